What follows belongs to an exercise in optimizing a design on an open flow for small area; a production flow would make more cautious choices.
Only simulation tests tie the RTL to the original design; equivalence was not proved.
The runs stand in the order in which they began. Some may have run side by side, so a run need not build on the results above it, and the first need not be the original design.
Some runs may be left out. An edit can pass the tests and still lose a function that they never use.
Power is estimated from default activity; no workload was simulated.

**flow/config.mk**
```make
export PLATFORM = sky130hd
export DESIGN_NAME = snn_top
export DESIGN_NICKNAME = snn_top
export VERILOG_FILES = /design/flow/design.v
export SDC_FILE = /design/flow/constraint.sdc
export NUM_CORES = 4
export LEC_CHECK = 0
export CAP_MARGIN = 20
export CORE_MARGIN = 2
export CORE_UTILIZATION = 40
export SLEW_MARGIN = 20
```
**flow/design.v**
```verilog
module snn_top #(
parameter ACT_PER_ADDR = 1,
parameter BW_PER_ACT = 1
)
(
    input                  clk,           
    input                  srstn,         
    input                  encode_input,  
    input                  en_compute_FC1,  
    input                  en_compute_FC2,  
    output sram_wen_a,
    output sram_wen_b,
    output [20:0] sram_addr_a,
    output [9:0] sram_addr_b,
    input [ACT_PER_ADDR*BW_PER_ACT-1:0] sram_rdata_a,
    input [ACT_PER_ADDR*BW_PER_ACT-1:0] sram_rdata_b,
    output [ACT_PER_ADDR*BW_PER_ACT-1:0] sram_wdata_a,
    output [ACT_PER_ADDR*BW_PER_ACT-1:0] sram_wdata_b,
    input [17:0]                              sram_raddr_weight,  
    input [7:0]                               sram_rdata_weight,  
    output                                    en_compute_FC1_finish,
    output                                    en_compute_FC2_finish
);
localparam NW = 99;             
reg  [6*NW-1:0] ring;           
wire [5:0] r_out1 = ring[6*98 +: 6];    
wire [5:0] r_out2 = ring[6*8 +: 6];     
wire       b6_out2 = ring[6*17];        
reg        done1;               
reg        done2;
reg        fc2_go;              
reg [9:0]  i;                   
reg [11:0] z;                   
reg [8:0]  b;                   
reg [3:0]  m;                   
reg        wen_b_r;
reg        d;                   
reg signed [17:0] acc;
wire l2     = done1;
wire active = l2 ? (fc2_go & ~done2) : en_compute_FC1;
wire last   = active & (l2 ? (i == 10'd99) : (i == 10'd783));
wire gate = l2 ? sram_rdata_a[0] : encode_input;
wire signed [17:0] wg = gate ? {{10{sram_rdata_weight[7]}}, sram_rdata_weight} : 18'sd0;
wire signed [17:0] s = acc + wg;
wire spike = l2 ? (s >= 18'sd182) : (s >= 18'sd136);
wire low   = (s <= 18'sd1);
wire [6:0] nv = spike ? (l2 ? 7'd91 : 7'd68) : (low ? 7'd0 : s[7:1]);
wire t0n = ~srstn | (l2 ? (b <= 9'd9) : (z <= 12'd99));
wire [5:0] fb  = l2 ? r_out2 : r_out1;
wire       fb6 = l2 ? b6_out2 : sram_rdata_a[0];
wire [6:0] init = t0n ? 7'd0 : {fb6, fb};
wire load = ~srstn | ~active | last;
always @(posedge clk)
    acc <= load ? {11'd0, init} : s;
wire [5:0] r0_in  = last ? nv[5:0] : fb;
wire       r9_in  = l2 ? (last ? nv[6] : b6_out2) : ring[6*8];
always @(posedge clk)
begin
    ring <= {ring[6*NW-7:6*8+1], r9_in, ring[6*8-1:0], r0_in};
    if (last)
        d <= l2 ? spike : nv[6];
end
always @(posedge clk)
begin
    if (!srstn)
    begin
        done1 <= 0;
        done2 <= 0;
        fc2_go <= 0;
        i <= 0;
        z <= 0;
        b <= 1;
        m <= 0;
        wen_b_r <= 1;
    end
    else
    begin
        fc2_go <= en_compute_FC2;
        i <= (active & ~last) ? i + 10'd1 : 10'd0;
        wen_b_r <= ~(last & l2);
        if (!l2)
        begin
            if (active && i == 10'd1)
            begin
                z <= z + 12'd1;
                if (z == 12'd3500)
                    done1 <= 1;
            end
        end
        else
        begin
            if (!en_compute_FC2)
                z <= 12'd1;
            else if (!done2)
                z <= z + ((i == 10'd98 && !(m[3] && m[0])) ? 12'hF9D : 12'd1);   
            if (last)
                m <= (m[3] && m[0]) ? 4'd0 : m + 4'd1;
            if (!wen_b_r)
            begin
                b <= b + 9'd1;
                if (b == 9'd350)
                    done2 <= 1;
            end
        end
    end
end
wire wr_spk = (i == 10'd0) & (z != 12'd0);
wire wr_b6  = (i == 10'd1) & (z != 12'd0) & (z <= 12'd3400);
assign sram_wen_a   = ~(~done1 & (wr_spk | wr_b6));
assign sram_addr_a  = {9'd0, z + (((i == 10'd1) & ~done1) ? 12'd99 : 12'd0)};
assign sram_wdata_a = d & (i[0] | (ring[5:0] == 6'd4));    
assign sram_wen_b   = wen_b_r;
assign sram_addr_b  = {1'b0, b};
assign sram_wdata_b = d;
assign en_compute_FC1_finish = done1;
assign en_compute_FC2_finish = done2;
endmodule
```
**flow/run.sh**
```bash
#!/bin/bash
# synth_recipe.tcl (not shown) runs the flow's synth.tcl, then flattens the netlist and writes it again
# the make line also repeats each setting of config.mk as NAME=value (left out here)
make -C /OpenROAD-flow-scripts/flow DESIGN_CONFIG=/design/flow/config.mk WORK_HOME=/design/flow/orfs CLKGATE_MAP_FILE= SYNTH_SCRIPT=/design/flow/synth_recipe.tcl finish
```
**flow/constraint.sdc**
```tcl
create_clock -name core_clock -period 14.0 [get_ports {clk}]
set_input_delay 2.8000 -clock core_clock [delete_from_list [all_inputs] [get_ports {clk}]]
set_output_delay 2.8000 -clock core_clock [all_outputs]
set_load 0.01 [all_outputs]
```
==> results of run 1 <==
==> per-stage QoR <==
stage               setup WS [ps]  utilization  area, µm²  hold WS [ps]  power, mW
finish                       6930        0.478      19600           307       3.54
global route                 6580        0.478      19600           308       3.67
CTS                          6870        0.478      19600           304       3.59
detailed placement           6890        0.428      17600           312       1.96
global placement             6890        0.428      17600           310       1.96
floorplan                    7760            -      16700           310       1.95
==> cell type report <==
class                      instances  area (µm²)
tap                              532         666
sequential                       652       13100
multi-input combinational        477        3310
clock inverter                    27         402
inverter                          28         105
fill                            3544       21400
timing repair buffer              44         430
clock buffer                      80        1630
==> power by group <==
part / internal, mW / total [mW] / switching, mW / leakage, nW
Clock: 0.968 / 1.62 / 0.656 / 0.992
Sequential: 1.86 / 1.86 / 0.00386 / 5.26
Combinational: 0.0241 / 0.0571 / 0.0329 / 1.57
Total: 2.85 / 3.54 / 0.693 / 7.82
==> cell families after synthesis <==
family / Yosys count / synth area share
multiplexers: 12 / 0.00751
adder cells (fa/ha/maj): 31 / 0.0242
AND/OR/NAND/NOR: 216 / 0.0695
other: 1 / 0.000225
AO/OA/AOI/OAI: 161 / 0.0697
flip-flops: 652 / 0.784
buffers and inverters: 71 / 0.0199
XOR/XNOR: 47 / 0.0252
==> state kept, by name, summed over array words and instances (netlist names) <==
signal / cells
m: 4
i: 10
done1: 1
done2: 1
d: 1
wen_b_r: 1
ring: 594
fc2_go: 1
z: 12
acc: 18
b: 9
==> worst min path at each step <==
stage / startpoint / endpoint / slack [ps] / depth (start not counted)
after global routing: ring[37] / ring[43] / 310 / 0
final: ring[37] / ring[43] / 310 / 0
after detailed placement: ring[203] / ring[209] / 310 / 0
after floorplan: ring[94] / ring[100] / 310 / 0
after CTS: ring[37] / ring[43] / 300 / 0
after global placement: ring[7] / ring[13] / 310 / 0
==> metal layers <==
layer / global-route usage / wire [µm] / up-vias
met5: 0 / 0 / -
met4: 0.0511 / 763 / 0
met3: 0.0229 / 906 / 56
met2: 0.152 / 9280 / 138
met1: 0.165 / 12600 / 3765
li1: - / - / 4139
==> placed cells by master (no fill, tap or decap), types with 18 or more instances in the layout <==
cell             instances
a21oi_1                 31
nor2_1                  40
and2_1                  19
xor2_1                  19
ha_1                    29
nor3_1                  18
xnor2_1                 27
dfxtp_1                651
clkbuf_16               57
nand3_1                 19
inv_1                   27
o21ai_0                 23
clkdlybuf4s50_1         40
nand2_1                 43
==> key figures, run 1 <==
Critical path
  • Crit-path most repeated cell: inv_1
  • Reg2Reg Setup Slack: 9250 ps
  • Worst Path Max Fanout: 6
  • CP Capture Type: primary output
  • Critical Path Max Stage Delay: 560 ps
  • FF-to-FF End: ring[0]
  • CP startpoint kind: register
  • Crit path max-delay cell type: or4_1
  • Critical path's top delay family: simple AND/OR/NAND/NOR gates
  • Crit path kind: register to primary output
  • Critical Path End: sram_addr_a[10]
  • Worst path required time: 11200 ps
  • Critical Path Source: i[2]
  • Reg2reg start: done1
  • Stages on the worst setup path: 14
  • Arr. time, crit path: 4270 ps
  • Reg2Reg Depth: 14
  • Worst-path cell chain: or4_1, nor3_1, nand3_1, inv_1, ha_1, inv_1, fa_1, inv_1, a31oi_1, nor2b_1, o21ai_0, nor2_1, xor2_1, clkdlybuf4s50_1
  • WP buf/inv: 4

Placement
  • Post-DP HPWL: 13400 µm
  • Port-buffer cells: 40
  • Placed Instances: 1733
  • Placer Congestion: 0.813

Timing
  • Slew headroom: 0.405
  • Max Fclk: 0.142 GHz
  • Min cycle time layout: 7070 ps
  • Tcrit/Tclk final: 0.505
  • Final setup TNS: 0 ps
  • Hold Violations, Final: 0
  • Final Setup Violations: 0
  • Pins Over Slew Limit: 0
  • RSZ-0062 raised after global routing: no
  • Worst slew pin tran: 891 ps
  • Worst Clk Skew: 18.7 ps

Die
  • Horiz. Die Dim: 208 µm
  • Core box area: 41000 µm²
  • Die area: 43300 µm²
  • IO Count: 70
  • Die Y: 208 µm
  • Starting Density: 0.406
  • Rows: 74

Clock network
  • CTS tree: done
  • Skew-Pair Late Insertion Delay: 580 ps
  • PostCTS Resize Cnt: 0
  • CTS Hold Buffers Added: 0
  • Clock transition at path regs: 70 ps
  • Longest Clk Path Bufs: 3
  • CTS Root Buffer Type: clkbuf_16
  • Number of buffers inserted during clock tree synthesis: 57
  • Postcts setup bufs: 0
  • Htree depth: 2
  • CTS sink count: 652

Global route
  • Largest net degree at the start of global routing: 40
  • Initial antenna violation count: 0
  • Tot GR Track Use: 0.110
  • Vias in the first global route: 7847
  • First-pass GRT wire length: 39800 µm
  • Remaining Overflow, GRT: 0

Detailed routing
  • Post-route ant nets: 0
  • Post-Route WL: 23600 µm
  • Drt initial violations: 376
  • Routed vias: 8098
  • WL/cell: 12.8 µm
  • Via density: 4.40
  • Residual DRC: 0
  • Drt first pass iters: 4

Logic synthesis
  • Cell taking the most area after synthesis: dfxtp_1
  • Yosys top cell area share: 0.782
  • Most numerous cell in the Yosys netlist: dfxtp_1
  • Share of the yosys chip area belonging to registers: 0.784
  • Number of flops mapped to enable cells by yosys: 1
  • Post-Synthesis Cells: 1191
  • Cell Area, Synth: 16700 µm²
  • Synth top cells by count: 651 x dfxtp_1, 43 x nand2_1, 40 x nor2_1
  • Synth unique cells: 75
  • Top cells by area, synth: dfxtp_1 78%, ha_1 2.2%, xnor2_1 1.4%, xor2_1 1.0%, nand2_1 0.97%
  • Yosys warnings: 1
  • Main synth FF type: dfxtp_1
  • Syn Area/Cell: 14.0 µm²
  • Seq cells post-synth: 652
  • Ys async rst share: 0

Final layout
  • Finished Layout Cells: 1840
  • # diodes: 0
  • Area Growth Syn to Fin: 17.6%
  • Layout cells sized above 1: 0.0986
  • # nets final: 1324

Worst hold path
  • Hold Crit Class: register to register

Outcome
  • Run status: timing/DRC/antenna clean

Power and ir drop
  • VDD IR-drop max: 0.000124 V
  • Pwr/cell area: 181 nW/µm²
  • Leak: 7.82 nW

Job
  • Max_cap viols: 0
==> run 2: changes to the inputs <==
--- a/flow/design.v
+++ b/flow/design.v
@@ -22,10 +22,9 @@
     output                                    en_compute_FC2_finish
 );
 localparam NW = 99;             
-reg  [6*NW-1:0] ring;           
-wire [5:0] r_out1 = ring[6*98 +: 6];    
-wire [5:0] r_out2 = ring[6*8 +: 6];     
-wire       b6_out2 = ring[6*17];        
+reg  [7*NW-1:0] ring;           
+wire [6:0] r_out1 = ring[7*98 +: 7];    
+wire [6:0] r_out2 = ring[7*8 +: 7];     
 reg        done1;               
 reg        done2;
 reg        fc2_go;              
@@ -46,19 +45,17 @@
 wire low   = (s <= 18'sd1);
 wire [6:0] nv = spike ? (l2 ? 7'd91 : 7'd68) : (low ? 7'd0 : s[7:1]);
 wire t0n = ~srstn | (l2 ? (b <= 9'd9) : (z <= 12'd99));
-wire [5:0] fb  = l2 ? r_out2 : r_out1;
-wire       fb6 = l2 ? b6_out2 : sram_rdata_a[0];
-wire [6:0] init = t0n ? 7'd0 : {fb6, fb};
+wire [6:0] fb  = l2 ? r_out2 : r_out1;
+wire [6:0] init = t0n ? 7'd0 : fb;
 wire load = ~srstn | ~active | last;
 always @(posedge clk)
     acc <= load ? {11'd0, init} : s;
-wire [5:0] r0_in  = last ? nv[5:0] : fb;
-wire       r9_in  = l2 ? (last ? nv[6] : b6_out2) : ring[6*8];
+wire [6:0] r0_in  = last ? nv : fb;
 always @(posedge clk)
 begin
-    ring <= {ring[6*NW-7:6*8+1], r9_in, ring[6*8-1:0], r0_in};
+    ring <= {ring[7*NW-8:0], r0_in};
     if (last)
-        d <= l2 ? spike : nv[6];
+        d <= spike;
 end
 always @(posedge clk)
 begin
@@ -104,11 +101,9 @@
         end
     end
 end
-wire wr_spk = (i == 10'd0) & (z != 12'd0);
-wire wr_b6  = (i == 10'd1) & (z != 12'd0) & (z <= 12'd3400);
-assign sram_wen_a   = ~(~done1 & (wr_spk | wr_b6));
-assign sram_addr_a  = {9'd0, z + (((i == 10'd1) & ~done1) ? 12'd99 : 12'd0)};
-assign sram_wdata_a = d & (i[0] | (ring[5:0] == 6'd4));    
+assign sram_wen_a   = ~(~done1 & (i == 10'd0) & (z != 12'd0));
+assign sram_addr_a  = {9'd0, z};
+assign sram_wdata_a = d;
 assign sram_wen_b   = wen_b_r;
 assign sram_addr_b  = {1'b0, b};
 assign sram_wdata_b = d;
==> run 2 against run 1 <==
Die area is 8.0% higher. Highest routed layer unchanged. Final cell count is 6.6% higher. Register-to-register slack better by 340 ps. Combinational power is 13% lower. First-iteration DRC count is 15% higher. Power is 16% higher. Design area is 9.5% higher. Critical path depth is 1 lower. Clock-buffer cell count is 22 higher. Clock power is 19% higher.
==> key figures, run 2 <==
Global route
  • GR Util met1: 0.154
  • First-pass GRT wire length: 40400 µm
  • Largest net degree at the start of global routing: 36
  • Met2 usage: 0.140
  • Initial antenna violation count: 0
  • Busiest grt layer: met1
  • Vias in the first global route: 8134
  • Routing usage on met3: 0.0292
  • Remaining Overflow, GRT: 0
  • Tot GR Track Use: 0.104

Critical path
  • Stages on the worst setup path: 13
  • Worst-path cell chain: clkdlybuf4s50_1, mux2_4, and2_1, ha_1, a21oi_1, o211ai_2, a31oi_1, o22ai_1, xor2_1, or3_1, nor4_4, a21o_1, a32oi_1
  • Critical path's top delay family: compound AO/OA/AOI/OAI gates
  • Reg2Reg Setup Slack: 9590 ps
  • CP Capture Type: register
  • Crit path kind: input pin to register
  • Arr. time, crit path: 6650 ps
  • Reg2Reg Depth: 13
  • Worst Path Max Fanout: 18
  • Worst path required time: 14440 ps
  • Critical Path Max Stage Delay: 490 ps
  • WP buf/inv: 1
  • Crit path max-delay cell type: nor4_4
  • CP startpoint kind: input pin

Logic synthesis
  • Synth Area in Compound Gates: 0.0414
  • Syn Area/Cell: 14.7 µm²
  • Share of the yosys chip area belonging to registers: 0.835
  • Cell Area, Synth: 18000 µm²
  • Main synth FF type: dfxtp_1
  • Top cells by area, synth: dfxtp_1 83%, ha_1 1.7%, nor2_1 1.2%, xnor2_1 1.0%, xor2_1 0.97%
  • Cell taking the most area after synthesis: dfxtp_1
  • Number of flops mapped to enable cells by yosys: 1
  • Post-Synthesis Cells: 1224
  • Synth top cells by count: 750 x dfxtp_1, 57 x nor2_1, 34 x nand2_1
  • Most numerous cell in the Yosys netlist: dfxtp_1
  • Ys async rst share: 0
  • Synth Area in XOR/XNOR: 0.0208
  • Synth Area in Simple Gates: 0.0612
  • Seq cells post-synth: 751
  • Synth unique cells: 56
  • Post-Synth Adder-Cell Area: 0.0178
  • Mux cell area share after synthesis: 0.00861
  • Yosys top cell area share: 0.833
  • Yosys warnings: 1
  • Main combinational cell family by area after synthesis: simple AND/OR/NAND/NOR gates

Clock network
  • Htree depth: 3
  • Skew-Pair Late Insertion Delay: 570 ps
  • CTS Root Buffer Type: clkbuf_16
  • CTS tree: done
  • Longest Clk Path Bufs: 3
  • CTS sink count: 751
  • CTS Hold Buffers Added: 0
  • Clock transition at path regs: 60 ps
  • Number of buffers inserted during clock tree synthesis: 70
  • PostCTS Resize Cnt: 0
  • Postcts setup bufs: 0

Detailed routing
  • Via density: 4.25
  • Drt first pass iters: 5
  • WL/cell: 12.1 µm
  • Post-route ant nets: 0
  • Routed vias: 8331
  • Residual DRC: 0
  • Drt initial violations: 434
  • Post-Route WL: 23800 µm

Placement
  • Placed instance area: 19000 µm²
  • Placer Congestion: 0.812
  • Port-buffer cells: 40
  • Post-DP HPWL: 13100 µm

Worst hold path
  • Hold depth: 0
  • Hold Crit Class: register to register

Final layout
  • Layout cells sized above 1: 0.0877
  • Max FFs per register: 693
  • Final Cell Area: 21500 µm²
  • Regs by FF count: ring: 693 flops, acc: 18 flops, z: 12 flops
  • # diodes: 0
  • # nets final: 1372
  • Most flops, register: ring
  • Commonest cells after routing, fill and taps aside: 750 x dfxtp_1, 71 x clkbuf_16, 57 x nor2_1
  • Commonest non-fill, non-tap cell in the layout: dfxtp_1
  • Area Growth Syn to Fin: 19.1%
  • Fill cells: 3876

Timing
  • Hold Violations, Final: 0
  • Tcrit/Tclk final: 0.444
  • Pins Over Slew Limit: 0
  • Slew headroom: 0.354
  • Final hold slack: 314 ps
  • Min cycle time layout: 6220 ps
  • Worst Clk Skew: 14.3 ps
  • RSZ-0062 raised after global routing: no
  • Max Fclk: 0.161 GHz
  • Final setup TNS: 0 ps
  • Worst slew pin tran: 966 ps
  • Final Setup Violations: 0

Outcome
  • Run status: timing/DRC/antenna clean

Power and ir drop
  • VDD IR-drop max: 0.000105 V
  • Pwr/cell area: 192 nW/µm²
  • Leak: 8.49 nW

Die
  • Rows: 77
  • Starting Density: 0.407
  • Horiz. Die Dim: 216 µm
  • Die area: 46800 µm²
  • Die Y: 216 µm
  • IO Count: 70
  • Core box area: 44300 µm²

Job
  • Max_cap viols: 0
run 2: cell count changes after synthesis, moves of 5 or more:
cell	change
ha_1	-5
xnor2_1	-6
nand2_1	-9
o22ai_2	-5
nand3_1	+14
dfxtp_1	+99
or2_2	-5
clkbuf_1	-6
a32oi_1	+6
nor2_1	+17
nor2b_1	-14
a21boi_0	-5
run 2: per-stage QoR:
step | total power, mW | utilization | cells | worst slack, ps
6_report | 4.12 | 0.484 | 1961 | 7780
2_1_floorplan | 2.23 | - | 1233 | 8010
5_1_grt | 4.28 | 0.484 | 1961 | 7550
4_1_cts | 4.18 | 0.484 | 1961 | 7770
3_3_place_gp | 2.24 | 0.430 | 1834 | 7190
3_5_place_dp | 2.24 | 0.430 | 1834 | 7190
run 2: cell families after synthesis:
kind of cell / Yosys count
fa+ha+maj: 25
flops: 751
buf+inv: 59
simple gates: 214
other cells: 1
xor+xnor: 42
mux: 15
compound gates: 117
run 2: path summary, 6_finish.rpt:
kind / from / end
worst max register to register: done1 / ring[0]
worst min register to register: ring[143] / ring[150]
worst max-delay path: encode_input / ring[0]
worst min-delay path: ring[143] / ring[150]
run 2: report_power, final:
part | switching, mW | internal (mW) | total (mW) | leakage [nW]
sequential | 0.00358 | 2.14 | 2.14 | 6.06
combinational | 0.0299 | 0.0196 | 0.0495 | 1.25
clock | 0.766 | 1.17 | 1.93 | 1.18
run 2: layout make-up:
class | instances | area [µm²] | share of cell area
inverter | 25 | 93.8 | 0.00437
timing repair buffer | 43 | 423 | 0.0197
clock inverter | 25 | 398 | 0.0185
clock buffer | 102 | 2020 | 0.0943
multi-input combinational | 423 | 2740 | 0.128
sequential | 751 | 15000 | 0.701
tap | 592 | 741 | 0.0345
run 2: layer usage:
layer | vias to the layer above | wire (µm)
met5 | - | 0
met4 | 0 | 680
met3 | 62 | 1190
met2 | 167 | 9360
met1 | 3886 | 12600
li1 | 4216 | -
==> run 3: changes to the inputs <==
--- a/flow/design.v
+++ b/flow/design.v
@@ -22,9 +22,10 @@
     output                                    en_compute_FC2_finish
 );
 localparam NW = 99;             
-reg  [7*NW-1:0] ring;           
-wire [6:0] r_out1 = ring[7*98 +: 7];    
-wire [6:0] r_out2 = ring[7*8 +: 7];     
+reg  [6*NW-1:0] ring;           
+wire [5:0] r_out1 = ring[6*98 +: 6];    
+wire [5:0] r_out2 = ring[6*8 +: 6];     
+wire       b6_out2 = ring[6*17];        
 reg        done1;               
 reg        done2;
 reg        fc2_go;              
@@ -45,17 +46,19 @@
 wire low   = (s <= 18'sd1);
 wire [6:0] nv = spike ? (l2 ? 7'd91 : 7'd68) : (low ? 7'd0 : s[7:1]);
 wire t0n = ~srstn | (l2 ? (b <= 9'd9) : (z <= 12'd99));
-wire [6:0] fb  = l2 ? r_out2 : r_out1;
-wire [6:0] init = t0n ? 7'd0 : fb;
+wire [5:0] fb  = l2 ? r_out2 : r_out1;
+wire       fb6 = l2 ? b6_out2 : sram_rdata_a[0];
+wire [6:0] init = t0n ? 7'd0 : {fb6, fb};
 wire load = ~srstn | ~active | last;
 always @(posedge clk)
     acc <= load ? {11'd0, init} : s;
-wire [6:0] r0_in  = last ? nv : fb;
+wire [5:0] r0_in  = last ? nv[5:0] : fb;
+wire       r9_in  = l2 ? (last ? nv[6] : b6_out2) : ring[6*8];
 always @(posedge clk)
 begin
-    ring <= {ring[7*NW-8:0], r0_in};
+    ring <= {ring[6*NW-7:6*8+1], r9_in, ring[6*8-1:0], r0_in};
     if (last)
-        d <= spike;
+        d <= l2 ? spike : nv[6];
 end
 always @(posedge clk)
 begin
@@ -101,9 +104,11 @@
         end
     end
 end
-assign sram_wen_a   = ~(~done1 & (i == 10'd0) & (z != 12'd0));
-assign sram_addr_a  = {9'd0, z};
-assign sram_wdata_a = d;
+wire wr_spk = (i == 10'd0) & (z != 12'd0);
+wire wr_b6  = (i == 10'd1) & (z != 12'd0) & (z <= 12'd3400);
+assign sram_wen_a   = ~(~done1 & (wr_spk | wr_b6));
+assign sram_addr_a  = {9'd0, z + (((i == 10'd1) & ~done1) ? 12'd99 : 12'd0)};
+assign sram_wdata_a = d & (i[0] | (ring[5:0] == 6'd4));    
 assign sram_wen_b   = wen_b_r;
 assign sram_addr_b  = {1'b0, b};
 assign sram_wdata_b = d;
--- a/flow/config.mk
+++ b/flow/config.mk
@@ -8,4 +8,5 @@
 export CAP_MARGIN = 20
 export CORE_MARGIN = 2
 export CORE_UTILIZATION = 40
+export CTS_BUF_LIST = sky130_fd_sc_hd__clkbuf_1 sky130_fd_sc_hd__clkbuf_2 sky130_fd_sc_hd__clkbuf_4
 export SLEW_MARGIN = 20
==> run 3 against run 2 <==
Still clean on timing, DRC and antenna. Global-route usage grew 1.3 points. Sequential share of layout area fell by 2.1 points. Clock-buffer cell count up 119. Design area fell by 11%. Via count up 4.6%. Synthesized cell count is 2.7% lower. Critical endpoint is now sram_addr_a[10]. Highest routed layer unchanged.
==> key figures, run 3 <==
Outcome
  • Run status: timing/DRC/antenna clean

Die
  • Rows: 74
  • Horiz. Die Dim: 208 µm
  • Die area: 43300 µm²
  • Core box area: 41000 µm²
  • Starting Density: 0.406
  • Die Y: 208 µm
  • IO Count: 70

Critical path
  • Worst Path Max Fanout: 6
  • Critical Path Max Stage Delay: 560 ps
  • Crit path max-delay cell type: or4_1
  • WP buf/inv: 4
  • CP Capture Type: primary output
  • CP startpoint kind: register
  • Crit-path most repeated cell: inv_1
  • Worst-path cell chain: or4_1, nor3_1, nand3_1, inv_1, ha_1, inv_1, fa_1, inv_1, a31oi_1, nor2b_1, o21ai_0, nor2_1, xor2_1, clkdlybuf4s50_1
  • Worst path required time: 11200 ps
  • Critical path's top delay family: simple AND/OR/NAND/NOR gates
  • Crit path kind: register to primary output
  • Arr. time, crit path: 4430 ps

Final layout
  • Fill cells: 3669
  • Commonest cells after routing, fill and taps aside: 651 x dfxtp_1, 152 x clkbuf_4, 69 x clkbuf_1
  • Most flops, register: ring
  • Area Growth Syn to Fin: 15.2%
  • # nets final: 1418
  • Max FFs per register: 594
  • Regs by FF count: ring: 594 flops, acc: 18 flops, z: 12 flops
  • Commonest non-fill, non-tap cell in the layout: dfxtp_1
  • Layout cells sized above 1: 0.139

Timing
  • Worst Clk Skew: 42.6 ps
  • Min cycle time layout: 7230 ps
  • Pins Over Slew Limit: 0
  • Hold Violations, Final: 0
  • Final Setup Violations: 0
  • Final setup TNS: 0 ps
  • Slew headroom: 0.406
  • RSZ-0062 raised after global routing: no
  • Worst slew pin tran: 889 ps
  • Tcrit/Tclk final: 0.517
  • Max Fclk: 0.138 GHz
  • Final hold slack: 295 ps

Placement
  • Post-DP HPWL: 13400 µm
  • Placer Congestion: 0.813
  • Port-buffer cells: 40

Detailed routing
  • Drt first pass iters: 4
  • Via density: 4.38
  • Post-Route WL: 24400 µm
  • Routed vias: 8718
  • WL/cell: 12.3 µm
  • Residual DRC: 0
  • Drt initial violations: 387
  • Post-route ant nets: 0

Logic synthesis
  • Synth top cells by count: 651 x dfxtp_1, 43 x nand2_1, 40 x nor2_1
  • Top cells by area, synth: dfxtp_1 78%, ha_1 2.2%, xnor2_1 1.4%, xor2_1 1.0%, nand2_1 0.97%
  • Most numerous cell in the Yosys netlist: dfxtp_1
  • Yosys warnings: 1
  • Cell taking the most area after synthesis: dfxtp_1
  • Syn Area/Cell: 14.0 µm²
  • Cell Area, Synth: 16700 µm²
  • Ys async rst share: 0
  • Share of the yosys chip area belonging to registers: 0.784
  • Post-Synthesis Cells: 1191
  • Synth unique cells: 75
  • Number of flops mapped to enable cells by yosys: 1
  • Yosys top cell area share: 0.782
  • Main synth FF type: dfxtp_1
  • Seq cells post-synth: 652

Job
  • Max_cap viols: 0

Clock network
  • Htree depth: 4
  • CTS Hold Buffers Added: 0
  • Number of buffers inserted during clock tree synthesis: 151
  • Longest Clk Path Bufs: 3
  • CTS sink count: 652
  • CTS Root Buffer Type: clkbuf_4
  • CTS tree: done
  • Postcts setup bufs: 0
  • Skew-Pair Late Insertion Delay: 770 ps
  • Clock transition at path regs: 70 ps
  • PostCTS Resize Cnt: 0

Global route
  • Initial antenna violation count: 1
  • Remaining Overflow, GRT: 0
  • Tot GR Track Use: 0.118
  • Largest net degree at the start of global routing: 40
  • Vias in the first global route: 8829
  • First-pass GRT wire length: 42100 µm

Power and ir drop
  • Register share of total power: 0.578
  • VDD IR-drop max: 0.0000825 V
  • Int Pwr: 2.51 mW
  • Pwr/cell area: 168 nW/µm²
  • NetSw: 0.712 mW
  • Clock power share: 0.405
  • Leak: 7.72 nW
  • Sw Ratio: 0.221
  • Combinational Power Share: 0.018

Worst hold path
  • Hold Crit Class: register to register
## run 3: cell count changes after synthesis, sizes merged, moves of 6 or more
cell	previous run	this run
clkbuf	17	24
nand2	34	44
nand3	33	19
dfxtp	750	651
a32oi	6	0
nor2b	3	17
nor2	58	40
xnor2	21	27
## run 3: final timing paths
check / start / to / slack (ps) / cells after the start
setup / recovery: i[2] / sram_addr_a[10] / 6770 / 14
hold / removal: ring[17] / ring[23] / 300 / 0
setup reg to reg: done1 / ring[1] / 9250 / 14
hold reg to reg: ring[17] / ring[23] / 300 / 0
## run 3: kinds of logic after synthesis
logic type,Yosys count,synth area share
XOR/XNOR,47,0.0252
buffers and inverters,71,0.0199
other,1,0.000225
adder cells (fa/ha/maj),31,0.0242
AO/OA/AOI/OAI,161,0.0697
AND/OR/NAND/NOR,216,0.0695
flip-flops,652,0.784
multiplexers,12,0.00751
## run 3: power groups by stage
stage | combinational [mW] | clock [mW] | sequential, mW
2_1_floorplan | 0.0446 | 0 | 1.90
4_1_cts | 0.0572 | 1.37 | 1.86
5_1_grt | 0.0633 | 1.47 | 1.86
3_3_place_gp | 0.0565 | 0 | 1.90
6_report | 0.0568 | 1.31 | 1.86
3_5_place_dp | 0.0568 | 0 | 1.90
## run 3: per-stage QoR
stage	instance area [µm²]	cells	util	power, mW	worst slack [ps]
after floorplan	16700	1200	-	1.95	7760
after global routing	19200	1990	0.468	3.40	6340
after global placement	17600	1733	0.428	1.96	6890
after detailed placement	17600	1733	0.428	1.96	6890
after CTS	19200	1989	0.468	3.29	6640
final	19200	1990	0.468	3.23	6770
## run 3: per-layer routing
| metal | global-route usage | part of all wire | wire length (µm) | up-vias |
|---|---|---|---|---|
| li1 | - | - | - | 4415 |
| met4 | 0.0707 | 0.027 | 650 | 0 |
| met3 | 0.0385 | 0.048 | 1170 | 50 |
| met1 | 0.161 | 0.51 | 12500 | 4059 |
| met5 | 0 | 0 | 0 | - |
| met2 | 0.162 | 0.41 | 10100 | 194 |
## run 3: worst reg2reg max path, delay by kind of cell, from the launching register on
kind,cells,cell delay (ps)
AOI/OAI and AO/OA,7,1770
adders and majority gates,2,630
buffers and inverters,1,470
DFF,1,350
muxes,1,450
and+or+nand+nor,3,980
## run 3: layout make-up
cell class	instances	area [µm²]	area share
clock inverters	35	234	0.0122
inverters	28	105	0.00547
flip-flops and latches	652	13100	0.680
well taps	532	666	0.0347
multi-input cells	477	3310	0.172
clock buffers	221	1400	0.0729
repair buffers	44	430	0.0224
diodes	1	2.50	0.000130
==> run 4: changes to the inputs <==
==> flow/flow/run.sh (new file) <==
#!/bin/bash
# Standard layout (standard.sh: standard synthesis and ORFS steps) with two
# CTS / placement options changed:
#  - CTS: small clock buffers only and no dummy loads on the leaf nets;
#  - port buffers: sky130_fd_sc_hd__buf_1 instead of the flow's default pick.
# All of make's output goes to flow_make.log in the work folder.
set -euo pipefail
export CTS_ARGS="-sink_clustering_enable -repair_clock_nets -dont_use_dummy_load -buf_list {sky130_fd_sc_hd__clkbuf_1 sky130_fd_sc_hd__clkbuf_2 sky130_fd_sc_hd__clkbuf_4}"
export BUFFER_PORTS_ARGS="-buffer_cell sky130_fd_sc_hd__buf_1"
bash standard.sh > flow_make.log 2>&1
==> flow/standard.sh (new file) <==
#!/bin/bash
# synth_recipe.tcl (not shown) runs the flow's synth.tcl, then flattens the netlist and writes it again
# the make line also repeats each setting of config.mk as NAME=value (left out here)
make -C /OpenROAD-flow-scripts/flow DESIGN_CONFIG=/design/flow/config.mk WORK_HOME=/design/flow/orfs CLKGATE_MAP_FILE= SYNTH_SCRIPT=/design/flow/synth_recipe.tcl "${@:-finish}"
--- a/flow/config.mk
+++ b/flow/config.mk
@@ -8,5 +8,4 @@
 export CAP_MARGIN = 20
 export CORE_MARGIN = 2
 export CORE_UTILIZATION = 40
-export CTS_BUF_LIST = sky130_fd_sc_hd__clkbuf_1 sky130_fd_sc_hd__clkbuf_2 sky130_fd_sc_hd__clkbuf_4
 export SLEW_MARGIN = 20
removed: flow/run.sh
==> run 4 against run 3 <==
Design area fell by 3.9%. Synthesized area unchanged. Critical endpoint unchanged. Non-clock buffer count fell by 1. Synthesized cell count unchanged. Sequential share of layout area is 2.7 points higher. Critical path depth unchanged.
==> key figures, run 4 <==
Logic synthesis
  • Synth unique cells: 75
  • Post-Synthesis Cells: 1191
  • Syn Area/Cell: 14.0 µm²
  • Share of the yosys chip area belonging to registers: 0.784
  • Yosys warnings: 1
  • Top cells by area, synth: dfxtp_1 78%, ha_1 2.2%, xnor2_1 1.4%, xor2_1 1.0%, nand2_1 0.97%
  • Synth Area in XOR/XNOR: 0.0252
  • Synth top cells by count: 651 x dfxtp_1, 43 x nand2_1, 40 x nor2_1
  • Post-Synth Adder-Cell Area: 0.0242
  • Mux cell area share after synthesis: 0.00751
  • Main combinational cell family by area after synthesis: compound AO/OA/AOI/OAI gates
  • Number of flops mapped to enable cells by yosys: 1
  • Synth Area in Compound Gates: 0.0697
  • Seq cells post-synth: 652
  • Yosys top cell area share: 0.782
  • Cell taking the most area after synthesis: dfxtp_1
  • Cell Area, Synth: 16700 µm²
  • Most numerous cell in the Yosys netlist: dfxtp_1
  • Synth Area in Simple Gates: 0.0695
  • Ys async rst share: 0
  • Main synth FF type: dfxtp_1

Die
  • Rows: 74
  • IO Count: 70
  • Horiz. Die Dim: 208 µm
  • Die Y: 208 µm
  • Die area: 43300 µm²
  • Core box area: 41000 µm²
  • Starting Density: 0.406

Final layout
  • Area Growth Syn to Fin: 10.8%
  • Max FFs per register: 594
  • Most flops, register: ring
  • Layout cells sized above 1: 0.137
  • Commonest cells after routing, fill and taps aside: 651 x dfxtp_1, 152 x clkbuf_4, 43 x nand2_1
  • Commonest non-fill, non-tap cell in the layout: dfxtp_1
  • Finished Layout Cells: 1885
  • # nets final: 1418
  • Regs by FF count: ring: 594 flops, acc: 18 flops, z: 12 flops

Global route
  • Largest net degree at the start of global routing: 40
  • Tot GR Track Use: 0.113
  • Remaining Overflow, GRT: 0
  • Initial antenna violation count: 1
  • Vias in the first global route: 8561
  • First-pass GRT wire length: 40300 µm

Detailed routing
  • Via density: 4.44
  • Drt first pass iters: 4
  • Post-Route WL: 23800 µm
  • Routed vias: 8374
  • Post-route ant nets: 0
  • WL/cell: 12.6 µm
  • Residual DRC: 0
  • Drt initial violations: 364

Clock network
  • PostCTS Resize Cnt: 0
  • Clock transition at path regs: 60 ps
  • CTS Hold Buffers Added: 0
  • Number of buffers inserted during clock tree synthesis: 152
  • Skew-Pair Late Insertion Delay: 760 ps
  • CTS Root Buffer Type: clkbuf_4
  • Longest Clk Path Bufs: 3
  • CTS tree: done
  • Postcts setup bufs: 0
  • Htree depth: 4
  • CTS sink count: 652

Placement
  • Placed Instances: 1732
  • Port-buffer cells: 40
  • Post-DP HPWL: 13500 µm
  • Placer Congestion: 0.818

Timing
  • Worst Clk Skew: 91.6 ps
  • Hold Violations, Final: 0
  • Final hold slack: 259 ps
  • Slew headroom: 0.399
  • Final setup TNS: 0 ps
  • Final Setup Violations: 0
  • Pins Over Slew Limit: 0
  • Worst slew pin tran: 899 ps
  • Min cycle time layout: 6850 ps
  • Tcrit/Tclk final: 0.489
  • RSZ-0062 raised after global routing: no
  • Max Fclk: 0.146 GHz

Critical path
  • Worst path required time: 11200 ps
  • CP startpoint kind: register
  • Worst Path Max Fanout: 6
  • CP Capture Type: primary output
  • Reg2reg start: done1
  • Critical Path Source: i[2]
  • Crit path kind: register to primary output
  • Arr. time, crit path: 4050 ps

Power and ir drop
  • Leak: 7.43 nW
  • Total power: 2.99 mW
  • Pwr/cell area: 162 nW/µm²
  • VDD IR-drop max: 0.0000744 V

Outcome
  • Run status: timing/DRC/antenna clean

Job
  • Max_cap viols: 0

Worst hold path
  • Hold path start: ring[430]
  • Hold Crit Class: register to register
## run 4: changes by cell type in the layout (fill, tap and decap cells not counted), moves of 4 or more
| cell | delta |
|---|---|
| inv_6 | -4 |
| clkbuf_1 | -69 |
| clkinv_2 | -4 |
| clkinvlp_4 | -4 |
| clkdlybuf4s50_1 | -40 |
| clkinv_1 | -17 |
| buf_1 | +40 |
## run 4: metrics by stage
| stage | instance area (µm²) | setup slack [ps] | utilization |
|---|---|---|---|
| 2_1_floorplan | 16700 | 7760 | - |
| 3_3_place_gp | 17300 | 7250 | 0.422 |
| 3_5_place_dp | 17300 | 7190 | 0.422 |
| 4_1_cts | 18500 | 7060 | 0.450 |
| 5_1_grt | 18500 | 6810 | 0.450 |
| 6_report | 18500 | 7150 | 0.450 |
## run 4: report_power, final
part | internal (mW) | leakage [nW] | switching (mW)
Clock | 0.493 | 0.699 | 0.574
Combinational | 0.0202 | 1.47 | 0.0326
Sequential | 1.86 | 5.26 | 0.00374
Total | 2.37 | 7.43 | 0.611
## run 4: cells by family after synthesis
group / count (synthesis)
buffers and inverters: 71
and+or+nand+nor: 216
DFF: 652
other: 1
adders and majority gates: 31
AOI/OAI and AO/OA: 161
xor gates and xnor gates: 47
muxes: 12
## run 4: layer usage
metal / share of wire / up-vias / wire, µm / track usage
li1: - / 4291 / - / -
met1: 0.53 / 3910 / 12500 / 0.154
met2: 0.42 / 139 / 9910 / 0.157
met3: 0.042 / 34 / 994 / 0.0417
met4: 0.016 / 0 / 380 / 0.0581
met5: 0 / - / 0 / 0
## run 4: cell type report
type / count / area [µm²]
fill: 3746 / 22600
sequential: 652 / 13100
multi-input combinational: 477 / 3310
clock buffer: 152 / 1140
tap: 532 / 666
timing repair buffer: 43 / 173
inverter: 28 / 105
antenna: 1 / 2.50
## run 4: worst paths after layout
kind	endpoint	slack [ps]	cells after the start
setup / recovery	sram_addr_a[10]	7150	14
hold / removal	ring[436]	260	0
setup reg to reg	ring[0]	9250	14
hold reg to reg	ring[436]	260	0
## run 4: critical path: stages, from the launching register on
cell	delay (ps)
dfxtp_1	350
or4_1	560
nor3_1	400
nand3_1	230
inv_1	190
ha_1	200
inv_1	60
fa_1	430
inv_1	80
a31oi_1	100
nor2b_1	110
o21ai_0	120
nor2_1	170
xor2_1	160
buf_1	160
==> run 5: changes to the inputs <==
--- a/flow/design.v
+++ b/flow/design.v
@@ -22,10 +22,11 @@
     output                                    en_compute_FC2_finish
 );
 localparam NW = 99;             
-reg  [6*NW-1:0] ring;           
-wire [5:0] r_out1 = ring[6*98 +: 6];    
-wire [5:0] r_out2 = ring[6*8 +: 6];     
-wire       b6_out2 = ring[6*17];        
+reg  [5*NW-1:0] ring;           
+wire [4:0] r_out1 = ring[5*98 +: 5];    
+wire [4:0] r_out2 = ring[5*8 +: 5];     
+wire       b5_out2 = ring[5*17];        
+wire       b6_out2 = ring[5*17+1];      
 reg        done1;               
 reg        done2;
 reg        fc2_go;              
@@ -34,7 +35,9 @@
 reg [8:0]  b;                   
 reg [3:0]  m;                   
 reg        wen_b_r;
-reg        d;                   
+reg        d5;                  
+reg        d6;                  
+reg        h;                   
 reg signed [17:0] acc;
 wire l2     = done1;
 wire active = l2 ? (fc2_go & ~done2) : en_compute_FC1;
@@ -46,19 +49,27 @@
 wire low   = (s <= 18'sd1);
 wire [6:0] nv = spike ? (l2 ? 7'd91 : 7'd68) : (low ? 7'd0 : s[7:1]);
 wire t0n = ~srstn | (l2 ? (b <= 9'd9) : (z <= 12'd99));
-wire [5:0] fb  = l2 ? r_out2 : r_out1;
+wire [4:0] fb  = l2 ? r_out2 : r_out1;
+wire       fb5 = l2 ? b5_out2 : h;
 wire       fb6 = l2 ? b6_out2 : sram_rdata_a[0];
-wire [6:0] init = t0n ? 7'd0 : {fb6, fb};
+wire [6:0] init = t0n ? 7'd0 : {fb6, fb5, fb};
 wire load = ~srstn | ~active | last;
 always @(posedge clk)
     acc <= load ? {11'd0, init} : s;
-wire [5:0] r0_in  = last ? nv[5:0] : fb;
-wire       r9_in  = l2 ? (last ? nv[6] : b6_out2) : ring[6*8];
+wire [4:0] r0_in  = last ? nv[4:0] : fb;
+wire       r9a_in = l2 ? (last ? nv[5] : b5_out2) : ring[5*8];
+wire       r9b_in = l2 ? (last ? nv[6] : b6_out2) : ring[5*8+1];
+wire       t34    = (z >= 12'd3401);        
 always @(posedge clk)
 begin
-    ring <= {ring[6*NW-7:6*8+1], r9_in, ring[6*8-1:0], r0_in};
+    ring <= {ring[5*NW-6:5*8+2], r9b_in, r9a_in, ring[5*8-1:0], r0_in};
     if (last)
-        d <= l2 ? spike : nv[6];
+    begin
+        d5 <= (l2 | t34) ? spike : nv[5];
+        d6 <= nv[6];
+    end
+    if (i == 10'd782)
+        h <= sram_rdata_a[0];
 end
 always @(posedge clk)
 begin
@@ -80,7 +91,7 @@
         wen_b_r <= ~(last & l2);
         if (!l2)
         begin
-            if (active && i == 10'd1)
+            if (active && i == 10'd2)
             begin
                 z <= z + 12'd1;
                 if (z == 12'd3500)
@@ -104,14 +115,21 @@
         end
     end
 end
-wire wr_spk = (i == 10'd0) & (z != 12'd0);
-wire wr_b6  = (i == 10'd1) & (z != 12'd0) & (z <= 12'd3400);
-assign sram_wen_a   = ~(~done1 & (wr_spk | wr_b6));
-assign sram_addr_a  = {9'd0, z + (((i == 10'd1) & ~done1) ? 12'd99 : 12'd0)};
-assign sram_wdata_a = d & (i[0] | (ring[5:0] == 6'd4));    
+wire c0 = (i == 10'd0), c1 = (i == 10'd1), c2 = (i == 10'd2);
+wire c781 = (i == 10'd781), c782 = (i == 10'd782);
+wire wr_s  = c0 & (z >= 12'd100) & (z <= 12'd3499);
+wire wr_b5 = c1 & (z != 12'd0);
+wire wr_b6 = c2 & (z != 12'd0) & (z <= 12'd3400);
+wire [11:0] aoff = done1       ? 12'd0 :
+                   (c0 | c781) ? 12'hF9D :       
+                   c2          ? 12'd100 :
+                   c782        ? 12'd1 : 12'd0;
+assign sram_wen_a   = ~(~done1 & (wr_s | wr_b5 | wr_b6));
+assign sram_addr_a  = {9'd0, z + aoff};
+assign sram_wdata_a = c0 ? (acc[6:0] == 7'd68) : (c1 ? d5 : d6);
 assign sram_wen_b   = wen_b_r;
 assign sram_addr_b  = {1'b0, b};
-assign sram_wdata_b = d;
+assign sram_wdata_b = d5;
 assign en_compute_FC1_finish = done1;
 assign en_compute_FC2_finish = done2;
 endmodule
==> flow/flow/run.sh (replaced) <==
#!/bin/bash
# Standard layout (standard.sh: standard synthesis and ORFS steps) with CTS and
# port-buffer options changed:
#  - CTS: clock buffers up to clkbuf_8, sink clusters of up to 16 flip-flops within 80 um,
#    and no dummy loads on the leaf nets;
#  - port buffers: sky130_fd_sc_hd__buf_1 instead of the flow's default pick.
# All of make's output goes to flow_make.log in the work folder (ORFS's per-step logs are
# under orfs/logs/).
set -euo pipefail
export CTS_ARGS="-sink_clustering_enable -repair_clock_nets -dont_use_dummy_load -sink_clustering_size 16 -sink_clustering_max_diameter 80 -buf_list {sky130_fd_sc_hd__clkbuf_1 sky130_fd_sc_hd__clkbuf_2 sky130_fd_sc_hd__clkbuf_4 sky130_fd_sc_hd__clkbuf_8}"
export BUFFER_PORTS_ARGS="-buffer_cell sky130_fd_sc_hd__buf_1"
bash standard.sh > flow_make.log 2>&1
==> run 5 against run 4 <==
Combinational power is 16% higher. Maximum frequency is 3.9% lower. Sequential share of layout area is 1.1 points lower. Clock skew is 34 ps lower. Via count is 8.9% lower. First-iteration DRC count is 12% higher. Design area is 13% lower. Highest routed layer unchanged.
==> key figures, run 5 <==
Outcome
  • Run status: timing/DRC/antenna clean

Critical path
  • Critical path's top delay family: simple AND/OR/NAND/NOR gates
  • Crit path max-delay cell type: nor2_1
  • Reg2reg start: done1
  • FF-to-FF End: ring[2]
  • CP Capture Type: primary output
  • Stages on the worst setup path: 15
  • Crit-path most repeated cell: a21oi_1
  • Reg2Reg Setup Slack: 9110 ps
  • Worst path required time: 11200 ps
  • Worst Path Max Fanout: 7
  • Critical Path Max Stage Delay: 540 ps
  • Crit path kind: register to primary output
  • Reg2Reg Depth: 15
  • Arr. time, crit path: 4330 ps
  • CP startpoint kind: register
  • WP buf/inv: 1
  • Worst-path cell chain: nor4_1, and3_1, a32oi_1, nor2_1, ha_1, a21oi_1, o21bai_1, a21oi_1, nor2b_1, o21a_1, o21ai_0, nand2b_1, a21oi_1, xnor2_1, buf_1

Timing
  • Worst slew pin tran: 895 ps
  • Worst Clk Skew: 57.6 ps
  • Tcrit/Tclk final: 0.509
  • Final setup TNS: 0 ps
  • Slew headroom: 0.399
  • Min cycle time layout: 7130 ps
  • Max Fclk: 0.140 GHz
  • Pins Over Slew Limit: 0
  • Final Setup Violations: 0
  • Hold Violations, Final: 0
  • RSZ-0062 raised after global routing: no

Logic synthesis
  • Cell taking the most area after synthesis: dfxtp_1
  • Top cells by area, synth: dfxtp_1 75%, ha_1 3.2%, nor2_1 1.9%, a21oi_1 1.6%, xnor2_1 1.6%
  • Number of flops mapped to enable cells by yosys: 3
  • Share of the yosys chip area belonging to registers: 0.752
  • Syn Area/Cell: 13.1 µm²
  • Main synth FF type: dfxtp_1
  • Seq cells post-synth: 555
  • Ys async rst share: 0
  • Cell Area, Synth: 14800 µm²
  • Synth unique cells: 75
  • Synth top cells by count: 552 x dfxtp_1, 75 x nor2_1, 48 x a21oi_1
  • Most numerous cell in the Yosys netlist: dfxtp_1
  • Post-Synthesis Cells: 1131
  • Yosys top cell area share: 0.746
  • Yosys warnings: 1

Final layout
  • # diodes: 0
  • Regs by FF count: ring: 495 flops, acc: 18 flops, z: 12 flops
  • Most flops, register: ring
  • Layout cells sized above 1: 0.0540
  • Max FFs per register: 495
  • # nets final: 1260
  • Area Growth Syn to Fin: 7.88%
  • Final Cell Area: 16000 µm²
  • Commonest non-fill, non-tap cell in the layout: dfxtp_1
  • Commonest cells after routing, fill and taps aside: 551 x dfxtp_1, 75 x nor2_1, 48 x a21oi_1

Clock network
  • CTS sink count: 555
  • CTS tree: done
  • Htree depth: 2
  • Skew-Pair Late Insertion Delay: 560 ps
  • CTS Root Buffer Type: clkbuf_8
  • CTS Hold Buffers Added: 0
  • PostCTS Resize Cnt: 0
  • Longest Clk Path Bufs: 3
  • Postcts setup bufs: 0
  • Number of buffers inserted during clock tree synthesis: 41
  • Clock transition at path regs: 110 ps

Die
  • Rows: 70
  • Horiz. Die Dim: 196 µm
  • Die Y: 196 µm
  • Die area: 38600 µm²
  • Starting Density: 0.406
  • IO Count: 70
  • Core box area: 36500 µm²

Power and ir drop
  • Total power: 2.35 mW
  • Leak: 6.22 nW
  • VDD IR-drop max: 0.0000802 V
  • Pwr/cell area: 147 nW/µm²

Global route
  • Largest net degree at the start of global routing: 27
  • First-pass GRT wire length: 36800 µm
  • Initial antenna violation count: 0
  • Vias in the first global route: 7257
  • Tot GR Track Use: 0.116
  • Remaining Overflow, GRT: 0

Placement
  • Placed instance area: 15400 µm²
  • Placer Congestion: 0.893
  • Post-DP HPWL: 14000 µm
  • Port-buffer cells: 40

Detailed routing
  • WL/cell: 13.5 µm
  • Residual DRC: 0
  • Post-route ant nets: 0
  • Via density: 4.61
  • Routed vias: 7631
  • Drt first pass iters: 5
  • Drt initial violations: 406
  • Post-Route WL: 22300 µm

Worst hold path
  • Hold depth: 0
  • Hold path start: ring[12]
  • Endpoint, Worst Hold: ring[17]
  • Hold Crit Class: register to register

Job
  • Max_cap viols: 0
run 5: changes by cell type in the layout (fill, tap and decap cells not counted), moves of 11 or more:
cell      before  now
dfxtp_1      651  551
a21oi_1       31   48
nor2_1        40   75
clkbuf_4     152    0
nor2b_1       17    4
clkbuf_8       0   41
nor3_1        18    7
run 5: layer usage:
metal  track usage  part of all wire  vias up
met5             0                 0        -
met4        0.0354             0.020        0
met3        0.0258             0.053       35
met2         0.167              0.40      156
met1         0.174              0.52     3575
li1              -                 -     3865
run 5: cells by family after synthesis:
kind of cell	Yosys count	share of synthesized area
other	1	0.000253
adder cells (fa/ha/maj)	39	0.0334
AND/OR/NAND/NOR	237	0.0809
multiplexers	13	0.0100
XOR/XNOR	50	0.0295
AO/OA/AOI/OAI	166	0.0723
flip-flops	555	0.752
buffers and inverters	70	0.0219
run 5: report_power, final:
group	leakage, nW	switching [mW]	internal, mW
registers	4.48	0.00387	1.58
clock network	0.295	0.435	0.264
logic	1.44	0.0387	0.0227
run 5: final cells by class:
| cell class | instances | area [µm²] |
|---|---|---|
| clock buffers | 41 | 564 |
| fillers | 3339 | 20500 |
| repair buffers | 44 | 188 |
| inverters | 31 | 119 |
| well taps | 468 | 586 |
| multi-input cells | 515 | 3390 |
| flip-flops and latches | 555 | 11100 |
run 5: worst register-to-register path, delay by kind of cell, from the launching register on:
kind,cells,cell delay [ps]
and+or+nand+nor,3,750
DFF,1,570
AOI/OAI and AO/OA,7,2090
muxes,1,400
adders and majority gates,2,380
buffers and inverters,2,500
run 5: worst max path at each step:
stage	slack [ps]	startpoint	endpoint
2_1_floorplan	8020	encode_input	d5
3_3_place_gp	7330	sram_rdata_a[0]	ring[2]
3_5_place_dp	7340	sram_rdata_a[0]	ring[2]
4_1_cts	6810	i[8]	sram_addr_a[10]
5_1_grt	6390	i[4]	sram_addr_a[10]
6_report	6870	i[8]	sram_addr_a[10]
run 5: stage by stage:
stage	setup slack, ps	util	hold WS, ps	instances
floorplan	8020	-	310	1140
global placement	7330	0.422	311	1612
detailed placement	7340	0.422	312	1613
CTS	6810	0.438	267	1654
global route	6390	0.438	259	1654
finish	6870	0.438	270	1654
==> run 6: changes to the inputs <==
--- a/flow/config.mk
+++ b/flow/config.mk
@@ -7,5 +7,6 @@
 export LEC_CHECK = 0
 export CAP_MARGIN = 20
 export CORE_MARGIN = 2
-export CORE_UTILIZATION = 40
+export CORE_UTILIZATION = 65
+export PLACE_DENSITY = 0.8
 export SLEW_MARGIN = 20
==> run 6 against run 5 <==
Design area fell by 1.6%. Combinational power barely moved. Register-to-register slack improved by 80 ps. First-iteration DRC count rose by 39%.
==> key figures, run 6 <==
Outcome
  • Run status: timing/DRC/antenna clean

Timing
  • Worst slew pin tran: 757 ps
  • Tcrit/Tclk final: 0.501
  • Final Setup Violations: 0
  • Max Fclk: 0.143 GHz
  • Final setup TNS: 0 ps
  • Worst Clk Skew: 55.6 ps
  • RSZ-0062 raised after global routing: no
  • Pins Over Slew Limit: 0
  • Setup WS post-layout: 6990 ps
  • Slew headroom: 0.492
  • Min cycle time layout: 7010 ps
  • Hold Violations, Final: 0

Critical path
  • Reg2Reg Depth: 15
  • Critical Path End: sram_addr_a[10]
  • Critical Path Max Stage Delay: 460 ps
  • Stages on the worst setup path: 15
  • Worst-path cell chain: nor4_1, and3_1, a32oi_1, nor2_1, ha_1, a21oi_1, o21bai_1, a21oi_1, nor2b_1, o21a_1, o21ai_0, nand2b_1, a21oi_1, xnor2_1, buf_1
  • Reg2Reg Setup Slack: 9190 ps
  • Worst Path Max Fanout: 7
  • FF-to-FF End: ring[2]
  • Crit path max-delay cell type: nor2_1
  • Critical path's top delay family: simple AND/OR/NAND/NOR gates
  • Worst path required time: 11200 ps
  • Arr. time, crit path: 4210 ps
  • WP buf/inv: 1
  • CP Capture Type: primary output
  • CP startpoint kind: register
  • Reg2reg start: done1
  • Crit path kind: register to primary output
  • Crit-path most repeated cell: a21oi_1
  • Critical Path Source: i[8]

Logic synthesis
  • Share of the yosys chip area belonging to registers: 0.752
  • Post-Synth Adder-Cell Area: 0.0334
  • Synth unique cells: 75
  • Yosys warnings: 1
  • Synth Area in XOR/XNOR: 0.0295
  • Top cells by area, synth: dfxtp_1 75%, ha_1 3.2%, nor2_1 1.9%, a21oi_1 1.6%, xnor2_1 1.6%
  • Post-Synthesis Cells: 1131
  • Main combinational cell family by area after synthesis: simple AND/OR/NAND/NOR gates
  • Synth Area in Compound Gates: 0.0723
  • Main synth FF type: dfxtp_1
  • Seq cells post-synth: 555
  • Ys async rst share: 0
  • Cell taking the most area after synthesis: dfxtp_1
  • Syn Area/Cell: 13.1 µm²
  • Most numerous cell in the Yosys netlist: dfxtp_1
  • Synth Area in Simple Gates: 0.0809
  • Cell Area, Synth: 14800 µm²
  • Number of flops mapped to enable cells by yosys: 3
  • Synth top cells by count: 552 x dfxtp_1, 75 x nor2_1, 48 x a21oi_1
  • Mux cell area share after synthesis: 0.0100
  • Yosys top cell area share: 0.746

Detailed routing
  • Residual DRC: 0
  • Via density: 5.28
  • WL/cell: 15.4 µm
  • Drt initial violations: 564
  • Post-Route WL: 22700 µm
  • Post-route ant nets: 0
  • Routed vias: 7759
  • Drt first pass iters: 5

Final layout
  • Area Growth Syn to Fin: 6.15%
  • Regs by FF count: ring: 495 flops, acc: 18 flops, z: 12 flops
  • # nets final: 1258
  • Layout cells sized above 1: 0.0524
  • Most flops, register: ring
  • Layout Utilization: 0.699
  • Commonest non-fill, non-tap cell in the layout: dfxtp_1
  • Max FFs per register: 495
  • FF/Latch Area: 11100 µm²
  • Area of the multi-input gates: 3390 µm²
  • Commonest cells after routing, fill and taps aside: 551 x dfxtp_1, 75 x nor2_1, 48 x a21oi_1
  • Fill cells: 1535
  • Finished Layout Cells: 1470

Worst hold path
  • Hold path start: ring[5]
  • Hold Crit Class: register to register

Clock network
  • PostCTS Resize Cnt: 0
  • Clock transition at path regs: 100 ps
  • Htree depth: 2
  • CTS sink count: 555
  • CTS Root Buffer Type: clkbuf_8
  • Number of buffers inserted during clock tree synthesis: 40
  • CTS tree: done
  • CTS Hold Buffers Added: 0
  • Skew-Pair Late Insertion Delay: 560 ps
  • Longest Clk Path Bufs: 3
  • Postcts setup bufs: 0

Power and ir drop
  • Total power: 2.33 mW
  • Pwr/cell area: 148 nW/µm²
  • VDD IR-drop max: 0.000117 V
  • Leak: 6.20 nW

Global route
  • Initial antenna violation count: 1
  • First-pass GRT wire length: 37400 µm
  • Remaining Overflow, GRT: 0
  • Tot GR Track Use: 0.193
  • Vias in the first global route: 7583
  • Largest net degree at the start of global routing: 40

Die
  • Die Y: 155 µm
  • Core box area: 22500 µm²
  • IO Count: 70
  • Die area: 24000 µm²
  • Rows: 55
  • Horiz. Die Dim: 155 µm
  • Starting Density: 0.659

Placement
  • Placer Congestion: 0.875
  • Placed Instances: 1429
  • Dpl ws: 7200 ps
  • Port-buffer cells: 40
  • Post-DP HPWL: 14800 µm

Job
  • Max_cap viols: 0
-- run 6: layout make-up --
class / instances / area share
Clock buffer: 40 / 0.0350
Sequential cell: 555 / 0.708
Timing Repair Buffer: 43 / 0.0110
Inverter: 31 / 0.00755
Tap cell: 285 / 0.0227
Antenna cell: 1 / 0.000159
Multi-Input combinational cell: 515 / 0.216
-- run 6: cell families after synthesis --
group,after synthesis
flops,555
compound gates,166
simple gates,237
other cells,1
xor+xnor,50
buf+inv,70
mux,13
fa+ha+maj,39
-- run 6: where the power goes --
part | leakage, nW | switching [mW] | internal, mW
logic | 1.43 | 0.0392 | 0.0225
registers | 4.48 | 0.00378 | 1.58
clock network | 0.288 | 0.423 | 0.257
total | 6.20 | 0.466 | 1.86
-- run 6: worst min-delay path by stage --
stage / end / slack [ps] / depth (start not counted)
finish: ring[10] / 290 / 0
global route: ring[10] / 280 / 0
CTS: ring[483] / 280 / 0
detailed placement: ring[108] / 310 / 0
global placement: ring[86] / 310 / 0
floorplan: ring[100] / 310 / 0
-- run 6: metrics by stage --
| stage | hold WS, ps | instance area [µm²] |
|---|---|---|
| global route | 284 | 15700 |
| finish | 291 | 15700 |
| detailed placement | 312 | 15200 |
| global placement | 310 | 15200 |
| floorplan | 310 | 14900 |
| CTS | 278 | 15700 |
-- run 6: worst register-to-register path: cells and delay by family, from the launching register on --
family	cells	cell delay (ps)
muxes	2	620
buffers and inverters	2	510
DFF	1	390
xor gates and xnor gates	1	160
AOI/OAI and AO/OA	5	1550
adders and majority gates	2	570
and+or+nand+nor	3	800
-- run 6: per-layer routing --
metal	GRT usage	share of wire	vias up
met2	0.299	0.44	189
met4	0.0688	0.028	0
met3	0.0415	0.059	54
met1	0.272	0.47	3638
met5	0	0	-
li1	-	-	3878
==> run 7: changes to the inputs <==
--- a/flow/config.mk
+++ b/flow/config.mk
@@ -5,6 +5,7 @@
 export SDC_FILE = /design/flow/constraint.sdc
 export NUM_CORES = 4
 export LEC_CHECK = 0
+export ABC_AREA = 1
 export CAP_MARGIN = 20
 export CORE_MARGIN = 2
 export CORE_UTILIZATION = 65
==> run 7 against run 6 <==
Synthesized area up 2.5%. Register-to-register slack better by 680 ps. Design area up 2.9%. Via count up 8.3%. Flip-flop and latch count unchanged. Critical path depth up 6. Setup slack better by 44 ps. Power up 1.2%. Combinational power up about 30%. Die area up 2.5%. Critical path type unchanged.
==> key figures, run 7 <==
Detailed routing
  • WL/cell: 14.2 µm
  • Post-route ant nets: 0
  • M1 WL: 11300 µm
  • Met2 routed WL: 10800 µm
  • Drt initial violations: 578
  • Residual DRC: 0
  • Drt first pass iters: 5
  • Via density: 4.97
  • Wire length on met3: 1290 µm
  • Post-Route WL: 24000 µm
  • Routed vias: 8402
  • Uppermost layer routed: met4

Final layout
  • Regs by FF count: ring: 495 flops, acc: 18 flops, z: 12 flops
  • Layout cells sized above 1: 0.0581
  • # diodes: 0
  • Area Growth Syn to Fin: 6.52%
  • Commonest cells after routing, fill and taps aside: 552 x dfxtp_1, 182 x nand2_1, 127 x inv_1
  • Finished Layout Cells: 1689
  • Most flops, register: ring
  • Fill cells: 1624
  • Commonest non-fill, non-tap cell in the layout: dfxtp_1
  • Area of the multi-input gates: 3430 µm²
  • Layout Utilization: 0.711
  • Max FFs per register: 495
  • FF/Latch Area: 11100 µm²
  • # nets final: 1450

Logic synthesis
  • Yosys warnings: 1
  • Cell taking the most area after synthesis: dfxtp_1
  • Synth Area in XOR/XNOR: 0.0144
  • Ys async rst share: 0
  • Yosys top cell area share: 0.727
  • Mux cell area share after synthesis: 0.00329
  • Post-Synth Adder-Cell Area: 0.0326
  • Seq cells post-synth: 555
  • Synth Area in Simple Gates: 0.120
  • Synth Area in Compound Gates: 0.0534
  • Most numerous cell in the Yosys netlist: dfxtp_1
  • Main synth FF type: dfxtp_1
  • Cell Area, Synth: 15200 µm²
  • Share of the yosys chip area belonging to registers: 0.733
  • Syn Area/Cell: 11.6 µm²
  • Synth unique cells: 55
  • Top cells by area, synth: dfxtp_1 73%, nand2_1 4.5%, inv_1 3.1%, ha_1 3.1%, nor2_1 2.1%
  • Main combinational cell family by area after synthesis: simple AND/OR/NAND/NOR gates
  • Synth top cells by count: 552 x dfxtp_1, 182 x nand2_1, 127 x inv_1
  • Post-Synthesis Cells: 1308
  • Number of flops mapped to enable cells by yosys: 3

Critical path
  • Crit path max-delay cell type: dfxtp_1
  • Crit-path most repeated cell: nand2_1
  • CP startpoint kind: register
  • Arr. time, crit path: 4170 ps
  • Crit path kind: register to primary output
  • Worst path required time: 11200 ps
  • Critical Path Max Stage Delay: 360 ps
  • Worst-path cell chain: nor2_1, nand2_1, nor2_1, nand3_1, o21ai_0, nand2_1, inv_1, ha_1, a21oi_1, o21bai_1, nand2_1, nand2_1, a21oi_1, nor2_1, o21ai_0, nand2_1, nand2_1, nand2_1, a21oi_1, xor2_1, buf_1
  • Worst Path Max Fanout: 6
  • CP Capture Type: primary output

Global route
  • Tot GR Track Use: 0.202
  • Largest net degree at the start of global routing: 28
  • Remaining Overflow, GRT: 0
  • Vias in the first global route: 8116
  • First-pass GRT wire length: 39600 µm
  • Initial antenna violation count: 0

Timing
  • RSZ-0062 raised after global routing: no
  • Pins Over Slew Limit: 0
  • Worst slew pin tran: 882 ps
  • Hold Violations, Final: 0
  • Worst Clk Skew: 31.3 ps
  • Final setup TNS: 0 ps
  • Slew headroom: 0.412
  • Final Setup Violations: 0
  • Final hold slack: 313 ps
  • Max Fclk: 0.144 GHz
  • Min cycle time layout: 6970 ps
  • Tcrit/Tclk final: 0.498

Die
  • IO Count: 70
  • Starting Density: 0.667
  • Die Y: 157 µm
  • Horiz. Die Dim: 157 µm
  • Core box area: 22800 µm²
  • Die area: 24600 µm²
  • Rows: 55

Clock network
  • Postcts setup bufs: 0
  • CTS tree: done
  • PostCTS Resize Cnt: 0
  • Skew-Pair Late Insertion Delay: 550 ps
  • CTS sink count: 555
  • Number of buffers inserted during clock tree synthesis: 40
  • Htree depth: 2
  • Longest Clk Path Bufs: 3
  • Clock transition at path regs: 110 ps
  • CTS Hold Buffers Added: 0
  • CTS Root Buffer Type: clkbuf_8

Power and ir drop
  • Clock power share: 0.293
  • NetSw: 0.490 mW
  • Int Pwr: 1.87 mW
  • Register share of total power: 0.673
  • Sw Ratio: 0.208
  • Pwr/cell area: 146 nW/µm²
  • Leak: 6.89 nW
  • VDD IR-drop max: 0.000120 V
  • Combinational Power Share: 0.034
  • Total power: 2.36 mW

Placement
  • Placed Instances: 1649
  • Placer Congestion: 0.859
  • Port-buffer cells: 40
  • Post-DP HPWL: 15500 µm

Worst hold path
  • Hold Crit Class: register to register

Job
  • Max_cap viols: 0

Outcome
  • Run status: timing/DRC/antenna clean
-- run 7: cell count changes after synthesis, moves of 12 or more --
cell and delta:
nand2_1 +135, inv_1 +98, nand3_1 +26, xnor2_1 -21
and2_1 -16, clkbuf_1 -15, nor2_1 +12
-- run 7: final cells by class --
type                    instances  area share
flip-flops and latches        555       0.688
repair buffers                 42      0.0102
well taps                     313      0.0242
multi-input cells             605       0.212
inverters                     134      0.0312
clock buffers                  40      0.0340
-- run 7: metal layers --
layer,vias up,track usage
li1,4283,-
met1,3851,0.280
met2,211,0.324
met3,57,0.0366
met4,0,0.0664
met5,-,0
-- run 7: cells by family after synthesis --
logic type      after synthesis
buf+inv                     157
xor+xnor                     25
other cells                   1
flops                       555
mux                           5
fa+ha+maj                    39
compound gates              134
simple gates                392
-- run 7: per-stage QoR --
stage | instance area, µm² | setup slack [ps]
after floorplan | 15200 | 8270
after global placement | 15600 | 7680
after detailed placement | 15600 | 7640
after CTS | 16200 | 7020
after global routing | 16200 | 6440
final | 16200 | 7030
-- run 7: final timing paths --
path                                start              end  slack [ps]  cells past startpoint
worst min-delay path            ring[200]        ring[205]         310                      0
worst min register to register  ring[200]        ring[205]         310                      0
worst max register to register      done1          ring[0]        9870                     23
worst max-delay path                 i[7]  sram_addr_a[11]        7030                     21
-- run 7: power by group through the flow --
stage	combinational (mW)	clock, mW	sequential, mW
after floorplan	0.0635	0	1.62
after global placement	0.0770	0	1.62
after detailed placement	0.0786	0	1.62
after CTS	0.0792	0.715	1.59
after global routing	0.0905	0.771	1.59
final	0.0800	0.690	1.59
-- run 7: critical path, delay by kind of cell (launching register included) --
| kind | cells | cell delay [ps] |
|---|---|---|
| and+or+nand+nor | 11 | 1430 |
| AOI/OAI and AO/OA | 6 | 960 |
| buffers and inverters | 2 | 400 |
| DFF | 1 | 360 |
| adders and majority gates | 1 | 320 |
| xor gates and xnor gates | 1 | 160 |
==> run 8: changes to the inputs <==
==> flow/flow/run.sh (replaced) <==
#!/bin/bash
# Standard layout (standard.sh: standard synthesis and ORFS steps) with these
# options changed:
#  - CTS: clock buffers up to clkbuf_8, sink clusters of up to 16 flip-flops within 80 um,
#    and no dummy loads on the leaf nets;
#  - port buffers: sky130_fd_sc_hd__buf_1 instead of the flow's default pick;
#  - the buffers ABC inserts are removed at floorplan (REMOVE_ABC_BUFFERS);
#  - after global routing, cells on paths with slack are downsized (RECOVER_POWER).
# All of make's output goes to flow_make.log in the work folder (ORFS's per-step logs are
# under orfs/logs/).
set -euo pipefail
export CTS_ARGS="-sink_clustering_enable -repair_clock_nets -dont_use_dummy_load -sink_clustering_size 16 -sink_clustering_max_diameter 80 -buf_list {sky130_fd_sc_hd__clkbuf_1 sky130_fd_sc_hd__clkbuf_2 sky130_fd_sc_hd__clkbuf_4 sky130_fd_sc_hd__clkbuf_8}"
export BUFFER_PORTS_ARGS="-buffer_cell sky130_fd_sc_hd__buf_1"
export REMOVE_ABC_BUFFERS=1
export RECOVER_POWER=100
bash standard.sh > flow_make.log 2>&1
--- a/flow/config.mk
+++ b/flow/config.mk
@@ -5,7 +5,6 @@
 export SDC_FILE = /design/flow/constraint.sdc
 export NUM_CORES = 4
 export LEC_CHECK = 0
-export ABC_AREA = 1
 export CAP_MARGIN = 20
 export CORE_MARGIN = 2
 export CORE_UTILIZATION = 65
==> run 8 against run 7 <==
Clock-buffer cell count unchanged. Global-route usage fell by 0.88 points. Synthesized area shrank 2.5%. Register-to-register slack worse by 1700 ps. Clock skew rose by 22 ps. Power is 1.2% lower. Clock power shrank 0.9%. Sequential power is essentially flat. Highest routed layer unchanged.
==> key figures, run 8 <==
Final layout
  • Commonest cells after routing, fill and taps aside: 552 x dfxtp_1, 75 x nor2_1, 48 x a21oi_1
  • Most flops, register: ring
  • # nets final: 1258
  • Fill cells: 1529
  • Regs by FF count: ring: 495 flops, acc: 18 flops, z: 12 flops
  • Layout Utilization: 0.698
  • Max FFs per register: 495
  • Final Cell Area: 15700 µm²
  • Commonest non-fill, non-tap cell in the layout: dfxtp_1
  • Layout cells sized above 1: 0.0481
  • Area Growth Syn to Fin: 5.93%
  • # diodes: 0

Placement
  • Dpl ws: 7280 ps
  • Post-DP HPWL: 14100 µm
  • Port-buffer cells: 40
  • Placed instance area: 15200 µm²
  • Placer Congestion: 0.870

Logic synthesis
  • Share of the yosys chip area belonging to registers: 0.752
  • Syn Area/Cell: 13.1 µm²
  • Yosys warnings: 1
  • Synth top cells by count: 552 x dfxtp_1, 75 x nor2_1, 48 x a21oi_1
  • Seq cells post-synth: 555
  • Top cells by area, synth: dfxtp_1 75%, ha_1 3.2%, nor2_1 1.9%, a21oi_1 1.6%, xnor2_1 1.6%
  • Ys async rst share: 0
  • Cell taking the most area after synthesis: dfxtp_1
  • Number of flops mapped to enable cells by yosys: 3
  • Yosys top cell area share: 0.746
  • Synth unique cells: 75
  • Post-Synthesis Cells: 1131
  • Main synth FF type: dfxtp_1
  • Most numerous cell in the Yosys netlist: dfxtp_1
  • Cell Area, Synth: 14800 µm²

Clock network
  • Longest Clk Path Bufs: 3
  • CTS sink count: 555
  • Skew-Pair Late Insertion Delay: 550 ps
  • Number of buffers inserted during clock tree synthesis: 40
  • CTS Root Buffer Type: clkbuf_8
  • Postcts setup bufs: 0
  • PostCTS Resize Cnt: 0
  • Clock transition at path regs: 90 ps
  • CTS tree: done
  • CTS Hold Buffers Added: 0
  • Htree depth: 2

Die
  • Die Y: 155 µm
  • Core box area: 22500 µm²
  • Rows: 55
  • Die area: 24000 µm²
  • Horiz. Die Dim: 155 µm
  • Starting Density: 0.659
  • IO Count: 70

Detailed routing
  • Post-Route WL: 22400 µm
  • Via density: 5.23
  • Routed vias: 7688
  • WL/cell: 15.2 µm
  • Drt first pass iters: 5
  • Residual DRC: 0
  • Post-route ant nets: 0
  • Drt initial violations: 476

Timing
  • Setup WS post-layout: 6850 ps
  • Tcrit/Tclk final: 0.511
  • Worst slew pin tran: 1210 ps
  • Pins Over Slew Limit: 0
  • RSZ-0062 raised after global routing: no
  • Final Setup Violations: 0
  • Min cycle time layout: 7150 ps
  • Worst Clk Skew: 53.1 ps
  • Final setup TNS: 0 ps
  • Slew headroom: 0.197
  • Max Fclk: 0.140 GHz
  • Hold Violations, Final: 0

Critical path
  • Worst Path Max Fanout: 7
  • Arr. time, crit path: 4350 ps
  • Worst path required time: 11200 ps
  • CP startpoint kind: register
  • CP Capture Type: primary output
  • Crit path kind: register to primary output

Power and ir drop
  • Int Pwr: 1.86 mW
  • NetSw: 0.468 mW
  • VDD IR-drop max: 0.000101 V
  • Total power: 2.33 mW
  • Pwr/cell area: 148 nW/µm²
  • Register share of total power: 0.681
  • Leak: 6.19 nW
  • Combinational Power Share: 0.025
  • Sw Ratio: 0.201
  • Clock power share: 0.294

Global route
  • Remaining Overflow, GRT: 0
  • First-pass GRT wire length: 37600 µm
  • Initial antenna violation count: 0
  • Vias in the first global route: 7566
  • Busiest grt layer: met2
  • Routing usage on met3: 0.0354
  • Largest net degree at the start of global routing: 28
  • Tot GR Track Use: 0.193
  • Met2 usage: 0.305
  • GR Util met1: 0.274

Outcome
  • Run status: timing/DRC/antenna clean

Job
  • Max_cap viols: 0

Worst hold path
  • Hold Crit Class: register to register
[run 8: per-layer routing]
layer  routed length [µm]  vias to the layer above  part of all wire
li1                     -                     3870                 -
met1                10900                     3588              0.49
met2                 9860                      189              0.44
met3                 1190                       41             0.053
met4                  402                        0             0.018
met5                    0                        -                 0
[run 8: cells by family after synthesis]
family                     after synthesis  synth area share
DFF                                    555             0.752
buffers and inverters                   70            0.0219
other                                    1          0.000253
and+or+nand+nor                        237            0.0809
adders and majority gates               39            0.0334
xor gates and xnor gates                50            0.0295
muxes                                   13            0.0100
AOI/OAI and AO/OA                      166            0.0723
[run 8: power by group through the flow]
stage	logic, mW	registers [mW]	clock network (mW)
3_5_place_dp	0.0601	1.62	0
6_report	0.0585	1.59	0.684
2_1_floorplan	0.0448	1.62	0
3_3_place_gp	0.0593	1.62	0
4_1_cts	0.0605	1.59	0.712
5_1_grt	0.0653	1.59	0.770
[run 8: stage by stage]
stage | instances | hold WS (ps)
after floorplan | 1101 | 310
after global placement | 1429 | 310
after detailed placement | 1429 | 312
after CTS | 1469 | 276
after global routing | 1469 | 281
final | 1469 | 291
[run 8: critical path, cell delays in order, from the launching register on]
cell	delay (ps)
dfxtp_1	360
nor4_1	330
and3_1	350
a32oi_1	150
nor2_1	580
ha_1	390
inv_1	70
o21bai_1	80
a21oi_1	290
o21bai_1	100
a21oi_1	230
o21ai_0	180
a21o_1	210
a21oi_1	180
xnor2_1	170
buf_1	170
[run 8: worst paths after layout]
path	from	cells after the start	slack, ps	endpoint
max	i[8]	15	6850	sram_addr_a[11]
min	ring[9]	0	290	ring[14]
max reg2reg	done1	16	8200	d5
min reg2reg	ring[9]	0	290	ring[14]
[run 8: cell type report]
type | count | area [µm²] | area share
Tap cell | 285 | 357 | 0.0227
Inverter | 31 | 119 | 0.00757
Timing Repair Buffer | 43 | 169 | 0.0108
Clock buffer | 40 | 551 | 0.0351
Sequential cell | 555 | 11100 | 0.710
Multi-Input combinational cell | 515 | 3360 | 0.214
==> run 9: changes to the inputs <==
==> flow/design.v (replaced) <==
module snn_top #(
parameter ACT_PER_ADDR = 1,
parameter BW_PER_ACT = 1
)
(
    input                  clk,           
    input                  srstn,         
    input                  encode_input,  
    input                  en_compute_FC1,  
    input                  en_compute_FC2,  
    output sram_wen_a,
    output sram_wen_b,
    output [20:0] sram_addr_a,
    output [9:0] sram_addr_b,
    input [ACT_PER_ADDR*BW_PER_ACT-1:0] sram_rdata_a,
    input [ACT_PER_ADDR*BW_PER_ACT-1:0] sram_rdata_b,
    output [ACT_PER_ADDR*BW_PER_ACT-1:0] sram_wdata_a,
    output [ACT_PER_ADDR*BW_PER_ACT-1:0] sram_wdata_b,
    input [17:0]                              sram_raddr_weight,  
    input [7:0]                               sram_rdata_weight,  
    output                                    en_compute_FC1_finish,
    output                                    en_compute_FC2_finish
);
localparam NW = 99;             
reg  [5*NW-1:0] ring;           
wire [4:0] r_out1 = ring[5*98 +: 5];    
wire [4:0] r_out2 = ring[5*8 +: 5];     
wire       b5_out2 = ring[5*17];        
wire       b6_out2 = ring[5*17+1];      
wire       sp_out2 = ring[5*98+3];      
reg        done1;               
reg        done2;
reg        fc2_go;              
reg [9:0]  i;                   
reg [11:0] z;                   
reg [8:0]  b;                   
reg [3:0]  m;                   
reg        wen_b_r;
reg        d5;                  
reg        d6;                  
reg        h;                   
reg signed [17:0] acc;
localparam [9:0] P0 = 10'd0, P1 = 10'd1, P99 = 10'd761,
                 P781 = 10'd424, P782 = 10'd849, P783 = 10'd675;
wire [9:0] i_nx = {i[8:0], ~(i[9] ^ i[6])};
wire c0 = (i == P0), c1 = (i == P1), c782 = (i == P782);
wire l2     = done1;
wire active = l2 ? (fc2_go & ~done2) : en_compute_FC1;
wire last   = active & (l2 ? (i == P99) : (i == P783));
wire m0     = (m == 4'd0);
wire m9     = m[3] & m[0];
wire gate = l2 ? (m0 ? sram_rdata_a[0] : sp_out2) : encode_input;
wire signed [17:0] wg = gate ? {{10{sram_rdata_weight[7]}}, sram_rdata_weight} : 18'sd0;
wire signed [17:0] s = acc + wg;
wire spike = l2 ? (s >= 18'sd182) : (s >= 18'sd136);
wire low   = (s <= 18'sd1);
wire [6:0] nv = spike ? (l2 ? 7'd91 : 7'd68) : (low ? 7'd0 : s[7:1]);
wire t0n = ~srstn | ~active | (l2 ? (b <= 9'd9) : (z <= 12'd98));
wire [4:0] fb  = l2 ? r_out2 : r_out1;
wire       fb5 = l2 ? b5_out2 : h;
wire       fb6 = l2 ? b6_out2 : sram_rdata_a[0];
wire [6:0] pv  = {fb6, fb5, fb};
wire [6:0] init = t0n ? 7'd0 : pv;
wire load = ~srstn | ~active | last;
always @(posedge clk)
    acc <= load ? {11'd0, init} : s;
wire [4:0] r0_in  = last ? nv[4:0] : fb;
wire       r9a_in = l2 ? (last ? nv[5] : b5_out2) : ring[5*8];
wire       r9b_in = l2 ? (last ? nv[6] : b6_out2) : ring[5*8+1];
wire       r9c_in = l2 ? gate : ring[5*8+2];
wire       r89_in = l2 ? ring[5*98+2] : ring[5*88+3];
wire       t34    = (z >= 12'd3400);        
always @(posedge clk)
begin
    ring <= {ring[5*NW-6:5*89-1], r89_in, ring[5*89-3:5*8+3], r9c_in, r9b_in, r9a_in, ring[5*8-1:0], r0_in};
    if (last)
    begin
        d5 <= (l2 | t34) ? spike : nv[5];
        d6 <= nv[6];
    end
    if (c782)
        h <= sram_rdata_a[0];
end
wire [11:0] aoff = (l2 | c0) ? 12'd1 :
                   c1        ? 12'd100 :
                   c782      ? 12'd2 : 12'hF9E;      
wire [11:0] addr = z + aoff;
wire adv2 = en_compute_FC2 & ~done2 & (~fc2_go | (m0 & (i != P99)) | (m9 & (i == P99)));
always @(posedge clk)
begin
    if (!srstn)
    begin
        done1 <= 0;
        done2 <= 0;
        fc2_go <= 0;
        i <= P0;
        z <= 12'hFFF;
        b <= 1;
        m <= 0;
        wen_b_r <= 1;
    end
    else
    begin
        fc2_go <= en_compute_FC2;
        i <= (active & ~last) ? i_nx : P0;
        wen_b_r <= ~(last & l2);
        if (!l2)
        begin
            if (active && c0)
            begin
                z <= addr;
                if (z == 12'd3499)
                    done1 <= 1;
            end
        end
        else
        begin
            if (!en_compute_FC2)
                z <= 12'd0;
            else if (adv2)
                z <= addr;
            if (last)
                m <= m9 ? 4'd0 : m + 4'd1;
            if (!wen_b_r)
            begin
                b <= b + 9'd1;
                if (b == 9'd350)
                    done2 <= 1;
            end
        end
    end
end
wire wr_b5 = c0 & (z != 12'hFFF);
wire wr_b6 = c1 & (z <= 12'd3400);
wire wr_s  = last & (z >= 12'd99) & (z <= 12'd3498);
assign sram_wen_a   = ~(~done1 & (wr_b5 | wr_b6 | wr_s));
assign sram_addr_a  = {9'd0, addr};
assign sram_wdata_a = c0 ? d5 : (c1 ? d6 : (pv == 7'd68));    
assign sram_wen_b   = wen_b_r;
assign sram_addr_b  = {1'b0, b};
assign sram_wdata_b = d5;
assign en_compute_FC1_finish = done1;
assign en_compute_FC2_finish = done2;
endmodule
==> run 9 against run 8 <==
Now fails the layout checks on max-capacitance violations, max-slew violations. Power up 3.4%. Synthesized cell count is 9.7% lower. Via count shrank 9.7%. Setup slack worse by 380 ps. Critical path depth rose by 2. Hold slack improved by 15 ps. Design area down 3.9%. Global-route usage is 2.1 points lower. Flip-flop and latch count unchanged. Clock power about the same. Core utilization about the same. Highest routed layer unchanged.
==> key figures, run 9 <==
Timing
  • Final Setup Violations: 0
  • RSZ-0062 raised after global routing: no
  • Hold Violations, Final: 0
  • Max Fclk: 0.133 GHz
  • Tcrit/Tclk final: 0.538
  • Worst slew pin tran: 1720 ps
  • Pins Over Slew Limit: 30
  • Worst Clk Skew: 33.2 ps
  • Final setup TNS: 0 ps
  • Min cycle time layout: 7530 ps
  • Slew headroom: -0.144

Detailed routing
  • Post-route ant nets: 0
  • Drt initial violations: 318
  • Residual DRC: 0
  • Routed vias: 6944
  • Drt first pass iters: 5
  • WL/cell: 14.6 µm
  • Post-Route WL: 19900 µm
  • Via density: 5.09

Clock network
  • Number of buffers inserted during clock tree synthesis: 40
  • Clock transition at path regs: 100 ps
  • CTS tree: done
  • Skew-Pair Late Insertion Delay: 540 ps
  • Postcts setup bufs: 0
  • CTS sink count: 555
  • PostCTS Resize Cnt: 0
  • Htree depth: 2
  • Longest Clk Path Bufs: 3
  • CTS Root Buffer Type: clkbuf_8
  • CTS Hold Buffers Added: 0

Critical path
  • Worst Path Max Fanout: 11
  • Crit path kind: input pin to register
  • Arr. time, crit path: 7800 ps
  • CP startpoint kind: input pin
  • Worst path required time: 14270 ps
  • CP Capture Type: register

Placement
  • Post-DP HPWL: 12300 µm
  • Port-buffer cells: 40
  • Placed instance area: 14600 µm²
  • Placed Instances: 1325
  • Placer Congestion: 0.895

Logic synthesis
  • Cell taking the most area after synthesis: dfxtp_1
  • Synth top cells by count: 552 x dfxtp_1, 54 x nor2_1, 43 x nand2_1
  • Yosys warnings: 1
  • Post-Synthesis Cells: 1021
  • Cell Area, Synth: 14200 µm²
  • Number of flops mapped to enable cells by yosys: 3
  • Most numerous cell in the Yosys netlist: dfxtp_1
  • Top cells by area, synth: dfxtp_1 78%, ha_1 2.1%, nor2_1 1.4%, nand2_1 1.1%, xnor2_1 1.1%
  • Syn Area/Cell: 13.9 µm²
  • Synth unique cells: 70
  • Seq cells post-synth: 555
  • Yosys top cell area share: 0.777
  • Ys async rst share: 0
  • Main synth FF type: dfxtp_1
  • Share of the yosys chip area belonging to registers: 0.784

Final layout
  • FF/Latch Area: 11100 µm²
  • Area Growth Syn to Fin: 6.17%
  • Final Cell Area: 15100 µm²
  • Commonest cells after routing, fill and taps aside: 552 x dfxtp_1, 54 x nor2_1, 43 x nand2_1
  • Area of the multi-input gates: 2810 µm²
  • Fill cells: 1473
  • # diodes: 0
  • Regs by FF count: ring: 495 flops, acc: 18 flops, z: 12 flops
  • Finished Layout Cells: 1365
  • # nets final: 1146
  • Max FFs per register: 495
  • Layout cells sized above 1: 0.0507
  • Commonest non-fill, non-tap cell in the layout: dfxtp_1
  • Most flops, register: ring

Die
  • Horiz. Die Dim: 152 µm
  • Die area: 23100 µm²
  • IO Count: 70
  • Starting Density: 0.658
  • Rows: 54
  • Die Y: 152 µm
  • Core box area: 21600 µm²

Global route
  • Largest net degree at the start of global routing: 30
  • First-pass GRT wire length: 32800 µm
  • Tot GR Track Use: 0.172
  • Initial antenna violation count: 0
  • Vias in the first global route: 6701
  • Remaining Overflow, GRT: 0

Job
  • Max_cap viols: 1

Power and ir drop
  • VDD IR-drop max: 0.000111 V
  • Pwr/cell area: 159 nW/µm²
  • Leak: 6.00 nW

Outcome
  • Run status: complete, but fails checks
  • Failing Checks: max-capacitance violations, max-slew violations

Worst hold path
  • Hold Crit Class: register to register
run 9: changes by cell type after synthesis, sizes merged, moves of 6 or more:
cell    change
a21oi      -25
nor2       -20
ha         -14
clkbuf     -12
o211ai     +12
nand3       -9
xor2        -9
xnor2       -8
inv         -7
nor3        +7
o21ai       -7
nand3b      +6
run 9: power by group:
group	switching [mW]	total, mW	internal [mW]
Combinational	0.0772	0.127	0.0502
Sequential	0.00939	1.60	1.59
Clock	0.426	0.684	0.258
run 9: final cells by class:
| class | instances | share of cell area |
|---|---|---|
| sequential | 555 | 0.738 |
| multi-input combinational | 425 | 0.186 |
| clock buffer | 40 | 0.0365 |
| tap | 280 | 0.0232 |
| timing repair buffer | 42 | 0.0104 |
| inverter | 23 | 0.00572 |
run 9: kinds of logic after synthesis:
logic type | count (synthesis) | share of synthesized area
XOR/XNOR | 33 | 0.0209
multiplexers | 20 | 0.0145
adder cells (fa/ha/maj) | 26 | 0.0239
buffers and inverters | 50 | 0.0170
flip-flops | 555 | 0.784
AND/OR/NAND/NOR | 211 | 0.0767
AO/OA/AOI/OAI | 125 | 0.0631
other | 1 | 0.000264
run 9: final timing paths:
kind	start	endpoint	slack, ps	depth (start not counted)
setup / recovery	sram_rdata_a[0]	d5	6470	17
hold / removal	ring[315]	ring[320]	310	0
setup reg to reg	done1	d5	7310	16
hold reg to reg	ring[315]	ring[320]	310	0
run 9: per-stage QoR:
| stage | util | total power [mW] | worst slack (ps) | hold slack [ps] |
|---|---|---|---|---|
| 2_1_floorplan | - | 1.73 | 7570 | 310 |
| 3_3_place_gp | 0.676 | 1.76 | 6760 | 310 |
| 3_5_place_dp | 0.676 | 1.76 | 6690 | 312 |
| 4_1_cts | 0.701 | 2.43 | 6610 | 301 |
| 5_1_grt | 0.698 | 2.50 | 5990 | 299 |
| 6_report | 0.698 | 2.41 | 6470 | 306 |
run 9: critical path, stage by stage:
cell,delay [ps]
buf_1,170
nor2b_1,80
mux2_1,480
nor2_1,380
and2_0,200
ha_1,190
inv_1,70
fa_1,390
and2b_1,250
o31ai_1,100
a21oi_1,540
mux2i_1,220
o32ai_1,400
o211ai_1,200
o41ai_1,970
mux2i_1,270
a21oi_1,80
run 9: per-layer routing:
metal / vias to the layer above / track usage / share of wire
met5: - / 0 / 0
li1: 3520 / - / -
met4: 0 / 0.0712 / 0.031
met2: 193 / 0.245 / 0.41
met1: 3185 / 0.260 / 0.51
met3: 46 / 0.0348 / 0.050
==> run 10: changes to the inputs <==
--- a/flow/config.mk
+++ b/flow/config.mk
@@ -7,6 +7,6 @@
 export LEC_CHECK = 0
 export CAP_MARGIN = 20
 export CORE_MARGIN = 2
-export CORE_UTILIZATION = 65
-export PLACE_DENSITY = 0.8
+export CORE_UTILIZATION = 80
+export PLACE_DENSITY = 0.9
 export SLEW_MARGIN = 20
==> run 10 against run 9 <==
Still fails the layout checks on max-capacitance violations, max-slew violations. Combinational power is 6% higher. Clock power is 3% higher. Sequential share of layout area is 0.30 points higher. Clock skew is 10 ps lower. Critical path depth is 1 lower. Die area is 18% lower. Clock-buffer cell count stayed put. Core utilization is 17 points higher. Global-route usage is 12 points higher. Power is 1.1% higher.
==> key figures, run 10 <==
Detailed routing
  • Routed vias: 7542
  • WL/cell: 20.3 µm
  • Post-Route WL: 26600 µm
  • Drt first pass iters: 5
  • Post-route ant nets: 0
  • Residual DRC: 0
  • Via density: 5.76
  • Drt initial violations: 565

Global route
  • Largest net degree at the start of global routing: 30
  • Remaining Overflow, GRT: 0
  • Tot GR Track Use: 0.292
  • Initial antenna violation count: 0
  • First-pass GRT wire length: 41400 µm
  • Vias in the first global route: 7664

Timing
  • Pins Over Slew Limit: 30
  • Tcrit/Tclk final: 0.599
  • RSZ-0062 raised after global routing: no
  • Worst Clk Skew: 23.0 ps
  • Worst slew pin tran: 1820 ps
  • Hold Violations, Final: 0
  • Slew headroom: -0.211
  • Max Fclk: 0.119 GHz
  • Setup WS post-layout: 5620 ps
  • Final Setup Violations: 0
  • Final setup TNS: 0 ps
  • Min cycle time layout: 8380 ps

Logic synthesis
  • Top cells by area, synth: dfxtp_1 78%, ha_1 2.1%, nor2_1 1.4%, nand2_1 1.1%, xnor2_1 1.1%
  • Yosys top cell area share: 0.777
  • Ys async rst share: 0
  • Most numerous cell in the Yosys netlist: dfxtp_1
  • Syn Area/Cell: 13.9 µm²
  • Yosys warnings: 1
  • Synth unique cells: 70
  • Number of flops mapped to enable cells by yosys: 3
  • Synth top cells by count: 552 x dfxtp_1, 54 x nor2_1, 43 x nand2_1
  • Share of the yosys chip area belonging to registers: 0.784
  • Post-Synthesis Cells: 1021
  • Cell Area, Synth: 14200 µm²
  • Main synth FF type: dfxtp_1
  • Cell taking the most area after synthesis: dfxtp_1
  • Seq cells post-synth: 555

Die
  • IO Count: 70
  • Rows: 48
  • Horiz. Die Dim: 137 µm
  • Starting Density: 0.819
  • Core box area: 17400 µm²
  • Die Y: 137 µm
  • Die area: 18900 µm²

Critical path
  • Crit path kind: input pin to register
  • Crit-path most repeated cell: mux2i_1
  • Crit path max-delay cell type: o41ai_1
  • Arr. time, crit path: 8650 ps
  • Reg2Reg Depth: 16
  • CP Capture Type: register
  • Critical Path Max Stage Delay: 1230 ps
  • Worst Path Max Fanout: 11
  • Worst path required time: 14270 ps
  • Reg2Reg Setup Slack: 6440 ps
  • CP startpoint kind: input pin
  • Worst-path cell chain: buf_1, nor2b_1, mux2_1, nor2_1, nand2_1, inv_1, ha_1, a211oi_1, o21ai_0, a31oi_1, mux2i_1, xnor2_1, nand4_1, o41ai_1, mux2i_1, a21oi_1
  • Reg2reg start: done1
  • FF-to-FF End: d5

Final layout
  • Max FFs per register: 495
  • Regs by FF count: ring: 495 flops, acc: 18 flops, z: 12 flops
  • Layout cells sized above 1: 0.0516
  • Commonest non-fill, non-tap cell in the layout: dfxtp_1
  • # diodes: 0
  • Layout Utilization: 0.866
  • # nets final: 1146
  • FF/Latch Area: 11100 µm²
  • Area Growth Syn to Fin: 5.74%
  • Most flops, register: ring
  • Fill cells: 720
  • Commonest cells after routing, fill and taps aside: 552 x dfxtp_1, 54 x nor2_1, 43 x nand2_1
  • Area of the multi-input gates: 2820 µm²

Clock network
  • Htree depth: 2
  • PostCTS Resize Cnt: 0
  • Longest Clk Path Bufs: 3
  • Clock transition at path regs: 100 ps
  • Number of buffers inserted during clock tree synthesis: 40
  • CTS tree: done
  • CTS sink count: 555
  • Postcts setup bufs: 0
  • CTS Hold Buffers Added: 0
  • CTS Root Buffer Type: clkbuf_8
  • Skew-Pair Late Insertion Delay: 550 ps

Placement
  • Post-DP HPWL: 16100 µm
  • Placer Congestion: 0.915
  • Port-buffer cells: 40
  • Dpl ws: 6450 ps

Power and ir drop
  • Pwr/cell area: 162 nW/µm²
  • VDD IR-drop max: 0.000133 V
  • Leak: 6.01 nW

Outcome
  • Run status: complete, but fails checks
  • Failing Checks: max-capacitance violations, max-slew violations

Job
  • Max_cap viols: 1

Worst hold path
  • Endpoint, Worst Hold: ring[405]
  • Hold Crit Class: register to register
  • Hold depth: 0
  • Hold path start: ring[400]
-- run 10: worst max path at each step --
stage | startpoint | to | slack, ps
5_1_grt | sram_rdata_a[0] | d5 | 5400
4_1_cts | i[4] | sram_addr_a[10] | 6640
3_3_place_gp | sram_rdata_a[0] | d5 | 6860
2_1_floorplan | sram_rdata_a[0] | d5 | 7570
3_5_place_dp | sram_rdata_a[0] | d5 | 6450
6_report | sram_rdata_a[0] | d5 | 5620
-- run 10: layer usage --
layer	global-route usage	up-vias	routed length, µm
li1	-	3505	-
met1	0.352	3573	10800
met2	0.507	357	13000
met3	0.0596	107	1630
met4	0.133	0	1090
met5	0	-	0
-- run 10: cell type report --
type | instances | area share
timing repair buffer | 42 | 0.0105
tap | 225 | 0.0187
clock buffer | 40 | 0.0366
inverter | 23 | 0.00574
multi-input combinational | 425 | 0.187
sequential | 555 | 0.741
-- run 10: kinds of logic after synthesis --
kind of cell,count (synthesis),share of synthesized area
AO/OA/AOI/OAI,125,0.0631
XOR/XNOR,33,0.0209
adder cells (fa/ha/maj),26,0.0239
buffers and inverters,50,0.0170
flip-flops,555,0.784
multiplexers,20,0.0145
other,1,0.000264
AND/OR/NAND/NOR,211,0.0767
-- run 10: metrics by stage --
step	instance area [µm²]	hold WS, ps	power, mW	cells
floorplan	14100	310	1.73	1003
global placement	14500	310	1.76	1270
detailed placement	14500	312	1.76	1270
CTS	15100	318	2.43	1310
global route	15000	324	2.50	1310
finish	15000	322	2.43	1310
-- run 10: critical path, delay by kind of cell --
family,cells,cell delay [ps]
AOI/OAI and AO/OA,5,2850
xor gates and xnor gates,1,200
adders and majority gates,1,270
buffers and inverters,2,300
muxes,3,1190
and+or+nand+nor,4,1010
-- run 10: where the power goes --
group / leakage [nW] / switching (mW) / internal [mW]
logic: 1.23 / 0.0829 / 0.0508
registers: 4.49 / 0.00991 / 1.59
clock network: 0.288 / 0.444 / 0.258
total: 6.01 / 0.537 / 1.90
==> run 11: changes to the inputs <==
--- a/flow/design.v
+++ b/flow/design.v
@@ -74,10 +74,11 @@
 begin
     ring <= {ring[5*NW-6:5*89-1], r89_in, ring[5*89-3:5*8+3], r9c_in, r9b_in, r9a_in, ring[5*8-1:0], r0_in};
     if (last)
-    begin
         d5 <= (l2 | t34) ? spike : nv[5];
+    if (!srstn)
+        d6 <= 0;                
+    else if (last)
         d6 <= nv[6];
-    end
     if (c782)
         h <= sram_rdata_a[0];
 end
==> flow/flow/run.sh (replaced) <==
#!/bin/bash
# Standard layout (standard.sh: standard synthesis and ORFS steps) with these
# options changed:
#  - CTS: clock buffers up to clkbuf_8, sink clusters of up to 16 flip-flops within 80 um,
#    and no dummy loads on the leaf nets;
#  - port buffers: sky130_fd_sc_hd__buf_1 instead of the flow's default pick;
#  - the buffers ABC inserts are removed at floorplan (REMOVE_ABC_BUFFERS); placement's
#    repair_design then buffers whatever still needs it.
# All of make's output goes to flow_make.log in the work folder (ORFS's per-step logs are
# under orfs/logs/).
set -euo pipefail
export CTS_ARGS="-sink_clustering_enable -repair_clock_nets -dont_use_dummy_load -sink_clustering_size 16 -sink_clustering_max_diameter 80 -buf_list {sky130_fd_sc_hd__clkbuf_1 sky130_fd_sc_hd__clkbuf_2 sky130_fd_sc_hd__clkbuf_4 sky130_fd_sc_hd__clkbuf_8}"
export BUFFER_PORTS_ARGS="-buffer_cell sky130_fd_sc_hd__buf_1"
export REMOVE_ABC_BUFFERS=1
bash standard.sh > flow_make.log 2>&1
--- a/flow/config.mk
+++ b/flow/config.mk
@@ -7,6 +7,6 @@
 export LEC_CHECK = 0
 export CAP_MARGIN = 20
 export CORE_MARGIN = 2
-export CORE_UTILIZATION = 80
-export PLACE_DENSITY = 0.9
+export CORE_UTILIZATION = 65
+export PLACE_DENSITY = 0.8
 export SLEW_MARGIN = 20
==> run 11 against run 10 <==
The run now finishes clean. Non-clock buffer count increased by 1. Largest cell class unchanged. Clock skew increased by 4.5 ps. Die area rose by 23%. Power decreased by 1.3%. Clock-buffer cell count stayed put. Global-route usage shrank 11 points. Flip-flop and latch count is the same. Combinational power shrank 7%. Synthesized area increased by 0.80%. Critical endpoint is now sram_addr_a[11]. Sequential power is essentially flat.
==> key figures, run 11 <==
Global route
  • Remaining Overflow, GRT: 0
  • Vias in the first global route: 7028
  • Largest net degree at the start of global routing: 33
  • First-pass GRT wire length: 34100 µm
  • Tot GR Track Use: 0.177
  • Initial antenna violation count: 0

Timing
  • Pins Over Slew Limit: 0
  • Final Setup Violations: 0
  • Worst slew pin tran: 1030 ps
  • Tcrit/Tclk final: 0.531
  • Min cycle time layout: 7430 ps
  • Final setup TNS: 0 ps
  • Max Fclk: 0.135 GHz
  • Hold Violations, Final: 0
  • Worst Clk Skew: 27.5 ps
  • RSZ-0062 raised after global routing: no
  • Final hold slack: 308 ps
  • Slew headroom: 0.306

Die
  • Starting Density: 0.659
  • IO Count: 70
  • Die Y: 152 µm
  • Die area: 23300 µm²
  • Rows: 54
  • Horiz. Die Dim: 152 µm
  • Core box area: 21800 µm²

Detailed routing
  • Via density: 5.18
  • Drt initial violations: 443
  • WL/cell: 14.8 µm
  • Post-Route WL: 20600 µm
  • Drt first pass iters: 5
  • Routed vias: 7188
  • Residual DRC: 0
  • Post-route ant nets: 0

Power and ir drop
  • Pwr/cell area: 157 nW/µm²
  • Register share of total power: 0.664
  • NetSw: 0.509 mW
  • Int Pwr: 1.89 mW
  • Sw Ratio: 0.212
  • VDD IR-drop max: 0.000113 V
  • Leak: 6.08 nW
  • Total power: 2.40 mW
  • Combinational Power Share: 0.052
  • Clock power share: 0.284

Clock network
  • CTS Hold Buffers Added: 0
  • Number of buffers inserted during clock tree synthesis: 40
  • Skew-Pair Late Insertion Delay: 530 ps
  • Htree depth: 2
  • Longest Clk Path Bufs: 3
  • CTS sink count: 555
  • CTS Root Buffer Type: clkbuf_8
  • PostCTS Resize Cnt: 0
  • Postcts setup bufs: 0
  • CTS tree: done
  • Clock transition at path regs: 100 ps

Logic synthesis
  • Post-Synthesis Cells: 1045
  • Share of the yosys chip area belonging to registers: 0.777
  • Number of flops mapped to enable cells by yosys: 2
  • Syn Area/Cell: 13.7 µm²
  • Ys async rst share: 0
  • Main combinational cell family by area after synthesis: simple AND/OR/NAND/NOR gates
  • Cell taking the most area after synthesis: dfxtp_1
  • Synth top cells by count: 553 x dfxtp_1, 50 x nand2_1, 45 x nor2_1
  • Seq cells post-synth: 555
  • Post-Synth Adder-Cell Area: 0.0237
  • Yosys warnings: 1
  • Mux cell area share after synthesis: 0.0107
  • Main synth FF type: dfxtp_1
  • Synth Area in Simple Gates: 0.0855
  • Yosys top cell area share: 0.773
  • Synth Area in Compound Gates: 0.0651
  • Top cells by area, synth: dfxtp_1 77%, ha_1 2.1%, xnor2_1 1.6%, and2_1 1.3%, nand2_1 1.3%
  • Synth unique cells: 70
  • Most numerous cell in the Yosys netlist: dfxtp_1
  • Cell Area, Synth: 14300 µm²
  • Synth Area in XOR/XNOR: 0.0196

Final layout
  • Layout Utilization: 0.702
  • # nets final: 1168
  • Commonest cells after routing, fill and taps aside: 553 x dfxtp_1, 50 x nand2_1, 45 x nor2_1
  • Layout cells sized above 1: 0.0524
  • # diodes: 0
  • Max FFs per register: 495
  • Finished Layout Cells: 1387
  • Most flops, register: ring
  • Regs by FF count: ring: 495 flops, acc: 18 flops, z: 12 flops
  • Commonest non-fill, non-tap cell in the layout: dfxtp_1
  • Area Growth Syn to Fin: 6.61%

Critical path
  • Reg2Reg Setup Slack: 8800 ps
  • Worst Path Max Fanout: 6
  • Critical Path Max Stage Delay: 700 ps
  • Worst path required time: 11200 ps
  • Arr. time, crit path: 4630 ps
  • Critical path's top delay family: compound AO/OA/AOI/OAI gates
  • CP Capture Type: primary output
  • WP buf/inv: 1
  • Worst-path cell chain: or3_1, nor4_1, nor2_1, ha_1, a21o_1, a21oi_1, o21bai_1, a211oi_1, o31ai_1, o41ai_1, xor2_1, xnor2_1, buf_1
  • Crit path max-delay cell type: nor4_1
  • CP startpoint kind: register
  • Crit path kind: register to primary output

Placement
  • Placer Congestion: 0.902
  • Port-buffer cells: 40
  • Placed Instances: 1347
  • Post-DP HPWL: 13100 µm

Outcome
  • Run status: timing/DRC/antenna clean

Worst hold path
  • Hold Crit Class: register to register

Job
  • Max_cap viols: 0
## run 11: changes by cell type in the layout (fill, tap and decap cells not counted), moves of 5 or more
| cell | previous run | this run |
|---|---|---|
| xnor2_1 | 18 | 26 |
| nand2_1 | 43 | 50 |
| nand4_1 | 10 | 16 |
| and2_1 | 9 | 30 |
| a21oi_1 | 25 | 20 |
| xor2_1 | 14 | 6 |
| and2_0 | 10 | 0 |
| nor2_1 | 54 | 45 |
| o21ai_0 | 22 | 27 |
| or4_1 | 0 | 7 |
| a221o_1 | 5 | 0 |
| and3_1 | 8 | 3 |
| o21a_1 | 2 | 7 |
## run 11: worst reg2reg max path: stages (launching register included)
cell	delay, ps
dfxtp_1	610
clkinv_1	440
a211oi_2	580
nor2_1	240
nand2_1	170
inv_1	50
ha_1	280
a211oi_1	460
o21a_1	250
or2_1	390
o311a_1	250
nor2_1	60
a2111o_1	440
nor3_4	410
a21oi_1	120
o21a_1	200
## run 11: logic make-up (layout without fill, tap and decap cells)
family | count (synthesis) | count (layout)
xor+xnor | 32 | 32
flops | 555 | 555
simple gates | 228 | 228
buf+inv | 56 | 109
compound gates | 132 | 132
fa+ha+maj | 26 | 26
other cells | 1 | 10
mux | 15 | 15
## run 11: power groups by stage
stage | clock network, mW | registers, mW | logic, mW
final | 0.682 | 1.60 | 0.124
after global routing | 0.759 | 1.60 | 0.137
after CTS | 0.707 | 1.59 | 0.123
after detailed placement | 0 | 1.63 | 0.122
after global placement | 0 | 1.63 | 0.119
after floorplan | 0 | 1.63 | 0.0923
## run 11: final timing paths
path	from	end	cells past startpoint
setup reg to reg	done1	d5	15
hold / removal	ring[302]	ring[307]	0
setup / recovery	i[1]	sram_addr_a[11]	13
hold reg to reg	ring[302]	ring[307]	0
## run 11: cell type report
cell class	count	area, µm²
clock buffers	40	551
repair buffers	43	173
well taps	280	350
inverters	26	103
flip-flops and latches	555	11100
multi-input cells	443	2970
fillers	1474	6480
## run 11: per-layer routing
layer | vias up | part of all wire | track usage
met3 | 46 | 0.050 | 0.0338
met2 | 178 | 0.43 | 0.264
met5 | - | 0 | 0
met4 | 0 | 0.024 | 0.0631
met1 | 3368 | 0.50 | 0.263
li1 | 3596 | - | -
## run 11: through the flow
stage               setup WS (ps)  cell area [µm²]
floorplan                    7520            14200
global placement             6800            14700
detailed placement           6780            14700
CTS                          6520            15300
global route                 6260            15300
finish                       6570            15300
==> run 12: changes to the inputs <==
--- a/flow/config.mk
+++ b/flow/config.mk
@@ -7,6 +7,6 @@
 export LEC_CHECK = 0
 export CAP_MARGIN = 20
 export CORE_MARGIN = 2
-export CORE_UTILIZATION = 65
-export PLACE_DENSITY = 0.8
+export CORE_UTILIZATION = 80
+export PLACE_DENSITY = 0.9
 export SLEW_MARGIN = 20
==> run 12 against run 11 <==
Largest cell class unchanged. Final cell count is 3.9% lower. Synthesized cell count unchanged. Setup slack lost 420 ps. Hold slack gained 14 ps. Synthesized area is the same. Critical path type unchanged. Highest routed layer unchanged.
==> key figures, run 12 <==
Clock network
  • CTS Hold Buffers Added: 0
  • CTS Root Buffer Type: clkbuf_8
  • Number of buffers inserted during clock tree synthesis: 40
  • CTS sink count: 555
  • PostCTS Resize Cnt: 0
  • Skew-Pair Late Insertion Delay: 540 ps
  • Longest Clk Path Bufs: 3
  • Clock transition at path regs: 100 ps
  • Htree depth: 2
  • Postcts setup bufs: 0
  • CTS tree: done

Timing
  • Tcrit/Tclk final: 0.561
  • Min cycle time layout: 7850 ps
  • Final hold slack: 322 ps
  • Worst Clk Skew: 26.4 ps
  • Slew headroom: 0.196
  • Max Fclk: 0.127 GHz
  • Worst slew pin tran: 1200 ps
  • Pins Over Slew Limit: 0
  • Final Setup Violations: 0
  • RSZ-0062 raised after global routing: no
  • Hold Violations, Final: 0
  • Final setup TNS: 0 ps

Power and ir drop
  • Total power: 2.43 mW
  • Pwr/cell area: 160 nW/µm²
  • Leak: 6.08 nW
  • VDD IR-drop max: 0.000164 V

Logic synthesis
  • Top cells by area, synth: dfxtp_1 77%, ha_1 2.1%, xnor2_1 1.6%, and2_1 1.3%, nand2_1 1.3%
  • Post-Synthesis Cells: 1045
  • Ys async rst share: 0
  • Most numerous cell in the Yosys netlist: dfxtp_1
  • Seq cells post-synth: 555
  • Share of the yosys chip area belonging to registers: 0.777
  • Main synth FF type: dfxtp_1
  • Synth top cells by count: 553 x dfxtp_1, 50 x nand2_1, 45 x nor2_1
  • Number of flops mapped to enable cells by yosys: 2
  • Syn Area/Cell: 13.7 µm²
  • Cell taking the most area after synthesis: dfxtp_1
  • Synth unique cells: 70
  • Yosys top cell area share: 0.773
  • Yosys warnings: 1
  • Cell Area, Synth: 14300 µm²

Die
  • Starting Density: 0.823
  • IO Count: 70
  • Rows: 48
  • Horiz. Die Dim: 138 µm
  • Die Y: 138 µm
  • Core box area: 17400 µm²
  • Die area: 19000 µm²

Final layout
  • Fill cells: 668
  • Area Growth Syn to Fin: 6.18%
  • Commonest non-fill, non-tap cell in the layout: dfxtp_1
  • Regs by FF count: ring: 495 flops, acc: 18 flops, z: 12 flops
  • Max FFs per register: 495
  • Layout cells sized above 1: 0.0533
  • # nets final: 1168
  • Commonest cells after routing, fill and taps aside: 553 x dfxtp_1, 50 x nand2_1, 45 x nor2_1
  • Most flops, register: ring

Global route
  • Largest net degree at the start of global routing: 33
  • Tot GR Track Use: 0.297
  • Vias in the first global route: 7979
  • Initial antenna violation count: 1
  • Remaining Overflow, GRT: 0
  • First-pass GRT wire length: 42200 µm

Critical path
  • CP Capture Type: primary output
  • Arr. time, crit path: 5050 ps
  • Crit path kind: register to primary output
  • Worst Path Max Fanout: 6
  • Reg2Reg Depth: 16
  • FF-to-FF End: d5
  • CP startpoint kind: register
  • Reg2reg start: done1
  • Worst path required time: 11200 ps
  • Reg2Reg Setup Slack: 8280 ps

Detailed routing
  • Routed vias: 7868
  • WL/cell: 20.6 µm
  • Post-route ant nets: 0
  • Residual DRC: 0
  • Post-Route WL: 27400 µm
  • Via density: 5.90
  • Drt first pass iters: 6
  • Drt initial violations: 723

Placement
  • Placer Congestion: 0.904
  • Port-buffer cells: 40
  • Post-DP HPWL: 17300 µm

Outcome
  • Run status: timing/DRC/antenna clean

Worst hold path
  • Hold Crit Class: register to register
  • Endpoint, Worst Hold: ring[257]
  • Hold depth: 0
  • Hold path start: ring[252]

Job
  • Max_cap viols: 0
-- run 12: kinds of logic after synthesis --
| group | count (synthesis) | synth area share |
|---|---|---|
| flip-flops | 555 | 0.777 |
| AND/OR/NAND/NOR | 228 | 0.0855 |
| AO/OA/AOI/OAI | 132 | 0.0651 |
| buffers and inverters | 56 | 0.0183 |
| XOR/XNOR | 32 | 0.0196 |
| adder cells (fa/ha/maj) | 26 | 0.0237 |
| multiplexers | 15 | 0.0107 |
| other | 1 | 0.000262 |
-- run 12: critical path: stages, from the launching register on --
cell and delay [ps]:
dfxtp_1 370, or3_1 440, nor4_1 920, nor2_1 200
ha_1 350, a21o_1 160, a21oi_1 260, o21bai_1 150
a211oi_1 410, o31ai_1 170, o41ai_1 460, xor2_1 280
xnor2_1 150, buf_1 190
-- run 12: layout make-up --
type	count	area (µm²)	area share
inverters	26	103	0.00674
well taps	225	282	0.0185
repair buffers	43	173	0.0113
diodes	1	2.50	0.000164
clock buffers	40	551	0.0362
multi-input cells	443	2980	0.196
flip-flops and latches	555	11100	0.732
-- run 12: how the worst max path moves through the flow --
stage | startpoint | end
3_3_place_gp | sram_rdata_a[0] | ring[4]
6_report | i[1] | sram_addr_a[11]
2_1_floorplan | en_compute_FC1 | sram_wen_a
5_1_grt | i[1] | sram_addr_a[11]
4_1_cts | i[1] | sram_addr_a[11]
3_5_place_dp | sram_rdata_a[0] | d5
-- run 12: where the power goes --
group / total (mW) / leakage, nW / switching [mW] / internal, mW
Combinational: 0.140 / 1.31 / 0.0894 / 0.0503
Clock: 0.694 / 0.288 / 0.436 / 0.258
Sequential: 1.60 / 4.48 / 0.0115 / 1.59
Total: 2.43 / 6.08 / 0.537 / 1.89
-- run 12: layer usage --
layer,vias up,routed length (µm),track usage
met5,-,0,0
met4,0,1380,0.138
met3,131,1740,0.0552
met2,455,13500,0.522
met1,3688,10900,0.354
li1,3594,-,-
-- run 12: metrics by stage --
stage	cells	utilization	instance area, µm²	worst slack [ps]
global placement	1292	0.842	14700	6820
CTS	1332	0.873	15200	6360
finish	1333	0.874	15200	6150
detailed placement	1292	0.842	14700	6600
global route	1332	0.873	15200	5860
floorplan	1024	-	14200	7520
==> run 13: changes to the inputs <==
==> flow/flow/run.sh (replaced) <==
#!/bin/bash
# The standard layout (standard.sh: ORFS synthesis and steps) with these changes:
#  - synthesis: synth_recipe.tcl as given, plus flow/abc_override.tcl, which maps the
#    combinational logic with ABC's default (area) script instead of ORFS's speed script;
#    yosys synth still runs with -nofsm -noshare, and flattening and renaming are the standard flow's;
#  - CTS: clock buffers up to clkbuf_8, sink clusters of up to 16 flip-flops within 80 um,
#    and no dummy loads on the leaf nets;
#  - port buffers: sky130_fd_sc_hd__buf_1 instead of the flow's default pick;
#  - the buffers synthesis inserts are removed at floorplan (REMOVE_ABC_BUFFERS); placement's
#    repair_design then buffers whatever still needs it.
# All of make's output goes to flow_make.log in the work folder (ORFS's per-step logs are
# under orfs/logs/).
set -euo pipefail
{ head -n 1 synth_recipe.tcl; cat flow/abc_override.tcl; tail -n +2 synth_recipe.tcl; } > my_synth.tcl
sed "s#SYNTH_SCRIPT=[^ ]*synth_recipe.tcl'\?#SYNTH_SCRIPT=$PWD/my_synth.tcl#" standard.sh > my_standard.sh
grep -q "SYNTH_SCRIPT=$PWD/my_synth.tcl" my_standard.sh
export CTS_ARGS="-sink_clustering_enable -repair_clock_nets -dont_use_dummy_load -sink_clustering_size 16 -sink_clustering_max_diameter 80 -buf_list {sky130_fd_sc_hd__clkbuf_1 sky130_fd_sc_hd__clkbuf_2 sky130_fd_sc_hd__clkbuf_4 sky130_fd_sc_hd__clkbuf_8}"
export BUFFER_PORTS_ARGS="-buffer_cell sky130_fd_sc_hd__buf_1"
export REMOVE_ABC_BUFFERS=1
bash my_standard.sh > flow_make.log 2>&1
==> flow/flow/abc_override.tcl (new file) <==
# Map the combinational logic with ABC's default script for a liberty library (area
# oriented, no delay target) in place of ORFS's speed script. Only the abc call changes:
# flip-flop mapping, register names, flattening and renaming stay as in the standard flow's synthesis.
proc abc {args} {
  set out {}
  set skip 0
  foreach a $args {
    if {$skip} { set skip 0; continue }
    if {$a eq "-script" || $a eq "-D" || $a eq "-constr"} { set skip 1; continue }
    lappend out $a
  }
  yosys abc {*}$out
}
==> run 13 against run 12 <==
The flow now stops in detailed placement (3_5_place_dp). Synthesized cell count decreased by 4.1%. Synthesized area decreased by 3.4%.
==> key figures, run 13 <==
Die
  • IO Count: 70
  • Horiz. Die Dim: 136 µm
  • Starting Density: 0.808
  • Die Y: 136 µm
  • Rows: 48

Logic synthesis
  • Main combinational cell family by area after synthesis: simple AND/OR/NAND/NOR gates
  • Post-Synthesis Cells: 1002
  • Share of the yosys chip area belonging to registers: 0.804
  • Top cells by area, synth: dfxtp_1 80%, ha_1 2.2%, nand2_1 1.8%, a21oi_1 1.6%, nor2_1 1.5%
  • Cell Area, Synth: 13800 µm²
  • Cell taking the most area after synthesis: dfxtp_1
  • Syn Area/Cell: 13.8 µm²
  • Synth Area in Compound Gates: 0.0507
  • Most numerous cell in the Yosys netlist: dfxtp_1
  • Seq cells post-synth: 555
  • Yosys top cell area share: 0.800
  • Synth unique cells: 51
  • Synth Area in XOR/XNOR: 0.0209
  • Number of flops mapped to enable cells by yosys: 2
  • Main synth FF type: dfxtp_1
  • Synth top cells by count: 553 x dfxtp_1, 66 x nand2_1, 54 x nor2_1
  • Yosys warnings: 1
  • Mux cell area share after synthesis: 0.00696
  • Post-Synth Adder-Cell Area: 0.0246
  • Ys async rst share: 0
  • Synth Area in Simple Gates: 0.0793

Placement
  • Placer Congestion: 0.880
  • Post-DP HPWL: 15800 µm
  • Port-buffer cells: 40

Outcome
  • Halt Stage: detailed placement (3_5_place_dp)
  • Stop err: [ERROR DPL-0033] detailed placement checks failed during check placement.
  • Run status: did not finish
[run 13: cell types whose count changed after synthesis, sizes merged, moves of 9 or more]
cell,before,now
and2,30,15
nor2,45,54
nand3,19,29
and3,3,14
a21oi,20,45
inv,25,0
clkbuf,15,0
clkinv,1,27
o211ai,15,4
nand2,51,66
nand4,16,7
[run 13: stage by stage]
step / worst slack, ps / power [mW] / std cells
after floorplan: 6980 / 1.72 / 1001
after global placement: 5970 / 1.75 / 1271
[run 13: worst max-delay path by stage]
stage                     from         end  slack [ps]  cells past startpoint
3_3_place_gp   sram_rdata_a[0]          d5        5970                     23
2_1_floorplan   en_compute_FC1  sram_wen_a        6980                      7
[run 13: cells by family after synthesis]
logic type | after synthesis
DFF | 555
adders and majority gates | 26
xor gates and xnor gates | 33
muxes | 9
other | 1
and+or+nand+nor | 226
AOI/OAI and AO/OA | 115
buffers and inverters | 37
[run 13: power by group through the flow]
stage / logic, mW / registers (mW) / clock network (mW)
2_1_floorplan: 0.0902 / 1.63 / 0
3_3_place_gp: 0.117 / 1.63 / 0
==> run 14: changes to the inputs <==
--- a/flow/config.mk
+++ b/flow/config.mk
@@ -7,6 +7,6 @@
 export LEC_CHECK = 0
 export CAP_MARGIN = 20
 export CORE_MARGIN = 2
-export CORE_UTILIZATION = 80
-export PLACE_DENSITY = 0.9
+export CORE_UTILIZATION = 65
+export PLACE_DENSITY = 0.8
 export SLEW_MARGIN = 20
==> run 14 against run 13 <==
Now clean on timing, DRC and antenna. Synthesized area unchanged. Synthesized cell count unchanged.
==> key figures, run 14 <==
Outcome
  • Run status: timing/DRC/antenna clean

Detailed routing
  • Routed vias: 6686
  • Drt first pass iters: 5
  • Post-route ant nets: 0
  • Post-Route WL: 18600 µm
  • Drt initial violations: 288
  • Via density: 4.91
  • WL/cell: 13.7 µm
  • Residual DRC: 0

Global route
  • Remaining Overflow, GRT: 0
  • Largest net degree at the start of global routing: 35
  • Vias in the first global route: 6442
  • Initial antenna violation count: 0
  • First-pass GRT wire length: 30500 µm
  • Tot GR Track Use: 0.170

Logic synthesis
  • Yosys warnings: 1
  • Yosys top cell area share: 0.800
  • Cell Area, Synth: 13800 µm²
  • Seq cells post-synth: 555
  • Post-Synthesis Cells: 1002
  • Cell taking the most area after synthesis: dfxtp_1
  • Ys async rst share: 0
  • Number of flops mapped to enable cells by yosys: 2
  • Main synth FF type: dfxtp_1
  • Syn Area/Cell: 13.8 µm²
  • Most numerous cell in the Yosys netlist: dfxtp_1
  • Synth top cells by count: 553 x dfxtp_1, 66 x nand2_1, 54 x nor2_1
  • Synth unique cells: 51
  • Share of the yosys chip area belonging to registers: 0.804
  • Top cells by area, synth: dfxtp_1 80%, ha_1 2.2%, nand2_1 1.8%, a21oi_1 1.6%, nor2_1 1.5%

Placement
  • Port-buffer cells: 40
  • Post-DP HPWL: 11500 µm
  • Placer Congestion: 0.903

Final layout
  • Area Growth Syn to Fin: 7.51%
  • Commonest cells after routing, fill and taps aside: 553 x dfxtp_1, 66 x nand2_1, 54 x nor2_1
  • Layout cells sized above 1: 0.0414
  • Layout Utilization: 0.710
  • Regs by FF count: ring: 495 flops, acc: 18 flops, z: 12 flops
  • # nets final: 1147
  • # diodes: 0
  • Commonest non-fill, non-tap cell in the layout: dfxtp_1
  • Max FFs per register: 495
  • Fill cells: 1458
  • Most flops, register: ring

Clock network
  • Skew-Pair Late Insertion Delay: 570 ps
  • CTS sink count: 555
  • Postcts setup bufs: 0
  • Number of buffers inserted during clock tree synthesis: 40
  • Htree depth: 2
  • Clock transition at path regs: 100 ps
  • CTS Hold Buffers Added: 0
  • Longest Clk Path Bufs: 3
  • PostCTS Resize Cnt: 0
  • CTS Root Buffer Type: clkbuf_8
  • CTS tree: done

Critical path
  • Worst-path cell chain: buf_1, mux2i_1, a21oi_1, and2_0, ha_1, clkinv_1, fa_1, nor2b_1, o21ai_0, a21boi_0, o21a_1, o21ai_0, a2111oi_0, o211ai_1, a31oi_1, a21oi_1, xor2_1, a211oi_1, nand4b_1, o21ai_0, a21oi_1, or3_1, a21oi_1
  • Reg2reg start: m[0]
  • Worst path required time: 14400 ps
  • Critical Path Source: sram_rdata_a[0]
  • Critical Path Max Stage Delay: 650 ps
  • Arr. time, crit path: 8090 ps
  • Crit-path most repeated cell: a21oi_1
  • Worst Path Max Fanout: 8
  • CP startpoint kind: input pin
  • CP Capture Type: register
  • Reg2Reg Depth: 25
  • Crit path max-delay cell type: a2111oi_0
  • Crit path kind: input pin to register

Timing
  • Final Setup Violations: 0
  • Worst slew pin tran: 1050 ps
  • Worst Clk Skew: 47.9 ps
  • Max Fclk: 0.130 GHz
  • RSZ-0062 raised after global routing: no
  • Tcrit/Tclk final: 0.549
  • Hold Violations, Final: 0
  • Final setup TNS: 0 ps
  • Slew headroom: 0.302
  • Pins Over Slew Limit: 0
  • Min cycle time layout: 7690 ps

Die
  • Starting Density: 0.660
  • Core box area: 21000 µm²
  • Horiz. Die Dim: 150 µm
  • Die Y: 150 µm
  • IO Count: 70
  • Rows: 53
  • Die area: 22500 µm²

Power and ir drop
  • NetSw: 0.511 mW
  • Pwr/cell area: 161 nW/µm²
  • Total power: 2.40 mW
  • Sw Ratio: 0.213
  • Leak: 5.94 nW
  • VDD IR-drop max: 0.0000785 V
  • Combinational Power Share: 0.050
  • Register share of total power: 0.664
  • Int Pwr: 1.89 mW
  • Clock power share: 0.286

Job
  • Max_cap viols: 0

Worst hold path
  • Hold depth: 0
  • Hold path start: ring[482]
  • Hold Crit Class: register to register
[run 14: cell counts after synthesis]
Identical to the previous run, type by type.
[run 14: final cells by class]
type                    instances  area [µm²]  share of cell area
flip-flops and latches        555       11100               0.748
multi-input cells             419        2560               0.172
clock buffers                  40         551              0.0370
well taps                     275         344              0.0231
repair buffers                 45         185              0.0124
inverters                      27         101             0.00681
[run 14: logic make-up after synthesis]
group / count (synthesis) / share of synthesized area
muxes: 9 / 0.00696
and+or+nand+nor: 226 / 0.0793
buffers and inverters: 37 / 0.0128
DFF: 555 / 0.804
xor gates and xnor gates: 33 / 0.0209
AOI/OAI and AO/OA: 115 / 0.0507
other: 1 / 0.000271
adders and majority gates: 26 / 0.0246
[run 14: power groups by stage]
| stage | sequential, mW | combinational, mW | clock, mW |
|---|---|---|---|
| floorplan | 1.63 | 0.0902 | 0 |
| global placement | 1.63 | 0.117 | 0 |
| detailed placement | 1.63 | 0.119 | 0 |
| CTS | 1.60 | 0.120 | 0.710 |
| global route | 1.60 | 0.136 | 0.768 |
| finish | 1.60 | 0.120 | 0.687 |
[run 14: critical path: cells and delay by family]
family                   cells  cell delay, ps
AO/OA/AOI/OAI               13            3200
AND/OR/NAND/NOR              4             900
adder cells (fa/ha/maj)      2             580
buffers and inverters        2             260
XOR/XNOR                     1             190
multiplexers                 1             160
[run 14: metrics by stage]
| stage | worst slack, ps | hold slack, ps | instances | area (µm²) |
|---|---|---|---|---|
| after floorplan | 6980 | 310 | 1001 | 13800 |
| after global placement | 6030 | 310 | 1320 | 14300 |
| after detailed placement | 5800 | 312 | 1320 | 14300 |
| after CTS | 6340 | 289 | 1360 | 14900 |
| after global routing | 5670 | 296 | 1361 | 14900 |
| final | 6310 | 285 | 1361 | 14900 |
[run 14: final timing paths]
path | end | slack [ps]
hold reg to reg | ring[487] | 290
setup reg to reg | d5 | 7600
hold / removal | ring[487] | 290
setup / recovery | d5 | 6310
[run 14: per-layer routing]
layer	wire length (µm)	global-route usage	vias up	share of wire
met5	0	0	-	0
met4	459	0.0637	0	0.025
met3	904	0.0448	37	0.049
met2	7900	0.254	126	0.42
met1	9370	0.241	3075	0.50
li1	-	-	3448	-
==> run 15: changes to the inputs <==
--- a/flow/flow/run.sh
+++ b/flow/flow/run.sh
@@ -1,7 +1,8 @@
 #!/bin/bash
 # The standard layout (standard.sh: ORFS synthesis and steps) with these changes:
 #  - synthesis: synth_recipe.tcl as given, plus flow/abc_override.tcl, which maps the
-#    combinational logic with ABC's default (area) script instead of ORFS's speed script;
+#    combinational logic with the area-oriented ABC script flow/area.abc (amap) instead of
+#    ORFS's speed script;
 #    yosys synth still runs with -nofsm -noshare, and flattening and renaming are the standard flow's;
 #  - CTS: clock buffers up to clkbuf_8, sink clusters of up to 16 flip-flops within 80 um,
 #    and no dummy loads on the leaf nets;
@@ -17,4 +18,5 @@
 export CTS_ARGS="-sink_clustering_enable -repair_clock_nets -dont_use_dummy_load -sink_clustering_size 16 -sink_clustering_max_diameter 80 -buf_list {sky130_fd_sc_hd__clkbuf_1 sky130_fd_sc_hd__clkbuf_2 sky130_fd_sc_hd__clkbuf_4 sky130_fd_sc_hd__clkbuf_8}"
 export BUFFER_PORTS_ARGS="-buffer_cell sky130_fd_sc_hd__buf_1"
 export REMOVE_ABC_BUFFERS=1
+export MY_AREA_ABC="$PWD/flow/area.abc"
 bash my_standard.sh > flow_make.log 2>&1
==> flow/flow/abc_override.tcl (replaced) <==
# Map the combinational logic with an area-oriented ABC script (flow/area.abc) in place
# of ORFS's speed script. Only the abc call changes: flip-flop mapping, register names,
# flattening and renaming stay as in the standard flow's synthesis.
proc abc {args} {
  set out {}
  set skip 0
  foreach a $args {
    if {$skip} { set skip 0; continue }
    if {$a eq "-script" || $a eq "-D" || $a eq "-constr"} { set skip 1; continue }
    lappend out $a
  }
  yosys abc {*}$out -script $::env(MY_AREA_ABC)
}
==> flow/flow/area.abc (new file) <==
strash; ifraig; scorr; dc2; strash; dc2; strash; dch -f; amap; topo
==> run 15 against run 14 <==
Still clean. Die area down 1.2%. Sequential power about the same. Synthesized cell count up 1.1%. Register-to-register slack better by 350 ps. Largest cell class unchanged. Largest power group unchanged. Highest routed layer unchanged.
==> key figures, run 15 <==
Outcome
  • Run status: timing/DRC/antenna clean

Global route
  • Initial antenna violation count: 2
  • Tot GR Track Use: 0.173
  • Largest net degree at the start of global routing: 31
  • Remaining Overflow, GRT: 0
  • First-pass GRT wire length: 30500 µm
  • Vias in the first global route: 6377

Critical path
  • Critical path's top delay family: compound AO/OA/AOI/OAI gates
  • Arr. time, crit path: 8040 ps
  • Critical Path Max Stage Delay: 390 ps
  • Crit path kind: input pin to register
  • Crit-path most repeated cell: nand2_1
  • Worst Path Max Fanout: 8
  • Crit path max-delay cell type: fa_1
  • Reg2reg start: m[0]
  • Critical Path End: d5
  • Stages on the worst setup path: 33
  • CP Capture Type: register
  • Critical Path Source: sram_rdata_a[0]
  • Reg2Reg Depth: 35
  • FF-to-FF End: d5
  • CP startpoint kind: input pin
  • Reg2Reg Setup Slack: 7950 ps
  • Worst path required time: 14410 ps
  • WP buf/inv: 4

Timing
  • Max Fclk: 0.131 GHz
  • Slew headroom: 0.368
  • Worst Clk Skew: 38.3 ps
  • Worst slew pin tran: 940 ps
  • Final setup TNS: 0 ps
  • Tcrit/Tclk final: 0.545
  • RSZ-0062 raised after global routing: no
  • Pins Over Slew Limit: 0
  • Final hold slack: 301 ps
  • Final Setup Violations: 0
  • Hold Violations, Final: 0
  • Min cycle time layout: 7630 ps

Detailed routing
  • Drt initial violations: 363
  • Via density: 4.94
  • Drt first pass iters: 7
  • WL/cell: 13.5 µm
  • Residual DRC: 0
  • Post-route ant nets: 0
  • Routed vias: 6784
  • Post-Route WL: 18500 µm

Clock network
  • CTS tree: done
  • PostCTS Resize Cnt: 0
  • Clock transition at path regs: 100 ps
  • Skew-Pair Late Insertion Delay: 560 ps
  • CTS Hold Buffers Added: 0
  • CTS sink count: 555
  • CTS Root Buffer Type: clkbuf_8
  • Postcts setup bufs: 0
  • Number of buffers inserted during clock tree synthesis: 40
  • Htree depth: 2
  • Longest Clk Path Bufs: 3

Final layout
  • Layout cells sized above 1: 0.0419
  • Layout Utilization: 0.707
  • Area Growth Syn to Fin: 7.68%
  • Regs by FF count: ring: 495 flops, acc: 18 flops, z: 12 flops
  • Commonest non-fill, non-tap cell in the layout: dfxtp_1
  • Area of the multi-input gates: 2240 µm²
  • Fill cells: 1407
  • FF/Latch Area: 11100 µm²
  • # nets final: 1158
  • Max FFs per register: 495
  • Commonest cells after routing, fill and taps aside: 553 x dfxtp_1, 75 x nor2_1, 71 x clkinv_1
  • Most flops, register: ring

Die
  • Die area: 22200 µm²
  • Horiz. Die Dim: 149 µm
  • Core box area: 20800 µm²
  • IO Count: 70
  • Rows: 53
  • Starting Density: 0.657
  • Die Y: 149 µm

Logic synthesis
  • Cell Area, Synth: 13700 µm²
  • Yosys warnings: 1
  • Most numerous cell in the Yosys netlist: dfxtp_1
  • Seq cells post-synth: 555
  • Synth top cells by count: 553 x dfxtp_1, 75 x nor2_1, 71 x clkinv_1
  • Yosys top cell area share: 0.810
  • Synth unique cells: 45
  • Post-Synthesis Cells: 1013
  • Syn Area/Cell: 13.5 µm²
  • Cell taking the most area after synthesis: dfxtp_1
  • Number of flops mapped to enable cells by yosys: 2
  • Top cells by area, synth: dfxtp_1 81%, ha_1 2.2%, nor2_1 2.1%, clkinv_1 1.9%, nand2_1 1.6%
  • Ys async rst share: 0
  • Share of the yosys chip area belonging to registers: 0.814
  • Main synth FF type: dfxtp_1

Worst hold path
  • Hold Crit Class: register to register

Power and ir drop
  • Total power: 2.39 mW
  • Pwr/cell area: 162 nW/µm²
  • Leak: 5.79 nW
  • VDD IR-drop max: 0.000131 V

Placement
  • Placer Congestion: 0.865
  • Port-buffer cells: 40
  • Post-DP HPWL: 11500 µm

Job
  • Max_cap viols: 0
[run 15: kinds of logic (layout without fill, tap and decap cells)]
family,count (synthesis),in the layout,share of synthesized area
adder cells (fa/ha/maj),26,26,0.0249
AND/OR/NAND/NOR,199,199,0.0651
buffers and inverters,81,156,0.0250
XOR/XNOR,1,1,0.000641
AO/OA/AOI/OAI,150,150,0.0700
other,1,11,0.000274
flip-flops,555,555,0.814
[run 15: worst min path at each step]
stage / from / to / slack (ps) / cells past startpoint
2_1_floorplan: ring[95] / ring[100] / 310 / 0
3_3_place_gp: ring[1] / ring[6] / 310 / 0
3_5_place_dp: ring[357] / ring[362] / 310 / 0
4_1_cts: ring[348] / ring[353] / 300 / 0
5_1_grt: ring[348] / ring[353] / 310 / 0
6_report: ring[385] / ring[390] / 300 / 0
[run 15: routing by layer]
| layer | wire length (µm) | up-vias | share of wire | GRT usage |
|---|---|---|---|---|
| met5 | 0 | - | 0 | 0 |
| li1 | - | 3500 | - | - |
| met1 | 9330 | 3099 | 0.50 | 0.250 |
| met2 | 7830 | 138 | 0.42 | 0.255 |
| met3 | 854 | 47 | 0.046 | 0.0401 |
| met4 | 518 | 0 | 0.028 | 0.0667 |
[run 15: final cells by class]
class / instances / share of cell area
clock buffers: 40 / 0.0374
flip-flops and latches: 555 / 0.756
multi-input cells: 386 / 0.152
inverters: 71 / 0.0181
repair buffers: 45 / 0.0127
well taps: 275 / 0.0234
diodes: 1 / 0.000170
[run 15: per-stage QoR]
step / instance area (µm²) / worst slack (ps) / std cells
floorplan: 13600 / 6680 / 1012
global placement: 14200 / 5740 / 1332
detailed placement: 14200 / 5700 / 1332
CTS: 14700 / 6260 / 1372
global route: 14700 / 5680 / 1373
finish: 14700 / 6370 / 1373
[run 15: worst reg2reg max path: cells and delay by family (launching register included)]
kind	cells	cell delay [ps]
xor+xnor	1	190
buf+inv	4	360
compound gates	12	2180
simple gates	15	1910
flops	1	420
fa+ha+maj	3	850
[run 15: power by group]
part	leakage, nW	switching, mW	total, mW	internal, mW
clock	0.288	0.429	0.686	0.258
sequential	4.48	0.00749	1.60	1.59
combinational	1.02	0.0666	0.103	0.0363
==> run 16: changes to the inputs <==
--- a/flow/flow/run.sh
+++ b/flow/flow/run.sh
@@ -2,7 +2,8 @@
 # The standard layout (standard.sh: ORFS synthesis and steps) with these changes:
 #  - synthesis: synth_recipe.tcl as given, plus flow/abc_override.tcl, which maps the
 #    combinational logic with the area-oriented ABC script flow/area.abc (amap) instead of
-#    ORFS's speed script;
+#    ORFS's speed script; the adders are left to ABC too (ADDER_MAP_FILE empty: no
+#    extract_fa / half- and full-adder cell mapping before ABC);
 #    yosys synth still runs with -nofsm -noshare, and flattening and renaming are the standard flow's;
 #  - CTS: clock buffers up to clkbuf_8, sink clusters of up to 16 flip-flops within 80 um,
 #    and no dummy loads on the leaf nets;
@@ -19,4 +20,5 @@
 export BUFFER_PORTS_ARGS="-buffer_cell sky130_fd_sc_hd__buf_1"
 export REMOVE_ABC_BUFFERS=1
 export MY_AREA_ABC="$PWD/flow/area.abc"
+export ADDER_MAP_FILE=
 bash my_standard.sh > flow_make.log 2>&1
==> run 16 against run 15 <==
Final cell count fell by 0.29%. Maximum frequency is 6.7% lower. Die area decreased by 1.5%. Setup slack lost 550 ps. Highest routed layer unchanged. Largest cell class unchanged. Design area down 1.6%. Sequential share of layout area grew 1.2 points. Clock power is essentially flat. Clock-buffer cell count stayed put. Sequential power is essentially flat. Power shrank 0.61%. Via count rose by 0.15%. Core utilization rose by 0.69 points.
==> key figures, run 16 <==
Outcome
  • Run status: timing/DRC/antenna clean

Worst hold path
  • Hold path start: ring[27]
  • Endpoint, Worst Hold: ring[32]
  • Hold Crit Class: register to register
  • Hold depth: 0

Timing
  • Worst slew pin tran: 968 ps
  • Final setup TNS: 0 ps
  • Final hold slack: 292 ps
  • Worst Clk Skew: 42.7 ps
  • Pins Over Slew Limit: 0
  • Slew headroom: 0.355
  • Tcrit/Tclk final: 0.584
  • Max Fclk: 0.122 GHz
  • RSZ-0062 raised after global routing: no
  • Hold Violations, Final: 0
  • Min cycle time layout: 8170 ps
  • Final Setup Violations: 0

Power and ir drop
  • Pwr/cell area: 164 nW/µm²
  • Leak: 5.59 nW
  • VDD IR-drop max: 0.0000829 V

Detailed routing
  • Met2 routed WL: 8310 µm
  • Uppermost layer routed: met4
  • WL/cell: 13.8 µm
  • Drt initial violations: 421
  • Drt first pass iters: 5
  • Post-Route WL: 18900 µm
  • Routed vias: 6794
  • Post-route ant nets: 0
  • Residual DRC: 0
  • Wire length on met3: 989 µm
  • M1 WL: 9170 µm
  • Via density: 4.96

Clock network
  • Skew-Pair Late Insertion Delay: 560 ps
  • CTS Root Buffer Type: clkbuf_8
  • Postcts setup bufs: 0
  • Number of buffers inserted during clock tree synthesis: 40
  • PostCTS Resize Cnt: 0
  • Htree depth: 2
  • Longest Clk Path Bufs: 3
  • CTS sink count: 555
  • CTS Hold Buffers Added: 0
  • Clock transition at path regs: 90 ps
  • CTS tree: done

Critical path
  • Worst-path cell chain: buf_1, a21boi_0, o21bai_1, nor2_1, clkinv_1, o41ai_1, clkinv_1, o311ai_0, nand2_1, buf_1
  • Reg2Reg Setup Slack: 7560 ps
  • Reg2Reg Depth: 36
  • WP buf/inv: 4
  • Arr. time, crit path: 5370 ps
  • CP Capture Type: primary output
  • Critical path's top delay family: compound AO/OA/AOI/OAI gates
  • Reg2reg start: m[0]
  • FF-to-FF End: ring[46]
  • Worst path required time: 11200 ps
  • Crit path kind: input pin to primary output
  • Crit path max-delay cell type: o311ai_0
  • Critical Path Max Stage Delay: 530 ps
  • CP startpoint kind: input pin
  • Worst Path Max Fanout: 9

Global route
  • Largest net degree at the start of global routing: 30
  • Initial antenna violation count: 0
  • Vias in the first global route: 6682
  • Tot GR Track Use: 0.181
  • Remaining Overflow, GRT: 0
  • First-pass GRT wire length: 31900 µm

Die
  • Starting Density: 0.663
  • Rows: 52
  • Die area: 21900 µm²
  • Die Y: 148 µm
  • Horiz. Die Dim: 148 µm
  • IO Count: 70
  • Core box area: 20300 µm²

Final layout
  • # diodes: 0
  • # nets final: 1134
  • Most flops, register: ring
  • Layout cells sized above 1: 0.0409
  • Final Cell Area: 14500 µm²
  • Area Growth Syn to Fin: 7.69%
  • Commonest non-fill, non-tap cell in the layout: dfxtp_1
  • Regs by FF count: ring: 495 flops, acc: 18 flops, z: 12 flops
  • Commonest cells after routing, fill and taps aside: 553 x dfxtp_1, 89 x nor2_1, 80 x clkinv_1
  • Max FFs per register: 495

Logic synthesis
  • Cell Area, Synth: 13500 µm²
  • Syn Area/Cell: 13.3 µm²
  • Most numerous cell in the Yosys netlist: dfxtp_1
  • Main synth FF type: dfxtp_1
  • Top cells by area, synth: dfxtp_1 82%, nor2_1 2.5%, clkinv_1 2.2%, o21ai_0 1.9%, nand2_1 1.6%
  • Yosys warnings: 1
  • Post-Synthesis Cells: 1015
  • Synth top cells by count: 553 x dfxtp_1, 89 x nor2_1, 80 x clkinv_1
  • Share of the yosys chip area belonging to registers: 0.827
  • Seq cells post-synth: 555
  • Synth unique cells: 43
  • Cell taking the most area after synthesis: dfxtp_1
  • Yosys top cell area share: 0.823
  • Number of flops mapped to enable cells by yosys: 2
  • Ys async rst share: 0

Placement
  • Placed instance area: 13900 µm²
  • Placer Congestion: 0.857
  • Post-DP HPWL: 12100 µm
  • Port-buffer cells: 40

Job
  • Max_cap viols: 0
==> run 16: cell types whose count changed in the layout (fill, tap and decap cells not counted), moves of 6 or more <==
cell and change:
a21oi_1 -12, clkinv_1 +9, ha_1 -24, nor2_1 +14
o21ai_0 +10, o22ai_1 +12, o32ai_1 -6
==> run 16: through the flow <==
| stage | utilization | worst slack, ps | instances | power (mW) |
|---|---|---|---|---|
| floorplan | - | 6640 | 1014 | 1.70 |
| global placement | 0.687 | 5540 | 1329 | 1.72 |
| detailed placement | 0.687 | 5230 | 1329 | 1.72 |
| CTS | 0.714 | 5810 | 1369 | 2.39 |
| global route | 0.714 | 5130 | 1369 | 2.47 |
| finish | 0.714 | 5830 | 1369 | 2.37 |
==> run 16: area by class of cell <==
| class | count | area (µm²) |
|---|---|---|
| Sequential cell | 555 | 11100 |
| Clock buffer | 40 | 551 |
| Tap cell | 270 | 338 |
| Fill cell | 1341 | 5810 |
| Timing Repair Buffer | 45 | 188 |
| Inverter | 80 | 300 |
| Multi-Input combinational cell | 379 | 1990 |
==> run 16: per-layer routing <==
metal | track usage | vias to the layer above
li1 | - | 3479
met1 | 0.258 | 3116
met2 | 0.283 | 161
met3 | 0.0340 | 38
met4 | 0.0643 | 0
met5 | 0 | -
==> run 16: cells by family after synthesis <==
logic type,count (synthesis),synth area share
AOI/OAI and AO/OA,164,0.0787
xor gates and xnor gates,1,0.000651
buffers and inverters,90,0.0279
DFF,555,0.827
other,1,0.000279
and+or+nand+nor,204,0.0654
==> run 16: worst max-delay path by stage <==
stage / start / to / cells after the start
2_1_floorplan: sram_rdata_a[0] / ring[46] / 37
3_3_place_gp: encode_input / ring[46] / 31
3_5_place_dp: encode_input / ring[46] / 31
4_1_cts: encode_input / ring[46] / 31
5_1_grt: sram_rdata_a[0] / ring[46] / 34
6_report: en_compute_FC1 / sram_wen_a / 10
==> run 16: where the power goes <==
| group | internal, mW | leakage [nW] | switching [mW] |
|---|---|---|---|
| Clock | 0.258 | 0.288 | 0.425 |
| Sequential | 1.59 | 4.48 | 0.00571 |
| Combinational | 0.0303 | 0.821 | 0.0671 |
| Total | 1.87 | 5.59 | 0.498 |
==> run 17: changes to the inputs <==
--- a/flow/flow/run.sh
+++ b/flow/flow/run.sh
@@ -5,7 +5,7 @@
 #    ORFS's speed script; the adders are left to ABC too (ADDER_MAP_FILE empty: no
 #    extract_fa / half- and full-adder cell mapping before ABC);
 #    yosys synth still runs with -nofsm -noshare, and flattening and renaming are the standard flow's;
-#  - CTS: clock buffers up to clkbuf_8, sink clusters of up to 16 flip-flops within 80 um,
+#  - CTS: clock buffers up to clkbuf_8, sink clusters of up to 20 flip-flops within 50 um,
 #    and no dummy loads on the leaf nets;
 #  - port buffers: sky130_fd_sc_hd__buf_1 instead of the flow's default pick;
 #  - the buffers synthesis inserts are removed at floorplan (REMOVE_ABC_BUFFERS); placement's
@@ -16,7 +16,7 @@
 { head -n 1 synth_recipe.tcl; cat flow/abc_override.tcl; tail -n +2 synth_recipe.tcl; } > my_synth.tcl
 sed "s#SYNTH_SCRIPT=[^ ]*synth_recipe.tcl'\?#SYNTH_SCRIPT=$PWD/my_synth.tcl#" standard.sh > my_standard.sh
 grep -q "SYNTH_SCRIPT=$PWD/my_synth.tcl" my_standard.sh
-export CTS_ARGS="-sink_clustering_enable -repair_clock_nets -dont_use_dummy_load -sink_clustering_size 16 -sink_clustering_max_diameter 80 -buf_list {sky130_fd_sc_hd__clkbuf_1 sky130_fd_sc_hd__clkbuf_2 sky130_fd_sc_hd__clkbuf_4 sky130_fd_sc_hd__clkbuf_8}"
+export CTS_ARGS="-sink_clustering_enable -repair_clock_nets -dont_use_dummy_load -sink_clustering_size 20 -sink_clustering_max_diameter 50 -buf_list {sky130_fd_sc_hd__clkbuf_1 sky130_fd_sc_hd__clkbuf_2 sky130_fd_sc_hd__clkbuf_4 sky130_fd_sc_hd__clkbuf_8}"
 export BUFFER_PORTS_ARGS="-buffer_cell sky130_fd_sc_hd__buf_1"
 export REMOVE_ABC_BUFFERS=1
 export MY_AREA_ABC="$PWD/flow/area.abc"
==> run 17 against run 16 <==
First-iteration DRC count down 4.8%. Setup slack worse by 250 ps. Still clean on timing, DRC and antenna. Clock power shrank 4.0%. Final cell count shrank 0.29%. Critical endpoint is now ring[46]. Clock skew grew 27 ps. Design area decreased by 0.38%. Non-clock buffer count is the same. Critical path depth is 21 higher. Routed wire length rose by 3.2%. Critical path type is now input pin to register.
==> key figures, run 17 <==
Clock network
  • Skew-Pair Late Insertion Delay: 560 ps
  • Htree depth: 2
  • CTS tree: done
  • Number of buffers inserted during clock tree synthesis: 36
  • Postcts setup bufs: 0
  • PostCTS Resize Cnt: 0
  • CTS sink count: 555
  • CTS Root Buffer Type: clkbuf_8
  • Longest Clk Path Bufs: 3
  • Clock transition at path regs: 120 ps
  • CTS Hold Buffers Added: 0

Power and ir drop
  • Total power: 2.35 mW
  • Pwr/cell area: 162 nW/µm²
  • Sw Ratio: 0.211
  • VDD IR-drop max: 0.0000843 V
  • Register share of total power: 0.679
  • Combinational Power Share: 0.042
  • Int Pwr: 1.85 mW
  • Leak: 5.56 nW
  • Clock power share: 0.280
  • NetSw: 0.496 mW

Critical path
  • CP startpoint kind: input pin
  • Worst path required time: 14450 ps
  • Crit path kind: input pin to register
  • CP Capture Type: register
  • Worst Path Max Fanout: 8
  • Crit path max-delay cell type: o21ai_0
  • Critical path's top delay family: compound AO/OA/AOI/OAI gates
  • Critical Path Max Stage Delay: 880 ps
  • WP buf/inv: 2
  • Arr. time, crit path: 8870 ps

Timing
  • Hold Violations, Final: 0
  • Final hold slack: 277 ps
  • Slew headroom: 0.235
  • Max Fclk: 0.119 GHz
  • RSZ-0062 raised after global routing: no
  • Pins Over Slew Limit: 0
  • Final Setup Violations: 0
  • Final setup TNS: 0 ps
  • Min cycle time layout: 8420 ps
  • Setup WS post-layout: 5580 ps
  • Worst Clk Skew: 69.2 ps
  • Worst slew pin tran: 1140 ps
  • Tcrit/Tclk final: 0.602

Detailed routing
  • Via density: 5.00
  • Routed vias: 6826
  • Residual DRC: 0
  • Drt initial violations: 401
  • Drt first pass iters: 5
  • WL/cell: 14.3 µm
  • Post-Route WL: 19500 µm
  • Post-route ant nets: 0

Final layout
  • # diodes: 0
  • Layout cells sized above 1: 0.0374
  • # nets final: 1130
  • Max FFs per register: 495
  • Area Growth Syn to Fin: 7.28%
  • Finished Layout Cells: 1365
  • Most flops, register: ring
  • Commonest non-fill, non-tap cell in the layout: dfxtp_1
  • Regs by FF count: ring: 495 flops, acc: 18 flops, z: 12 flops
  • Commonest cells after routing, fill and taps aside: 553 x dfxtp_1, 89 x nor2_1, 80 x clkinv_1

Logic synthesis
  • Syn Area/Cell: 13.3 µm²
  • Cell Area, Synth: 13500 µm²
  • Most numerous cell in the Yosys netlist: dfxtp_1
  • Seq cells post-synth: 555
  • Top cells by area, synth: dfxtp_1 82%, nor2_1 2.5%, clkinv_1 2.2%, o21ai_0 1.9%, nand2_1 1.6%
  • Share of the yosys chip area belonging to registers: 0.827
  • Cell taking the most area after synthesis: dfxtp_1
  • Post-Synthesis Cells: 1015
  • Yosys top cell area share: 0.823
  • Yosys warnings: 1
  • Main synth FF type: dfxtp_1
  • Synth unique cells: 43
  • Number of flops mapped to enable cells by yosys: 2
  • Ys async rst share: 0
  • Synth top cells by count: 553 x dfxtp_1, 89 x nor2_1, 80 x clkinv_1

Die
  • Rows: 52
  • IO Count: 70
  • Horiz. Die Dim: 148 µm
  • Core box area: 20300 µm²
  • Starting Density: 0.663
  • Die Y: 148 µm
  • Die area: 21900 µm²

Global route
  • Vias in the first global route: 6695
  • Tot GR Track Use: 0.184
  • Remaining Overflow, GRT: 0
  • First-pass GRT wire length: 32400 µm
  • Largest net degree at the start of global routing: 30
  • Initial antenna violation count: 0

Outcome
  • Run status: timing/DRC/antenna clean

Placement
  • Dpl ws: 5230 ps
  • Port-buffer cells: 40
  • Placed Instances: 1329
  • Placer Congestion: 0.857
  • Post-DP HPWL: 12100 µm

Job
  • Max_cap viols: 0

Worst hold path
  • Hold Crit Class: register to register
[run 17: cell count changes in the layout (fill, tap and decap cells not counted)]
cell and change:
o21ai_1 -1, o21ai_0 +1, clkbuf_8 -4
[run 17: power by group through the flow]
stage | Sequential [mW] | Combinational [mW] | Clock (mW)
6_report | 1.59 | 0.0981 | 0.656
3_5_place_dp | 1.63 | 0.0965 | 0
5_1_grt | 1.59 | 0.111 | 0.732
2_1_floorplan | 1.63 | 0.0688 | 0
3_3_place_gp | 1.63 | 0.0934 | 0
4_1_cts | 1.59 | 0.0973 | 0.673
[run 17: per-layer routing]
metal | track usage | up-vias | routed length [µm]
met5 | 0 | - | 0
met4 | 0.0529 | 0 | 375
met3 | 0.0380 | 39 | 958
met2 | 0.292 | 171 | 8780
met1 | 0.261 | 3141 | 9380
li1 | - | 3475 | -
[run 17: per-stage QoR]
step / util / cell area (µm²)
3_5_place_dp: 0.687 / 13900
3_3_place_gp: 0.687 / 13900
2_1_floorplan: - / 13400
5_1_grt: 0.711 / 14400
4_1_cts: 0.711 / 14400
6_report: 0.711 / 14400
[run 17: worst paths after layout]
path / start / endpoint / slack (ps) / cells past startpoint
worst max-delay path: encode_input / ring[46] / 5580 / 31
worst min-delay path: ring[11] / ring[16] / 280 / 0
worst max register to register: m[0] / ring[46] / 7290 / 36
worst min register to register: ring[11] / ring[16] / 280 / 0
[run 17: worst reg2reg max path: cells and delay by family, from the launching register on]
kind / cells / cell delay [ps]
simple gates: 18 / 2830
compound gates: 15 / 3190
buf+inv: 3 / 310
flops: 1 / 330
[run 17: cell families after synthesis]
family | share of synthesized area
xor gates and xnor gates | 0.000651
AOI/OAI and AO/OA | 0.0787
and+or+nand+nor | 0.0654
DFF | 0.827
buffers and inverters | 0.0279
other | 0.000279
[run 17: final cells by class]
class / count / area (µm²)
Timing Repair Buffer: 45 / 188
Multi-Input combinational cell: 379 / 1990
Inverter: 80 / 300
Tap cell: 270 / 338
Fill cell: 1346 / 5860
Clock buffer: 36 / 495
Sequential cell: 555 / 11100

## afterwards: timing with drivers on the ports
The results above use ideal ports. As a check the final layouts listed here were re-extracted and re-timed, cells and wires unchanged.
Step 1, drivers: a clkbuf_16 drives clk and a buf_2 each remaining input, both assumed.
Step 2 moves the port delays by t, midway between the first and last clock arrival at a register: inputs arrive t later, outputs are due t later. That takes back most of the time a late clock gives input paths.
a / b / c = no drivers / after step 1 / after step 2; a / b = the first two.
run | t, ns | slack for setup (ns) | hold slack, ns | worst setup path after step 2 | slew at the worst register clock pin (ns)
run 1 | 0.622 | 6.935 / 6.887 / 6.882 | 0.307 / 0.307 / 0.307 | input to register | 0.07 / 0.07
run 2 | 0.611 | 7.785 / 7.809 / 7.198 | 0.314 / 0.314 / 0.314 | input to register | 0.06 / 0.06
run 3 | 0.788 | 6.767 / 6.725 / 6.880 | 0.295 / 0.295 / 0.295 | input to register | 0.08 / 0.08
run 4 | 0.767 | 7.154 / 7.109 / 7.243 | 0.259 / 0.259 / 0.259 | input to register | 0.07 / 0.07
run 5 | 0.579 | 6.873 / 6.829 / 7.230 | 0.270 / 0.270 / 0.270 | input to register | 0.11 / 0.11
run 6 | 0.576 | 6.989 / 6.945 / 7.135 | 0.291 / 0.291 / 0.291 | input to register | 0.10 / 0.10
run 7 | 0.570 | 7.033 / 6.992 / 7.562 | 0.313 / 0.313 / 0.313 | register to output | 0.11 / 0.11
run 8 | 0.566 | 6.847 / 6.807 / 6.422 | 0.291 / 0.291 / 0.291 | input to register | 0.10 / 0.10
run 9 | 0.569 | 6.471 / 6.488 / 5.919 | 0.306 / 0.306 / 0.306 | input to register | 0.10 / 0.10
run 10 | 0.577 | 5.617 / 5.593 / 5.016 | 0.322 / 0.322 / 0.322 | input to register | 0.11 / 0.11
run 11 | 0.561 | 6.568 / 6.528 / 6.691 | 0.308 / 0.308 / 0.308 | input to register | 0.11 / 0.11
run 12 | 0.565 | 6.151 / 6.113 / 6.108 | 0.322 / 0.322 / 0.322 | input to register | 0.10 / 0.10
run 14 | 0.583 | 6.311 / 6.299 / 5.747 | 0.285 / 0.285 / 0.285 | input to register | 0.10 / 0.10
run 15 | 0.585 | 6.373 / 6.391 / 5.806 | 0.301 / 0.301 / 0.301 | input to register | 0.10 / 0.10
run 16 | 0.570 | 5.827 / 5.791 / 5.442 | 0.292 / 0.292 / 0.292 | input to register | 0.10 / 0.10
run 17 | 0.565 | 5.575 / 5.593 / 5.028 | 0.277 / 0.277 / 0.277 | input to register | 0.12 / 0.12
The setup slack of run 10, which loses most, moves by -0.024 ns with the drivers and by -0.601 ns with both steps.
